From an optimization exercise on the open Yosys and OpenROAD flow, aimed at small area and a short achievable clock period; shortcuts taken in it are not production practice. Where RTL was checked, it was by simulation tests only, not by an equivalence proof against the original. Runs are listed by start time; runs that overlapped did not see each other's results, and the first one shown may already differ from the original design. Some runs may be left out. An edit can pass the tests and still lose a function that they never use. Only the layout flow was run in runs 2 to 8 and 21; the RTL was not checked for function there. Power figures rest on the tool's default switching activity, not on a simulated workload.

==> design.v <==
`timescale 1ns / 1ps
module alu (
input [7:0] op_a,
input [7:0] op_b,
input [3:0] alu_op,
output reg [7:0] res,
output reg [7:0] ext_res,
output reg cb_out
);
parameter ALU_NOP = 4'b0000;
parameter ALU_ADD = 4'b0001;
parameter ALU_SUB = 4'b0010;
parameter ALU_MUL = 4'b0011;
parameter ALU_LSL = 4'b0100;
parameter ALU_LSR = 4'b0101;
parameter ALU_CIR = 4'b0110;
parameter ALU_CIL = 4'b0111;
parameter ALU_ASR = 4'b1000;
parameter ALU_AND = 4'b1001;
parameter ALU_XOR = 4'b1010;
parameter ALU_CMP = 4'b1011;
parameter ALU_INC = 4'b1100;
parameter ALU_DEC = 4'b1101;
parameter ALU_PASS_B = 4'b1110;
wire [8:0] add_tmp;
assign add_tmp = {1'b0, op_a} + {1'b0, op_b};
always @(*) begin
res = 8'b0;
ext_res = 8'b0;
cb_out = 1'b0;
case (alu_op)
ALU_ADD: begin
res = add_tmp[7:0];
cb_out = add_tmp[8];
end
ALU_SUB: begin
res = op_a - op_b;
cb_out = (op_b > op_a);
end
ALU_MUL: begin
{ext_res, res} = op_a * op_b;
end
ALU_LSL: begin
res = op_a << 1;
end
ALU_LSR: begin
  res = op_a >> 1;
end
ALU_CIR: begin
res = {op_a[0], op_a[7:1]};
end
ALU_CIL: begin
res = {op_a[6:0], op_a[7]};
end
ALU_ASR: begin
res = {op_a[7], op_a[7:1]};
end
ALU_AND: begin
res = op_a & op_b;
end
ALU_XOR: begin
res = op_a ^ op_b;
end
ALU_CMP: begin
res = op_a;
cb_out = (op_a < op_b);
end
ALU_INC: begin
res = op_a + 1;
cb_out = (op_a == 8'b11111111);
end
ALU_DEC: begin
res = op_a - 1;
cb_out = (op_a == 8'b00000000);
end
ALU_PASS_B: begin
res = op_b;
end
default: begin
res = op_a;
ext_res = 8'b0;
cb_out = 1'b0;
end
endcase
end
endmodule
`timescale 1ns / 1ps
module control_unit (
input clk,
input rst,
input [7:0] instr,
input cb_in,
output reg rf_we,
output reg [3:0] alu_op,
output reg pc_load,
output reg pc_inc,
output reg acc_we,
output reg ext_we,
output reg cb_we,
output reg halt
);
parameter OP_NOP = 8'b00000000;
parameter OP_LSL_ACC = 8'b00000001;
parameter OP_LSR_ACC = 8'b00000010;
parameter OP_CIR_ACC = 8'b00000011;
parameter OP_CIL_ACC = 8'b00000100;
parameter OP_ASR_ACC = 8'b00000101;
parameter OP_INC_ACC = 8'b00000110;
parameter OP_DEC_ACC = 8'b00000111;
parameter OP_HLT = 8'b11111111;
parameter OP4_ADD_RI = 4'b0001;
parameter OP4_SUB_RI = 4'b0010;
parameter OP4_MUL_RI = 4'b0011;
parameter OP4_AND_RI = 4'b0101;
parameter OP4_XRA_RI = 4'b0110;
parameter OP4_CMP_RI = 4'b0111;
parameter OP4_BR = 4'b1000;
parameter OP4_MOV_ACC_RI = 4'b1001;
parameter OP4_MOV_RI_ACC = 4'b1010;
parameter OP4_RET = 4'b1011;
parameter ALU_NOP = 4'b0000;
parameter ALU_ADD = 4'b0001;
parameter ALU_SUB = 4'b0010;
parameter ALU_MUL = 4'b0011;
parameter ALU_LSL = 4'b0100;
parameter ALU_LSR = 4'b0101;
parameter ALU_CIR = 4'b0110;
parameter ALU_CIL = 4'b0111;
parameter ALU_ASR = 4'b1000;
parameter ALU_AND = 4'b1001;
parameter ALU_XOR = 4'b1010;
parameter ALU_CMP = 4'b1011;
parameter ALU_INC = 4'b1100;
parameter ALU_DEC = 4'b1101;
parameter ALU_PASS_B = 4'b1110;
wire [3:0] op4 = instr[7:4];
always @(*) begin
rf_we = 1'b0;
alu_op = ALU_NOP;
pc_load = 1'b0;
pc_inc = 1'b0;
acc_we = 1'b0;
ext_we = 1'b0;
cb_we = 1'b0;
halt = 1'b0;
case (instr)
OP_NOP:
pc_inc = 1'b1;
OP_LSL_ACC: begin
alu_op = ALU_LSL;
acc_we = 1'b1;
pc_inc = 1'b1;
end
OP_LSR_ACC: begin
alu_op = ALU_LSR;
acc_we = 1'b1;
pc_inc = 1'b1;
end
OP_CIR_ACC: begin
alu_op = ALU_CIR;
acc_we = 1'b1;
pc_inc = 1'b1;
end
OP_CIL_ACC: begin
alu_op = ALU_CIL;
acc_we = 1'b1;
pc_inc = 1'b1;
end
OP_ASR_ACC: begin
alu_op = ALU_ASR;
acc_we = 1'b1;
pc_inc = 1'b1;
end
OP_INC_ACC: begin
alu_op = ALU_INC;
acc_we = 1'b1;
cb_we = 1'b1;
pc_inc = 1'b1;
end
OP_DEC_ACC: begin
alu_op = ALU_DEC;
acc_we = 1'b1;
cb_we = 1'b1;
pc_inc = 1'b1;
end
OP_HLT: begin
halt = 1'b1;
pc_inc = 1'b0;
end
default: begin
case (op4)
OP4_ADD_RI: begin
alu_op = ALU_ADD;
acc_we = 1'b1;
cb_we = 1'b1;
pc_inc = 1'b1;
end
OP4_SUB_RI: begin
alu_op = ALU_SUB;
acc_we = 1'b1;
cb_we = 1'b1;
pc_inc = 1'b1;
end
OP4_MUL_RI: begin
alu_op = ALU_MUL;
acc_we = 1'b1;
ext_we = 1'b1;
pc_inc = 1'b1;
end
OP4_AND_RI: begin
alu_op = ALU_AND;
acc_we = 1'b1;
  pc_inc = 1'b1;
end
OP4_XRA_RI: begin
alu_op = ALU_XOR;
acc_we = 1'b1;
pc_inc = 1'b1;
end
OP4_CMP_RI: begin
alu_op = ALU_CMP;
cb_we = 1'b1;
pc_inc = 1'b1;
end
OP4_BR: begin
if (cb_in == 1'b1) begin
pc_load = 1'b1;
pc_inc = 1'b0;
end else begin
pc_load = 1'b0;
pc_inc = 1'b1;
end
end
OP4_MOV_ACC_RI: begin
alu_op = ALU_PASS_B;
acc_we = 1'b1;
pc_inc = 1'b1;
end
OP4_MOV_RI_ACC: begin
rf_we = 1'b1;
pc_inc = 1'b1;
end
OP4_RET: begin
pc_load = 1'b1;
pc_inc = 1'b0;
end
default:
pc_inc = 1'b1;
endcase
end
endcase
if (halt)
pc_inc = 1'b0;
end
endmodule
`timescale 1ns / 1ps
module program_counter (
input clk,
input rst,
input load,
input inc,
input [4:0] adr_in,
output reg [4:0] pc
);
always @(posedge clk or posedge rst) begin
if (rst)
pc <= 5'b00000;
else begin
if (load)
pc <= adr_in;
else if (inc)
pc <= pc + 1;
end
end
endmodule
`timescale 1ns / 1ps
module register_file (
input clk,
input rst,
input [3:0] r_adr,
input [3:0] w_adr,
input [7:0] w_data,
input we,
output [7:0] r_data
);
reg [7:0] regs [0:15];
assign r_data = regs[r_adr];
integer i;
always @(posedge clk or posedge rst) begin
if (rst)
for (i = 0; i < 16; i = i + 1)
regs[i] <= i;
else if (we)
regs[w_adr] <= w_data;
end
endmodule
`timescale 1ns / 1ps
module processor_top (
input clk,
input rst,
input [7:0] instr_in,
output [4:0] pc_out,
output [7:0] acc_out,
output [7:0] ext_out,
output cb_out,
output halt_out
);
wire [4:0] pc_adr;
wire [7:0] instr;
wire [3:0] rf_adr;
wire [4:0] br_adr;
wire [7:0] rf_data;
wire [7:0] alu_res;
wire [7:0] alu_ext;
wire [3:0] alu_op_s;
wire alu_cb;
wire rf_we_s;
wire pc_load_s;
wire pc_inc_s;
wire acc_we_s;
wire ext_we_s;
wire cb_we_s;
wire halt_s;
reg [7:0] acc;
reg [7:0] ext;
reg cb;
program_counter pc0 (
.clk(clk),
.rst(rst),
.load(pc_load_s),
.inc(pc_inc_s),
.adr_in(br_adr),
.pc(pc_adr)
);
assign pc_out = pc_adr;
assign instr = instr_in;
assign rf_adr = instr[3:0];
register_file rf0 (
.clk(clk),
.rst(rst),
.r_adr(rf_adr),
.w_adr(rf_adr),
.w_data(acc),
.we(rf_we_s),
.r_data(rf_data)
);
alu alu0 (
.op_a(acc),
.op_b(rf_data),
.alu_op(alu_op_s),
.res(alu_res),
.ext_res(alu_ext),
.cb_out(alu_cb)
);
assign br_adr = instr[3:0];
control_unit cu0 (
.clk(clk),
.rst(rst),
.instr(instr),
.cb_in(cb),
.rf_we(rf_we_s),
.alu_op(alu_op_s),
.pc_load(pc_load_s),
.pc_inc(pc_inc_s),
.acc_we(acc_we_s),
.ext_we(ext_we_s),
.cb_we(cb_we_s),
.halt(halt_s)
);
always @(posedge clk or posedge rst) begin
if (rst) begin
acc <= 8'b0;
ext <= 8'b0;
cb <= 1'b0;
end else begin
if (acc_we_s)
acc <= alu_res;
if (ext_we_s)
ext <= alu_ext;
if (cb_we_s)
cb <= alu_cb;
end
end
assign halt_out = halt_s;
assign acc_out = acc;
assign ext_out = ext;
assign cb_out = cb;
endmodule
==> run.sh <==
#!/bin/bash
# synth_recipe.tcl (not shown) runs the flow's synth.tcl, then flattens the netlist and writes it again
# the make line also repeats each setting of config.mk as NAME=value (left out here)
make -C /OpenROAD-flow-scripts/flow DESIGN_CONFIG=/design/flow/config.mk WORK_HOME=/design/flow/orfs CLKGATE_MAP_FILE= SYNTH_SCRIPT=/design/flow/synth_recipe.tcl finish
==> config.mk <==
export PLATFORM = sky130hd
export DESIGN_NAME = processor_top
export DESIGN_NICKNAME = processor_top
export VERILOG_FILES = /design/flow/design.v
export SDC_FILE = /design/flow/constraint.sdc
export NUM_CORES = 4
export LEC_CHECK = 0
export CAP_MARGIN = 20
export CORE_MARGIN = 2
export CORE_UTILIZATION = 40
export SLEW_MARGIN = 20
==> constraint.sdc <==
create_clock -name core_clock -period 8.0 [get_ports {clk}]
set_input_delay 1.6000 -clock core_clock [delete_from_list [all_inputs] [get_ports {clk}]]
set_output_delay 1.6000 -clock core_clock [all_outputs]
set_load 0.01 [all_outputs]
==> results.sh, run 1 <==
export IMPL_outcome="finished clean"
export IMPL_initial_core_util_pct=40.3
export IMPL_dp_hpwl_um=22700
export IMPL_tns_ps=0
export IMPL_critPathKind="in2reg"
export IMPL_arrival_ps=7720
export IMPL_dpl_cell_area_um2=11200
export IMPL_powerDensity_nw_per_um2=285
export IMPL_nets=1290
export IMPL_tritoncts="yes"
export IMPL_clock_fmax_ghz=0.135
export IMPL_critPathCaptureType="flop"
export IMPL_routed_via_density=5.73
export IMPL_critical_path_max_fanout=42
export IMPL_leakagePower_nw=5.20
export IMPL_cellInternalPower_mw=1.96
export IMPL_syn_area_um2=10400
export IMPL_fin_crit_sh_pct=92.5
export IMPL_h_tree_depth=4
export IMPL_power_frac_clock_pct=24.2
export IMPL_coreArea_um2=25800
export IMPL_p_switching_mw=1.39
export IMPL_ant_nets=0
export IMPL_die_area_um2=27300
export IMPL_drv_slew=0
export IMPL_synth_nets=1278
export IMPL_layout_cells_non_filler=1528
export IMPL_cts_root_buf="clkbuf_16"
export IMPL_grt_pass1_wl_um=49900
export IMPL_grt_total_usage_pct=24.4
export IMPL_place_inst=1496
export IMPL_rsz0062_at_grt="no"
export IMPL_swShare_pct=41.4
export IMPL_fillCellCount=2546
export IMPL_drtPass1Iterations=5
export IMPL_numCtsBuffers=17
export IMPL_die_y_um=165
export IMPL_hold_path_class="reg2reg"
export IMPL_wl_per_cell_um=20.7
export IMPL_port_buffers=32
export IMPL_setup_slack_ps=597
export IMPL_period_needed_ps=7400
export IMPL_multi_input_area_um2=6000
export IMPL_synth_area_leader_cell="dfrtp_1"
export IMPL_fp_dieW_um=165
export IMPL_final_cell_mix="nand2_1 (171), o21ai_0 (136), dfrtp_1 (118)"
export IMPL_syn_to_final_growth_pct=12.8
export IMPL_place_congestion=0.966
export IMPL_syn_inst=1168
export IMPL_clk_path_buf_depth=2
export IMPL_drt_iter0_drc=817
export IMPL_cp_required_ps=8320
export IMPL_cap_violations=0
export IMPL_drt_wl_total_um=31700
export IMPL_clk_pin_slew_ps=70
export IMPL_post_cts_buffers=0
export IMPL_finalPower_mw=3.35
export IMPL_antenna_found_initial=0
export IMPL_seq_area_frac_synth_pct=36.4
export IMPL_synth_top_area_share_pct=28.4
export IMPL_seq_area_um2=3790
export IMPL_synth_area_top_cells="dfrtp_1 (28%), dfstp_2 (8.1%), fa_1 (7.5%)"
export IMPL_finalSetupViolCount=0
export IMPL_ir_drop_mv=0.250
export IMPL_p_seq_share_pct=31.3
export IMPL_drive_gt1_share_pct=12.6
export IMPL_cts_sinks=150
export IMPL_synth_ff_type="dfrtp_1"
export IMPL_final_common_cell="nand2_1"
export IMPL_finalHoldViolCount=0
export IMPL_grt_pass1_vias=8536
export IMPL_maxSlewHeadroom_pct=22.7
export IMPL_cts_resized=0
export IMPL_avgSynthCellArea_um2=8.92
export IMPL_remaining_drc_errors=0
export IMPL_async_reset_ff_share_pct=100
export IMPL_synth_edf_count=0
export IMPL_worst_pin_slew_ps=1150
export IMPL_fin_util_pct=45.5
export IMPL_boundaryPins=33
export IMPL_cts_hold_buf=0
export IMPL_pwr_share_comb_pct=44.4
export IMPL_ys_types=78
export IMPL_grt_overflow_total=0
export IMPL_whs_ps=479
export IMPL_num_rows=59
export IMPL_post_place_ws_ps=215
export IMPL_clk_latency_ps=440
export IMPL_grt_max_degree=90
export IMPL_startpoint_type="input port"
export IMPL_fin_skew_ps=13.4
export IMPL_antenna_cells=0
export IMPL_fin_area_um2=11700
export IMPL_yosys_warnings=6
export IMPL_vias=8759
export IMPL_ys_seq_elements=150
sequential cells by signal, indices dropped and copies added (netlist names):
signal,cells
ext,8
acc,8
pc0.pc,5
cb,1
rf0.regs,128
area by class of cell:
class | instances | area share (%)
inverters | 86 | 2.79
clock buffers | 19 | 3.86
repair buffers | 67 | 5.24
flip-flops and latches | 150 | 32.3
well taps | 335 | 3.57
multi-input cells | 858 | 51.1
clock inverters | 13 | 1.15
Yosys cell counts, types with 3 or more instances:
| master | instances |
|---|---|
| clkbuf_1 | 57 |
| dfstp_2 | 32 |
| o21ai_0 | 136 |
| o211ai_1 | 10 |
| or4_1 | 3 |
| or2_2 | 5 |
| a21o_1 | 5 |
| a31oi_1 | 9 |
| ha_1 | 61 |
| nand2_1 | 171 |
| nand4_1 | 5 |
| o21a_1 | 8 |
| o22ai_1 | 13 |
| a22oi_1 | 11 |
| nor3_1 | 21 |
| a22o_1 | 9 |
| mux2i_1 | 7 |
| nor4_1 | 5 |
| mux4_2 | 4 |
| inv_1 | 81 |
| a32oi_1 | 3 |
| o21bai_1 | 4 |
| and2_1 | 5 |
| nor2b_1 | 18 |
| o32ai_1 | 3 |
| xnor2_1 | 21 |
| a221oi_1 | 9 |
| buf_2 | 13 |
| a211oi_1 | 8 |
| nand3_1 | 11 |
| mux2_2 | 32 |
| a221o_1 | 3 |
| o41a_1 | 4 |
| and3_1 | 8 |
| nand2b_1 | 12 |
| a21oi_1 | 35 |
| xor2_1 | 7 |
| clkinv_1 | 5 |
| dfrtp_1 | 118 |
| a222oi_1 | 8 |
| nor2_1 | 98 |
| buf_1 | 3 |
| or3_1 | 6 |
| fa_1 | 39 |
worst paths after layout:
| path | start | end | slack [ps] | cells after the start |
|---|---|---|---|---|
| setup / recovery | instr_in[1] | acc[7]$_DFFE_PP0P_ | 600 | 21 |
| hold / removal | rf0.regs[1][0]$_DFFE_PP1P_ | rf0.regs[1][0]$_DFFE_PP1P_ | 480 | 2 |
| setup reg to reg | rf0.regs[15][7]$_DFFE_PP0P_ | acc[7]$_DFFE_PP0P_ | 2230 | 19 |
| hold reg to reg | rf0.regs[1][0]$_DFFE_PP1P_ | rf0.regs[1][0]$_DFFE_PP1P_ | 480 | 2 |
| max in group asynchronous | rst | rf0.regs[0][7]$_DFFE_PP0P_ | 4940 | 3 |
| min in group asynchronous | rst | rf0.regs[12][6]$_DFFE_PP0P_ | 1700 | 2 |
per-layer routing:
| metal | share of wire [%] | track usage (%) | wire length, um | vias up |
|---|---|---|---|---|
| li1 | - | - | - | 4086 |
| met1 | 46 | 34.3 | 14600 | 4296 |
| met2 | 45 | 37.3 | 14100 | 307 |
| met3 | 6.1 | 5.12 | 1930 | 70 |
| met4 | 3.1 | 8.78 | 982 | 0 |
| met5 | 0 | 0 | 0 | - |
power groups by stage:
stage                     Sequential (mW)  Combinational (mW)  Clock, mW
after floorplan                      1.00                1.03          0
after global placement               1.06                1.46          0
after detailed placement             1.06                1.48          0
after CTS                            1.05                1.49      0.821
after global routing                 1.06                1.68      0.860
final                                1.05                1.49      0.811
critical path: stages:
cell	delay, ps
clkdlybuf4s50_1	500
buf_12	220
nor2b_1	380
a22o_1	220
a22oi_1	70
a311oi_1	620
nand2_1	150
fa_1	500
fa_1	560
inv_1	60
fa_1	540
inv_1	60
fa_1	530
inv_1	40
ha_1	320
o21a_1	130
o31a_1	180
a21oi_1	100
a222oi_1	350
o211ai_1	130
o41a_1	420
kinds of logic after synthesis:
kind of cell | Yosys count | synth area share [%]
compound gates | 304 | 18.8
xor+xnor | 28 | 2.35
fa+ha+maj | 100 | 14.8
buf+inv | 160 | 5.96
flops | 150 | 36.4
mux | 44 | 5.11
simple gates | 382 | 16.6
==> run 2, diff against run 1 <==
==> design.v (replaced) <==
`timescale 1ns / 1ps
module alu (
input [7:0] a,
input [7:0] b,
input binv,
input bz,
input [9:0] sel,
output [7:0] res,
output [7:0] ext_res,
output cb
);
wire [7:0] bb = (b & {8{~bz}}) ^ {8{binv}};
wire [8:0] sum = {1'b0, a} + {1'b0, bb} + {8'd0, binv ^ bz};
wire [15:0] prod;
mul8 m0 (.a(a), .b(b), .p(prod));
assign cb = sum[8] ^ binv;
assign ext_res = prod[15:8];
assign res = ({8{sel[0]}} & {a[6:0], 1'b0})
           | ({8{sel[1]}} & {1'b0, a[7:1]})
           | ({8{sel[2]}} & {a[0], a[7:1]})
           | ({8{sel[3]}} & {a[6:0], a[7]})
           | ({8{sel[4]}} & {a[7], a[7:1]})
           | ({8{sel[5]}} & sum[7:0])
           | ({8{sel[6]}} & prod[7:0])
           | ({8{sel[7]}} & (a & b))
           | ({8{sel[8]}} & (a ^ b))
           | ({8{sel[9]}} & b);
endmodule
module mul8 (input [7:0] a, input [7:0] b, output [15:0] p);
wire [9:0] a1 = {2'b0, a};
wire [9:0] a2 = {1'b0, a, 1'b0};
wire [9:0] a3 = a1 + a2;
function [9:0] sel4(input [1:0] s, input [9:0] x1, input [9:0] x2, input [9:0] x3);
  case (s) 2'd0: sel4 = 10'd0; 2'd1: sel4 = x1; 2'd2: sel4 = x2; default: sel4 = x3; endcase
endfunction
wire [9:0] q0 = sel4(b[1:0], a1, a2, a3);
wire [9:0] q1 = sel4(b[3:2], a1, a2, a3);
wire [9:0] q2 = sel4(b[5:4], a1, a2, a3);
wire [9:0] q3 = sel4(b[7:6], a1, a2, a3);
assign p = {6'd0, q0} + {4'd0, q1, 2'd0} + {2'd0, q2, 4'd0} + {q3, 6'd0};
endmodule
`timescale 1ns / 1ps
module control_unit (
input [7:0] instr,
input cb_in,
output rf_we,
output pc_load,
output halt,
output acc_we,
output ext_we,
output cb_we,
output binv,
output bz,
output [9:0] sel
);
wire [3:0] h = instr[7:4];
wire [3:0] l = instr[3:0];
wire z = (h == 4'h0);
wire acc1 = z & ~l[3] & (l[2:0] != 3'd0);
wire is_inc = z & (l == 4'h6);
wire is_dec = z & (l == 4'h7);
wire is_add = (h == 4'h1);
wire is_sub = (h == 4'h2);
wire is_mul = (h == 4'h3);
wire is_and = (h == 4'h5);
wire is_xor = (h == 4'h6);
wire is_cmp = (h == 4'h7);
wire is_br  = (h == 4'h8);
wire is_mov = (h == 4'h9);
wire is_st  = (h == 4'hA);
wire is_ret = (h == 4'hB);
assign halt = (instr == 8'hFF);
assign rf_we = is_st;
assign pc_load = is_ret | (is_br & cb_in);
assign acc_we = acc1 | is_add | is_sub | is_mul | is_and | is_xor | is_mov;
assign ext_we = is_mul;
assign cb_we = is_inc | is_dec | is_add | is_sub | is_cmp;
assign binv = is_sub | is_cmp | is_dec;
assign bz = is_inc | is_dec;
assign sel[0] = z & (l == 4'h1);
assign sel[1] = z & (l == 4'h2);
assign sel[2] = z & (l == 4'h3);
assign sel[3] = z & (l == 4'h4);
assign sel[4] = z & (l == 4'h5);
assign sel[5] = is_inc | is_dec | is_add | is_sub;
assign sel[6] = is_mul;
assign sel[7] = is_and;
assign sel[8] = is_xor;
assign sel[9] = is_mov;
endmodule
`timescale 1ns / 1ps
module program_counter (
input clk,
input rst,
input load,
input hold,
input [3:0] adr_in,
output reg [4:0] pc
);
always @(posedge clk or posedge rst) begin
if (rst)
pc <= 5'b00000;
else if (load)
pc <= {1'b0, adr_in};
else if (!hold)
pc <= pc + 5'd1;
end
endmodule
`timescale 1ns / 1ps
module register_file (
input clk,
input rst,
input [3:0] adr,
input [7:0] w_data,
input we,
output [7:0] r_data
);
reg [7:0] regs [0:15];
assign r_data = regs[adr];
integer i;
always @(posedge clk or posedge rst) begin
if (rst)
for (i = 0; i < 16; i = i + 1)
regs[i] <= i;
else if (we)
regs[adr] <= w_data;
end
endmodule
`timescale 1ns / 1ps
module processor_top (
input clk,
input rst,
input [7:0] instr_in,
output [4:0] pc_out,
output [7:0] acc_out,
output [7:0] ext_out,
output cb_out,
output halt_out
);
wire [3:0] n = instr_in[3:0];
wire [7:0] rf_data;
wire [7:0] alu_res;
wire [7:0] alu_ext;
wire alu_cb;
wire rf_we, pc_load, halt, acc_we, ext_we, cb_we;
wire [9:0] sel;
wire binv, bz;
reg [7:0] acc;
reg [7:0] ext;
reg cb;
control_unit cu0 (
.instr(instr_in),
.cb_in(cb),
.rf_we(rf_we),
.pc_load(pc_load),
.halt(halt),
.acc_we(acc_we),
.ext_we(ext_we),
.cb_we(cb_we),
.binv(binv),
.bz(bz),
.sel(sel)
);
program_counter pc0 (
.clk(clk),
.rst(rst),
.load(pc_load),
.hold(halt),
.adr_in(n),
.pc(pc_out)
);
register_file rf0 (
.clk(clk),
.rst(rst),
.adr(n),
.w_data(acc),
.we(rf_we),
.r_data(rf_data)
);
alu alu0 (
.a(acc),
.b(rf_data),
.binv(binv),
.bz(bz),
.sel(sel),
.res(alu_res),
.ext_res(alu_ext),
.cb(alu_cb)
);
always @(posedge clk or posedge rst) begin
if (rst) begin
acc <= 8'b0;
ext <= 8'b0;
cb <= 1'b0;
end else begin
if (acc_we)
acc <= alu_res;
if (ext_we)
ext <= alu_ext;
if (cb_we)
cb <= alu_cb;
end
end
assign halt_out = halt;
assign acc_out = acc;
assign ext_out = ext;
assign cb_out = cb;
endmodule
==> run 2 against run 1 <==
- still clean
- worst setup slack improved by 400 ps
- sequential share of layout area rose by 2.0 points
- wire length fell by 9.0%
- die area fell by 5.4%
- fmax rose by 5.8%
- via count fell by 11%
- utilization rose by 0.21 points
- combinational power fell by 53%
- worst hold slack got worse by 0.51 ps
- synthesized cell count fell by 18%
- count of clock-buffer cells in the layout fell by 1
- power fell by 25%
==> results.sh, run 2 <==
export IMPL_startpoint_type="input port"
export IMPL_arrival_ps=7340
export IMPL_clk_pin_slew_ps=70
export IMPL_boundaryPins=33
export IMPL_synth_top_area_share_pct=30.0
export IMPL_outcome="finished clean"
export IMPL_critPathCaptureType="flop"
export IMPL_drtPass1Iterations=5
export IMPL_antenna_found_initial=0
export IMPL_async_reset_ff_share_pct=100
export IMPL_coreArea_um2=24200
export IMPL_largest_register="rf0.regs"
export IMPL_yosys_warnings=5
export IMPL_cts_hold_buf=0
export IMPL_final_cell_mix="dfrtp_1 (118), mux2_2 (109), nand2_1 (89)"
export IMPL_multi_input_area_um2=5590
export IMPL_drt_iter0_drc=575
export IMPL_wl_per_cell_um=22.0
export IMPL_crit_chain="buf_2 > buf_4 > nor2_2 > a22oi_1 > o221ai_1 > o32a_1 > buf_4 > and2_1 > nand2_1 > o21ai_0 > fa_1 > fa_1 > ha_1 > nor2b_1 > o21ai_0 > a21oi_1 > o21ai_0 > a21oi_1 > o211a_1 > o21a_1 > o31ai_1"
export IMPL_place_inst=1280
export IMPL_synth_nets=1036
export IMPL_clk_latency_ps=440
export IMPL_grt_total_usage_pct=22.8
export IMPL_initial_core_util_pct=40.6
export IMPL_yosys_top_cells_count="dfrtp_1 (118), mux2_2 (109), nand2_1 (89)"
export IMPL_ys_types=74
export IMPL_cts_resized=0
export IMPL_seq_area_frac_synth_pct=38.6
export IMPL_final_common_cell="dfrtp_1"
export IMPL_die_area_um2=25900
export IMPL_cts_root_buf="clkbuf_16"
export IMPL_fin_skew_ps=9.54
export IMPL_ir_drop_mv=0.128
export IMPL_rsz0062_at_grt="no"
export IMPL_post_cts_buffers=0
export IMPL_place_congestion=0.856
export IMPL_hold_path_class="reg2reg"
export IMPL_syn_inst=963
export IMPL_cp_top_family="compound AO/OA/AOI/OAI gates"
export IMPL_finalHoldViolCount=0
export IMPL_drive_gt1_share_pct=22.6
export IMPL_tritoncts="yes"
export IMPL_cp_required_ps=8340
export IMPL_drt_wl_total_um=28800
export IMPL_nets=1048
export IMPL_ant_nets=0
export IMPL_antenna_cells=0
export IMPL_tns_ps=0
export IMPL_cp_common_cell="o21ai_0"
export IMPL_synth_ff_type="dfrtp_1"
export IMPL_num_rows=57
export IMPL_clk_path_buf_depth=2
export IMPL_worst_pin_slew_ps=1100
export IMPL_dp_hpwl_um=19700
export IMPL_vias=7782
export IMPL_path_buf_inv=3
export IMPL_post_place_ws_ps=545
export IMPL_clock_fmax_ghz=0.143
export IMPL_synth_area_leader_cell="dfrtp_1"
export IMPL_slowest_stage="nor2_2"
export IMPL_ys_seq_elements=150
export IMPL_cts_sinks=150
export IMPL_reg_largest_list="rf0.regs: 128 flops, acc: 8 flops, ext: 8 flops"
export IMPL_die_y_um=161
export IMPL_finalSetupViolCount=0
export IMPL_numCtsBuffers=17
export IMPL_cap_violations=0
export IMPL_fillCellCount=2320
export IMPL_syn_area_um2=9840
export IMPL_period_needed_ps=7000
export IMPL_grt_overflow_total=0
export IMPL_h_tree_depth=4
export IMPL_cp_slowest_stage_delay_ps=590
export IMPL_setup_slack_ps=1000
export IMPL_leakagePower_nw=4.97
export IMPL_synth_edf_count=0
export IMPL_powerDensity_nw_per_um2=226
export IMPL_remaining_drc_errors=0
export IMPL_seq_area_um2=3790
export IMPL_routed_via_density=5.93
export IMPL_syn_to_final_growth_pct=12.6
export IMPL_grt_pass1_vias=7801
export IMPL_synth_area_top_cells="dfrtp_1 (30%), mux2_2 (12%), dfstp_2 (8.5%)"
export IMPL_critPathKind="in2reg"
export IMPL_fp_dieW_um=161
export IMPL_layout_cells_non_filler=1312
export IMPL_synth_most_common_cell="dfrtp_1"
export IMPL_critical_path_max_fanout=19
export IMPL_avgSynthCellArea_um2=10.2
export IMPL_drv_slew=0
export IMPL_maxSlewHeadroom_pct=25.6
export IMPL_largest_reg_flops=128
export IMPL_grt_max_degree=93
export IMPL_fin_crit_sh_pct=87.5
export IMPL_port_buffers=32
export IMPL_grt_pass1_wl_um=45400
-- run 2: path summary, 6_finish.rpt --
path	cells past startpoint	slack, ps	endpoint	startpoint
max in group asynchronous	3	5060	rf0.regs[3][3]$_DFFE_PP0P_	rst
hold / removal	2	480	ext[0]$_DFFE_PP0P_	ext[0]$_DFFE_PP0P_
min in group asynchronous	2	1680	rf0.regs[4][3]$_DFFE_PP0P_	rst
hold reg to reg	2	480	ext[0]$_DFFE_PP0P_	ext[0]$_DFFE_PP0P_
setup reg to reg	18	2280	ext[7]$_DFFE_PP0P_	acc[6]$_DFFE_PP0P_
setup / recovery	21	1000	ext[6]$_DFFE_PP0P_	instr_in[3]
-- run 2: tightest hold or removal path: cells and delay by family, from the launching register on --
kind / cells / cell delay (ps)
and+or+nand+nor: 1 / 50
AOI/OAI and AO/OA: 1 / 50
DFF: 1 / 340
-- run 2: metal layers --
metal  vias to the layer above  global-route usage (%)  routed length (um)
met2                       277                    36.4               13400
met1                      3918                    31.4               12900
li1                       3529                       -                   -
met5                         -                       0                   0
met4                         0                    8.73                 812
met3                        58                    3.46                1740
-- run 2: kinds of logic (layout without fill, tap and decap cells) --
| family | after synthesis | count (layout) | synth area share, % |
|---|---|---|---|
| AO/OA/AOI/OAI | 237 | 237 | 16.5 |
| XOR/XNOR | 23 | 23 | 2.05 |
| adder cells (fa/ha/maj) | 63 | 63 | 9.23 |
| buffers and inverters | 101 | 126 | 4.63 |
| flip-flops | 150 | 150 | 38.6 |
| multiplexers | 157 | 157 | 17.9 |
| AND/OR/NAND/NOR | 232 | 232 | 11.2 |
-- run 2: through the flow --
step / hold slack (ps) / power, mW / util (%) / cell area [um2]
finish: 479 / 2.50 / 45.7 / 11100
CTS: 481 / 2.51 / 45.7 / 11100
global placement: 459 / 1.64 / 43.1 / 10400
detailed placement: 466 / 1.64 / 43.1 / 10400
floorplan: 441 / 1.39 / - / 9840
global route: 504 / 2.63 / 45.7 / 11100
-- run 2: cell type report --
class | count | area share [%]
repair buffers | 57 | 4.61
well taps | 324 | 3.66
flip-flops and latches | 150 | 34.3
multi-input cells | 712 | 50.5
clock buffers | 18 | 3.97
inverters | 37 | 1.30
clock inverters | 14 | 1.69
-- run 2: power breakdown --
group / switching (mW) / internal [mW] / leakage (nW)
combinational: 0.418 / 0.289 / 2.74
clock: 0.358 / 0.509 / 0.310
sequential: 0.0758 / 0.854 / 1.93
==> run 3, diff against run 2 <==
--- a/design.v
+++ b/design.v
@@ -34,9 +34,13 @@
   case (s) 2'd0: sel4 = 10'd0; 2'd1: sel4 = x1; 2'd2: sel4 = x2; default: sel4 = x3; endcase
 endfunction
-wire [9:0] q0 = sel4(b[1:0], a1, a2, a3);
-wire [9:0] q1 = sel4(b[3:2], a1, a2, a3);
-wire [9:0] q2 = sel4(b[5:4], a1, a2, a3);
-wire [9:0] q3 = sel4(b[7:6], a1, a2, a3);
-assign p = {6'd0, q0} + {4'd0, q1, 2'd0} + {2'd0, q2, 4'd0} + {q3, 6'd0};
+wire [15:0] r0 = {6'd0, sel4(b[1:0], a1, a2, a3)};
+wire [15:0] r1 = {4'd0, sel4(b[3:2], a1, a2, a3), 2'd0};
+wire [15:0] r2 = {2'd0, sel4(b[5:4], a1, a2, a3), 4'd0};
+wire [15:0] r3 = {sel4(b[7:6], a1, a2, a3), 6'd0};
+wire [15:0] s1 = r0 ^ r1 ^ r2;
+wire [15:0] c1 = ((r0 & r1) | (r0 & r2) | (r1 & r2)) << 1;
+wire [15:0] s2 = s1 ^ c1 ^ r3;
+wire [15:0] c2 = ((s1 & c1) | (s1 & r3) | (c1 & r3)) << 1;
+assign p = s2 + c2;
 endmodule
 `timescale 1ns / 1ps
==> run 3 against run 2 <==
- highest routed layer unchanged
- largest power group unchanged
- largest cell class unchanged
- worst setup slack improved by 220 ps
- flip-flop and latch count did not move
- first-iteration DRC count rose by 8.2%
==> results.sh, run 3 <==
export IMPL_synthSimpleGateAreaFrac_pct=12.7
export IMPL_dp_hpwl_um=20800
export IMPL_nets=1078
export IMPL_initial_core_util_pct=40.9
export IMPL_fp_dieW_um=162
export IMPL_post_cts_buffers=0
export IMPL_pwr_share_comb_pct=33.5
export IMPL_synth_adder_area_share_pct=8.77
export IMPL_grt_max_degree=94
export IMPL_cellInternalPower_mw=1.69
export IMPL_synth_edf_count=0
export IMPL_synth_nets=1073
export IMPL_cts_root_buf="clkbuf_16"
export IMPL_ys_types=79
export IMPL_h_tree_depth=4
export IMPL_synth_area_top_cells="dfrtp_1 (29%), mux2_2 (10%), dfstp_2 (8.4%)"
export IMPL_wl_per_cell_um=22.3
export IMPL_cp_top_family="compound AO/OA/AOI/OAI gates"
export IMPL_fin_crit_sh_pct=84.7
export IMPL_clk_path_buf_depth=2
export IMPL_syn_inst=1003
export IMPL_die_y_um=162
export IMPL_swShare_pct=36.3
export IMPL_async_reset_ff_share_pct=100
export IMPL_seq_area_frac_synth_pct=37.9
export IMPL_cts_sinks=150
export IMPL_tns_ps=0
export IMPL_largest_reg_flops=128
export IMPL_critical_path_max_fanout=30
export IMPL_synth_ff_type="dfrtp_1"
export IMPL_port_buffers=32
export IMPL_fin_area_um2=11200
export IMPL_cp_required_ps=8280
export IMPL_place_congestion=0.919
export IMPL_rr_worst_depth=20
export IMPL_slowest_stage="mux4_2"
export IMPL_crit_end="ext[6]$_DFFE_PP0P_"
export IMPL_yosys_warnings=5
export IMPL_powerDensity_nw_per_um2=236
export IMPL_hp_start="rf0.regs[1][0]$_DFFE_PP1P_"
export IMPL_ys_seq_elements=150
export IMPL_tritoncts="yes"
export IMPL_finalHoldViolCount=0
export IMPL_vias=8081
export IMPL_drt_iter0_drc=622
export IMPL_fin_util_pct=45.9
export IMPL_routed_via_density=6.00
export IMPL_leakagePower_nw=4.97
export IMPL_coreArea_um2=24500
export IMPL_cp_slowest_stage_delay_ps=530
export IMPL_r2r_slack_ps=2490
export IMPL_synth_compound_area_share_pct=16.9
export IMPL_numCtsBuffers=17
export IMPL_startpoint_type="input port"
export IMPL_p_switching_uw=959
export IMPL_grt_pass1_wl_um=47300
export IMPL_r2r_end="ext[6]$_DFFE_PP0P_"
export IMPL_num_rows=57
export IMPL_worstSetupPathDepth=19
export IMPL_critPathCaptureType="flop"
export IMPL_hold_path_class="reg2reg"
export IMPL_p_seq_share_pct=35.5
export IMPL_synth_most_common_cell="dfrtp_1"
export IMPL_drtPass1Iterations=5
export IMPL_final_cell_mix="dfrtp_1 (118), nand2_1 (102), mux2_2 (93)"
export IMPL_path_buf_inv=4
export IMPL_yosys_mux_area_fraction_pct=17.2
export IMPL_synth_area_leader_cell="dfrtp_1"
export IMPL_cp_startpoint="instr_in[0]"
export IMPL_final_common_cell="dfrtp_1"
export IMPL_avgSynthCellArea_um2=9.98
export IMPL_grt_overflow_total=0
export IMPL_clk_latency_ps=430
export IMPL_cts_hold_buf=0
export IMPL_fin_skew_ps=10.4
export IMPL_drv_slew=0
export IMPL_synth_top_family_by_area="multiplexers"
export IMPL_finalSetupViolCount=0
export IMPL_drt_wl_total_um=30100
export IMPL_ir_drop_mv=0.141
export IMPL_crit_chain="buf_2 > buf_4 > mux4_2 > a221oi_1 > a31o_2 > inv_2 > nor3_2 > a22oi_1 > fa_1 > fa_1 > inv_1 > ha_1 > nor2b_1 > o21a_1 > o21ai_0 > a21oi_1 > a221oi_1 > xor2_1 > o21ai_0"
export IMPL_worst_pin_slew_ps=1080
export IMPL_syn_area_um2=10000
export IMPL_largest_register="rf0.regs"
export IMPL_die_area_um2=26300
export IMPL_cap_violations=0
export IMPL_ant_nets=0
export IMPL_cts_resized=0
export IMPL_finalPower_mw=2.65
export IMPL_yosys_top_cells_count="dfrtp_1 (118), nand2_1 (102), mux2_2 (93)"
export IMPL_syn_to_final_growth_pct=12.1
export IMPL_outcome="finished clean"
export IMPL_arrival_ps=7060
export IMPL_synth_top_area_share_pct=29.5
export IMPL_antenna_found_initial=1
export IMPL_dpl_cell_area_um2=10600
export IMPL_drive_gt1_share_pct=20.5
export IMPL_r2r_start="acc[0]$_DFFE_PP0P_"
export IMPL_critPathKind="in2reg"
export IMPL_boundaryPins=33
export IMPL_clock_fmax_ghz=0.148
export IMPL_grt_pass1_vias=8232
export IMPL_clk_pin_slew_ps=70
export IMPL_period_needed_ps=6780
export IMPL_maxSlewHeadroom_pct=27.3
export IMPL_remaining_drc_errors=0
export IMPL_grt_total_usage_pct=23.7
export IMPL_reg_largest_list="rf0.regs: 128 flops, acc: 8 flops, ext: 8 flops"
export IMPL_rsz0062_at_grt="no"
export IMPL_power_frac_clock_pct=31.0
export IMPL_synth_xor_area_share_pct=1.92
export IMPL_fillCellCount=2345
run 3: cells by family (layout without fill, tap and decap cells):
family,Yosys count,count (layout)
mux,153,153
xor+xnor,22,22
compound gates,251,251
simple gates,258,258
other cells,0,1
buf+inv,109,127
fa+ha+maj,60,60
flops,150,150
run 3: power groups by stage:
stage	sequential [mW]	combinational, mW	clock, mW
after CTS	0.939	0.883	0.838
after global routing	0.951	0.975	0.867
final	0.939	0.887	0.820
after global placement	0.950	0.869	0
after floorplan	0.956	0.551	0
after detailed placement	0.952	0.876	0
run 3: per-stage QoR:
step	hold WS, ps	cells	setup slack, ps
2_1_floorplan	443	1003	2020
3_3_place_gp	450	1313	896
3_5_place_dp	456	1313	821
4_1_cts	466	1345	1280
5_1_grt	500	1345	941
6_report	464	1346	1220
run 3: worst min-delay path by stage:
stage	slack, ps	endpoint	cells after the start
global route	500	rf0.regs[1][0]$_DFFE_PP1P_	2
CTS	470	rf0.regs[1][0]$_DFFE_PP1P_	2
floorplan	440	rf0.regs[1][0]$_DFFE_PP1P_	2
global placement	450	rf0.regs[1][0]$_DFFE_PP1P_	2
finish	460	rf0.regs[1][0]$_DFFE_PP1P_	2
detailed placement	460	rf0.regs[1][0]$_DFFE_PP1P_	2
run 3: layout make-up:
class                      count  area, um2  area share (%)
antenna                        1       2.50          0.0223
inverter                      35        136            1.22
clock inverter                14        169            1.51
sequential                   150       3790            33.8
multi-input combinational    744       5760            51.3
tap                          324        405            3.61
timing repair buffer          60        523            4.66
clock buffer                  18        429            3.83
run 3: layer usage:
metal	routed length, um	vias to the layer above	track usage (%)
li1	-	3647	-
met1	12600	4012	30.3
met2	14100	332	37.7
met3	2090	90	5.69
met4	1290	0	11.7
met5	0	-	0
run 3: tightest hold or removal path, cell delays in order (launching register included):
cell and delay, ps:
dfstp_2 370, nand2_1 40, o21ai_1 50
==> run 4, diff against run 3 <==
--- a/design.v
+++ b/design.v
@@ -34,13 +34,9 @@
   case (s) 2'd0: sel4 = 10'd0; 2'd1: sel4 = x1; 2'd2: sel4 = x2; default: sel4 = x3; endcase
 endfunction
-wire [15:0] r0 = {6'd0, sel4(b[1:0], a1, a2, a3)};
-wire [15:0] r1 = {4'd0, sel4(b[3:2], a1, a2, a3), 2'd0};
-wire [15:0] r2 = {2'd0, sel4(b[5:4], a1, a2, a3), 4'd0};
-wire [15:0] r3 = {sel4(b[7:6], a1, a2, a3), 6'd0};
-wire [15:0] s1 = r0 ^ r1 ^ r2;
-wire [15:0] c1 = ((r0 & r1) | (r0 & r2) | (r1 & r2)) << 1;
-wire [15:0] s2 = s1 ^ c1 ^ r3;
-wire [15:0] c2 = ((s1 & c1) | (s1 & r3) | (c1 & r3)) << 1;
-assign p = s2 + c2;
+wire [9:0] q0 = sel4(b[1:0], a1, a2, a3);
+wire [9:0] q1 = sel4(b[3:2], a1, a2, a3);
+wire [9:0] q2 = sel4(b[5:4], a1, a2, a3);
+wire [9:0] q3 = sel4(b[7:6], a1, a2, a3);
+assign p = {6'd0, q0} + {4'd0, q1, 2'd0} + {2'd0, q2, 4'd0} + {q3, 6'd0};
 endmodule
 `timescale 1ns / 1ps
--- a/config.mk
+++ b/config.mk
@@ -6,6 +6,8 @@
 export NUM_CORES = 4
 export LEC_CHECK = 0
+export ABC_AREA = 1
 export CAP_MARGIN = 20
 export CORE_MARGIN = 2
 export CORE_UTILIZATION = 40
+export SETUP_SLACK_MARGIN = 3
 export SLEW_MARGIN = 20
==> run 4 against run 3 <==
- still clean on timing, DRC and antenna
- wire length up 8.7%
- power is 9.8% higher
- cell count up 28%
- sequential power grew 4.8%
- flip-flop and latch count stayed put
- register-to-register slack improved by 640 ps
- critical path type unchanged
- highest routed layer unchanged
==> results.sh, run 4 <==
export IMPL_outcome="finished clean"
export IMPL_cts_root_buf="clkbuf_16"
export IMPL_seq_area_um2=3800
export IMPL_cp_common_cell="nand3_2"
export IMPL_die_y_um=159
export IMPL_startpoint_type="input port"
export IMPL_powerDensity_nw_per_um2=232
export IMPL_cp_top_family="adder cells"
export IMPL_place_inst=1605
export IMPL_syn_to_final_growth_pct=31.2
export IMPL_cp_required_ps=8350
export IMPL_clk_path_buf_depth=2
export IMPL_wl_per_cell_um=19.0
export IMPL_final_cell_mix="nand2_1 (386), o21ai_0 (157), dfrtp_1 (116)"
export IMPL_syn_inst=1286
export IMPL_final_common_cell="nand2_1"
export IMPL_antenna_found_initial=0
export IMPL_reg_largest_list="rf0.regs: 128 flops, acc: 8 flops, ext: 8 flops"
export IMPL_grt_total_usage_pct=26.7
export IMPL_avgSynthCellArea_um2=7.44
export IMPL_die_area_um2=25200
export IMPL_grt_max_degree=79
export IMPL_drtPass1Iterations=8
export IMPL_arrival_ps=5510
export IMPL_cp_slowest_stage_delay_ps=590
export IMPL_largest_reg_flops=128
export IMPL_synth_area_leader_cell="dfrtp_1"
export IMPL_initial_core_util_pct=40.8
export IMPL_coreArea_um2=23500
export IMPL_place_congestion=0.926
export IMPL_grt_pass1_vias=8986
export IMPL_seq_area_frac_synth_pct=39.7
export IMPL_largest_register="rf0.regs"
export IMPL_synth_most_common_cell="nand2_1"
export IMPL_fin_skew_ps=18.3
export IMPL_fin_crit_sh_pct=64.4
export IMPL_nets=1466
export IMPL_yosys_warnings=5
export IMPL_ys_seq_elements=150
export IMPL_clk_pin_slew_ps=70
export IMPL_routed_via_density=5.45
export IMPL_clk_latency_ps=440
export IMPL_synth_top_area_share_pct=30.9
export IMPL_critical_path_max_fanout=7
export IMPL_synth_edf_count=0
export IMPL_finalHoldViolCount=0
export IMPL_async_reset_ff_share_pct=100
export IMPL_port_buffers=32
export IMPL_dp_hpwl_um=21800
export IMPL_tritoncts="yes"
export IMPL_yosys_top_cells_count="nand2_1 (401), o21ai_0 (167), dfrtp_1 (118)"
export IMPL_synth_nets=1359
export IMPL_grt_overflow_total=0
export IMPL_boundaryPins=33
export IMPL_grt_pass1_wl_um=50600
export IMPL_remaining_drc_errors=0
export IMPL_critPathKind="in2reg"
export IMPL_drt_iter0_drc=970
export IMPL_maxSlewHeadroom_pct=33.2
export IMPL_multi_input_area_um2=6060
export IMPL_hold_path_class="reg2reg"
export IMPL_period_needed_ps=5160
export IMPL_synth_area_top_cells="dfrtp_1 (31%), nand2_1 (16%), dfstp_2 (8.8%)"
export IMPL_fp_dieW_um=159
export IMPL_h_tree_depth=4
export IMPL_numCtsBuffers=17
export IMPL_synth_ff_type="dfrtp_1"
export IMPL_worst_pin_slew_ps=1000
export IMPL_slowest_stage="fa_1"
export IMPL_cap_violations=0
export IMPL_fillCellCount=2199
export IMPL_drv_slew=0
export IMPL_num_rows=56
export IMPL_drt_wl_total_um=32700
export IMPL_ir_drop_mv=0.160
export IMPL_critPathCaptureType="flop"
export IMPL_clock_fmax_ghz=0.194
export IMPL_drive_gt1_share_pct=23.4
export IMPL_layout_cells_non_filler=1725
export IMPL_finalSetupViolCount=0
export IMPL_ys_types=42
export IMPL_cts_hold_buf=0
export IMPL_cts_sinks=150
export IMPL_ant_nets=0
export IMPL_rsz0062_at_grt="yes"
export IMPL_syn_area_um2=9570
export IMPL_leakagePower_nw=5.66
export IMPL_vias=9409
export IMPL_tns_ps=0
export IMPL_path_buf_inv=4
export IMPL_antenna_cells=0
## run 4: cell count changes in the layout (fill, tap and decap cells not counted), sizes merged, moves of 17 or more
cell and delta:
mux2i -35, mux2 -114, nand3 +56, nor2 +77, inv +77, o21ai +88
a22oi -26, buf +66, nand2 +307, nor2b -17
## run 4: kinds of logic after synthesis
family | after synthesis | synth area share, %
xor gates and xnor gates | 13 | 1.19
DFF | 150 | 39.7
and+or+nand+nor | 646 | 28.4
adders and majority gates | 63 | 9.50
AOI/OAI and AO/OA | 262 | 15.2
buffers and inverters | 152 | 6.08
## run 4: path summary, 6_finish.rpt
path	cells after the start	from	slack, ps	endpoint
max	25	instr_in[3]	2840	ext[5]$_DFFE_PP0P_
min	2	rf0.regs[11][2]$_DFFE_PP0P_	490	rf0.regs[11][2]$_DFFE_PP0P_
max reg2reg	23	acc[0]$_DFFE_PP0P_	3130	ext[4]$_DFFE_PP0P_
min reg2reg	2	rf0.regs[11][2]$_DFFE_PP0P_	490	rf0.regs[11][2]$_DFFE_PP0P_
max in group asynchronous	3	rst	5350	acc[1]$_DFFE_PP0P_
min in group asynchronous	2	rst	1520	rf0.regs[6][6]$_DFFE_PP0P_
## run 4: cell type report
cell class                      count  area share, %
Clock buffer                       18           3.42
Timing Repair Buffer              126           9.38
Clock inverter                     14           1.65
Multi-Input combinational cell    987           48.3
Sequential cell                   150           30.3
Tap cell                          319           3.18
Inverter                          111           3.83
## run 4: power breakdown
| group | internal (mW) | total [mW] | leakage [nW] | switching, mW |
|---|---|---|---|---|
| Clock | 0.509 | 0.891 | 0.312 | 0.382 |
| Sequential | 0.867 | 0.984 | 1.93 | 0.117 |
| Combinational | 0.372 | 1.03 | 3.42 | 0.659 |
## run 4: per-stage QoR
step	instance area, um2	util (%)	total power, mW	setup WS (ps)	hold WS (ps)
detailed placement	10500	44.6	1.85	1110	466
floorplan	9870	-	1.49	3000	445
global placement	10500	44.6	1.85	1020	461
CTS	11900	50.5	2.81	2890	487
finish	12500	53.5	2.91	2840	486
global route	12500	53.5	3.04	2740	508
## run 4: repair_timing
action | 4_1_cts | 5_1_grt
resized for setup | 107 | 88
pin swaps | 55 | 79
setup buffers | 51 | 33
setup endpoints to repair | 16 | 13
cloned | 3 | 0
## run 4: worst reg2reg max path: stages (launching register included)
cell and delay, ps:
dfrtp_2 530, ha_1 280, fa_1 400, a21oi_1 160
o21ai_0 170, a21oi_1 180, nor2_1 50, nor2_1 180
xor2_2 350, nand3_1 130, nand2_1 90, nor2_2 60
fa_1 510, inv_2 40, fa_1 520, inv_2 50
ha_4 240, a21oi_2 150, o21ai_2 80, a21oi_2 150
nor2_1 70, o21ai_1 160, nand3_1 110, a31oi_1 160
## run 4: per-layer routing
layer / vias to the layer above / global-route usage [%] / wire, um
li1: 4467 / - / -
met1: 4522 / 36.2 / 14300
met2: 344 / 43.4 / 15200
met3: 76 / 4.93 / 2250
met4: 0 / 8.24 / 951
met5: - / 0 / 0
==> run 5, diff against run 4 <==
==> flow/run.sh (new file) <==
#!/bin/bash
# Standard layout, but synthesis leaves full and half adders to ABC as plain
# gates instead of mapping them to the library's fa/ha cells.
set -euo pipefail
export ADDER_MAP_FILE=
bash standard.sh finish > flow.log 2>&1
==> standard.sh (new file) <==
#!/bin/bash
# synth_recipe.tcl (not shown) runs the flow's synth.tcl, then flattens the netlist and writes it again
# the make line also repeats each setting of config.mk as NAME=value (left out here)
make -C /OpenROAD-flow-scripts/flow DESIGN_CONFIG=/design/flow/config.mk WORK_HOME=/design/flow/orfs CLKGATE_MAP_FILE= SYNTH_SCRIPT=/design/flow/synth_recipe.tcl "${@:-finish}"
removed: run.sh
==> run 5 against run 4 <==
- clock skew rose by 1.9 ps
- first-iteration DRC count rose by 21%
- worst setup slack improved by 290 ps
- still clean on timing, DRC and antenna
- synthesized cell count rose by 27%
- via count rose by 17%
- sequential power fell by 2.9%
- combinational power fell by 13%
- clock power fell by 7.9%
==> results.sh, run 5 <==
export IMPL_outcome="finished clean"
export IMPL_critical_path_max_fanout=8
export IMPL_wl_per_cell_um=18.0
export IMPL_reg_largest_list="rf0.regs: 128 flops, acc: 8 flops, ext: 8 flops"
export IMPL_drive_gt1_share_pct=14.4
export IMPL_clk_latency_ps=440
export IMPL_port_buffers=32
export IMPL_tritoncts="yes"
export IMPL_worst_pin_slew_ps=1080
export IMPL_period_needed_ps=4870
export IMPL_antenna_found_initial=0
export IMPL_drt_iter0_drc=1170
export IMPL_yosys_warnings=5
export IMPL_swShare_pct=40.9
export IMPL_grt_overflow_total=0
export IMPL_cp_common_cell="buf_4"
export IMPL_cp_required_ps=6400
export IMPL_syn_to_final_growth_pct=19.6
export IMPL_post_place_ws_ps=1680
export IMPL_clk_path_buf_depth=2
export IMPL_coreArea_um2=25300
export IMPL_gr_usage_met2_pct=44.7
export IMPL_routed_via_density=5.45
export IMPL_cp_slowest_stage_delay_ps=540
export IMPL_fin_crit_sh_pct=60.8
export IMPL_cts_sinks=150
export IMPL_startpoint_type="input port"
export IMPL_num_rows=58
export IMPL_critPathCaptureType="output pin"
export IMPL_final_common_cell="nand2_1"
export IMPL_yosys_top_cells_count="nand2_1 (614), nand3_1 (187), nor2_1 (171)"
export IMPL_place_inst=1943
export IMPL_synth_ff_type="dfrtp_1"
export IMPL_p_switching_mw=1.09
export IMPL_boundaryPins=33
export IMPL_drt_wl_total_um=36500
export IMPL_seq_area_frac_synth_pct=36.7
export IMPL_nets=1695
export IMPL_final_cell_mix="nand2_1 (596), nand3_1 (182), o21ai_0 (155)"
export IMPL_die_y_um=165
export IMPL_tns_ps=0
export IMPL_setup_slack_ps=3130
export IMPL_arrival_ps=3270
export IMPL_ys_types=46
export IMPL_numCtsBuffers=17
export IMPL_syn_inst=1633
export IMPL_grt_pass1_vias=10143
export IMPL_synth_area_top_cells="dfrtp_1 (29%), nand2_1 (22%), nand3_1 (9.1%)"
export IMPL_cellInternalPower_mw=1.58
export IMPL_fp_dieW_um=165
export IMPL_seq_area_um2=3790
export IMPL_met1_usage_pct=36.0
export IMPL_clock_fmax_ghz=0.205
export IMPL_grt_pass1_wl_um=56100
export IMPL_synth_top_area_share_pct=28.6
export IMPL_crit_chain="clkbuf_4 > nand2_4 > nor2_4 > buf_4 > buf_4 > nand4_1 > inv_1 > clkdlybuf4s50_1"
export IMPL_powerDensity_nw_per_um2=217
export IMPL_pwr_share_comb_pct=33.7
export IMPL_cap_violations=0
export IMPL_drv_slew=0
export IMPL_place_congestion=0.958
export IMPL_drtPass1Iterations=6
export IMPL_grt_use_met3_pct=4.72
export IMPL_cp_top_family="buffers and inverters"
export IMPL_hold_path_class="reg2reg"
export IMPL_leakagePower_nw=6.14
export IMPL_die_area_um2=27100
export IMPL_grt_max_degree=71
export IMPL_maxSlewHeadroom_pct=27.9
export IMPL_whs_ps=483
export IMPL_rsz0062_at_grt="no"
export IMPL_antenna_cells=0
export IMPL_synth_edf_count=0
export IMPL_clk_pin_slew_ps=80
export IMPL_fillCellCount=2604
export IMPL_path_buf_inv=5
export IMPL_ir_drop_mv=0.151
export IMPL_vias=11053
export IMPL_synth_most_common_cell="nand2_1"
export IMPL_cts_root_buf="clkbuf_16"
export IMPL_power_frac_clock_pct=30.7
export IMPL_h_tree_depth=4
export IMPL_largest_reg_flops=128
export IMPL_dp_hpwl_um=25100
export IMPL_ys_seq_elements=150
export IMPL_synth_area_leader_cell="dfrtp_1"
export IMPL_finalSetupViolCount=0
export IMPL_synth_nets=1643
export IMPL_cts_hold_buf=0
export IMPL_syn_area_um2=10300
export IMPL_grt_total_usage_pct=27.1
export IMPL_largest_register="rf0.regs"
export IMPL_avgSynthCellArea_um2=6.32
export IMPL_async_reset_ff_share_pct=100
export IMPL_multi_input_area_um2=6140
export IMPL_slowest_stage="clkdlybuf4s50_1"
export IMPL_initial_core_util_pct=40.9
export IMPL_ant_nets=0
export IMPL_remaining_drc_errors=0
export IMPL_critPathKind="in2out"
export IMPL_fin_skew_ps=20.2
export IMPL_finalHoldViolCount=0
export IMPL_p_seq_share_pct=35.7
export IMPL_busiest_layer="met2"
export IMPL_layout_cells_non_filler=2028
-- run 5: changes by cell type after synthesis, moves of 5 or more --
cell / previous run / this run
buf_2: 6 / 14
buf_4: 1 / 6
fa_1: 16 / 0
nand2_1: 401 / 614
ha_1: 47 / 0
o211ai_1: 9 / 4
clkbuf_1: 34 / 43
nor2_1: 108 / 171
o21ai_0: 167 / 155
o21ai_1: 3 / 11
a211oi_1: 8 / 1
inv_1: 96 / 119
a21oi_1: 43 / 29
nand3_1: 70 / 187
-- run 5: path summary, 6_finish.rpt --
check	from	endpoint	slack (ps)	cells after the start
hold reg to reg	ext[2]$_DFFE_PP0P_	ext[2]$_DFFE_PP0P_	480	2
min in group asynchronous	rst	acc[5]$_DFFE_PP0P_	1650	2
setup reg to reg	acc[4]$_DFFE_PP0P_	ext[7]$_DFFE_PP0P_	3330	27
max in group asynchronous	rst	rf0.regs[7][4]$_DFFE_PP0P_	4970	3
setup / recovery	instr_in[1]	halt_out	3130	8
hold / removal	ext[2]$_DFFE_PP0P_	ext[2]$_DFFE_PP0P_	480	2
-- run 5: cells by family (layout without fill, tap and decap cells) --
group / Yosys count / count (layout) / share of synthesized area (%)
AND/OR/NAND/NOR: 1029 / 1030 / 41.4
buffers and inverters: 197 / 261 / 7.55
flip-flops: 150 / 150 / 36.7
AO/OA/AOI/OAI: 245 / 245 / 13.3
XOR/XNOR: 12 / 12 / 1.02
-- run 5: power groups by stage --
| stage | combinational (mW) | sequential (mW) | clock, mW |
|---|---|---|---|
| 3_3_place_gp | 0.813 | 0.962 | 0 |
| 4_1_cts | 0.847 | 0.950 | 0.831 |
| 2_1_floorplan | 0.548 | 0.944 | 0 |
| 5_1_grt | 0.995 | 0.967 | 0.863 |
| 3_5_place_dp | 0.819 | 0.963 | 0 |
| 6_report | 0.901 | 0.955 | 0.821 |
-- run 5: layer usage --
layer  wire length, um  vias up
li1                  -     5396
met2             16800      406
met4              1190        0
met1             16200     5167
met3              2380       84
met5                 0        -
-- run 5: what timing repair did --
item / CTS / global route
resized for setup: 48 / 78
endpoints found under the setup margin: 15 / 14
gates cloned: 0 / 3
buffers inserted: 25 / 25
pin swaps: 13 / 17
-- run 5: area by class of cell --
type	instances	area share, %
multi-input combinational	1287	49.7
clock inverter	15	1.43
tap	330	3.34
timing repair buffer	94	7.06
clock buffer	17	3.45
timing repair inverter	1	0.0405
inverter	134	4.21
sequential	150	30.7
-- run 5: stage by stage --
step	util [%]	total power [mW]	cell area, um2
finish	48.9	2.68	12300
global route	48.9	2.83	12300
CTS	47.1	2.63	11900
detailed placement	43.0	1.78	10900
global placement	43.0	1.77	10900
floorplan	-	1.49	10300
-- run 5: worst min-delay path, stage by stage (launching register included) --
cell,delay (ps)
dfrtp_1,350
nand2_1,50
nand2_1,50
==> run 6, diff against run 5 <==
==> design.v (replaced) <==
`timescale 1ns / 1ps
module alu (
input [7:0] a,
input [7:0] b,
input binv,
input bz,
input sh_l,
input sh_r,
input rot_l,
input rot_r,
input asr,
input s_add,
input s_mul,
input s_and,
input s_xor,
input s_mov,
output [7:0] res,
output [7:0] ext_res,
output cb
);
wire [7:0] bx = (b & {8{~bz}}) ^ {8{binv}};
wire [8:0] sum = {1'b0, a} + {1'b0, bx} + {8'd0, binv ^ bz};
wire [15:0] prod;
mul8 m0 (.a(a), .b(b), .p(prod));
assign cb = sum[8] ^ binv;
assign ext_res = prod[15:8];
wire [7:0] left = {a[6:0], rot_l & a[7]};
wire [7:0] right = {(rot_r & a[0]) | (asr & a[7]), a[7:1]};
assign res = ({8{sh_l}} & left)
           | ({8{sh_r}} & right)
           | ({8{s_add}} & sum[7:0])
           | ({8{s_mul}} & prod[7:0])
           | ({8{s_and}} & (a & b))
           | ({8{s_xor}} & (a ^ b))
           | ({8{s_mov}} & b);
endmodule
module mul8 (
input [7:0] a,
input [7:0] b,
output [15:0] p
);
wire [9:0] a1 = {2'b0, a};
wire [9:0] a2 = {1'b0, a, 1'b0};
wire [9:0] a3 = a1 + a2;
wire [39:0] r;
genvar k;
generate for (k = 0; k < 4; k = k + 1) begin : g_pp
wire s1 = ~b[2*k+1] & b[2*k];
wire s2 = b[2*k+1] & ~b[2*k];
wire s3 = b[2*k+1] & b[2*k];
assign r[10*k +: 10] = ({10{s1}} & a1) | ({10{s2}} & a2) | ({10{s3}} & a3);
end endgenerate
wire [15:0] r0 = {6'd0, r[9:0]};
wire [15:0] r1 = {4'd0, r[19:10], 2'd0};
wire [15:0] r2 = {2'd0, r[29:20], 4'd0};
wire [15:0] r3 = {r[39:30], 6'd0};
wire [15:0] s1 = r0 ^ r1 ^ r2;
wire [15:0] c1 = ((r0 & r1) | (r0 & r2) | (r1 & r2)) << 1;
wire [15:0] s2 = s1 ^ c1 ^ r3;
wire [15:0] c2 = ((s1 & c1) | (s1 & r3) | (c1 & r3)) << 1;
assign p = s2 + c2;
endmodule
`timescale 1ns / 1ps
module control_unit (
input [7:0] instr,
input cb_in,
output rf_we,
output pc_load,
output halt,
output acc_we,
output ext_we,
output cb_we,
output binv,
output bz,
output sh_l,
output sh_r,
output rot_l,
output rot_r,
output asr,
output s_add,
output s_mul,
output s_and,
output s_xor,
output s_mov
);
wire [3:0] h = instr[7:4];
wire [3:0] l = instr[3:0];
wire z = (h == 4'h0) & ~l[3];
wire is_inc = z & (l[2:0] == 3'd6);
wire is_dec = z & (l[2:0] == 3'd7);
wire is_add = (h == 4'h1);
wire is_sub = (h == 4'h2);
wire is_cmp = (h == 4'h7);
wire is_br  = (h == 4'h8);
wire is_ret = (h == 4'hB);
assign halt = (instr == 8'hFF);
assign rf_we = (h == 4'hA);
assign pc_load = is_ret | (is_br & cb_in);
assign sh_l = z & ((l[2:0] == 3'd1) | (l[2:0] == 3'd4));
assign sh_r = z & ((l[2:0] == 3'd2) | (l[2:0] == 3'd3) | (l[2:0] == 3'd5));
assign rot_l = (l[2:0] == 3'd4);
assign rot_r = (l[2:0] == 3'd3);
assign asr = (l[2:0] == 3'd5);
assign s_add = is_inc | is_dec | is_add | is_sub;
assign s_mul = (h == 4'h3);
assign s_and = (h == 4'h5);
assign s_xor = (h == 4'h6);
assign s_mov = (h == 4'h9);
assign acc_we = sh_l | sh_r | s_add | s_mul | s_and | s_xor | s_mov;
assign ext_we = s_mul;
assign cb_we = s_add | is_cmp;
assign binv = is_sub | is_cmp | is_dec;
assign bz = is_inc | is_dec;
endmodule
`timescale 1ns / 1ps
module program_counter (
input clk,
input rst,
input load,
input hold,
input [3:0] adr_in,
output reg [4:0] pc
);
always @(posedge clk or posedge rst) begin
if (rst)
pc <= 5'b00000;
else if (load)
pc <= {1'b0, adr_in};
else if (!hold)
pc <= pc + 5'd1;
end
endmodule
`timescale 1ns / 1ps
module register_file (
input clk,
input rst,
input [3:0] adr,
input [7:0] w_data,
input we,
output [7:0] r_data
);
reg [7:0] regs [0:15];
assign r_data = regs[adr];
integer i;
always @(posedge clk or posedge rst) begin
if (rst)
for (i = 0; i < 16; i = i + 1)
regs[i] <= i;
else if (we)
regs[adr] <= w_data;
end
endmodule
`timescale 1ns / 1ps
module processor_top (
input clk,
input rst,
input [7:0] instr_in,
output [4:0] pc_out,
output [7:0] acc_out,
output [7:0] ext_out,
output cb_out,
output halt_out
);
wire [3:0] n = instr_in[3:0];
wire [7:0] rf_data;
wire [7:0] alu_res;
wire [7:0] alu_ext;
wire alu_cb;
wire rf_we, pc_load, halt, acc_we, ext_we, cb_we;
wire binv, bz, sh_l, sh_r, rot_l, rot_r, asr;
wire s_add, s_mul, s_and, s_xor, s_mov;
reg [7:0] acc;
reg [7:0] ext;
reg cb;
control_unit cu0 (
.instr(instr_in),
.cb_in(cb),
.rf_we(rf_we),
.pc_load(pc_load),
.halt(halt),
.acc_we(acc_we),
.ext_we(ext_we),
.cb_we(cb_we),
.binv(binv),
.bz(bz),
.sh_l(sh_l),
.sh_r(sh_r),
.rot_l(rot_l),
.rot_r(rot_r),
.asr(asr),
.s_add(s_add),
.s_mul(s_mul),
.s_and(s_and),
.s_xor(s_xor),
.s_mov(s_mov)
);
program_counter pc0 (
.clk(clk),
.rst(rst),
.load(pc_load),
.hold(halt),
.adr_in(n),
.pc(pc_out)
);
register_file rf0 (
.clk(clk),
.rst(rst),
.adr(n),
.w_data(acc),
.we(rf_we),
.r_data(rf_data)
);
alu alu0 (
.a(acc),
.b(rf_data),
.binv(binv),
.bz(bz),
.sh_l(sh_l),
.sh_r(sh_r),
.rot_l(rot_l),
.rot_r(rot_r),
.asr(asr),
.s_add(s_add),
.s_mul(s_mul),
.s_and(s_and),
.s_xor(s_xor),
.s_mov(s_mov),
.res(alu_res),
.ext_res(alu_ext),
.cb(alu_cb)
);
always @(posedge clk or posedge rst) begin
if (rst) begin
acc <= 8'b0;
ext <= 8'b0;
cb <= 1'b0;
end else begin
if (acc_we)
acc <= alu_res;
if (ext_we)
ext <= alu_ext;
if (cb_we)
cb <= alu_cb;
end
end
assign halt_out = halt;
assign acc_out = acc;
assign ext_out = ext;
assign cb_out = cb;
endmodule
==> run 6 against run 5 <==
- still clean
- clock power grew 1%
- utilization fell by 1.7 points
- combinational power shrank 6.4%
- die area decreased by 1.3%
- flip-flop and latch count is the same
- non-clock buffer count down 19
- cell count is 2.8% lower
- synthesized cell count decreased by 2.4%
- worst hold slack better by 1.2 ps
==> results.sh, run 6 <==
export IMPL_outcome="finished clean"
export IMPL_swShare_pct=40.4
export IMPL_layout_cells_non_filler=1971
export IMPL_drive_gt1_share_pct=11.8
export IMPL_setup_slack_ps=3270
export IMPL_avgSynthCellArea_um2=6.40
export IMPL_port_buffers=32
export IMPL_rsz0062_at_grt="yes"
export IMPL_seq_area_frac_synth_pct=37.2
export IMPL_hold_path_class="reg2reg"
export IMPL_period_needed_ps=4730
export IMPL_fin_crit_sh_pct=59.1
export IMPL_synth_area_leader_cell="dfrtp_1"
export IMPL_dp_hpwl_um=23300
export IMPL_synth_nets=1603
export IMPL_grt_pass1_vias=9479
export IMPL_fp_dieW_um=164
export IMPL_yosys_mux_area_fraction_pct=0
export IMPL_critical_path_max_fanout=6
export IMPL_post_place_ws_ps=1890
export IMPL_cts_sinks=150
export IMPL_grt_total_usage_pct=25.8
export IMPL_synth_compound_area_share_pct=12.4
export IMPL_async_reset_ff_share_pct=100
export IMPL_grt_overflow_total=0
export IMPL_cp_required_ps=6400
export IMPL_final_common_cell="nand2_1"
export IMPL_clk_latency_ps=440
export IMPL_drtPass1Iterations=6
export IMPL_reg_largest_list="rf0.regs: 128 flops, acc: 8 flops, ext: 8 flops"
export IMPL_syn_area_um2=10200
export IMPL_arrival_ps=3130
export IMPL_die_y_um=164
export IMPL_cap_violations=0
export IMPL_critPathKind="in2out"
export IMPL_remaining_drc_errors=0
export IMPL_synth_top_area_share_pct=29.0
export IMPL_ir_drop_mv=0.118
export IMPL_power_frac_clock_pct=31.3
export IMPL_routed_via_density=5.38
export IMPL_startpoint_type="input port"
export IMPL_yosys_warnings=4
export IMPL_clk_path_buf_depth=2
export IMPL_drt_wl_total_um=34200
export IMPL_initial_core_util_pct=40.6
export IMPL_synth_top_family_by_area="simple AND/OR/NAND/NOR gates"
export IMPL_grt_pass1_wl_um=53400
export IMPL_final_cell_mix="nand2_1 (593), nand3_1 (178), o21ai_0 (166)"
export IMPL_grt_max_degree=151
export IMPL_largest_register="rf0.regs"
export IMPL_clock_fmax_ghz=0.212
export IMPL_p_seq_share_pct=37.0
export IMPL_cellInternalPower_mw=1.58
export IMPL_critPathCaptureType="output pin"
export IMPL_synth_edf_count=0
export IMPL_h_tree_depth=4
export IMPL_yosys_top_cells_count="nand2_1 (600), nand3_1 (178), nor2_1 (173)"
export IMPL_antenna_cells=0
export IMPL_largest_reg_flops=128
export IMPL_nets=1638
export IMPL_ant_nets=0
export IMPL_place_congestion=0.886
export IMPL_synth_xor_area_share_pct=1.19
export IMPL_antenna_found_initial=0
export IMPL_powerDensity_nw_per_um2=225
export IMPL_num_rows=58
export IMPL_synth_area_top_cells="dfrtp_1 (29%), nand2_1 (22%), nand3_1 (8.7%)"
export IMPL_maxSlewHeadroom_pct=26.4
export IMPL_die_area_um2=26800
export IMPL_syn_to_final_growth_pct=16.1
export IMPL_tns_ps=0
export IMPL_vias=10613
export IMPL_syn_inst=1593
export IMPL_clk_pin_slew_ps=80
export IMPL_boundaryPins=33
export IMPL_tritoncts="yes"
export IMPL_finalHoldViolCount=0
export IMPL_synth_adder_area_share_pct=0
export IMPL_finalSetupViolCount=0
export IMPL_leakagePower_nw=5.89
export IMPL_pwr_share_comb_pct=31.7
export IMPL_ys_seq_elements=150
export IMPL_cts_root_buf="clkbuf_16"
export IMPL_ys_types=46
export IMPL_place_inst=1899
export IMPL_coreArea_um2=25100
export IMPL_fin_skew_ps=23.6
export IMPL_numCtsBuffers=17
export IMPL_drv_slew=0
export IMPL_synth_most_common_cell="nand2_1"
export IMPL_wl_per_cell_um=17.3
export IMPL_worst_pin_slew_ps=1100
export IMPL_synthSimpleGateAreaFrac_pct=42.2
export IMPL_synth_ff_type="dfrtp_1"
export IMPL_p_switching_mw=1.08
export IMPL_drt_iter0_drc=1371
==> run 6: final timing paths <==
check                                        endpoint  slack (ps)               start  cells after the start
min reg2reg                        ext[7]$_DFFE_PP0P_         480  ext[7]$_DFFE_PP0P_                      2
min                                ext[7]$_DFFE_PP0P_         480  ext[7]$_DFFE_PP0P_                      2
max                                          halt_out        3270         instr_in[4]                      6
max reg2reg                        ext[5]$_DFFE_PP0P_        3770  acc[3]$_DFFE_PP0P_                     23
max in group asynchronous  rf0.regs[0][0]$_DFFE_PP0P_        5580                 rst                      3
min in group asynchronous       pc0.pc[0]$_DFFE_PP0P_        1730                 rst                      3
==> run 6: stage by stage <==
step	hold WS, ps	power (mW)	cell area, um2	util (%)
5_1_grt	504	2.81	11800	47.1
6_report	484	2.66	11800	47.1
2_1_floorplan	453	1.50	10200	-
4_1_cts	490	2.63	11500	45.9
3_3_place_gp	463	1.78	10700	42.6
3_5_place_dp	471	1.78	10700	42.6
==> run 6: layout make-up <==
class,count,area (um2)
flip-flops and latches,150,3790
clock inverters,14,155
clock buffers,18,429
fillers,2630,13300
repair buffers,75,726
repair inverters,1,7.51
multi-input cells,1265,5860
well taps,330,413
inverters,118,453
==> run 6: kinds of logic (layout without fill, tap and decap cells) <==
logic type / after synthesis / after routing
AO/OA/AOI/OAI: 227 / 227
XOR/XNOR: 13 / 13
buffers and inverters: 179 / 226
AND/OR/NAND/NOR: 1024 / 1025
flip-flops: 150 / 150
==> run 6: worst max-delay path, stage by stage <==
cell and delay [ps]:
clkdlybuf4s50_1 520, nand2_1 140, inv_1 80, nand4_1 120
inv_1 110, clkdlybuf4s50_1 560
==> run 6: per-layer routing <==
metal	track usage, %	vias up	routed length (um)
met5	0	-	0
met4	7.54	0	797
met3	4.27	50	2750
li1	-	5221	-
met2	38.4	432	14600
met1	38.3	4910	16000
==> run 6: power by group through the flow <==
| stage | Clock (mW) | Sequential, mW | Combinational, mW |
|---|---|---|---|
| after global routing | 0.875 | 0.995 | 0.941 |
| after detailed placement | 0 | 0.993 | 0.788 |
| after global placement | 0 | 0.991 | 0.787 |
| after floorplan | 0 | 0.947 | 0.549 |
| final | 0.833 | 0.984 | 0.843 |
| after CTS | 0.841 | 0.980 | 0.806 |
==> run 6: timing repair <==
item | 4_1_cts | 5_1_grt
hold buffers | 0 | 0
setup endpoints to repair | 15 | 14
pin swaps | 8 | 13
buffers inserted | 14 | 24
gates resized for setup | 26 | 38
cloned | 0 | 2
==> run 7, diff against run 6 <==
--- a/config.mk
+++ b/config.mk
@@ -10,4 +10,4 @@
 export CORE_MARGIN = 2
 export CORE_UTILIZATION = 40
-export SETUP_SLACK_MARGIN = 3
+export SETUP_SLACK_MARGIN = 3.6
 export SLEW_MARGIN = 20
==> run 7 against run 6 <==
- clock power is essentially flat
- power rose by 6.2%
- register-to-register slack improved by 60 ps
- sequential power is 0.4% higher
- still clean on timing, DRC and antenna
- final area up 12%
- synthesized area unchanged
- cell count is 2.5% higher
- largest power group is now combinational cells
- worst setup slack gained 360 ps
- wire length grew 6.4%
- die area did not move
- flip-flop and latch count stayed put
- highest routed layer unchanged
==> results.sh, run 7 <==
export IMPL_cts_root_buf="clkbuf_16"
export IMPL_critPathKind="in2reg"
export IMPL_avgSynthCellArea_um2=6.40
export IMPL_nets=1687
export IMPL_drtPass1Iterations=6
export IMPL_finalSetupViolCount=0
export IMPL_cp_common_cell="nand2_1"
export IMPL_place_congestion=0.886
export IMPL_h_tree_depth=4
export IMPL_worst_pin_slew_ps=1150
export IMPL_drt_iter0_drc=1328
export IMPL_maxSlewHeadroom_pct=23.3
export IMPL_arrival_ps=4690
export IMPL_synth_edf_count=0
export IMPL_leakagePower_nw=6.37
export IMPL_tns_ps=0
export IMPL_final_common_cell="nand2_1"
export IMPL_tritoncts="yes"
export IMPL_whs_ps=476
export IMPL_grt_pass1_wl_um=54700
export IMPL_drive_gt1_share_pct=26.9
export IMPL_clock_fmax_ghz=0.229
export IMPL_dp_hpwl_um=23300
export IMPL_grt_pass1_vias=9719
export IMPL_fp_dieW_um=164
export IMPL_boundaryPins=33
export IMPL_ys_seq_elements=150
export IMPL_syn_to_final_growth_pct=30.2
export IMPL_cts_hold_buf=0
export IMPL_cp_slowest_stage_delay_ps=190
export IMPL_grt_total_usage_pct=26.4
export IMPL_ant_nets=0
export IMPL_coreArea_um2=25100
export IMPL_cap_violations=0
export IMPL_slowest_stage="nor2_4"
export IMPL_syn_area_um2=10200
export IMPL_synth_ff_type="dfrtp_1"
export IMPL_grt_max_degree=151
export IMPL_seq_area_frac_synth_pct=37.2
export IMPL_synth_nets=1603
export IMPL_synth_top_area_share_pct=29.0
export IMPL_fin_crit_sh_pct=54.5
export IMPL_grt_overflow_total=0
export IMPL_drv_slew=0
export IMPL_yosys_warnings=4
export IMPL_syn_inst=1593
export IMPL_clk_pin_slew_ps=80
export IMPL_finalPower_mw=2.83
export IMPL_largest_reg_flops=128
export IMPL_num_rows=58
export IMPL_fin_skew_ps=19.7
export IMPL_critical_path_max_fanout=6
export IMPL_routed_via_density=5.52
export IMPL_wl_per_cell_um=18.0
export IMPL_reg_largest_list="rf0.regs: 128 flops, acc: 8 flops, ext: 8 flops"
export IMPL_synth_area_top_cells="dfrtp_1 (29%), nand2_1 (22%), nand3_1 (8.7%)"
export IMPL_antenna_found_initial=0
export IMPL_synth_area_leader_cell="dfrtp_1"
export IMPL_rsz0062_at_grt="yes"
export IMPL_yosys_top_cells_count="nand2_1 (600), nand3_1 (178), nor2_1 (173)"
export IMPL_critPathCaptureType="flop"
export IMPL_initial_core_util_pct=40.6
export IMPL_final_cell_mix="nand2_1 (491), o21ai_0 (164), nand3_1 (137)"
export IMPL_ys_types=46
export IMPL_clk_latency_ps=440
export IMPL_drt_wl_total_um=36300
export IMPL_startpoint_type="input port"
export IMPL_clk_path_buf_depth=2
export IMPL_vias=11156
export IMPL_hold_path_class="reg2reg"
export IMPL_synth_most_common_cell="nand2_1"
export IMPL_async_reset_ff_share_pct=100
export IMPL_numCtsBuffers=17
export IMPL_cts_sinks=150
export IMPL_outcome="finished clean"
export IMPL_period_needed_ps=4360
export IMPL_cp_required_ps=8330
export IMPL_die_area_um2=26800
export IMPL_ir_drop_mv=0.120
export IMPL_largest_register="rf0.regs"
export IMPL_antenna_cells=0
export IMPL_die_y_um=164
export IMPL_port_buffers=32
export IMPL_cp_top_family="simple AND/OR/NAND/NOR gates"
export IMPL_path_buf_inv=5
export IMPL_finalHoldViolCount=0
export IMPL_remaining_drc_errors=0
export IMPL_powerDensity_nw_per_um2=213
-- run 7: cell counts after synthesis --
Identical to the previous run, type by type.
-- run 7: final cells by class --
type                            instances  area (um2)
Inverter                              118         470
Tap cell                              330         413
Clock buffer                           18         429
Fill cell                            2489       11800
Sequential cell                       150        3790
Timing Repair Buffer                  124        1180
Multi-Input combinational cell       1265        6810
Clock inverter                         14         155
Timing Repair inverter                  1        7.51
-- run 7: worst reg2reg max path, cell delays in order, from the launching register on --
cell,delay (ps)
dfrtp_1,750
inv_1,650
nand2_1,210
o21ai_0,170
inv_1,140
nand4_1,150
a21oi_1,370
nand3_1,200
inv_1,80
nand2_1,90
nand2_2,80
nand2_1,60
nand2_2,110
nand2_1,60
nand2_1,90
nand2_1,70
nand2_2,110
nand2_2,70
inv_2,80
nand2_4,70
o21a_1,220
nand2_2,100
nand2_2,50
nand3_2,50
nand2_1,50
nand2_1,60
-- run 7: logic make-up after synthesis --
family	synth area share (%)
AND/OR/NAND/NOR	42.2
AO/OA/AOI/OAI	12.4
buffers and inverters	7.05
flip-flops	37.2
XOR/XNOR	1.19
-- run 7: worst paths after layout --
check                           depth (start not counted)  slack (ps)                           to               start
worst min register to register                          2         480           ext[7]$_DFFE_PP0P_  ext[7]$_DFFE_PP0P_
worst max register to register                         25        3830           ext[7]$_DFFE_PP0P_  acc[3]$_DFFE_PP0P_
min in group asynchronous                               3        1740        pc0.pc[0]$_DFFE_PP0P_                 rst
max in group asynchronous                               3        5600  rf0.regs[13][4]$_DFFE_PP0P_                 rst
worst max-delay path                                   31        3640           ext[4]$_DFFE_PP0P_         instr_in[3]
worst min-delay path                                    2         480           ext[7]$_DFFE_PP0P_  ext[7]$_DFFE_PP0P_
-- run 7: per-layer routing --
metal | part of all wire, % | GRT usage (%)
met4 | 2.8 | 7.93
met5 | 0 | 0
met3 | 8.7 | 4.65
met2 | 44 | 39.4
met1 | 45 | 38.8
-- run 7: report_power, final --
part	switching (mW)	internal (mW)
registers	0.119	0.868
logic	0.666	0.338
clock network	0.390	0.443
-- run 7: timing repair --
| item | 4_1_cts | 5_1_grt |
|---|---|---|
| gates cloned | 2 | 1 |
| setup buffers | 42 | 44 |
| hold endpoints to repair | 0 | 0 |
| gates resized for setup | 100 | 278 |
| endpoints found under the setup margin | 18 | 15 |
| pin swaps | 24 | 97 |
-- run 7: through the flow --
| step | instances | instance area (um2) | setup WS (ps) | util (%) |
|---|---|---|---|---|
| after floorplan | 1593 | 10200 | 3700 | - |
| after global placement | 1899 | 10700 | 1900 | 42.6 |
| after detailed placement | 1899 | 10700 | 1890 | 42.6 |
| after CTS | 1975 | 12000 | 3570 | 47.7 |
| after global routing | 2020 | 13300 | 3440 | 52.8 |
| final | 2020 | 13300 | 3640 | 52.8 |
==> run 8, diff against run 7 <==
==> flow/run.sh (replaced) <==
#!/bin/bash
# Standard layout (standard.sh) with two changes:
# - synthesis leaves full and half adders to ABC as plain gates instead of
#   mapping them to the library's slow fa/ha cells;
# - the port buffers that placement inserts are buf_2 cells.
set -euo pipefail
export ADDER_MAP_FILE=
export BUFFER_PORTS_ARGS="-buffer_cell sky130_fd_sc_hd__buf_2"
bash standard.sh finish > flow.log 2>&1
--- a/config.mk
+++ b/config.mk
@@ -10,4 +10,5 @@
 export CORE_MARGIN = 2
 export CORE_UTILIZATION = 40
-export SETUP_SLACK_MARGIN = 3.6
+export CTS_BUF_LIST = sky130_fd_sc_hd__clkbuf_8
+export SETUP_SLACK_MARGIN = 3
 export SLEW_MARGIN = 20
==> run 8 against run 7 <==
- register-to-register slack worse by 190 ps
- cell count decreased by 3.1%
- critical path type unchanged
- first-iteration DRC count rose by 14%
- fmax is 8.6% lower
- flip-flop and latch count unchanged
- largest power group is now sequential cells
- wire length shrank 2.8%
- worst setup slack worse by 410 ps
- via count down 2.8%
==> results.sh, run 8 <==
export IMPL_outcome="finished clean"
export IMPL_cp_slowest_stage_delay_ps=360
export IMPL_critPathCaptureType="flop"
export IMPL_clk_path_buf_depth=2
export IMPL_coreArea_um2=25100
export IMPL_critical_path_max_fanout=9
export IMPL_drv_slew=0
export IMPL_grt_total_usage_pct=26.2
export IMPL_hold_end="ext[4]$_DFFE_PP0P_"
export IMPL_worst_pin_slew_ps=1090
export IMPL_grt_overflow_total=0
export IMPL_largest_register="rf0.regs"
export IMPL_drive_gt1_share_pct=12.7
export IMPL_wl_per_cell_um=18.1
export IMPL_fin_crit_sh_pct=59.7
export IMPL_synth_ff_type="dfrtp_1"
export IMPL_finalHoldViolCount=0
export IMPL_path_buf_inv=3
export IMPL_cts_root_buf="clkbuf_8"
export IMPL_r2r_start="acc[3]$_DFFE_PP0P_"
export IMPL_h_tree_depth=4
export IMPL_avgSynthCellArea_um2=6.40
export IMPL_leakagePower_nw=5.75
export IMPL_r2r_slack_ps=3640
export IMPL_largest_reg_flops=128
export IMPL_clock_fmax_ghz=0.209
export IMPL_drtPass1Iterations=7
export IMPL_tns_ps=0
export IMPL_cp_required_ps=8370
export IMPL_final_common_cell="nand2_1"
export IMPL_num_rows=58
export IMPL_routed_top_layer="met4"
export IMPL_dp_hpwl_um=24200
export IMPL_ys_types=46
export IMPL_seq_area_frac_synth_pct=37.2
export IMPL_r2r_end="ext[5]$_DFFE_PP0P_"
export IMPL_antenna_found_initial=0
export IMPL_dpl_cell_area_um2=10600
export IMPL_maxSlewHeadroom_pct=27.1
export IMPL_syn_area_um2=10200
export IMPL_vias=10839
export IMPL_period_needed_ps=4770
export IMPL_syn_inst=1593
export IMPL_place_congestion=0.932
export IMPL_grt_max_degree=72
export IMPL_yosys_warnings=4
export IMPL_ir_drop_mv=0.108
export IMPL_initial_core_util_pct=40.6
export IMPL_cap_violations=0
export IMPL_wl_met1_um=16100
export IMPL_boundaryPins=33
export IMPL_drt_wl_total_um=35300
export IMPL_arrival_ps=5150
export IMPL_fin_area_um2=11400
export IMPL_cts_hold_buf=0
export IMPL_critPathKind="in2reg"
export IMPL_cts_sinks=150
export IMPL_fin_skew_ps=17.8
export IMPL_async_reset_ff_share_pct=100
export IMPL_clk_pin_slew_ps=110
export IMPL_ant_nets=0
export IMPL_synth_most_common_cell="nand2_1"
export IMPL_slowest_stage="nor2_1"
export IMPL_multi_input_area_um2=5870
export IMPL_yosys_top_cells_count="nand2_1 (600), nand3_1 (178), nor2_1 (173)"
export IMPL_tritoncts="yes"
export IMPL_syn_to_final_growth_pct=11.7
export IMPL_synth_top_area_share_pct=29.0
export IMPL_remaining_drc_errors=0
export IMPL_synth_edf_count=0
export IMPL_rsz0062_at_grt="yes"
export IMPL_grt_pass1_wl_um=54100
export IMPL_wl_met3_um=3120
export IMPL_fillCellCount=2643
export IMPL_hp_start="ext[4]$_DFFE_PP0P_"
export IMPL_cp_top_family="simple AND/OR/NAND/NOR gates"
export IMPL_synth_area_leader_cell="dfrtp_1"
export IMPL_startpoint_type="input port"
export IMPL_seq_area_um2=3790
export IMPL_fp_dieW_um=164
export IMPL_drt_iter0_drc=1516
export IMPL_grt_pass1_vias=9735
export IMPL_antenna_cells=0
export IMPL_hold_path_class="reg2reg"
export IMPL_die_area_um2=26800
export IMPL_die_y_um=164
export IMPL_port_buffers=32
export IMPL_powerDensity_nw_per_um2=214
export IMPL_clk_latency_ps=470
export IMPL_dr_wl_met2_um=15100
export IMPL_numCtsBuffers=17
export IMPL_synth_nets=1603
export IMPL_holdPathStages=2
export IMPL_reg_largest_list="rf0.regs: 128 flops, acc: 8 flops, ext: 8 flops"
export IMPL_ys_seq_elements=150
export IMPL_routed_via_density=5.54
export IMPL_cp_common_cell="nand2_1"
export IMPL_synth_area_top_cells="dfrtp_1 (29%), nand2_1 (22%), nand3_1 (8.7%)"
export IMPL_nets=1625
export IMPL_rr_worst_depth=23
export IMPL_final_cell_mix="nand2_1 (595), nand3_1 (178), o21ai_0 (166)"
export IMPL_finalSetupViolCount=0
-- run 8: cell count changes in the layout (fill, tap and decap cells not counted), sizes merged --
cell	change
buf	-35
clkbuf	-2
clkdlybuf4s50	-24
dlymetal6s2s	-3
nor2	+2
-- run 8: what timing repair did --
item                                    in CTS  in global routing
endpoints found under the setup margin       7                 11
pin swaps                                    0                 12
gates resized for setup                      4                 43
buffers inserted                             0                 20
gates cloned                                 0                  3
endpoints found under the hold margin        0                  0
-- run 8: power breakdown --
part,leakage [nW],switching [mW],internal [mW]
clock,0.199,0.376,0.265
sequential,1.92,0.110,0.868
combinational,3.63,0.587,0.234
total,5.75,1.07,1.37
-- run 8: per-stage QoR --
stage	setup slack (ps)	hold slack, ps	total power, mW	instances	util [%]
2_1_floorplan	3700	453	1.50	1593	-
3_3_place_gp	2310	458	1.75	1903	42.1
3_5_place_dp	2290	462	1.76	1903	42.1
4_1_cts	3020	490	2.40	1935	43.8
5_1_grt	2950	512	2.58	1958	45.3
6_report	3230	485	2.44	1958	45.3
-- run 8: kinds of logic after synthesis --
family / Yosys count / synth area share (%)
compound gates: 227 / 12.4
xor+xnor: 13 / 1.19
buf+inv: 179 / 7.05
flops: 150 / 37.2
simple gates: 1024 / 42.2
-- run 8: routing by layer --
| layer | track usage, % | vias up |
|---|---|---|
| met5 | 0 | - |
| met4 | 8.45 | 0 |
| met3 | 5.18 | 86 |
| met2 | 39.7 | 504 |
| met1 | 37.5 | 5033 |
| li1 | - | 5216 |
-- run 8: how the worst max path moves through the flow --
stage | slack (ps) | end | from | cells after the start
3_5_place_dp | 2290 | ext[6]$_DFFE_PP0P_ | instr_in[1] | 23
6_report | 3230 | ext[6]$_DFFE_PP0P_ | instr_in[0] | 25
2_1_floorplan | 3700 | ext[4]$_DFFE_PP0P_ | instr_in[2] | 26
3_3_place_gp | 2310 | ext[6]$_DFFE_PP0P_ | instr_in[1] | 23
5_1_grt | 2950 | ext[7]$_DFFE_PP0P_ | instr_in[0] | 29
4_1_cts | 3020 | ext[6]$_DFFE_PP0P_ | instr_in[2] | 22
-- run 8: area by class of cell --
cell class	count	share of cell area [%]
clock buffer	17	2.06
clock inverter	15	1.55
inverter	118	4.01
multi-input combinational	1267	51.6
sequential	150	33.3
tap	330	3.63
timing repair buffer	61	3.87
-- run 8: worst register-to-register path, delay by kind of cell (launching register included) --
kind / cells / cell delay [ps]
and+or+nand+nor: 17 / 2080
buffers and inverters: 4 / 880
DFF: 1 / 760
AOI/OAI and AO/OA: 2 / 530
==> run 9, diff against run 8 <==
--- a/design.v
+++ b/design.v
@@ -131,5 +131,4 @@
 end
 endmodule
-`timescale 1ns / 1ps
 module register_file (
 input clk,
@@ -141,6 +140,20 @@
 );
 reg [7:0] regs [0:15];
-assign r_data = regs[adr];
 integer i;
+wire [3:0] lo = 4'd1 << adr[1:0];
+wire [3:0] hi = 4'd1 << adr[3:2];
+reg [7:0] g [0:3];
+reg [7:0] rd;
+integer k, m;
+always @(*) begin
+  rd = 8'd0;
+  for (k = 0; k < 4; k = k + 1) begin
+    g[k] = 8'd0;
+    for (m = 0; m < 4; m = m + 1)
+      g[k] = g[k] | ({8{lo[m]}} & regs[4*k+m]);
+    rd = rd | ({8{hi[k]}} & g[k]);
+  end
+end
+assign r_data = rd;
 always @(posedge clk or posedge rst) begin
 if (rst)
==> run 9 against run 8 <==
- critical path depth rose by 2
- sequential power fell by 2%
- synthesized area rose by 3.3%
- clock power fell by 14%
==> results.sh, run 9 <==
export IMPL_cp_required_ps=8380
export IMPL_fin_skew_ps=25.7
export IMPL_port_buffers=32
export IMPL_drive_gt1_share_pct=12.8
export IMPL_die_y_um=166
export IMPL_syn_area_um2=10500
export IMPL_nets=1606
export IMPL_synth_top_area_share_pct=28.0
export IMPL_synth_nets=1611
export IMPL_synth_edf_count=0
export IMPL_coreArea_um2=26000
export IMPL_seq_area_frac_synth_pct=36.0
export IMPL_worst_pin_slew_ps=1090
export IMPL_grt_pass1_wl_um=52400
export IMPL_critPathKind="in2reg"
export IMPL_clk_path_buf_depth=2
export IMPL_yosys_top_cells_count="nand2_1 (566), nand3_1 (210), o21ai_0 (170)"
export IMPL_boundaryPins=33
export IMPL_h_tree_depth=4
export IMPL_cap_violations=0
export IMPL_synth_area_leader_cell="dfrtp_1"
export IMPL_async_reset_ff_share_pct=100
export IMPL_dp_hpwl_um=22400
export IMPL_final_common_cell="nand2_1"
export IMPL_die_area_um2=27600
export IMPL_place_congestion=0.902
export IMPL_ys_seq_elements=150
export IMPL_antenna_found_initial=1
export IMPL_setup_slack_ps=3290
export IMPL_grt_overflow_total=0
export IMPL_largest_register="rf0.regs"
export IMPL_remaining_drc_errors=0
export IMPL_numCtsBuffers=17
export IMPL_syn_inst=1601
export IMPL_num_rows=59
export IMPL_whs_ps=487
export IMPL_clk_pin_slew_ps=110
export IMPL_post_place_ws_ps=2500
export IMPL_fin_crit_sh_pct=58.8
export IMPL_syn_to_final_growth_pct=6.83
export IMPL_tritoncts="yes"
export IMPL_cts_hold_buf=0
export IMPL_fillCellCount=2741
export IMPL_clock_fmax_ghz=0.212
export IMPL_cts_sinks=150
export IMPL_ys_types=47
export IMPL_critical_path_max_fanout=37
export IMPL_clk_latency_ps=480
export IMPL_critPathCaptureType="flop"
export IMPL_hold_path_class="reg2reg"
export IMPL_initial_core_util_pct=40.5
export IMPL_drt_wl_total_um=32600
export IMPL_yosys_warnings=5
export IMPL_fp_dieW_um=166
export IMPL_largest_reg_flops=128
export IMPL_period_needed_ps=4710
export IMPL_leakagePower_nw=5.64
export IMPL_drtPass1Iterations=6
export IMPL_synth_most_common_cell="nand2_1"
export IMPL_grt_total_usage_pct=23.7
export IMPL_finalSetupViolCount=0
export IMPL_wl_per_cell_um=16.7
export IMPL_cts_root_buf="clkbuf_8"
export IMPL_rsz0062_at_grt="no"
export IMPL_avgSynthCellArea_um2=6.58
export IMPL_final_cell_mix="nand2_1 (565), nand3_1 (210), o21ai_0 (169)"
export IMPL_tns_ps=0
export IMPL_grt_max_degree=151
export IMPL_powerDensity_nw_per_um2=203
export IMPL_finalHoldViolCount=0
export IMPL_drt_iter0_drc=1100
export IMPL_grt_pass1_vias=9667
export IMPL_drv_slew=0
export IMPL_ir_drop_mv=0.125
export IMPL_routed_via_density=5.38
export IMPL_ant_nets=0
export IMPL_startpoint_type="input port"
export IMPL_vias=10461
export IMPL_reg_largest_list="rf0.regs: 128 flops, acc: 8 flops, ext: 8 flops"
export IMPL_arrival_ps=5090
export IMPL_synth_ff_type="dfrtp_1"
export IMPL_outcome="finished clean"
export IMPL_synth_area_top_cells="dfrtp_1 (28%), nand2_1 (20%), nand3_1 (10%)"
export IMPL_maxSlewHeadroom_pct=27.0
## run 9: cell types whose count changed after synthesis, sizes merged, moves of 4 or more
cell    before  now
a21oi       19   23
buf         20   36
inv        116  123
nand2      607  591
nand3      181  212
nand4       15   21
nor2       193  127
nor4         1    5
o211ai       1    7
o21ai      169  206
o21bai       7    1
xnor2        6    2
## run 9: what timing repair did
| action | 4_1_cts | 5_1_grt |
|---|---|---|
| buffers inserted | 0 | 7 |
| setup endpoints to repair | 0 | 16 |
| resized for setup | 0 | 17 |
## run 9: kinds of logic after synthesis
logic type	after synthesis	synth area share, %
and+or+nand+nor	977	40.9
AOI/OAI and AO/OA	262	13.6
buffers and inverters	202	8.61
DFF	150	36.0
xor gates and xnor gates	10	0.832
## run 9: final cells by class
| class | instances | area, um2 | share of cell area (%) |
|---|---|---|---|
| multi-input combinational | 1249 | 5840 | 52.0 |
| sequential | 150 | 3790 | 33.7 |
| inverter | 125 | 480 | 4.27 |
| tap | 335 | 419 | 3.73 |
| timing repair buffer | 53 | 360 | 3.20 |
| clock buffer | 18 | 248 | 2.20 |
| clock inverter | 14 | 101 | 0.901 |
| antenna | 1 | 2.50 | 0.0222 |
## run 9: stage by stage
stage          cell area [um2]  util (%)  total power, mW  std cells
6_report                 11200      43.3             2.29       1945
3_3_place_gp             10800      41.5             1.72       1904
3_5_place_dp             10800      41.5             1.73       1905
5_1_grt                  11200      43.3             2.43       1944
4_1_cts                  11100      42.9             2.28       1937
2_1_floorplan            10500         -             1.48       1601
## run 9: final timing paths
check | startpoint | to | slack [ps] | cells past startpoint
max | instr_in[0] | ext[4]$_DFFE_PP0P_ | 3290 | 27
min | ext[3]$_DFFE_PP0P_ | ext[3]$_DFFE_PP0P_ | 490 | 2
max reg2reg | acc[4]$_DFFE_PP0P_ | ext[4]$_DFFE_PP0P_ | 4000 | 26
min reg2reg | ext[3]$_DFFE_PP0P_ | ext[3]$_DFFE_PP0P_ | 490 | 2
max in group asynchronous | rst | rf0.regs[4][1]$_DFFE_PP0P_ | 5980 | 3
min in group asynchronous | rst | pc0.pc[4]$_DFFE_PP0P_ | 1320 | 3
## run 9: critical path, cell delays in order
cell and delay, ps:
clkbuf_4 290, buf_8 310, nand2_2 130, inv_4 200, nand2_1 90, nand2_1 100
o21ai_0 90, nand2_1 230, inv_1 70, nand2_1 280, nand2_1 110, xor2_1 210
inv_1 60, nand2_1 100, nand2_1 60, nand2_1 90, nand2_1 70, nand2_2 100
nand2_2 90, nor2_1 210, nand2_1 100, nand2_2 110, nand3_1 100, nand2_1 70
nand2_1 50, nand3_1 80, nand2_1 50
## run 9: power by group
group	internal (mW)	total [mW]	switching [mW]
clock	0.225	0.553	0.328
sequential	0.858	0.960	0.102
combinational	0.217	0.773	0.557
total	1.30	2.29	0.987
## run 9: routing by layer
layer / global-route usage, % / share of wire, %
met1: 32.9 / 46
met2: 38.1 / 46
met3: 4.41 / 6.6
met4: 6.07 / 1.6
met5: 0 / 0.037
==> run 10, diff against run 9 <==
==> flow/run.sh (replaced) <==
#!/bin/bash
# The standard layout (standard.sh) with three changes:
# - synthesis leaves full and half adders to ABC as plain gates instead of
#   mapping them to the library's fa/ha cells (ADDER_MAP_FILE empty);
# - ABC maps the logic with flow/abc.script (a delay target with area
#   recovery) instead of ORFS's abc_area.script; everything else in the
#   synthesis (synth_recipe.tcl) is unchanged, so the registers are the same;
# - the port buffers that placement inserts are buf_2 cells.
set -euo pipefail
W=$PWD
export ADDER_MAP_FILE=
export BUFFER_PORTS_ARGS="-buffer_cell sky130_fd_sc_hd__buf_2"
export MY_ABC_SCRIPT=$W/flow/abc.script
cat > $W/my_synth.tcl <<EOF
proc abc {args} {
  set i [lsearch \$args -script]
  if { \$i >= 0 } { lset args [expr {\$i + 1}] \$::env(MY_ABC_SCRIPT) }
  yosys abc {*}\$args
}
source $W/synth_recipe.tcl
EOF
sed "s#SYNTH_SCRIPT=[^ ]*#SYNTH_SCRIPT=$W/my_synth.tcl#" standard.sh > $W/my_standard.sh
grep -q "SYNTH_SCRIPT=$W/my_synth.tcl" $W/my_standard.sh
bash $W/my_standard.sh finish > $W/flow.log 2>&1
==> flow/abc.script (new file) <==
strash
dch
map -D 2200
strash
dch
map -D 2200
topo
stime -c
buffer -c
upsize -c
dnsize -c
--- a/config.mk
+++ b/config.mk
@@ -11,4 +11,4 @@
 export CORE_UTILIZATION = 40
 export CTS_BUF_LIST = sky130_fd_sc_hd__clkbuf_8
-export SETUP_SLACK_MARGIN = 3
+export SETUP_SLACK_MARGIN = 3.3
 export SLEW_MARGIN = 20
==> run 10 against run 9 <==
- critical path depth is 3 lower
- still clean on timing, DRC and antenna
- sequential share of layout area is 0.29 points higher
- synthesized cell count is 18% lower
- highest routed layer is now met4
- register-to-register slack worse by 240 ps
- worst hold slack worse by 6.1 ps
==> results.sh, run 10 <==
export IMPL_tns_ps=0
export IMPL_arrival_ps=4990
export IMPL_synth_ff_type="dfrtp_1"
export IMPL_port_buffers=32
export IMPL_vias=9615
export IMPL_numCtsBuffers=17
export IMPL_boundaryPins=33
export IMPL_holdPathStages=1
export IMPL_period_needed_ps=4580
export IMPL_synth_most_common_cell="nand2_1"
export IMPL_finalPower_mw=2.32
export IMPL_critPathKind="in2reg"
export IMPL_critical_path_max_fanout=5
export IMPL_wl_per_cell_um=19.4
export IMPL_rsz0062_at_grt="yes"
export IMPL_routed_via_density=5.74
export IMPL_synth_area_top_cells="dfrtp_1 (31%), nand2_1 (16%), dfstp_2 (8.9%)"
export IMPL_fin_skew_ps=20.4
export IMPL_nets=1353
export IMPL_synth_nets=1319
export IMPL_seq_area_um2=3790
export IMPL_remaining_drc_errors=0
export IMPL_outcome="finished clean"
export IMPL_grt_total_usage_pct=25.2
export IMPL_h_tree_depth=4
export IMPL_ys_types=63
export IMPL_num_rows=56
export IMPL_clk_path_buf_depth=2
export IMPL_grt_pass1_vias=8918
export IMPL_cp_required_ps=8400
export IMPL_ant_nets=0
export IMPL_drive_gt1_share_pct=20.3
export IMPL_cts_sinks=150
export IMPL_dp_hpwl_um=20400
export IMPL_synth_xor_area_share_pct=1.57
export IMPL_largest_register="rf0.regs"
export IMPL_async_reset_ff_share_pct=100
export IMPL_synthSimpleGateAreaFrac_pct=28.2
export IMPL_coreArea_um2=23300
export IMPL_drtPass1Iterations=7
export IMPL_ys_seq_elements=150
export IMPL_reg_largest_list="rf0.regs: 128 flops, acc: 8 flops, ext: 8 flops"
export IMPL_ir_drop_mv=0.102
export IMPL_fin_crit_sh_pct=57.3
export IMPL_tritoncts="yes"
export IMPL_initial_core_util_pct=40.6
export IMPL_worst_pin_slew_ps=1020
export IMPL_fillCellCount=2344
export IMPL_synth_adder_area_share_pct=0
export IMPL_startpoint_type="input port"
export IMPL_antenna_cells=0
export IMPL_final_common_cell="nand2_1"
export IMPL_drt_iter0_drc=1109
export IMPL_fp_dieW_um=158
export IMPL_drv_slew=0
export IMPL_seq_area_frac_synth_pct=40.1
export IMPL_final_cell_mix="nand2_1 (400), o21ai_0 (158), dfrtp_1 (117)"
export IMPL_clk_latency_ps=460
export IMPL_cp_slowest_stage_delay_ps=330
export IMPL_syn_area_um2=9460
export IMPL_cts_root_buf="clkbuf_8"
export IMPL_drt_wl_total_um=32400
export IMPL_antenna_found_initial=0
export IMPL_synth_compound_area_share_pct=23.7
export IMPL_yosys_mux_area_fraction_pct=0
export IMPL_cp_common_cell="nand3_1"
export IMPL_synth_area_leader_cell="dfrtp_1"
export IMPL_avgSynthCellArea_um2=7.23
export IMPL_rr_worst_depth=22
export IMPL_multi_input_area_um2=5550
export IMPL_place_congestion=0.909
export IMPL_cap_violations=0
export IMPL_powerDensity_nw_per_um2=208
export IMPL_synth_top_area_share_pct=31.2
export IMPL_yosys_warnings=5
export IMPL_slowest_stage="a22oi_2"
export IMPL_grt_pass1_wl_um=48900
export IMPL_crit_chain="buf_12 > clkinv_8 > nor2_4 > clkbuf_16 > buf_12 > a22oi_2 > nand3_2 > a22oi_2 > nand2_4 > a21oi_4 > inv_4 > o211ai_4 > nor2_4 > inv_2 > nor2_2 > o22ai_2 > nand3_1 > nand4_1 > nand4_1 > nor3_2 > nand3_1 > nand3_2 > nand3_1 > a21oi_2"
export IMPL_die_area_um2=24900
export IMPL_critPathCaptureType="flop"
export IMPL_clk_pin_slew_ps=110
export IMPL_leakagePower_nw=4.69
export IMPL_syn_inst=1309
export IMPL_largest_reg_flops=128
export IMPL_hold_path_class="reg2reg"
export IMPL_grt_max_degree=66
export IMPL_synth_edf_count=0
export IMPL_clock_fmax_ghz=0.218
export IMPL_syn_to_final_growth_pct=17.9
export IMPL_synth_top_family_by_area="simple AND/OR/NAND/NOR gates"
export IMPL_die_y_um=158
export IMPL_finalSetupViolCount=0
export IMPL_yosys_top_cells_count="nand2_1 (410), o21ai_0 (164), dfrtp_1 (118)"
export IMPL_grt_overflow_total=0
export IMPL_maxSlewHeadroom_pct=32.0
export IMPL_finalHoldViolCount=0
-- run 10: cell types whose count changed in the layout (fill, tap and decap cells not counted), moves of 26 or more --
cell     previous run  this run
a22oi_1             2        41
nand3_1           210        59
nand2_1           565       400
inv_1             106        66
a21oi_1            20        46
o21ai_1            36         8
nor2_1             97        66
-- run 10: cell type report --
| cell class | instances | area share, % |
|---|---|---|
| Multi-Input combinational cell | 1016 | 49.8 |
| Timing Repair inverter | 3 | 0.168 |
| Inverter | 83 | 3.38 |
| Sequential cell | 150 | 34.0 |
| Clock buffer | 17 | 2.10 |
| Clock inverter | 15 | 1.72 |
| Tap cell | 319 | 3.58 |
| Timing Repair Buffer | 72 | 5.28 |
-- run 10: what timing repair did --
item / 4_1_cts / 5_1_grt
setup endpoints to repair: 13 / 12
buffers inserted: 0 / 28
hold buffers: 0 / 0
gates resized for setup: 26 / 135
pin swaps: 1 / 39
cloned: 0 / 5
-- run 10: worst paths after layout --
check | start | endpoint | slack [ps]
max reg2reg | acc[4]$_DFFE_PP0P_ | ext[4]$_DFFE_PP0P_ | 3760
min | pc0.pc[4]$_DFFE_PP0P_ | pc0.pc[4]$_DFFE_PP0P_ | 480
max | instr_in[0] | ext[7]$_DFFE_PP0P_ | 3420
min reg2reg | pc0.pc[4]$_DFFE_PP0P_ | pc0.pc[4]$_DFFE_PP0P_ | 480
min in group asynchronous | rst | pc0.pc[4]$_DFFE_PP0P_ | 1190
max in group asynchronous | rst | rf0.regs[4][1]$_DFFE_PP0P_ | 5570
-- run 10: cells by family (layout without fill, tap and decap cells) --
| family | Yosys count | in the layout |
|---|---|---|
| XOR/XNOR | 17 | 17 |
| AND/OR/NAND/NOR | 631 | 631 |
| AO/OA/AOI/OAI | 368 | 368 |
| flip-flops | 150 | 150 |
| buffers and inverters | 143 | 190 |
-- run 10: power by group --
part           total, mW  switching [mW]  internal (mW)  leakage (nW)
clock network      0.624           0.377          0.247         0.213
registers          0.952          0.0980          0.854          1.92
logic              0.744           0.518          0.226          2.57
-- run 10: metrics by stage --
stage	instances	util (%)	hold WS, ps	cell area, um2	worst slack [ps]
finish	1675	47.8	481	11200	3420
global route	1675	47.8	515	11200	3230
CTS	1642	44.3	479	10300	3290
detailed placement	1610	42.0	455	9810	2430
global placement	1610	42.0	447	9810	2420
floorplan	1309	-	453	9470	3610
-- run 10: layer usage --
layer	up-vias	share of wire, %	GRT usage (%)
li1	4557	-	-
met1	4597	45	35.1
met2	400	45	39.2
met3	61	7.6	4.85
met4	0	2.4	8.44
met5	-	0	0
-- run 10: critical path: cells and delay by family --
kind | cells | cell delay [ps]
simple gates | 12 | 1480
buf+inv | 6 | 640
compound gates | 6 | 1240
==> run 11, diff against run 10 <==
==> flow/run.sh (replaced) <==
#!/bin/bash
# Standard layout (standard.sh) with two changes:
# - synthesis leaves full and half adders to ABC as plain gates instead of
#   mapping them to the library's slow fa/ha cells;
# - the port buffers that placement inserts are buf_2 cells.
set -euo pipefail
export ADDER_MAP_FILE=
export BUFFER_PORTS_ARGS="-buffer_cell sky130_fd_sc_hd__buf_2"
bash standard.sh finish > flow.log 2>&1
removed: flow/abc.script
==> run 11 against run 10 <==
- highest routed layer is now met5
- die area rose by 11%
- worst setup slack improved by 160 ps
- via count rose by 10%
- cell count rose by 17%
- largest cell class unchanged
==> results.sh, run 11 <==
export IMPL_outcome="finished clean"
export IMPL_fin_crit_sh_pct=55.3
export IMPL_critPathKind="in2reg"
export IMPL_critPathCaptureType="flop"
export IMPL_ys_types=47
export IMPL_startpoint_type="input port"
export IMPL_syn_area_um2=10500
export IMPL_period_needed_ps=4430
export IMPL_cp_slowest_stage_delay_ps=230
export IMPL_async_reset_ff_share_pct=100
export IMPL_fin_skew_ps=29.5
export IMPL_coreArea_um2=26000
export IMPL_seq_area_frac_synth_pct=36.0
export IMPL_cp_required_ps=8390
export IMPL_arrival_ps=4820
export IMPL_r2r_slack_ps=3930
export IMPL_maxSlewHeadroom_pct=28.5
export IMPL_tritoncts="yes"
export IMPL_synth_area_leader_cell="dfrtp_1"
export IMPL_avgSynthCellArea_um2=6.58
export IMPL_cts_root_buf="clkbuf_8"
export IMPL_rsz0062_at_grt="no"
export IMPL_finalSetupViolCount=0
export IMPL_remaining_drc_errors=0
export IMPL_nets=1615
export IMPL_drv_slew=0
export IMPL_drt_wl_total_um=33200
export IMPL_synth_area_top_cells="dfrtp_1 (28%), nand2_1 (20%), nand3_1 (10%)"
export IMPL_yosys_top_cells_count="nand2_1 (566), nand3_1 (210), o21ai_0 (170)"
export IMPL_yosys_warnings=5
export IMPL_rr_worst_depth=26
export IMPL_final_common_cell="nand2_1"
export IMPL_synth_ff_type="dfrtp_1"
export IMPL_cts_sinks=150
export IMPL_critical_path_max_fanout=19
export IMPL_boundaryPins=33
export IMPL_grt_overflow_total=0
export IMPL_tns_ps=0
export IMPL_die_y_um=166
export IMPL_routed_via_density=5.43
export IMPL_holdPathStages=2
export IMPL_clk_path_buf_depth=2
export IMPL_grt_max_degree=151
export IMPL_clk_latency_ps=490
export IMPL_final_cell_mix="nand2_1 (563), nand3_1 (210), o21ai_0 (169)"
export IMPL_clock_fmax_ghz=0.226
export IMPL_place_congestion=0.902
export IMPL_hold_path_class="reg2reg"
export IMPL_syn_to_final_growth_pct=8.31
export IMPL_antenna_cells=0
export IMPL_worst_pin_slew_ps=1070
export IMPL_leakagePower_nw=5.71
export IMPL_port_buffers=32
export IMPL_fp_dieW_um=166
export IMPL_cp_common_cell="nand2_1"
export IMPL_numCtsBuffers=17
export IMPL_wl_per_cell_um=17.0
export IMPL_synth_nets=1611
export IMPL_dp_hpwl_um=22400
export IMPL_ys_seq_elements=150
export IMPL_synth_most_common_cell="nand2_1"
export IMPL_drt_iter0_drc=1023
export IMPL_setup_slack_ps=3570
export IMPL_antenna_found_initial=1
export IMPL_slowest_stage="nor2_1"
export IMPL_clk_pin_slew_ps=110
export IMPL_cap_violations=0
export IMPL_cts_hold_buf=0
export IMPL_largest_reg_flops=128
export IMPL_h_tree_depth=4
export IMPL_drive_gt1_share_pct=13.7
export IMPL_post_place_ws_ps=2500
export IMPL_ant_nets=0
export IMPL_synth_edf_count=0
export IMPL_die_area_um2=27600
export IMPL_synth_top_area_share_pct=28.0
export IMPL_reg_largest_list="rf0.regs: 128 flops, acc: 8 flops, ext: 8 flops"
export IMPL_largest_register="rf0.regs"
export IMPL_initial_core_util_pct=40.5
export IMPL_powerDensity_nw_per_um2=202
export IMPL_finalHoldViolCount=0
export IMPL_syn_inst=1601
export IMPL_grt_pass1_wl_um=52700
export IMPL_vias=10602
export IMPL_drtPass1Iterations=7
export IMPL_ir_drop_mv=0.132
export IMPL_grt_total_usage_pct=23.8
export IMPL_grt_pass1_vias=9739
export IMPL_num_rows=59
[run 11: cell types whose count changed in the layout (fill, tap and decap cells not counted), sizes merged, moves of 6 or more]
cell | previous run | this run
and2 | 6 | 0
inv | 86 | 130
a31oi | 25 | 2
o21ai | 174 | 206
nand3 | 67 | 212
o22ai | 11 | 5
nor2 | 87 | 127
a21boi | 8 | 0
buf | 69 | 60
a21oi | 59 | 23
a22oi | 54 | 2
nand2 | 419 | 591
clkinv | 9 | 3
[run 11: kinds of logic (layout without fill, tap and decap cells)]
| logic type | count (synthesis) | after routing | synth area share [%] |
|---|---|---|---|
| compound gates | 262 | 262 | 13.6 |
| simple gates | 977 | 977 | 40.9 |
| flops | 150 | 150 | 36.0 |
| buf+inv | 202 | 219 | 8.61 |
| xor+xnor | 10 | 10 | 0.832 |
[run 11: critical path: cells and delay by family]
kind / cells / cell delay, ps
and+or+nand+nor: 22 / 2420
AOI/OAI and AO/OA: 1 / 220
buffers and inverters: 4 / 540
[run 11: where the power goes]
group | leakage, nW | internal [mW] | total [mW] | switching (mW)
clock network | 0.178 | 0.225 | 0.554 | 0.329
registers | 1.93 | 0.858 | 0.961 | 0.103
logic | 3.60 | 0.226 | 0.788 | 0.562
total | 5.71 | 1.31 | 2.30 | 0.994
[run 11: worst paths after layout]
kind	startpoint	end
max in group asynchronous	rst	rf0.regs[4][1]$_DFFE_PP0P_
worst min-delay path	ext[3]$_DFFE_PP0P_	ext[3]$_DFFE_PP0P_
worst min register to register	ext[3]$_DFFE_PP0P_	ext[3]$_DFFE_PP0P_
worst max register to register	acc[4]$_DFFE_PP0P_	ext[4]$_DFFE_PP0P_
worst max-delay path	instr_in[0]	ext[4]$_DFFE_PP0P_
min in group asynchronous	rst	pc0.pc[4]$_DFFE_PP0P_
[run 11: layout make-up]
type / count / area, um2
clock buffer: 18 / 248
clock inverter: 14 / 101
multi-input combinational: 1249 / 5870
timing repair buffer: 62 / 480
tap: 335 / 419
sequential: 150 / 3790
inverter: 125 / 489
fill: 2735 / 14600
[run 11: timing repair]
item                                    CTS  global route
cloned                                    0             2
gates resized for setup                  12            18
pin swaps                                 2             3
setup buffers                             8             6
endpoints found under the setup margin   12            17
hold endpoints to repair                  0             0
[run 11: per-stage QoR]
stage | cells | power [mW] | instance area (um2) | hold WS (ps) | utilization [%]
2_1_floorplan | 1601 | 1.48 | 10500 | 453 | -
3_3_place_gp | 1904 | 1.72 | 10800 | 460 | 41.5
3_5_place_dp | 1905 | 1.73 | 10800 | 466 | 41.5
4_1_cts | 1945 | 2.29 | 11200 | 492 | 43.2
5_1_grt | 1953 | 2.45 | 11400 | 512 | 43.9
6_report | 1953 | 2.30 | 11400 | 488 | 43.9
[run 11: per-layer routing]
metal	track usage, %	routed length, um
met2	38.4	15100
met1	33.0	15300
met3	4.55	2290
met5	0	12
met4	6.00	557
==> run 12, diff against run 11 <==
--- a/config.mk
+++ b/config.mk
@@ -11,4 +11,5 @@
 export CORE_UTILIZATION = 40
 export CTS_BUF_LIST = sky130_fd_sc_hd__clkbuf_8
+export PLACE_DENSITY = 0.8
 export SETUP_SLACK_MARGIN = 3.3
 export SLEW_MARGIN = 20
==> run 12 against run 11 <==
- final area decreased by 0.59%
- flip-flop and latch count stayed put
- still clean
- worst hold slack worse by 2.9 ps
- largest cell class unchanged
- synthesized cell count stayed put
==> results.sh, run 12 <==
export IMPL_cp_common_cell="nand2_1"
export IMPL_grt_total_usage_pct=22.6
export IMPL_num_rows=59
export IMPL_critPathCaptureType="flop"
export IMPL_remaining_drc_errors=0
export IMPL_wl_per_cell_um=16.2
export IMPL_tns_ps=0
export IMPL_fin_crit_sh_pct=56.4
export IMPL_ant_nets=0
export IMPL_grt_max_degree=151
export IMPL_grt_pass1_wl_um=51200
export IMPL_hold_path_class="reg2reg"
export IMPL_cellInternalPower_mw=1.32
export IMPL_fp_dieW_um=166
export IMPL_synth_nets=1611
export IMPL_clk_path_buf_depth=2
export IMPL_synth_ff_type="dfrtp_1"
export IMPL_pwr_share_comb_pct=33.1
export IMPL_largest_reg_flops=128
export IMPL_fin_util_pct=43.6
export IMPL_routed_via_density=5.60
export IMPL_die_area_um2=27600
export IMPL_async_reset_ff_share_pct=100
export IMPL_yosys_warnings=5
export IMPL_cts_hold_buf=0
export IMPL_cp_slowest_stage_delay_ps=300
export IMPL_drtPass1Iterations=9
export IMPL_grt_overflow_total=0
export IMPL_p_switching_uw=989
export IMPL_critPathKind="in2reg"
export IMPL_reg_largest_list="rf0.regs: 128 flops, acc: 8 flops, ext: 8 flops"
export IMPL_nets=1601
export IMPL_layout_cells_non_filler=1939
export IMPL_clk_latency_ps=470
export IMPL_whs_ps=485
export IMPL_gr_usage_met2_pct=36.1
export IMPL_largest_register="rf0.regs"
export IMPL_powerDensity_nw_per_um2=203
export IMPL_synth_area_top_cells="dfrtp_1 (28%), nand2_1 (20%), nand3_1 (10%)"
export IMPL_power_frac_clock_pct=24.6
export IMPL_post_place_ws_ps=2350
export IMPL_boundaryPins=33
export IMPL_cap_violations=0
export IMPL_startpoint_type="input port"
export IMPL_cp_top_family="simple AND/OR/NAND/NOR gates"
export IMPL_die_y_um=166
export IMPL_hp_start="ext[3]$_DFFE_PP0P_"
export IMPL_port_buffers=32
export IMPL_syn_area_um2=10500
export IMPL_place_congestion=0.937
export IMPL_fin_skew_ps=27.5
export IMPL_syn_inst=1601
export IMPL_r2r_start="acc[6]$_DFFE_PP0P_"
export IMPL_final_cell_mix="nand2_1 (564), nand3_1 (210), o21ai_0 (169)"
export IMPL_met1_usage_pct=29.5
export IMPL_maxSlewHeadroom_pct=27.6
export IMPL_drive_gt1_share_pct=13.2
export IMPL_outcome="finished clean"
export IMPL_drv_slew=0
export IMPL_vias=10852
export IMPL_cp_required_ps=8360
export IMPL_seq_area_frac_synth_pct=36.0
export IMPL_syn_to_final_growth_pct=7.66
export IMPL_synth_top_area_share_pct=28.0
export IMPL_place_inst=1897
export IMPL_synth_edf_count=0
export IMPL_ys_seq_elements=150
export IMPL_antenna_cells=0
export IMPL_critical_path_max_fanout=16
export IMPL_path_buf_inv=5
export IMPL_numCtsBuffers=17
export IMPL_cp_startpoint="instr_in[3]"
export IMPL_fin_area_um2=11300
export IMPL_yosys_top_cells_count="nand2_1 (566), nand3_1 (210), o21ai_0 (170)"
export IMPL_grt_pass1_vias=10143
export IMPL_dp_hpwl_um=21100
export IMPL_h_tree_depth=4
export IMPL_rsz0062_at_grt="yes"
export IMPL_avgSynthCellArea_um2=6.58
export IMPL_ys_types=47
export IMPL_cts_sinks=150
export IMPL_finalPower_mw=2.30
export IMPL_period_needed_ps=4510
export IMPL_leakagePower_nw=5.62
export IMPL_coreArea_um2=26000
export IMPL_setup_slack_ps=3490
export IMPL_p_seq_share_pct=42.3
export IMPL_fillCellCount=2644
export IMPL_antenna_found_initial=1
export IMPL_slowest_stage="nand2_1"
export IMPL_busiest_layer="met2"
export IMPL_tritoncts="yes"
export IMPL_finalHoldViolCount=0
export IMPL_final_common_cell="nand2_1"
export IMPL_synth_area_leader_cell="dfrtp_1"
export IMPL_dpl_cell_area_um2=10700
export IMPL_synth_most_common_cell="nand2_1"
export IMPL_ir_drop_mv=0.159
export IMPL_grt_use_met3_pct=4.36
export IMPL_drt_wl_total_um=31300
export IMPL_cts_root_buf="clkbuf_8"
export IMPL_arrival_ps=4870
export IMPL_initial_core_util_pct=40.5
export IMPL_swShare_pct=42.9
export IMPL_clk_pin_slew_ps=110
export IMPL_worst_pin_slew_ps=1080
export IMPL_drt_iter0_drc=1235
export IMPL_finalSetupViolCount=0
export IMPL_clock_fmax_ghz=0.222
## run 12: cell counts after synthesis
Identical to the previous run, type by type.
## run 12: cells by family after synthesis
group / after synthesis / share of synthesized area [%]
AO/OA/AOI/OAI: 262 / 13.6
flip-flops: 150 / 36.0
XOR/XNOR: 10 / 0.832
buffers and inverters: 202 / 8.61
AND/OR/NAND/NOR: 977 / 40.9
## run 12: power by group through the flow
stage | Combinational [mW] | Clock [mW] | Sequential, mW
floorplan | 0.548 | 0 | 0.935
global placement | 0.709 | 0 | 0.976
detailed placement | 0.724 | 0 | 0.977
CTS | 0.728 | 0.572 | 0.964
global route | 0.846 | 0.608 | 0.984
finish | 0.763 | 0.568 | 0.974
## run 12: layer usage
layer	vias to the layer above	share of wire (%)
met5	-	0.042
met4	2	4.3
met3	119	9.3
met2	568	45
met1	4939	41
li1	5224	-
## run 12: worst paths after layout
check	endpoint	slack, ps	depth (start not counted)
hold reg to reg	ext[3]$_DFFE_PP0P_	480	2
min in group asynchronous	ext[1]$_DFFE_PP0P_	1340	3
setup / recovery	acc[7]$_DFFE_PP0P_	3490	25
hold / removal	ext[3]$_DFFE_PP0P_	480	2
setup reg to reg	ext[5]$_DFFE_PP0P_	3770	25
max in group asynchronous	rf0.regs[4][3]$_DFFE_PP0P_	6030	3
## run 12: what timing repair did
action | CTS | global route
cloned | 1 | 2
resized for setup | 7 | 24
setup buffers | 0 | 7
pin swaps | 1 | 5
setup endpoints to repair | 17 | 17
## run 12: worst register-to-register path, delay by kind of cell, from the launching register on
kind	cells	cell delay (ps)
DFF	1	800
buffers and inverters	3	810
and+or+nand+nor	22	2540
## run 12: area by class of cell
class | count | area (um2) | share of cell area [%]
multi-input combinational | 1250 | 5890 | 52.0
timing repair buffer | 45 | 357 | 3.15
timing repair inverter | 2 | 10.0 | 0.0883
inverter | 125 | 488 | 4.30
tap | 335 | 419 | 3.70
clock inverter | 13 | 115 | 1.02
sequential | 150 | 3790 | 33.5
clock buffer | 19 | 262 | 2.31
==> run 13, diff against run 12 <==
--- a/config.mk
+++ b/config.mk
@@ -11,5 +11,4 @@
 export CORE_UTILIZATION = 40
 export CTS_BUF_LIST = sky130_fd_sc_hd__clkbuf_8
-export PLACE_DENSITY = 0.8
-export SETUP_SLACK_MARGIN = 3.3
+export SETUP_SLACK_MARGIN = 3.9
 export SLEW_MARGIN = 20
==> run 13 against run 12 <==
- worst hold slack improved by 3.9 ps
- largest power group unchanged
- still clean
- combinational power grew 22%
- largest cell class unchanged
- worst setup slack better by 390 ps
- non-clock buffer count is 66 higher
- count of clock-buffer cells in the layout fell by 1
- final area increased by 13%
- die area did not move
==> results.sh, run 13 <==
export IMPL_drive_gt1_share_pct=25.6
export IMPL_dr_wl_met2_um=16500
export IMPL_tns_ps=0
export IMPL_whs_ps=489
export IMPL_routed_top_layer="met5"
export IMPL_fin_crit_sh_pct=51.5
export IMPL_leakagePower_nw=6.22
export IMPL_seq_area_um2=3790
export IMPL_cts_hold_buf=0
export IMPL_ir_drop_mv=0.133
export IMPL_dp_hpwl_um=22400
export IMPL_grt_pass1_wl_um=54200
export IMPL_period_needed_ps=4120
export IMPL_clock_fmax_ghz=0.243
export IMPL_clk_latency_ps=490
export IMPL_place_congestion=0.902
export IMPL_drtPass1Iterations=5
export IMPL_wl_per_cell_um=17.7
export IMPL_synth_top_area_share_pct=28.0
export IMPL_largest_register="rf0.regs"
export IMPL_arrival_ps=2520
export IMPL_antenna_found_initial=1
export IMPL_routed_via_density=5.51
export IMPL_ant_nets=0
export IMPL_worst_pin_slew_ps=1090
export IMPL_nets=1667
export IMPL_async_reset_ff_share_pct=100
export IMPL_yosys_warnings=5
export IMPL_startpoint_type="input port"
export IMPL_largest_reg_flops=128
export IMPL_vias=11057
export IMPL_syn_inst=1601
export IMPL_critPathCaptureType="output pin"
export IMPL_finalSetupViolCount=0
export IMPL_critPathKind="in2out"
export IMPL_clk_path_buf_depth=2
export IMPL_fp_dieW_um=166
export IMPL_synth_area_leader_cell="dfrtp_1"
export IMPL_rsz0062_at_grt="yes"
export IMPL_wl_met1_um=15900
export IMPL_maxSlewHeadroom_pct=26.8
export IMPL_cts_sinks=150
export IMPL_synth_ff_type="dfrtp_1"
export IMPL_ys_seq_elements=150
export IMPL_wl_met3_um=2390
export IMPL_synth_nets=1611
export IMPL_powerDensity_nw_per_um2=191
export IMPL_grt_overflow_total=0
export IMPL_tritoncts="yes"
export IMPL_initial_core_util_pct=40.5
export IMPL_synth_area_top_cells="dfrtp_1 (28%), nand2_1 (20%), nand3_1 (10%)"
export IMPL_antenna_cells=0
export IMPL_grt_max_degree=151
export IMPL_coreArea_um2=26000
export IMPL_remaining_drc_errors=0
export IMPL_synth_edf_count=0
export IMPL_r2r_slack_ps=4060
export IMPL_final_common_cell="nand2_1"
export IMPL_yosys_top_cells_count="nand2_1 (566), nand3_1 (210), o21ai_0 (170)"
export IMPL_synth_most_common_cell="nand2_1"
export IMPL_die_area_um2=27600
export IMPL_critical_path_max_fanout=6
export IMPL_hold_path_class="reg2reg"
export IMPL_seq_area_frac_synth_pct=36.0
export IMPL_port_buffers=32
export IMPL_cp_required_ps=6400
export IMPL_cap_violations=0
export IMPL_syn_to_final_growth_pct=21.7
export IMPL_drt_iter0_drc=1071
export IMPL_ys_types=47
export IMPL_multi_input_area_um2=6680
export IMPL_drv_slew=0
export IMPL_boundaryPins=33
export IMPL_clk_pin_slew_ps=100
export IMPL_grt_total_usage_pct=24.5
export IMPL_h_tree_depth=4
export IMPL_die_y_um=166
export IMPL_syn_area_um2=10500
export IMPL_reg_largest_list="rf0.regs: 128 flops, acc: 8 flops, ext: 8 flops"
export IMPL_finalHoldViolCount=0
export IMPL_fillCellCount=2599
export IMPL_outcome="finished clean"
export IMPL_num_rows=59
export IMPL_fin_skew_ps=29.3
export IMPL_grt_pass1_vias=9981
export IMPL_avgSynthCellArea_um2=6.58
export IMPL_final_cell_mix="nand2_1 (496), nand3_1 (178), o21ai_0 (160)"
export IMPL_drt_wl_total_um=35600
export IMPL_numCtsBuffers=17
export IMPL_cts_root_buf="clkbuf_8"
[run 13: final cells by class]
cell class,count,area share (%)
clock buffers,18,1.93
clock inverters,14,0.791
inverters,125,4.03
multi-input cells,1252,52.1
flip-flops and latches,150,29.6
well taps,335,3.27
repair buffers,111,8.27
[run 13: logic make-up after synthesis]
family | Yosys count | share of synthesized area, %
AND/OR/NAND/NOR | 977 | 40.9
AO/OA/AOI/OAI | 262 | 13.6
flip-flops | 150 | 36.0
XOR/XNOR | 10 | 0.832
buffers and inverters | 202 | 8.61
[run 13: critical path: stages]
cell	delay, ps
buf_2	210
nand2_2	210
nor4_4	320
buf_2	180
[run 13: layer usage]
metal,track usage [%],up-vias
li1,-,5362
met1,33.7,5222
met2,39.5,402
met3,4.96,69
met4,6.82,2
met5,0,-
[run 13: power by group]
| part | internal (mW) | total (mW) | leakage [nW] | switching (mW) |
|---|---|---|---|---|
| Sequential | 0.858 | 0.965 | 1.93 | 0.107 |
| Combinational | 0.296 | 0.934 | 4.11 | 0.638 |
| Clock | 0.225 | 0.554 | 0.178 | 0.329 |
| Total | 1.38 | 2.45 | 6.22 | 1.07 |
[run 13: final timing paths]
check | start | to | cells after the start
setup / recovery | instr_in[3] | halt_out | 4
max in group asynchronous | rst | acc[3]$_DFFE_PP0P_ | 3
min in group asynchronous | rst | pc0.pc[4]$_DFFE_PP0P_ | 3
hold reg to reg | ext[3]$_DFFE_PP0P_ | ext[3]$_DFFE_PP0P_ | 2
setup reg to reg | acc[4]$_DFFE_PP0P_ | acc[7]$_DFFE_PP0P_ | 24
hold / removal | ext[3]$_DFFE_PP0P_ | ext[3]$_DFFE_PP0P_ | 2
[run 13: through the flow]
step                setup slack, ps  power (mW)  instances  utilization (%)  instance area, um2
floorplan                      3940        1.48       1601                -               10500
global placement               2270        1.72       1904             41.5               10800
detailed placement             2500        1.73       1905             41.5               10800
CTS                            3900        2.33       1964             45.1               11700
global route                   3690        2.59       2005             49.3               12800
finish                         3880        2.45       2005             49.3               12800
[run 13: timing repair]
action | 4_1_cts | 5_1_grt
pin swaps | 17 | 75
gates resized for setup | 71 | 199
setup buffers | 23 | 36
setup endpoints to repair | 18 | 16
cloned | 4 | 5
==> run 14, diff against run 13 <==
--- a/config.mk
+++ b/config.mk
@@ -11,4 +11,4 @@
 export CORE_UTILIZATION = 40
 export CTS_BUF_LIST = sky130_fd_sc_hd__clkbuf_8
-export SETUP_SLACK_MARGIN = 3.9
+export SETUP_SLACK_MARGIN = 3.6
 export SLEW_MARGIN = 20
==> run 14 against run 13 <==
- still clean on timing, DRC and antenna
- largest cell class unchanged
- critical path depth increased by 1
- first-iteration DRC count increased by 13%
- flip-flop and latch count unchanged
- register-to-register slack improved by 50 ps
- non-clock buffer count decreased by 42
- global-route usage decreased by 0.69 points
- combinational power decreased by 13%
- sequential share of layout area increased by 2.9 points
- fmax decreased by 2.6%
- via count decreased by 3.3%
- power decreased by 4.9%
- count of clock-buffer cells in the layout unchanged
==> results.sh, run 14 <==
export IMPL_grt_pass1_vias=9741
export IMPL_rsz0062_at_grt="yes"
export IMPL_antenna_found_initial=1
export IMPL_hold_path_class="reg2reg"
export IMPL_critical_path_max_fanout=19
export IMPL_place_congestion=0.902
export IMPL_period_needed_ps=4230
export IMPL_place_inst=1905
export IMPL_leakagePower_nw=5.79
export IMPL_synth_edf_count=0
export IMPL_seq_area_frac_synth_pct=36.0
export IMPL_slowest_stage="nor4_2"
export IMPL_cp_slowest_stage_delay_ps=350
export IMPL_ir_drop_mv=0.134
export IMPL_drtPass1Iterations=6
export IMPL_fin_crit_sh_pct=52.9
export IMPL_critPathCaptureType="output pin"
export IMPL_vias=10694
export IMPL_cts_root_buf="clkbuf_8"
export IMPL_startpoint_type="input port"
export IMPL_cp_common_cell="buf_12"
export IMPL_clk_pin_slew_ps=100
export IMPL_async_reset_ff_share_pct=100
export IMPL_path_buf_inv=3
export IMPL_syn_area_um2=10500
export IMPL_dpl_cell_area_um2=10800
export IMPL_tritoncts="yes"
export IMPL_maxSlewHeadroom_pct=27.8
export IMPL_numCtsBuffers=17
export IMPL_die_y_um=166
export IMPL_largest_register="rf0.regs"
export IMPL_wl_met1_um=15400
export IMPL_final_cell_mix="nand2_1 (551), nand3_1 (208), o21ai_0 (165)"
export IMPL_wl_met3_um=2310
export IMPL_routed_via_density=5.44
export IMPL_fin_area_um2=11700
export IMPL_grt_max_degree=151
export IMPL_boundaryPins=33
export IMPL_drive_gt1_share_pct=15.8
export IMPL_ant_nets=0
export IMPL_wl_per_cell_um=17.2
export IMPL_cap_violations=0
export IMPL_outcome="finished clean"
export IMPL_largest_reg_flops=128
export IMPL_syn_inst=1601
export IMPL_ys_types=47
export IMPL_drt_wl_total_um=33900
export IMPL_crit_chain="buf_12 > buf_12 > nand2_2 > nor4_2 > buf_2"
export IMPL_clk_latency_ps=490
export IMPL_finalHoldViolCount=0
export IMPL_routed_top_layer="met4"
export IMPL_fin_skew_ps=26.6
export IMPL_synth_area_top_cells="dfrtp_1 (28%), nand2_1 (20%), nand3_1 (10%)"
export IMPL_synth_nets=1611
export IMPL_drv_slew=0
export IMPL_final_common_cell="nand2_1"
export IMPL_synth_most_common_cell="nand2_1"
export IMPL_synth_area_leader_cell="dfrtp_1"
export IMPL_arrival_ps=2630
export IMPL_post_place_ws_ps=2500
export IMPL_ys_seq_elements=150
export IMPL_cts_sinks=150
export IMPL_reg_largest_list="rf0.regs: 128 flops, acc: 8 flops, ext: 8 flops"
export IMPL_whs_ps=488
export IMPL_port_buffers=32
export IMPL_clk_path_buf_depth=2
export IMPL_dp_hpwl_um=22400
export IMPL_syn_to_final_growth_pct=10.8
export IMPL_synth_top_area_share_pct=28.0
export IMPL_initial_core_util_pct=40.5
export IMPL_finalSetupViolCount=0
export IMPL_fin_util_pct=44.9
export IMPL_h_tree_depth=4
export IMPL_dr_wl_met2_um=15600
export IMPL_nets=1626
export IMPL_coreArea_um2=26000
export IMPL_drt_iter0_drc=1214
export IMPL_grt_total_usage_pct=23.8
export IMPL_cp_top_family="buffers and inverters"
export IMPL_num_rows=59
export IMPL_grt_overflow_total=0
export IMPL_fp_dieW_um=166
export IMPL_yosys_top_cells_count="nand2_1 (566), nand3_1 (210), o21ai_0 (170)"
export IMPL_tns_ps=0
export IMPL_worst_pin_slew_ps=1070
export IMPL_die_area_um2=27600
export IMPL_cp_required_ps=6400
export IMPL_finalPower_mw=2.33
export IMPL_setup_slack_ps=3770
export IMPL_yosys_warnings=5
export IMPL_grt_pass1_wl_um=52800
export IMPL_avgSynthCellArea_um2=6.58
export IMPL_remaining_drc_errors=0
export IMPL_synth_ff_type="dfrtp_1"
export IMPL_critPathKind="in2out"
export IMPL_layout_cells_non_filler=1965
export IMPL_powerDensity_nw_per_um2=200
export IMPL_clock_fmax_ghz=0.236
[run 14: cell counts after synthesis]
No cell type changed its count.
[run 14: area by class of cell]
cell class              instances  area [um2]
repair buffers                 69         583
diodes                          1        2.50
inverters                     125         495
clock inverters                14         101
fillers                      2714       14300
flip-flops and latches        150        3790
clock buffers                  18         248
multi-input cells            1253        6030
well taps                     335         419
[run 14: timing repair]
item	CTS	global route
resized for setup	23	55
setup endpoints to repair	17	17
hold buffers	0	0
cloned	0	6
buffers inserted	8	13
pin swaps	2	12
[run 14: metal layers]
| layer | up-vias | track usage (%) |
|---|---|---|
| met5 | - | 0 |
| met4 | 0 | 6.03 |
| met3 | 51 | 4.60 |
| met2 | 404 | 38.4 |
| met1 | 4955 | 33.0 |
| li1 | 5284 | - |
[run 14: worst register-to-register path: cells and delay by family, from the launching register on]
family	cells	cell delay (ps)
XOR/XNOR	1	330
buffers and inverters	3	600
flip-flops	1	820
AND/OR/NAND/NOR	22	2060
[run 14: power breakdown]
part	total, mW	internal [mW]	switching (mW)
Sequential	0.961	0.858	0.103
Clock	0.557	0.225	0.332
Combinational	0.814	0.238	0.576
Total	2.33	1.32	1.01
[run 14: cell families (layout without fill, tap and decap cells)]
group / Yosys count / count (layout) / synth area share, %
buf+inv: 202 / 226 / 8.61
other cells: 0 / 1 / 0
simple gates: 977 / 981 / 40.9
flops: 150 / 150 / 36.0
compound gates: 262 / 262 / 13.6
xor+xnor: 10 / 10 / 0.832
[run 14: path summary, 6_finish.rpt]
path | slack [ps] | end | depth (start not counted) | start
setup / recovery | 3770 | halt_out | 5 | instr_in[0]
hold / removal | 490 | ext[3]$_DFFE_PP0P_ | 2 | ext[3]$_DFFE_PP0P_
setup reg to reg | 4110 | ext[4]$_DFFE_PP0P_ | 26 | acc[4]$_DFFE_PP0P_
hold reg to reg | 490 | ext[3]$_DFFE_PP0P_ | 2 | ext[3]$_DFFE_PP0P_
max in group asynchronous | 6010 | rf0.regs[4][1]$_DFFE_PP0P_ | 3 | rst
min in group asynchronous | 1320 | pc0.pc[4]$_DFFE_PP0P_ | 3 | rst
==> run 15, diff against run 14 <==
==> flow/run.sh (replaced) <==
#!/bin/bash
# The standard layout (standard.sh) with three changes:
# - synthesis leaves full and half adders to ABC as plain gates instead of
#   mapping them to the library's fa/ha cells (ADDER_MAP_FILE empty);
# - ABC maps the logic with flow/abc.script (a delay target with area
#   recovery) instead of ORFS's abc_area.script; everything else in the
#   synthesis (synth_recipe.tcl) is unchanged, so the registers are the same;
# - the port buffers that placement inserts are buf_2 cells.
set -euo pipefail
W=$PWD
export ADDER_MAP_FILE=
export BUFFER_PORTS_ARGS="-buffer_cell sky130_fd_sc_hd__buf_2"
export MY_ABC_SCRIPT=$W/flow/abc.script
cat > $W/my_synth.tcl <<EOF
proc abc {args} {
  set i [lsearch \$args -script]
  if { \$i >= 0 } { lset args [expr {\$i + 1}] \$::env(MY_ABC_SCRIPT) }
  yosys abc {*}\$args
}
source $W/synth_recipe.tcl
EOF
sed "s#SYNTH_SCRIPT=[^ ]*#SYNTH_SCRIPT=$W/my_synth.tcl#" standard.sh > $W/my_standard.sh
grep -q "SYNTH_SCRIPT=$W/my_synth.tcl" $W/my_standard.sh
bash $W/my_standard.sh finish > $W/flow.log 2>&1
==> flow/abc.script (new file) <==
strash
dch
map -B 0.9
strash
dch
map -B 0.9
topo
stime -c
buffer -c
upsize -c
dnsize -c
==> run 15 against run 14 <==
- via count grew 0.78%
- count of clock-buffer cells in the layout shrank 1
- clock power grew 11%
- still clean
- global-route usage grew 0.46 points
- clock skew shrank 8.4 ps
- largest cell class unchanged
- critical endpoint unchanged
- sequential power is essentially flat
- critical path depth is the same
- worst hold slack lost 6.6 ps
- die area shrank 0.41%
- power shrank 1.4%
- wire length grew 1.7%
- critical path type unchanged
==> results.sh, run 15 <==
export IMPL_outcome="finished clean"
export IMPL_final_common_cell="nand2_1"
export IMPL_ant_nets=0
export IMPL_die_area_um2=27500
export IMPL_cts_hold_buf=0
export IMPL_rsz0062_at_grt="yes"
export IMPL_drtPass1Iterations=7
export IMPL_r2r_end="ext[6]$_DFFE_PP0P_"
export IMPL_post_place_ws_ps=2480
export IMPL_cts_root_buf="clkbuf_8"
export IMPL_largest_register="rf0.regs"
export IMPL_drt_wl_total_um=34400
export IMPL_seq_area_frac_synth_pct=36.2
export IMPL_syn_to_final_growth_pct=10.7
export IMPL_coreArea_um2=25900
export IMPL_fin_skew_ps=18.2
export IMPL_synth_edf_count=0
export IMPL_clk_path_buf_depth=2
export IMPL_yosys_top_cells_count="nand2_1 (595), nand3_1 (202), o21ai_0 (173)"
export IMPL_hp_start="ext[5]$_DFFE_PP0P_"
export IMPL_fp_dieW_um=166
export IMPL_ys_seq_elements=150
export IMPL_period_needed_ps=4280
export IMPL_yosys_warnings=5
export IMPL_drv_slew=0
export IMPL_finalHoldViolCount=0
export IMPL_finalSetupViolCount=0
export IMPL_powerDensity_nw_per_um2=198
export IMPL_arrival_ps=2680
export IMPL_r2r_slack_ps=4000
export IMPL_antenna_cells=0
export IMPL_tritoncts="yes"
export IMPL_clock_fmax_ghz=0.234
export IMPL_startpoint_type="input port"
export IMPL_crit_chain="buf_12 > buf_12 > nand2_4 > nor4_4 > buf_2"
export IMPL_antenna_found_initial=0
export IMPL_largest_reg_flops=128
export IMPL_clk_latency_ps=470
export IMPL_synth_nets=1622
export IMPL_crit_end="halt_out"
export IMPL_num_rows=59
export IMPL_die_y_um=166
export IMPL_syn_inst=1612
export IMPL_syn_area_um2=10500
export IMPL_r2r_start="acc[3]$_DFFE_PP0P_"
export IMPL_routed_via_density=5.48
export IMPL_path_buf_inv=3
export IMPL_worst_pin_slew_ps=1110
export IMPL_grt_total_usage_pct=24.3
export IMPL_reg_largest_list="rf0.regs: 128 flops, acc: 8 flops, ext: 8 flops"
export IMPL_cp_top_family="buffers and inverters"
export IMPL_grt_pass1_vias=9615
export IMPL_grt_overflow_total=0
export IMPL_ys_types=47
export IMPL_fin_crit_sh_pct=53.5
export IMPL_critPathKind="in2out"
export IMPL_slowest_stage="nor4_4"
export IMPL_maxSlewHeadroom_pct=25.8
export IMPL_async_reset_ff_share_pct=100
export IMPL_rr_worst_depth=28
export IMPL_cellInternalPower_mw=1.33
export IMPL_tns_ps=0
export IMPL_synth_most_common_cell="nand2_1"
export IMPL_dp_hpwl_um=24000
export IMPL_drt_iter0_drc=980
export IMPL_synth_area_leader_cell="dfrtp_1"
export IMPL_avgSynthCellArea_um2=6.50
export IMPL_wl_per_cell_um=17.5
export IMPL_vias=10777
export IMPL_setup_slack_ps=3720
export IMPL_remaining_drc_errors=0
export IMPL_clk_pin_slew_ps=100
export IMPL_power_frac_clock_pct=26.8
export IMPL_cts_sinks=150
export IMPL_cp_slowest_stage_delay_ps=360
export IMPL_leakagePower_nw=5.82
export IMPL_port_buffers=32
export IMPL_boundaryPins=33
export IMPL_swShare_pct=42.4
export IMPL_initial_core_util_pct=40.5
export IMPL_grt_max_degree=83
export IMPL_whs_ps=482
export IMPL_pwr_share_comb_pct=31.5
export IMPL_drive_gt1_share_pct=15.6
export IMPL_nets=1630
export IMPL_h_tree_depth=4
export IMPL_ir_drop_mv=0.138
export IMPL_hold_path_class="reg2reg"
export IMPL_grt_pass1_wl_um=53500
export IMPL_critPathCaptureType="output pin"
export IMPL_p_switching_uw=975
export IMPL_synth_ff_type="dfrtp_1"
export IMPL_cp_common_cell="buf_12"
export IMPL_place_congestion=0.972
export IMPL_numCtsBuffers=17
export IMPL_cap_violations=0
export IMPL_final_cell_mix="nand2_1 (588), nand3_1 (194), o21ai_0 (168)"
export IMPL_cp_required_ps=6400
export IMPL_critical_path_max_fanout=30
export IMPL_p_seq_share_pct=41.7
export IMPL_cp_startpoint="instr_in[0]"
export IMPL_worstSetupPathDepth=5
export IMPL_synth_top_area_share_pct=28.2
export IMPL_synth_area_top_cells="dfrtp_1 (28%), nand2_1 (21%), nand3_1 (9.6%)"
-- run 15: repair_timing --
item / 4_1_cts / 5_1_grt
pin swaps: 1 / 13
endpoints found under the setup margin: 14 / 14
setup buffers: 1 / 18
resized for setup: 16 / 62
gates cloned: 0 / 4
-- run 15: logic make-up (layout without fill, tap and decap cells) --
logic type | Yosys count | count (layout) | share of synthesized area, %
DFF | 150 | 150 | 36.2
AOI/OAI and AO/OA | 255 | 255 | 13.2
and+or+nand+nor | 1013 | 1014 | 42.0
xor gates and xnor gates | 9 | 9 | 0.823
buffers and inverters | 185 | 205 | 7.86
-- run 15: power by group through the flow --
stage	registers, mW	logic, mW	clock network [mW]
after floorplan	0.923	0.495	0
after global placement	0.966	0.669	0
after detailed placement	0.963	0.677	0
after CTS	0.950	0.682	0.630
after global routing	0.971	0.801	0.663
final	0.959	0.724	0.617
-- run 15: through the flow --
step / total power, mW / cells / util, % / area, um2
6_report: 2.30 / 1968 / 44.8 / 11600
5_1_grt: 2.44 / 1968 / 44.8 / 11600
4_1_cts: 2.26 / 1946 / 43.2 / 11200
3_5_place_dp: 1.64 / 1913 / 41.4 / 10700
3_3_place_gp: 1.64 / 1913 / 41.4 / 10700
2_1_floorplan: 1.42 / 1612 / - / 10500
-- run 15: how the worst min path moves through the flow --
stage	to	slack [ps]	cells after the start
after CTS	pc0.pc[4]$_DFFE_PP0P_	480	1
after global placement	pc0.pc[4]$_DFFE_PP0P_	450	1
after floorplan	rf0.regs[15][4]$_DFFE_PP0P_	450	2
after global routing	rf0.regs[14][1]$_DFFE_PP1P_	510	2
after detailed placement	ext[5]$_DFFE_PP0P_	460	2
final	ext[5]$_DFFE_PP0P_	480	2
-- run 15: layout make-up --
type,count,area (um2)
clock inverters,15,181
flip-flops and latches,150,3800
repair inverters,3,17.5
inverters,112,463
multi-input cells,1278,6060
repair buffers,58,442
fillers,2693,14300
clock buffers,17,234
well taps,335,419
-- run 15: per-layer routing --
metal	track usage (%)	wire length (um)	part of all wire, %
met5	0	0	0
met4	7.26	851	2.5
met3	3.79	2420	7.0
met2	36.6	14800	43
met1	36.0	16400	47
-- run 15: worst reg2reg max path: cells and delay by family, from the launching register on --
family                 cells  cell delay (ps)
DFF                        1              650
and+or+nand+nor           26             2670
buffers and inverters      2              600
==> run 16, diff against run 15 <==
==> flow/run.sh (replaced) <==
#!/bin/bash
# Standard layout (standard.sh) with two changes:
# - synthesis leaves full and half adders to ABC as plain gates instead of
#   mapping them to the library's slow fa/ha cells;
# - the port buffers that placement inserts are buf_2 cells.
set -euo pipefail
export ADDER_MAP_FILE=
export BUFFER_PORTS_ARGS="-buffer_cell sky130_fd_sc_hd__buf_2"
bash standard.sh finish > flow.log 2>&1
--- a/config.mk
+++ b/config.mk
@@ -7,8 +7,8 @@
 export LEC_CHECK = 0
 export ABC_AREA = 1
-export CAP_MARGIN = 20
+export CAP_MARGIN = 5
 export CORE_MARGIN = 2
 export CORE_UTILIZATION = 40
 export CTS_BUF_LIST = sky130_fd_sc_hd__clkbuf_8
 export SETUP_SLACK_MARGIN = 3.6
-export SLEW_MARGIN = 20
+export SLEW_MARGIN = 5
removed: flow/abc.script
==> run 16 against run 15 <==
- flip-flop and latch count unchanged
- still clean on timing, DRC and antenna
- sequential power hardly changed
- synthesized cell count shrank 0.68%
==> results.sh, run 16 <==
export IMPL_syn_to_final_growth_pct=11.6
export IMPL_num_rows=59
export IMPL_grt_overflow_total=0
export IMPL_place_inst=1904
export IMPL_tritoncts="yes"
export IMPL_hold_path_class="reg2reg"
export IMPL_critPathCaptureType="output pin"
export IMPL_drive_gt1_share_pct=16.4
export IMPL_arrival_ps=2630
export IMPL_slowest_stage="nor4_2"
export IMPL_drt_wl_total_um=33700
export IMPL_ys_seq_elements=150
export IMPL_grt_pass1_wl_um=53000
export IMPL_yosys_top_cells_count="nand2_1 (566), nand3_1 (210), o21ai_0 (170)"
export IMPL_clock_fmax_ghz=0.236
export IMPL_fin_skew_ps=30.3
export IMPL_h_tree_depth=4
export IMPL_async_reset_ff_share_pct=100
export IMPL_yosys_warnings=5
export IMPL_cp_common_cell="buf_12"
export IMPL_worst_pin_slew_ps=1150
export IMPL_rr_worst_depth=26
export IMPL_grt_pass1_vias=9703
export IMPL_cts_hold_buf=0
export IMPL_boundaryPins=33
export IMPL_finalHoldViolCount=0
export IMPL_synth_area_top_cells="dfrtp_1 (28%), nand2_1 (20%), nand3_1 (10%)"
export IMPL_syn_inst=1601
export IMPL_startpoint_type="input port"
export IMPL_synth_edf_count=0
export IMPL_routed_via_density=5.46
export IMPL_coreArea_um2=26000
export IMPL_leakagePower_nw=5.84
export IMPL_tns_ps=0
export IMPL_place_congestion=0.902
export IMPL_synth_area_leader_cell="dfrtp_1"
export IMPL_avgSynthCellArea_um2=6.58
export IMPL_critPathKind="in2out"
export IMPL_period_needed_ps=4230
export IMPL_final_common_cell="nand2_1"
export IMPL_finalPower_mw=2.39
export IMPL_synth_most_common_cell="nand2_1"
export IMPL_die_y_um=166
export IMPL_layout_cells_non_filler=1964
export IMPL_fillCellCount=2689
export IMPL_antenna_found_initial=1
export IMPL_remaining_drc_errors=0
export IMPL_initial_core_util_pct=40.5
export IMPL_cts_root_buf="clkbuf_8"
export IMPL_ir_drop_mv=0.118
export IMPL_drtPass1Iterations=7
export IMPL_rsz0062_at_grt="yes"
export IMPL_holdPathStages=2
export IMPL_largest_reg_flops=128
export IMPL_clk_pin_slew_ps=110
export IMPL_die_area_um2=27600
export IMPL_fin_util_pct=45.2
export IMPL_cts_sinks=150
export IMPL_clk_latency_ps=490
export IMPL_maxSlewHeadroom_pct=22.5
export IMPL_drv_slew=0
export IMPL_synth_ff_type="dfrtp_1"
export IMPL_nets=1626
export IMPL_antenna_cells=0
export IMPL_fp_dieW_um=166
export IMPL_grt_total_usage_pct=23.9
export IMPL_reg_largest_list="rf0.regs: 128 flops, acc: 8 flops, ext: 8 flops"
export IMPL_vias=10725
export IMPL_seq_area_frac_synth_pct=36.0
export IMPL_port_buffers=32
export IMPL_ys_types=47
export IMPL_powerDensity_nw_per_um2=203
export IMPL_clk_path_buf_depth=2
export IMPL_critical_path_max_fanout=19
export IMPL_drt_iter0_drc=1117
export IMPL_largest_register="rf0.regs"
export IMPL_crit_chain="buf_12 > buf_12 > nand2_2 > nor4_2 > buf_2"
export IMPL_synth_nets=1611
export IMPL_final_cell_mix="nand2_1 (549), nand3_1 (208), o21ai_0 (164)"
export IMPL_wl_per_cell_um=17.2
export IMPL_cap_violations=0
export IMPL_fin_area_um2=11800
export IMPL_numCtsBuffers=17
export IMPL_grt_max_degree=151
export IMPL_cp_slowest_stage_delay_ps=350
export IMPL_dpl_cell_area_um2=10800
export IMPL_outcome="finished clean"
export IMPL_cp_required_ps=6400
export IMPL_finalSetupViolCount=0
export IMPL_syn_area_um2=10500
export IMPL_ant_nets=0
export IMPL_fin_crit_sh_pct=52.9
export IMPL_synth_top_area_share_pct=28.0
export IMPL_dp_hpwl_um=22300
## run 16: stage by stage
stage / setup WS, ps / hold slack, ps
final: 3770 / 491
after global routing: 3510 / 506
after CTS: 3610 / 492
after detailed placement: 2250 / 465
after global placement: 2270 / 460
after floorplan: 3940 / 453
## run 16: routing by layer
layer / vias up / part of all wire (%) / global-route usage, %
li1: 5277 / - / -
met1: 4992 / 46 / 33.2
met2: 386 / 46 / 38.1
met3: 68 / 6.0 / 3.81
met4: 2 / 2.7 / 7.98
met5: - / 0.039 / 0
## run 16: timing repair
| action | CTS | global route |
|---|---|---|
| pin swaps | 3 | 16 |
| gates resized for setup | 25 | 58 |
| cloned | 1 | 3 |
| buffers inserted | 10 | 14 |
| endpoints found under the setup margin | 18 | 17 |
## run 16: cell type report
class,count,area (um2),area share (%)
repair buffers,71,617,5.25
multi-input cells,1251,6050,51.4
clock buffers,18,248,2.11
flip-flops and latches,150,3790,32.3
clock inverters,14,139,1.18
inverters,125,492,4.18
well taps,335,419,3.57
## run 16: final timing paths
| path | endpoint | start | slack [ps] |
|---|---|---|---|
| min reg2reg | ext[4]$_DFFE_PP0P_ | ext[4]$_DFFE_PP0P_ | 490 |
| min in group asynchronous | rf0.regs[12][6]$_DFFE_PP0P_ | rst | 1310 |
| max in group asynchronous | rf0.regs[4][1]$_DFFE_PP0P_ | rst | 6000 |
| min | ext[4]$_DFFE_PP0P_ | ext[4]$_DFFE_PP0P_ | 490 |
| max reg2reg | ext[4]$_DFFE_PP0P_ | acc[4]$_DFFE_PP0P_ | 4080 |
| max | halt_out | instr_in[0] | 3770 |
## run 16: logic make-up (layout without fill, tap and decap cells)
| group | Yosys count | in the layout | share of synthesized area (%) |
|---|---|---|---|
| buffers and inverters | 202 | 228 | 8.61 |
| flip-flops | 150 | 150 | 36.0 |
| AO/OA/AOI/OAI | 262 | 262 | 13.6 |
| XOR/XNOR | 10 | 10 | 0.832 |
| AND/OR/NAND/NOR | 977 | 979 | 40.9 |
## run 16: power by group
part / total (mW) / internal, mW / switching [mW]
Clock: 0.607 / 0.264 / 0.343
Sequential: 0.962 / 0.858 / 0.103
Combinational: 0.818 / 0.240 / 0.577
## run 16: worst max-delay path: cells and delay by family
family / cells / cell delay, ps
and+or+nand+nor: 2 / 480
buffers and inverters: 3 / 530
==> run 17, diff against run 16 <==
==> flow/run.sh (replaced) <==
#!/bin/bash
# The standard layout (standard.sh) with three changes:
# - synthesis leaves full and half adders to ABC as plain gates instead of
#   mapping them to the library's fa/ha cells (ADDER_MAP_FILE empty);
# - ABC maps the logic with flow/abc.script (a delay target with area
#   recovery) instead of ORFS's abc_area.script; everything else in the
#   synthesis (synth_recipe.tcl) is unchanged, so the registers are the same;
# - the port buffers that placement inserts are buf_2 cells.
set -euo pipefail
W=$PWD
export ADDER_MAP_FILE=
export BUFFER_PORTS_ARGS="-buffer_cell sky130_fd_sc_hd__buf_2"
export MY_ABC_SCRIPT=$W/flow/abc.script
cat > $W/my_synth.tcl <<EOF
proc abc {args} {
  set i [lsearch \$args -script]
  if { \$i >= 0 } { lset args [expr {\$i + 1}] \$::env(MY_ABC_SCRIPT) }
  yosys abc {*}\$args
}
source $W/synth_recipe.tcl
EOF
sed "s#SYNTH_SCRIPT=[^ ]*#SYNTH_SCRIPT=$W/my_synth.tcl#" standard.sh > $W/my_standard.sh
grep -q "SYNTH_SCRIPT=$W/my_synth.tcl" $W/my_standard.sh
bash $W/my_standard.sh finish > $W/flow.log 2>&1
==> flow/abc.script (new file) <==
strash
dch
map -B 0.9
strash
dch
map -B 0.9
topo
stime -c
buffer -c
upsize -c
dnsize -c
--- a/config.mk
+++ b/config.mk
@@ -7,8 +7,8 @@
 export LEC_CHECK = 0
 export ABC_AREA = 1
-export CAP_MARGIN = 5
+export CAP_MARGIN = 20
 export CORE_MARGIN = 2
-export CORE_UTILIZATION = 40
+export CORE_UTILIZATION = 48
 export CTS_BUF_LIST = sky130_fd_sc_hd__clkbuf_8
 export SETUP_SLACK_MARGIN = 3.6
-export SLEW_MARGIN = 5
+export SLEW_MARGIN = 20
==> run 17 against run 16 <==
- critical path depth is 21 higher
- critical endpoint is now ext[6]$_DFFE_PP0P_
- register-to-register slack lost 100 ps
- clock power is 7.2% higher
- largest power group unchanged
- first-iteration DRC count increased by 3.9%
- worst setup slack got worse by 33 ps
- largest cell class unchanged
- non-clock buffer count rose by 9
- utilization increased by 10 points
- still clean on timing, DRC and antenna
- synthesized cell count grew 0.69%
==> results.sh, run 17 <==
export IMPL_boundaryPins=33
export IMPL_synth_most_common_cell="nand2_1"
export IMPL_coreArea_um2=21600
export IMPL_seq_area_frac_synth_pct=36.2
export IMPL_hold_path_class="reg2reg"
export IMPL_fp_dieW_um=152
export IMPL_ys_seq_elements=150
export IMPL_cap_violations=0
export IMPL_layout_cells_non_filler=1940
export IMPL_clock_fmax_ghz=0.234
export IMPL_clk_latency_ps=470
export IMPL_antenna_found_initial=0
export IMPL_clk_path_buf_depth=2
export IMPL_grt_max_degree=77
export IMPL_powerDensity_nw_per_um2=198
export IMPL_synth_area_top_cells="dfrtp_1 (28%), nand2_1 (21%), nand3_1 (9.6%)"
export IMPL_critPathCaptureType="flop"
export IMPL_dp_hpwl_um=24100
export IMPL_syn_to_final_growth_pct=14.0
export IMPL_grt_overflow_total=0
export IMPL_leakagePower_nw=6.05
export IMPL_ir_drop_mv=0.0936
export IMPL_arrival_ps=4620
export IMPL_maxSlewHeadroom_pct=33.1
export IMPL_syn_inst=1612
export IMPL_drv_slew=0
export IMPL_die_area_um2=23000
export IMPL_finalHoldViolCount=0
export IMPL_yosys_warnings=5
export IMPL_avgSynthCellArea_um2=6.50
export IMPL_final_common_cell="nand2_1"
export IMPL_initial_core_util_pct=48.5
export IMPL_grt_total_usage_pct=31.1
export IMPL_clk_pin_slew_ps=80
export IMPL_largest_reg_flops=128
export IMPL_period_needed_ps=4270
export IMPL_ys_types=47
export IMPL_fin_crit_sh_pct=53.3
export IMPL_antenna_cells=0
export IMPL_synth_nets=1622
export IMPL_remaining_drc_errors=0
export IMPL_wl_per_cell_um=18.8
export IMPL_h_tree_depth=4
export IMPL_drtPass1Iterations=7
export IMPL_async_reset_ff_share_pct=100
export IMPL_startpoint_type="input port"
export IMPL_port_buffers=32
export IMPL_drt_iter0_drc=1161
export IMPL_synth_edf_count=0
export IMPL_ant_nets=0
export IMPL_place_congestion=0.984
export IMPL_num_rows=54
export IMPL_synth_area_leader_cell="dfrtp_1"
export IMPL_routed_via_density=5.65
export IMPL_numCtsBuffers=17
export IMPL_finalSetupViolCount=0
export IMPL_yosys_top_cells_count="nand2_1 (595), nand3_1 (202), o21ai_0 (173)"
export IMPL_cp_required_ps=8350
export IMPL_drt_wl_total_um=36500
export IMPL_nets=1657
export IMPL_critical_path_max_fanout=12
export IMPL_worst_pin_slew_ps=1000
export IMPL_rsz0062_at_grt="yes"
export IMPL_outcome="finished clean"
export IMPL_final_cell_mix="nand2_1 (582), nand3_1 (191), o21ai_0 (167)"
export IMPL_reg_largest_list="rf0.regs: 128 flops, acc: 8 flops, ext: 8 flops"
export IMPL_place_inst=1861
export IMPL_synth_ff_type="dfrtp_1"
export IMPL_fin_skew_ps=18.0
export IMPL_cts_root_buf="clkbuf_8"
export IMPL_cts_sinks=150
export IMPL_largest_register="rf0.regs"
export IMPL_drive_gt1_share_pct=17.9
export IMPL_cts_hold_buf=0
export IMPL_tritoncts="yes"
export IMPL_vias=10966
export IMPL_grt_pass1_vias=9645
export IMPL_tns_ps=0
export IMPL_critPathKind="in2reg"
export IMPL_synth_top_area_share_pct=28.2
export IMPL_die_y_um=152
export IMPL_syn_area_um2=10500
export IMPL_grt_pass1_wl_um=54500
-- run 17: cell types whose count changed after synthesis, sizes merged, moves of 11 or more --
cell,before,now
inv,123,110
o21ai,206,195
nand2,591,619
nor2,127,151
-- run 17: cell families (layout without fill, tap and decap cells) --
kind of cell           count (synthesis)  in the layout  synth area share, %
flip-flops                           150            150                 36.2
AND/OR/NAND/NOR                     1013           1020                 42.0
AO/OA/AOI/OAI                        255            255                 13.2
XOR/XNOR                               9              9                0.823
buffers and inverters                185            226                 7.86
-- run 17: through the flow --
stage                     worst slack [ps]  instance area (um2)  utilization [%]  total power, mW  hold WS (ps)
after CTS                             3610                11300             52.1             2.31           478
after global placement                2560                10700             49.4             1.64           455
after floorplan                       3990                10500                -             1.42           453
after detailed placement              2540                10700             49.4             1.64           461
final                                 3730                12000             55.3             2.37           476
after global routing                  3560                12000             55.3             2.50           500
-- run 17: final cells by class --
class | instances | area [um2]
clock buffers | 17 | 234
clock inverters | 15 | 188
fillers | 2180 | 9670
inverters | 112 | 459
multi-input cells | 1284 | 6180
flip-flops and latches | 150 | 3800
well taps | 280 | 350
repair buffers | 80 | 737
repair inverters | 2 | 12.5
-- run 17: worst paths after layout --
path / startpoint / endpoint / slack, ps / cells past startpoint
min in group asynchronous: rst / rf0.regs[10][5]$_DFFE_PP0P_ / 1340 / 3
min reg2reg: ext[3]$_DFFE_PP0P_ / ext[3]$_DFFE_PP0P_ / 480 / 2
max: instr_in[1] / ext[6]$_DFFE_PP0P_ / 3730 / 26
min: ext[3]$_DFFE_PP0P_ / ext[3]$_DFFE_PP0P_ / 480 / 2
max reg2reg: acc[3]$_DFFE_PP0P_ / ext[6]$_DFFE_PP0P_ / 3980 / 28
max in group asynchronous: rst / acc[4]$_DFFE_PP0P_ / 5120 / 4
-- run 17: timing repair --
action	CTS	global route
resized for setup	20	83
endpoints found under the setup margin	16	13
buffers inserted	6	25
pin swaps	3	28
cloned	3	13
-- run 17: routing by layer --
metal	up-vias	share of wire (%)	global-route usage [%]
met5	-	0	0
met4	0	2.9	10.1
met3	90	10	6.56
met2	515	42	44.9
met1	5020	45	46.3
li1	5341	-	-
-- run 17: where the power goes --
| group | internal, mW | total (mW) | switching [mW] |
|---|---|---|---|
| sequential | 0.852 | 0.959 | 0.107 |
| combinational | 0.226 | 0.761 | 0.535 |
| clock | 0.317 | 0.651 | 0.335 |
-- run 17: critical path, stage by stage --
cell	delay (ps)
buf_8	140
clkbuf_16	170
nor2_4	230
buf_4	170
nand2_1	50
nand2_1	110
o21ai_1	80
nand2_1	140
nor2_4	80
buf_4	160
nor2_2	180
nand2_1	80
nand3_1	150
nand3_1	170
nand2_1	100
nand2_1	70
nand3_1	110
nand2_2	110
nor2_1	140
nand2_1	90
nor2_2	100
nand4_1	110
nand3_1	100
nand2_1	50
nand3_1	70
nand2_1	50
==> run 18, diff against run 17 <==
--- a/flow/run.sh
+++ b/flow/run.sh
@@ -1,4 +1,4 @@
 #!/bin/bash
-# The standard layout (standard.sh) with three changes:
+# The standard layout (standard.sh) with four changes:
 # - synthesis leaves full and half adders to ABC as plain gates instead of
 #   mapping them to the library's fa/ha cells (ADDER_MAP_FILE empty);
@@ -6,5 +6,6 @@
 #   recovery) instead of ORFS's abc_area.script; everything else in the
 #   synthesis (synth_recipe.tcl) is unchanged, so the registers are the same;
-# - the port buffers that placement inserts are buf_2 cells.
+# - the port buffers that placement inserts are buf_2 cells;
+# - all ports are placed on the right edge of the die (flow/io.tcl).
 set -euo pipefail
 W=$PWD
@@ -12,4 +13,5 @@
 export BUFFER_PORTS_ARGS="-buffer_cell sky130_fd_sc_hd__buf_2"
 export MY_ABC_SCRIPT=$W/flow/abc.script
+export IO_CONSTRAINTS=$W/flow/io.tcl
 cat > $W/my_synth.tcl <<EOF
 proc abc {args} {
==> flow/io.tcl (new file) <==
# Keep every port on the right edge of the die, close to each other.
set_io_pin_constraint -region right:* -pin_names {clk rst instr_in[0] instr_in[1] instr_in[2] instr_in[3] instr_in[4] instr_in[5] instr_in[6] instr_in[7] pc_out[0] pc_out[1] pc_out[2] pc_out[3] pc_out[4] acc_out[0] acc_out[1] acc_out[2] acc_out[3] acc_out[4] acc_out[5] acc_out[6] acc_out[7] ext_out[0] ext_out[1] ext_out[2] ext_out[3] ext_out[4] ext_out[5] ext_out[6] ext_out[7] cb_out halt_out}
--- a/config.mk
+++ b/config.mk
@@ -9,5 +9,5 @@
 export CAP_MARGIN = 20
 export CORE_MARGIN = 2
-export CORE_UTILIZATION = 48
+export CORE_UTILIZATION = 40
 export CTS_BUF_LIST = sky130_fd_sc_hd__clkbuf_8
 export SETUP_SLACK_MARGIN = 3.6
==> run 18 against run 17 <==
- clock power decreased by 3%
- final area grew 0.54%
- die area grew 19%
- flip-flop and latch count is the same
- critical path depth is 3 higher
- still clean on timing, DRC and antenna
- non-clock buffer count grew 12
- global-route usage decreased by 6.6 points
- largest power group unchanged
==> results.sh, run 18 <==
export IMPL_ir_drop_mv=0.129
export IMPL_h_tree_depth=4
export IMPL_cellInternalPower_mw=1.36
export IMPL_synth_ff_type="dfrtp_1"
export IMPL_routed_via_density=5.46
export IMPL_cp_required_ps=8370
export IMPL_clk_latency_ps=470
export IMPL_final_cell_mix="nand2_1 (578), nand3_1 (193), o21ai_0 (169)"
export IMPL_ys_types=47
export IMPL_tns_ps=0
export IMPL_grt_pass1_wl_um=54200
export IMPL_drtPass1Iterations=5
export IMPL_clk_pin_slew_ps=100
export IMPL_p_switching_uw=984
export IMPL_drv_slew=0
export IMPL_vias=10931
export IMPL_wl_per_cell_um=17.5
export IMPL_grt_max_degree=78
export IMPL_p_seq_share_pct=39.5
export IMPL_grt_overflow_total=0
export IMPL_antenna_found_initial=0
export IMPL_worst_pin_slew_ps=991
export IMPL_drt_wl_total_um=35000
export IMPL_tritoncts="yes"
export IMPL_power_frac_clock_pct=26.9
export IMPL_maxSlewHeadroom_pct=33.9
export IMPL_dp_hpwl_um=23400
export IMPL_drt_iter0_drc=997
export IMPL_critical_path_max_fanout=16
export IMPL_die_y_um=166
export IMPL_place_congestion=0.904
export IMPL_port_buffers=32
export IMPL_cts_root_buf="clkbuf_8"
export IMPL_cap_violations=0
export IMPL_grt_pass1_vias=9881
export IMPL_reg_largest_list="rf0.regs: 128 flops, acc: 8 flops, ext: 8 flops"
export IMPL_fin_skew_ps=19.6
export IMPL_swShare_pct=41.9
export IMPL_yosys_warnings=5
export IMPL_gr_usage_met2_pct=38.3
export IMPL_final_common_cell="nand2_1"
export IMPL_outcome="finished clean"
export IMPL_drive_gt1_share_pct=18.6
export IMPL_ant_nets=0
export IMPL_synth_edf_count=0
export IMPL_initial_core_util_pct=40.5
export IMPL_avgSynthCellArea_um2=6.50
export IMPL_met1_usage_pct=34.6
export IMPL_startpoint_type="input port"
export IMPL_layout_cells_non_filler=2003
export IMPL_cts_sinks=150
export IMPL_synth_area_top_cells="dfrtp_1 (28%), nand2_1 (21%), nand3_1 (9.6%)"
export IMPL_async_reset_ff_share_pct=100
export IMPL_antenna_cells=0
export IMPL_clk_path_buf_depth=2
export IMPL_finalHoldViolCount=0
export IMPL_powerDensity_nw_per_um2=195
export IMPL_largest_register="rf0.regs"
export IMPL_yosys_top_cells_count="nand2_1 (595), nand3_1 (202), o21ai_0 (173)"
export IMPL_hold_path_class="reg2reg"
export IMPL_leakagePower_nw=6.03
export IMPL_numCtsBuffers=17
export IMPL_slowest_stage="buf_16"
export IMPL_cp_top_family="simple AND/OR/NAND/NOR gates"
export IMPL_fin_crit_sh_pct=52.2
export IMPL_largest_reg_flops=128
export IMPL_synth_top_area_share_pct=28.2
export IMPL_seq_area_frac_synth_pct=36.2
export IMPL_cp_common_cell="nand2_1"
export IMPL_grt_total_usage_pct=24.5
export IMPL_boundaryPins=33
export IMPL_ys_seq_elements=150
export IMPL_cp_slowest_stage_delay_ps=170
export IMPL_critPathCaptureType="flop"
export IMPL_critPathKind="in2reg"
export IMPL_pwr_share_comb_pct=33.6
export IMPL_remaining_drc_errors=0
export IMPL_finalSetupViolCount=0
export IMPL_clock_fmax_ghz=0.239
export IMPL_nets=1665
export IMPL_syn_area_um2=10500
export IMPL_rsz0062_at_grt="yes"
export IMPL_synth_area_leader_cell="dfrtp_1"
export IMPL_arrival_ps=4540
export IMPL_fp_dieW_um=166
export IMPL_place_inst=1921
export IMPL_period_needed_ps=4180
export IMPL_busiest_layer="met2"
export IMPL_synth_most_common_cell="nand2_1"
export IMPL_die_area_um2=27500
export IMPL_grt_use_met3_pct=5.22
export IMPL_num_rows=59
export IMPL_synth_nets=1622
export IMPL_syn_to_final_growth_pct=14.6
export IMPL_path_buf_inv=5
export IMPL_coreArea_um2=25900
export IMPL_syn_inst=1612
==> run 18: layout make-up <==
class / count / area [um2]
Sequential cell: 150 / 3790
Clock buffer: 19 / 262
Fill cell: 2672 / 13900
Timing Repair Buffer: 92 / 782
Clock inverter: 13 / 153
Timing Repair inverter: 1 / 5.00
Tap cell: 335 / 419
Multi-Input combinational cell: 1281 / 6130
Inverter: 112 / 473
==> run 18: logic make-up (layout without fill, tap and decap cells) <==
| family | count (synthesis) | in the layout | share of synthesized area (%) |
|---|---|---|---|
| buf+inv | 185 | 237 | 7.86 |
| xor+xnor | 9 | 9 | 0.823 |
| simple gates | 1013 | 1017 | 42.0 |
| flops | 150 | 150 | 36.2 |
| compound gates | 255 | 255 | 13.2 |
==> run 18: per-stage QoR <==
step,hold slack (ps),utilization (%),area [um2],total power [mW],setup WS (ps)
floorplan,453,-,10500,1.42,3990
global placement,448,41.6,10800,1.64,2530
detailed placement,449,41.6,10800,1.65,2510
CTS,466,43.5,11300,2.29,3470
global route,475,46.4,12000,2.49,3550
finish,461,46.4,12000,2.35,3820
==> run 18: timing repair <==
item / in CTS / in global routing
setup endpoints to repair: 14 / 14
resized for setup: 9 / 91
pin swaps: 3 / 31
hold buffers: 0 / 0
cloned: 1 / 8
buffers inserted: 3 / 38
==> run 18: power groups by stage <==
stage	logic (mW)	registers, mW	clock network [mW]
2_1_floorplan	0.495	0.923	0
3_3_place_gp	0.704	0.938	0
3_5_place_dp	0.712	0.938	0
4_1_cts	0.719	0.924	0.645
5_1_grt	0.874	0.939	0.679
6_report	0.788	0.928	0.632
==> run 18: routing by layer <==
metal	routed length, um	up-vias
met5	0	-
met4	806	0
met3	2880	65
met2	15500	418
met1	15800	5095
li1	-	5353
==> run 18: final timing paths <==
path	start	endpoint	slack (ps)	cells past startpoint
max	instr_in[0]	ext[6]$_DFFE_PP0P_	3820	29
min	pc0.pc[4]$_DFFE_PP0P_	pc0.pc[4]$_DFFE_PP0P_	460	1
max reg2reg	acc[4]$_DFFE_PP0P_	ext[5]$_DFFE_PP0P_	4070	24
min reg2reg	pc0.pc[4]$_DFFE_PP0P_	pc0.pc[4]$_DFFE_PP0P_	460	1
max in group asynchronous	rst	rf0.regs[9][4]$_DFFE_PP0P_	5840	3
min in group asynchronous	rst	rf0.regs[12][4]$_DFFE_PP0P_	1030	2
==> run 19, diff against run 18 <==
--- a/flow/run.sh
+++ b/flow/run.sh
@@ -1,4 +1,4 @@
 #!/bin/bash
-# The standard layout (standard.sh) with four changes:
+# The standard layout (standard.sh) with three changes:
 # - synthesis leaves full and half adders to ABC as plain gates instead of
 #   mapping them to the library's fa/ha cells (ADDER_MAP_FILE empty);
@@ -6,6 +6,5 @@
 #   recovery) instead of ORFS's abc_area.script; everything else in the
 #   synthesis (synth_recipe.tcl) is unchanged, so the registers are the same;
-# - the port buffers that placement inserts are buf_2 cells;
-# - all ports are placed on the right edge of the die (flow/io.tcl).
+# - the port buffers that placement inserts are buf_2 cells.
 set -euo pipefail
 W=$PWD
@@ -13,5 +12,4 @@
 export BUFFER_PORTS_ARGS="-buffer_cell sky130_fd_sc_hd__buf_2"
 export MY_ABC_SCRIPT=$W/flow/abc.script
-export IO_CONSTRAINTS=$W/flow/io.tcl
 cat > $W/my_synth.tcl <<EOF
 proc abc {args} {
--- a/config.mk
+++ b/config.mk
@@ -11,4 +11,4 @@
 export CORE_UTILIZATION = 40
 export CTS_BUF_LIST = sky130_fd_sc_hd__clkbuf_8
-export SETUP_SLACK_MARGIN = 3.6
+export SETUP_SLACK_MARGIN = 3.75
 export SLEW_MARGIN = 20
removed: flow/io.tcl
==> run 19 against run 18 <==
- worst hold slack better by 19 ps
- non-clock buffer count down 14
- still clean on timing, DRC and antenna
- fmax up 1.2%
- cell count down 0.75%
- power up 0.21%
- synthesized cell count unchanged
- critical endpoint is now halt_out
==> results.sh, run 19 <==
export IMPL_cap_violations=0
export IMPL_slowest_stage="nor4_4"
export IMPL_seq_area_frac_synth_pct=36.2
export IMPL_cp_slowest_stage_delay_ps=350
export IMPL_arrival_ps=2530
export IMPL_grt_overflow_total=0
export IMPL_antenna_cells=0
export IMPL_place_congestion=0.972
export IMPL_synth_top_area_share_pct=28.2
export IMPL_coreArea_um2=25900
export IMPL_boundaryPins=33
export IMPL_cp_required_ps=6400
export IMPL_synth_most_common_cell="nand2_1"
export IMPL_drv_slew=0
export IMPL_critical_path_max_fanout=7
export IMPL_vias=10963
export IMPL_numCtsBuffers=17
export IMPL_grt_max_degree=83
export IMPL_cellInternalPower_mw=1.35
export IMPL_ir_drop_mv=0.119
export IMPL_finalSetupViolCount=0
export IMPL_drive_gt1_share_pct=19.7
export IMPL_largest_register="rf0.regs"
export IMPL_finalHoldViolCount=0
export IMPL_fin_crit_sh_pct=51.6
export IMPL_grt_total_usage_pct=24.7
export IMPL_synth_adder_area_share_pct=0
export IMPL_antenna_found_initial=0
export IMPL_die_y_um=166
export IMPL_p_seq_share_pct=40.9
export IMPL_tritoncts="yes"
export IMPL_die_area_um2=27500
export IMPL_synth_area_top_cells="dfrtp_1 (28%), nand2_1 (21%), nand3_1 (9.6%)"
export IMPL_remaining_drc_errors=0
export IMPL_syn_to_final_growth_pct=15.8
export IMPL_syn_area_um2=10500
export IMPL_swShare_pct=42.6
export IMPL_grt_pass1_wl_um=54200
export IMPL_maxSlewHeadroom_pct=29.5
export IMPL_yosys_mux_area_fraction_pct=0
export IMPL_h_tree_depth=4
export IMPL_critPathCaptureType="output pin"
export IMPL_dp_hpwl_um=24000
export IMPL_clk_path_buf_depth=2
export IMPL_period_needed_ps=4130
export IMPL_p_switching_mw=1.00
export IMPL_worst_pin_slew_ps=1060
export IMPL_ys_seq_elements=150
export IMPL_synthSimpleGateAreaFrac_pct=42.0
export IMPL_yosys_warnings=5
export IMPL_final_common_cell="nand2_1"
export IMPL_clk_latency_ps=480
export IMPL_routed_via_density=5.51
export IMPL_outcome="finished clean"
export IMPL_pwr_share_comb_pct=32.8
export IMPL_ant_nets=0
export IMPL_leakagePower_nw=6.04
export IMPL_fin_skew_ps=18.8
export IMPL_startpoint_type="input port"
export IMPL_fillCellCount=2642
export IMPL_critPathKind="in2out"
export IMPL_crit_chain="buf_16 > buf_16 > nand2_8 > nor4_4 > buf_2"
export IMPL_synth_edf_count=0
export IMPL_grt_pass1_vias=9656
export IMPL_rsz0062_at_grt="no"
export IMPL_yosys_top_cells_count="nand2_1 (595), nand3_1 (202), o21ai_0 (173)"
export IMPL_drt_wl_total_um=35900
export IMPL_synth_top_family_by_area="simple AND/OR/NAND/NOR gates"
export IMPL_synth_compound_area_share_pct=13.2
export IMPL_synth_area_leader_cell="dfrtp_1"
export IMPL_largest_reg_flops=128
export IMPL_fp_dieW_um=166
export IMPL_synth_ff_type="dfrtp_1"
export IMPL_final_cell_mix="nand2_1 (559), nand3_1 (186), o21ai_0 (167)"
export IMPL_powerDensity_nw_per_um2=194
export IMPL_nets=1650
export IMPL_async_reset_ff_share_pct=100
export IMPL_cts_sinks=150
export IMPL_clock_fmax_ghz=0.242
export IMPL_synth_nets=1622
export IMPL_synth_xor_area_share_pct=0.823
export IMPL_cts_hold_buf=0
export IMPL_avgSynthCellArea_um2=6.50
export IMPL_cts_root_buf="clkbuf_8"
export IMPL_clk_pin_slew_ps=90
export IMPL_tns_ps=0
export IMPL_num_rows=59
export IMPL_drtPass1Iterations=8
export IMPL_reg_largest_list="rf0.regs: 128 flops, acc: 8 flops, ext: 8 flops"
export IMPL_cp_common_cell="buf_16"
export IMPL_ys_types=47
export IMPL_drt_iter0_drc=1044
export IMPL_power_frac_clock_pct=26.4
export IMPL_hold_path_class="reg2reg"
export IMPL_initial_core_util_pct=40.5
export IMPL_whs_ps=481
export IMPL_port_buffers=32
export IMPL_wl_per_cell_um=18.1
export IMPL_syn_inst=1612
## run 19: cell counts after synthesis
No cell type changed its count.
## run 19: worst max-delay path, delay by kind of cell
family	cells	cell delay (ps)
AND/OR/NAND/NOR	2	420
buffers and inverters	3	490
## run 19: layer usage
layer | routed length (um) | share of wire, % | vias to the layer above | global-route usage, %
li1 | - | - | 5335 | -
met1 | 16500 | 46 | 5088 | 36.5
met2 | 15400 | 43 | 468 | 37.1
met3 | 2960 | 8.2 | 72 | 4.03
met4 | 985 | 2.7 | 0 | 7.41
met5 | 0 | 0 | - | 0
## run 19: kinds of logic (layout without fill, tap and decap cells)
family | Yosys count | in the layout
buffers and inverters | 185 | 225
XOR/XNOR | 9 | 9
AND/OR/NAND/NOR | 1013 | 1014
AO/OA/AOI/OAI | 255 | 255
flip-flops | 150 | 150
## run 19: through the flow
step	cells	worst slack (ps)	util [%]	cell area (um2)	power [mW]
2_1_floorplan	1612	3990	-	10500	1.42
3_3_place_gp	1913	2550	41.4	10700	1.64
3_5_place_dp	1913	2480	41.4	10700	1.64
4_1_cts	1949	3720	43.6	11300	2.28
5_1_grt	1988	3640	46.9	12100	2.48
6_report	1988	3870	46.9	12100	2.35
## run 19: cell type report
| cell class | count | area [um2] | share of cell area [%] |
|---|---|---|---|
| well taps | 335 | 419 | 3.45 |
| clock inverters | 15 | 181 | 1.49 |
| repair buffers | 78 | 721 | 5.94 |
| multi-input cells | 1278 | 6290 | 51.8 |
| repair inverters | 3 | 17.5 | 0.144 |
| inverters | 112 | 477 | 3.93 |
| flip-flops and latches | 150 | 3800 | 31.3 |
| clock buffers | 17 | 234 | 1.93 |
## run 19: final timing paths
kind	startpoint	endpoint	slack [ps]	depth (start not counted)
max	instr_in[0]	halt_out	3870	5
min	pc0.pc[4]$_DFFE_PP0P_	pc0.pc[4]$_DFFE_PP0P_	480	1
max reg2reg	acc[2]$_DFFE_PP0P_	ext[5]$_DFFE_PP0P_	4140	25
min reg2reg	pc0.pc[4]$_DFFE_PP0P_	pc0.pc[4]$_DFFE_PP0P_	480	1
max in group asynchronous	rst	acc[4]$_DFFE_PP0P_	5130	4
min in group asynchronous	rst	rf0.regs[11][5]$_DFFE_PP0P_	1350	3
## run 19: timing repair
action	CTS	global route
setup endpoints to repair	16	14
hold endpoints to repair	0	0
cloned	2	7
resized for setup	32	125
buffers inserted	2	32
pin swaps	4	39
## run 19: power by group through the flow
stage          combinational, mW  sequential (mW)  clock (mW)
2_1_floorplan              0.495            0.923           0
3_3_place_gp               0.669            0.966           0
3_5_place_dp               0.677            0.963           0
4_1_cts                    0.692            0.953       0.630
5_1_grt                    0.847            0.973       0.663
6_report                   0.771            0.962       0.620
==> run 20, diff against run 19 <==
--- a/design.v
+++ b/design.v
@@ -131,4 +131,5 @@
 end
 endmodule
+`timescale 1ns / 1ps
 module register_file (
 input clk,
--- a/flow/run.sh
+++ b/flow/run.sh
@@ -2,9 +2,11 @@
 # The standard layout (standard.sh) with three changes:
 # - synthesis leaves full and half adders to ABC as plain gates instead of
-#   mapping them to the library's fa/ha cells (ADDER_MAP_FILE empty);
-# - ABC maps the logic with flow/abc.script (a delay target with area
-#   recovery) instead of ORFS's abc_area.script; everything else in the
-#   synthesis (synth_recipe.tcl) is unchanged, so the registers are the same;
+#   mapping them to the library's slow fa/ha cells (ADDER_MAP_FILE empty);
+# - ABC maps the logic with flow/abc.script (ORFS's abc_area.script with the
+#   strash/dch/map steps run twice) in place of abc_area.script; everything
+#   else in the synthesis (synth_recipe.tcl) is unchanged, so the registers
+#   are the same;
 # - the port buffers that placement inserts are buf_2 cells.
+# The make output goes to flow.log; ORFS keeps each tool's log in orfs/logs.
 set -euo pipefail
 W=$PWD
--- a/config.mk
+++ b/config.mk
@@ -11,4 +11,4 @@
 export CORE_UTILIZATION = 40
 export CTS_BUF_LIST = sky130_fd_sc_hd__clkbuf_8
-export SETUP_SLACK_MARGIN = 3.75
+export SETUP_SLACK_MARGIN = 3.6
 export SLEW_MARGIN = 20
==> run 20 against run 19 <==
- still clean on timing, DRC and antenna
- cell count decreased by 1.0%
- utilization shrank 2.0 points
- combinational power is 6.1% lower
- die area stayed put
- first-iteration DRC count is 6.1% lower
- register-to-register slack got worse by 140 ps
- count of clock-buffer cells in the layout unchanged
- sequential share of layout area is 1.4 points higher
- final area down 4.4%
- flip-flop and latch count stayed put
- worst setup slack got worse by 150 ps
==> results.sh, run 20 <==
export IMPL_drt_wl_total_um=34400
export IMPL_grt_pass1_vias=9615
export IMPL_ys_seq_elements=150
export IMPL_synth_ff_type="dfrtp_1"
export IMPL_ant_nets=0
export IMPL_clk_path_buf_depth=2
export IMPL_rsz0062_at_grt="yes"
export IMPL_fp_dieW_um=166
export IMPL_fin_util_pct=44.8
export IMPL_initial_core_util_pct=40.5
export IMPL_wl_per_cell_um=17.5
export IMPL_finalPower_mw=2.30
export IMPL_antenna_cells=0
export IMPL_fin_skew_ps=18.2
export IMPL_grt_pass1_wl_um=53500
export IMPL_numCtsBuffers=17
export IMPL_antenna_found_initial=0
export IMPL_async_reset_ff_share_pct=100
export IMPL_place_congestion=0.972
export IMPL_powerDensity_nw_per_um2=198
export IMPL_layout_cells_non_filler=1968
export IMPL_tritoncts="yes"
export IMPL_whs_ps=482
export IMPL_place_inst=1913
export IMPL_die_area_um2=27500
export IMPL_cp_required_ps=6400
export IMPL_final_cell_mix="nand2_1 (588), nand3_1 (194), o21ai_0 (168)"
export IMPL_boundaryPins=33
export IMPL_cap_violations=0
export IMPL_yosys_warnings=5
export IMPL_ys_types=47
export IMPL_remaining_drc_errors=0
export IMPL_syn_inst=1612
export IMPL_rr_worst_depth=28
export IMPL_cts_hold_buf=0
export IMPL_grt_overflow_total=0
export IMPL_fillCellCount=2693
export IMPL_fin_area_um2=11600
export IMPL_die_y_um=166
export IMPL_finalSetupViolCount=0
export IMPL_num_rows=59
export IMPL_reg_largest_list="rf0.regs: 128 flops, acc: 8 flops, ext: 8 flops"
export IMPL_grt_total_usage_pct=24.3
export IMPL_critical_path_max_fanout=30
export IMPL_critPathKind="in2out"
export IMPL_clk_latency_ps=470
export IMPL_seq_area_frac_synth_pct=36.2
export IMPL_drive_gt1_share_pct=15.6
export IMPL_clock_fmax_ghz=0.234
export IMPL_vias=10777
export IMPL_dp_hpwl_um=24000
export IMPL_largest_reg_flops=128
export IMPL_holdPathStages=2
export IMPL_startpoint_type="input port"
export IMPL_port_buffers=32
export IMPL_multi_input_area_um2=6060
export IMPL_final_common_cell="nand2_1"
export IMPL_maxSlewHeadroom_pct=25.8
export IMPL_cts_root_buf="clkbuf_8"
export IMPL_post_place_ws_ps=2480
export IMPL_synth_edf_count=0
export IMPL_synth_nets=1622
export IMPL_synth_area_top_cells="dfrtp_1 (28%), nand2_1 (21%), nand3_1 (9.6%)"
export IMPL_worst_pin_slew_ps=1110
export IMPL_dpl_cell_area_um2=10700
export IMPL_ir_drop_mv=0.138
export IMPL_synth_area_leader_cell="dfrtp_1"
export IMPL_nets=1630
export IMPL_drt_iter0_drc=980
export IMPL_coreArea_um2=25900
export IMPL_synth_top_area_share_pct=28.2
export IMPL_tns_ps=0
export IMPL_synth_most_common_cell="nand2_1"
export IMPL_critPathCaptureType="output pin"
export IMPL_drv_slew=0
export IMPL_arrival_ps=2680
export IMPL_finalHoldViolCount=0
export IMPL_outcome="finished clean"
export IMPL_hold_path_class="reg2reg"
export IMPL_fin_crit_sh_pct=53.5
export IMPL_syn_area_um2=10500
export IMPL_period_needed_ps=4280
export IMPL_largest_register="rf0.regs"
export IMPL_seq_area_um2=3800
export IMPL_leakagePower_nw=5.82
export IMPL_h_tree_depth=4
export IMPL_syn_to_final_growth_pct=10.7
export IMPL_clk_pin_slew_ps=100
export IMPL_grt_max_degree=83
export IMPL_routed_via_density=5.48
export IMPL_setup_slack_ps=3720
export IMPL_avgSynthCellArea_um2=6.50
export IMPL_yosys_top_cells_count="nand2_1 (595), nand3_1 (202), o21ai_0 (173)"
export IMPL_cts_sinks=150
export IMPL_drtPass1Iterations=7
==> run 20: cell counts after synthesis <==
Identical to the previous run, type by type.
==> run 20: power by group <==
| part | internal (mW) | switching (mW) | leakage [nW] |
|---|---|---|---|
| clock | 0.267 | 0.351 | 0.208 |
| sequential | 0.852 | 0.107 | 1.93 |
| combinational | 0.207 | 0.517 | 3.69 |
| total | 1.33 | 0.975 | 5.82 |
==> run 20: cell families (layout without fill, tap and decap cells) <==
logic type	count (synthesis)	after routing	share of synthesized area, %
xor+xnor	9	9	0.823
compound gates	255	255	13.2
flops	150	150	36.2
buf+inv	185	205	7.86
simple gates	1013	1014	42.0
==> run 20: final timing paths <==
check / startpoint / to / slack (ps)
worst max-delay path: instr_in[0] / halt_out / 3720
worst min-delay path: ext[5]$_DFFE_PP0P_ / ext[5]$_DFFE_PP0P_ / 480
worst max register to register: acc[3]$_DFFE_PP0P_ / ext[6]$_DFFE_PP0P_ / 4000
worst min register to register: ext[5]$_DFFE_PP0P_ / ext[5]$_DFFE_PP0P_ / 480
max in group asynchronous: rst / acc[5]$_DFFE_PP0P_ / 5130
min in group asynchronous: rst / rf0.regs[9][2]$_DFFE_PP0P_ / 1360
==> run 20: worst max-delay path: stages <==
cell and delay [ps]:
buf_12 190, buf_12 230, nand2_4 90, nor4_4 360
buf_2 190
==> run 20: layout make-up <==
cell class / instances / share of cell area, %
multi-input combinational: 1278 / 52.2
timing repair buffer: 58 / 3.80
clock inverter: 15 / 1.56
clock buffer: 17 / 2.02
tap: 335 / 3.61
inverter: 112 / 3.99
sequential: 150 / 32.7
timing repair inverter: 3 / 0.151
==> run 20: routing by layer <==
layer  part of all wire [%]  up-vias  global-route usage (%)
li1                       -     5285                       -
met1                     47     5047                    36.0
met2                     43      394                    36.6
met3                    7.0       51                    3.79
met4                    2.5        0                    7.26
met5                      0        -                       0
==> run 20: what timing repair did <==
| item | in CTS | in global routing |
|---|---|---|
| gates resized for setup | 16 | 62 |
| setup endpoints to repair | 14 | 14 |
| cloned | 0 | 4 |
| setup buffers | 1 | 18 |
| pin swaps | 1 | 13 |
==> run 21, diff against run 20 <==
==> design.v: back to that of run 3 <==
==> run 21 against run 20 <==
- still clean on timing, DRC and antenna
- clock power decreased by 3%
- utilization increased by 6.2 points
- global-route usage increased by 2.0 points
- largest cell class unchanged
==> results.sh, run 21 <==
export IMPL_wl_per_cell_um=17.7
export IMPL_yosys_top_cells_count="nand2_1 (602), o21ai_0 (171), nand3_1 (152)"
export IMPL_grt_pass1_wl_um=53800
export IMPL_synthSimpleGateAreaFrac_pct=40.6
export IMPL_slowest_stage="nor2_4"
export IMPL_num_rows=57
export IMPL_clk_pin_slew_ps=100
export IMPL_boundaryPins=33
export IMPL_period_needed_ps=4210
export IMPL_place_congestion=0.937
export IMPL_arrival_ps=4570
export IMPL_syn_inst=1558
export IMPL_powerDensity_nw_per_um2=194
export IMPL_power_frac_clock_pct=24.9
export IMPL_cp_required_ps=8360
export IMPL_synth_area_leader_cell="dfrtp_1"
export IMPL_syn_to_final_growth_pct=24.6
export IMPL_synth_compound_area_share_pct=13.5
export IMPL_dp_hpwl_um=23300
export IMPL_rsz0062_at_grt="yes"
export IMPL_grt_max_degree=64
export IMPL_reg_largest_list="rf0.regs: 128 flops, acc: 8 flops, ext: 8 flops"
export IMPL_finalHoldViolCount=0
export IMPL_clock_fmax_ghz=0.237
export IMPL_grt_overflow_total=0
export IMPL_cts_hold_buf=0
export IMPL_worst_pin_slew_ps=1140
export IMPL_drv_slew=0
export IMPL_synth_top_family_by_area="simple AND/OR/NAND/NOR gates"
export IMPL_yosys_mux_area_fraction_pct=0
export IMPL_synth_area_top_cells="dfrtp_1 (30%), nand2_1 (23%), o21ai_0 (8.6%)"
export IMPL_synth_xor_area_share_pct=0.963
export IMPL_p_switching_mw=1.02
export IMPL_drt_iter0_drc=1084
export IMPL_ys_types=42
export IMPL_startpoint_type="input port"
export IMPL_clk_path_buf_depth=2
export IMPL_synth_most_common_cell="nand2_1"
export IMPL_ys_seq_elements=150
export IMPL_synth_ff_type="dfrtp_1"
export IMPL_final_common_cell="nand2_1"
export IMPL_tritoncts="yes"
export IMPL_layout_cells_non_filler=1980
export IMPL_numCtsBuffers=17
export IMPL_cts_sinks=150
export IMPL_pwr_share_comb_pct=35.4
export IMPL_cellInternalPower_mw=1.40
export IMPL_initial_core_util_pct=40.9
export IMPL_critical_path_max_fanout=6
export IMPL_synth_edf_count=0
export IMPL_async_reset_ff_share_pct=100
export IMPL_die_y_um=162
export IMPL_whs_ps=484
export IMPL_remaining_drc_errors=0
export IMPL_swShare_pct=42.1
export IMPL_post_place_ws_ps=2610
export IMPL_drive_gt1_share_pct=24.6
export IMPL_avgSynthCellArea_um2=6.42
export IMPL_cts_root_buf="clkbuf_8"
export IMPL_largest_reg_flops=128
export IMPL_final_cell_mix="nand2_1 (532), o21ai_0 (159), nand3_1 (121)"
export IMPL_grt_total_usage_pct=26.3
export IMPL_finalSetupViolCount=0
export IMPL_fin_crit_sh_pct=52.6
export IMPL_cp_slowest_stage_delay_ps=270
export IMPL_critPathCaptureType="flop"
export IMPL_fin_skew_ps=14.7
export IMPL_place_inst=1869
export IMPL_tns_ps=0
export IMPL_maxSlewHeadroom_pct=24.2
export IMPL_h_tree_depth=4
export IMPL_yosys_warnings=5
export IMPL_cap_violations=0
export IMPL_syn_area_um2=10000
export IMPL_grt_pass1_vias=9867
export IMPL_synth_nets=1568
export IMPL_p_seq_share_pct=39.7
export IMPL_antenna_found_initial=0
export IMPL_nets=1653
export IMPL_leakagePower_nw=6.03
export IMPL_cp_common_cell="nand2_2"
export IMPL_vias=10768
export IMPL_cp_top_family="simple AND/OR/NAND/NOR gates"
export IMPL_routed_via_density=5.44
export IMPL_die_area_um2=26300
export IMPL_outcome="finished clean"
export IMPL_critPathKind="in2reg"
export IMPL_ant_nets=0
export IMPL_path_buf_inv=5
export IMPL_ir_drop_mv=0.105
export IMPL_antenna_cells=0
export IMPL_seq_area_frac_synth_pct=37.9
export IMPL_port_buffers=32
export IMPL_coreArea_um2=24500
export IMPL_synth_top_area_share_pct=29.5
export IMPL_synth_adder_area_share_pct=0
export IMPL_hold_path_class="reg2reg"
export IMPL_setup_slack_ps=3790
export IMPL_clk_latency_ps=470
export IMPL_largest_register="rf0.regs"
export IMPL_drtPass1Iterations=5
export IMPL_fp_dieW_um=162
export IMPL_drt_wl_total_um=35000
-- run 21: cell families (layout without fill, tap and decap cells) --
kind of cell / Yosys count / in the layout
and+or+nand+nor: 972 / 975
buffers and inverters: 178 / 273
DFF: 150 / 150
AOI/OAI and AO/OA: 247 / 247
xor gates and xnor gates: 11 / 11
-- run 21: power groups by stage --
stage               clock (mW)  sequential (mW)  combinational, mW
floorplan                    0            0.940              0.492
global placement             0            0.964              0.690
detailed placement           0            0.966              0.700
CTS                      0.606            0.953              0.735
global route             0.638            0.969              0.939
finish                   0.601            0.958              0.856
-- run 21: timing repair --
item / in CTS / in global routing
pin swaps: 17 / 60
resized for setup: 61 / 226
cloned: 0 / 3
setup buffers: 38 / 37
endpoints found under the hold margin: 0 / 0
endpoints found under the setup margin: 15 / 14
-- run 21: cell type report --
cell class              instances  area [um2]
fillers                      2419       12000
multi-input cells            1233        6410
flip-flops and latches        150        3790
repair buffers                116         960
inverters                     125         520
well taps                     324         405
clock buffers                  18         248
clock inverters                14         139
-- run 21: per-layer routing --
layer	track usage, %	vias to the layer above	routed length, um	share of wire, %
li1	-	5225	-	-
met1	34.7	4965	14800	42
met2	43.2	467	15900	46
met4	11.5	0	1550	4.4
met5	0	-	0	0
met3	3.60	111	2690	7.7
-- run 21: tightest hold or removal path, cell delays in order (launching register included) --
cell     delay (ps)
dfrtp_1         350
nand2_1          50
nand2_1          50
-- run 21: metrics by stage --
stage / power (mW) / utilization, % / cell area (um2)
5_1_grt: 2.55 / 51.0 / 12500
4_1_cts: 2.29 / 46.5 / 11400
2_1_floorplan: 1.43 / - / 10000
6_report: 2.42 / 51.0 / 12500
3_3_place_gp: 1.65 / 42.5 / 10400
3_5_place_dp: 1.67 / 42.5 / 10400
-- run 21: path summary, 6_finish.rpt --
check                                   start                     endpoint  slack, ps  cells past startpoint
max                               instr_in[1]           ext[5]$_DFFE_PP0P_       3790                     31
max reg2reg                acc[2]$_DFFE_PP0P_           ext[5]$_DFFE_PP0P_       3950                     27
max in group asynchronous                 rst  rf0.regs[14][0]$_DFFE_PP0P_       5540                      4
min                        ext[6]$_DFFE_PP0P_           ext[6]$_DFFE_PP0P_        480                      2
min reg2reg                ext[6]$_DFFE_PP0P_           ext[6]$_DFFE_PP0P_        480                      2
min in group asynchronous                 rst           ext[0]$_DFFE_PP0P_       1100                      2
==> run 22, diff against run 21 <==
==> design.v: back to that of run 20 <==
--- a/config.mk
+++ b/config.mk
@@ -11,4 +11,5 @@
 export CORE_UTILIZATION = 40
 export CTS_BUF_LIST = sky130_fd_sc_hd__clkbuf_8
+export GPL_ROUTABILITY_DRIVEN = 0
 export SETUP_SLACK_MARGIN = 3.6
 export SLEW_MARGIN = 20
==> run 22 against run 21 <==
- via count increased by 0.21%
- non-clock buffer count decreased by 52
- critical path depth decreased by 26
- cell count decreased by 0.30%
- first-iteration DRC count increased by 13%
- register-to-register slack improved by 70 ps
- worst setup slack got worse by 29 ps
- highest routed layer unchanged
==> results.sh, run 22 <==
export IMPL_leakagePower_nw=5.88
export IMPL_grt_pass1_vias=9609
export IMPL_boundaryPins=33
export IMPL_synth_edf_count=0
export IMPL_clk_latency_ps=470
export IMPL_yosys_warnings=5
export IMPL_remaining_drc_errors=0
export IMPL_rsz0062_at_grt="yes"
export IMPL_cp_required_ps=6400
export IMPL_die_y_um=166
export IMPL_cp_slowest_stage_delay_ps=360
export IMPL_tritoncts="yes"
export IMPL_wl_per_cell_um=17.6
export IMPL_seq_area_frac_synth_pct=36.2
export IMPL_clk_path_buf_depth=2
export IMPL_fillCellCount=2675
export IMPL_ir_drop_mv=0.100
export IMPL_fp_dieW_um=166
export IMPL_die_area_um2=27500
export IMPL_port_buffers=32
export IMPL_synth_area_leader_cell="dfrtp_1"
export IMPL_h_tree_depth=4
export IMPL_clock_fmax_ghz=0.236
export IMPL_avgSynthCellArea_um2=6.50
export IMPL_drtPass1Iterations=5
export IMPL_routed_via_density=5.47
export IMPL_critPathKind="in2out"
export IMPL_worst_pin_slew_ps=1030
export IMPL_cp_top_family="buffers and inverters"
export IMPL_fin_crit_sh_pct=53.0
export IMPL_path_buf_inv=3
export IMPL_grt_max_degree=151
export IMPL_drv_slew=0
export IMPL_ant_nets=0
export IMPL_place_inst=1912
export IMPL_syn_area_um2=10500
export IMPL_synth_ff_type="dfrtp_1"
export IMPL_final_common_cell="nand2_1"
export IMPL_async_reset_ff_share_pct=100
export IMPL_slowest_stage="nor4_4"
export IMPL_numCtsBuffers=17
export IMPL_synth_nets=1622
export IMPL_reg_largest_list="rf0.regs: 128 flops, acc: 8 flops, ext: 8 flops"
export IMPL_grt_pass1_wl_um=53500
export IMPL_synth_top_area_share_pct=28.2
export IMPL_drt_wl_total_um=34800
export IMPL_syn_to_final_growth_pct=11.6
export IMPL_finalHoldViolCount=0
export IMPL_drive_gt1_share_pct=15.9
export IMPL_antenna_found_initial=0
export IMPL_fin_skew_ps=16.6
export IMPL_antenna_cells=0
export IMPL_initial_core_util_pct=40.5
export IMPL_tns_ps=0
export IMPL_synth_most_common_cell="nand2_1"
export IMPL_clk_pin_slew_ps=80
export IMPL_synth_area_top_cells="dfrtp_1 (28%), nand2_1 (21%), nand3_1 (9.6%)"
export IMPL_syn_inst=1612
export IMPL_powerDensity_nw_per_um2=193
export IMPL_arrival_ps=2640
export IMPL_crit_chain="buf_16 > buf_12 > nand2_4 > nor4_4 > buf_2"
export IMPL_period_needed_ps=4240
export IMPL_dp_hpwl_um=23300
export IMPL_ys_types=47
export IMPL_drt_iter0_drc=1230
export IMPL_final_cell_mix="nand2_1 (588), nand3_1 (195), o21ai_0 (168)"
export IMPL_yosys_top_cells_count="nand2_1 (595), nand3_1 (202), o21ai_0 (173)"
export IMPL_startpoint_type="input port"
export IMPL_hold_path_class="reg2reg"
export IMPL_maxSlewHeadroom_pct=31.3
export IMPL_coreArea_um2=25900
export IMPL_nets=1636
export IMPL_cts_root_buf="clkbuf_8"
export IMPL_finalSetupViolCount=0
export IMPL_ys_seq_elements=150
export IMPL_critical_path_max_fanout=24
export IMPL_outcome="finished clean"
export IMPL_grt_total_usage_pct=24.2
export IMPL_largest_reg_flops=128
export IMPL_largest_register="rf0.regs"
export IMPL_num_rows=59
export IMPL_layout_cells_non_filler=1974
export IMPL_cap_violations=0
export IMPL_cts_sinks=150
export IMPL_vias=10791
export IMPL_grt_overflow_total=0
export IMPL_critPathCaptureType="output pin"
[run 22: cell count changes after synthesis, moves of 5 or more]
cell and change:
nand3_1 +50, xnor2_1 -7, o21ai_1 +11, inv_2 +12, nand4_1 +8, o211ai_1 +5, buf_6 +10, inv_1 -27
buf_2 +10, nand2_1 -7, nor2_4 +6, nor2_1 -21, nand2_2 +7
[run 22: cells by family (layout without fill, tap and decap cells)]
| family | Yosys count | count (layout) | share of synthesized area (%) |
|---|---|---|---|
| AO/OA/AOI/OAI | 255 | 255 | 13.2 |
| XOR/XNOR | 9 | 9 | 0.823 |
| buffers and inverters | 185 | 211 | 7.86 |
| flip-flops | 150 | 150 | 36.2 |
| AND/OR/NAND/NOR | 1013 | 1014 | 42.0 |
[run 22: final timing paths]
| check | slack (ps) | cells after the start | endpoint | from |
|---|---|---|---|---|
| max in group asynchronous | 5970 | 3 | acc[4]$_DFFE_PP0P_ | rst |
| worst min-delay path | 470 | 1 | pc0.pc[4]$_DFFE_PP0P_ | pc0.pc[4]$_DFFE_PP0P_ |
| worst min register to register | 470 | 1 | pc0.pc[4]$_DFFE_PP0P_ | pc0.pc[4]$_DFFE_PP0P_ |
| min in group asynchronous | 1360 | 3 | rf0.regs[13][4]$_DFFE_PP0P_ | rst |
| worst max-delay path | 3760 | 5 | halt_out | instr_in[0] |
| worst max register to register | 4020 | 28 | ext[6]$_DFFE_PP0P_ | acc[3]$_DFFE_PP0P_ |
[run 22: per-layer routing]
| layer | wire length, um | track usage (%) | part of all wire (%) | vias to the layer above |
|---|---|---|---|---|
| li1 | - | - | - | 5303 |
| met1 | 15800 | 35.1 | 45 | 4969 |
| met2 | 15300 | 36.4 | 44 | 435 |
| met3 | 2750 | 4.55 | 7.9 | 84 |
| met4 | 1020 | 8.05 | 2.9 | 0 |
| met5 | 0 | 0 | 0 | - |
[run 22: final cells by class]
cell class	count	area [um2]	area share (%)
well taps	335	419	3.58
clock inverters	13	113	0.962
clock buffers	19	262	2.23
repair inverters	3	17.5	0.150
multi-input cells	1278	6060	51.8
inverters	112	462	3.95
repair buffers	64	571	4.88
flip-flops and latches	150	3800	32.4
[run 22: power breakdown]
group / switching (mW) / leakage [nW] / total, mW / internal (mW)
clock network: 0.327 / 0.194 / 0.568 / 0.241
registers: 0.106 / 1.93 / 0.958 / 0.852
logic: 0.521 / 3.76 / 0.734 / 0.214
total: 0.953 / 5.88 / 2.26 / 1.31
[run 22: worst register-to-register path: cells and delay by family, from the launching register on]
family                 cells  cell delay, ps
flip-flops                 1             630
AND/OR/NAND/NOR           26            2640
buffers and inverters      2             600
[run 22: metrics by stage]
stage                     power (mW)  util, %  instance area [um2]  setup WS (ps)  hold WS [ps]
after global placement          1.63     41.4                10700           2470           452
after detailed placement        1.64     41.4                10700           2470           455
after global routing            2.39     45.2                11700           3550           482
after floorplan                 1.42        -                10500           3990           453
final                           2.26     45.2                11700           3760           474
after CTS                       2.21     43.1                11200           3590           469
[run 22: timing repair]
| item | 4_1_cts | 5_1_grt |
|---|---|---|
| buffers inserted | 2 | 22 |
| endpoints found under the setup margin | 14 | 16 |
| hold buffers | 0 | 0 |
| pin swaps | 2 | 17 |
| resized for setup | 15 | 68 |
| cloned | 0 | 6 |
==> run 23, diff against run 22 <==
--- a/config.mk
+++ b/config.mk
@@ -11,5 +11,5 @@
 export CORE_UTILIZATION = 40
 export CTS_BUF_LIST = sky130_fd_sc_hd__clkbuf_8
-export GPL_ROUTABILITY_DRIVEN = 0
 export SETUP_SLACK_MARGIN = 3.6
 export SLEW_MARGIN = 20
+export TNS_END_PERCENT = 0
==> run 23 against run 22 <==
- clock power is 8.6% higher
- global-route usage increased by 0.083 points
- combinational power is 0.7% lower
- first-iteration DRC count fell by 9.3%
- worst setup slack improved by 6.8 ps
- sequential share of layout area is 0.056 points higher
- fmax is 0.16% higher
==> results.sh, run 23 <==
export IMPL_outcome="finished clean"
export IMPL_fp_dieW_um=166
export IMPL_cap_violations=0
export IMPL_critPathCaptureType="output pin"
export IMPL_clk_path_buf_depth=2
export IMPL_synth_area_top_cells="dfrtp_1 (28%), nand2_1 (21%), nand3_1 (9.6%)"
export IMPL_grt_pass1_wl_um=53500
export IMPL_finalHoldViolCount=0
export IMPL_hold_path_class="reg2reg"
export IMPL_wl_per_cell_um=17.7
export IMPL_hp_start="pc0.pc[4]$_DFFE_PP0P_"
export IMPL_whs_ps=479
export IMPL_port_buffers=32
export IMPL_seq_area_um2=3800
export IMPL_powerDensity_nw_per_um2=197
export IMPL_cts_sinks=150
export IMPL_h_tree_depth=4
export IMPL_vias=10814
export IMPL_post_place_ws_ps=2480
export IMPL_grt_total_usage_pct=24.3
export IMPL_yosys_warnings=5
export IMPL_cts_root_buf="clkbuf_8"
export IMPL_die_y_um=166
export IMPL_fin_skew_ps=17.4
export IMPL_final_cell_mix="nand2_1 (590), nand3_1 (194), o21ai_0 (169)"
export IMPL_ant_nets=0
export IMPL_arrival_ps=2630
export IMPL_multi_input_area_um2=6060
export IMPL_cp_slowest_stage_delay_ps=350
export IMPL_fillCellCount=2692
export IMPL_numCtsBuffers=17
export IMPL_startpoint_type="input port"
export IMPL_largest_reg_flops=128
export IMPL_yosys_top_cells_count="nand2_1 (595), nand3_1 (202), o21ai_0 (173)"
export IMPL_routed_top_layer="met4"
export IMPL_tritoncts="yes"
export IMPL_dp_hpwl_um=24000
export IMPL_synth_ff_type="dfrtp_1"
export IMPL_synth_edf_count=0
export IMPL_worst_pin_slew_ps=1110
export IMPL_cts_hold_buf=0
export IMPL_rr_worst_depth=28
export IMPL_dr_wl_met2_um=15000
export IMPL_leakagePower_nw=5.87
export IMPL_crit_chain="buf_12 > buf_16 > nand2_4 > nor4_4 > buf_2"
export IMPL_fin_crit_sh_pct=52.9
export IMPL_syn_inst=1612
export IMPL_drt_iter0_drc=1115
export IMPL_clk_pin_slew_ps=90
export IMPL_grt_max_degree=83
export IMPL_r2r_slack_ps=4000
export IMPL_place_inst=1913
export IMPL_routed_via_density=5.48
export IMPL_reg_largest_list="rf0.regs: 128 flops, acc: 8 flops, ext: 8 flops"
export IMPL_drv_slew=0
export IMPL_holdPathStages=1
export IMPL_clock_fmax_ghz=0.236
export IMPL_drive_gt1_share_pct=15.8
export IMPL_synth_top_area_share_pct=28.2
export IMPL_boundaryPins=33
export IMPL_ys_seq_elements=150
export IMPL_initial_core_util_pct=40.5
export IMPL_syn_area_um2=10500
export IMPL_clk_latency_ps=470
export IMPL_wl_met1_um=16400
export IMPL_nets=1636
export IMPL_wl_met3_um=2520
export IMPL_synth_most_common_cell="nand2_1"
export IMPL_setup_slack_ps=3770
export IMPL_slowest_stage="nor4_4"
export IMPL_finalSetupViolCount=0
export IMPL_syn_to_final_growth_pct=11.4
export IMPL_seq_area_frac_synth_pct=36.2
export IMPL_num_rows=59
export IMPL_tns_ps=0
export IMPL_synth_nets=1622
export IMPL_drtPass1Iterations=5
export IMPL_rsz0062_at_grt="yes"
export IMPL_cp_required_ps=6400
export IMPL_layout_cells_non_filler=1975
export IMPL_r2r_end="ext[6]$_DFFE_PP0P_"
export IMPL_grt_pass1_vias=9603
export IMPL_drt_wl_total_um=34900
export IMPL_maxSlewHeadroom_pct=26.1
export IMPL_fin_util_pct=45.1
export IMPL_critical_path_max_fanout=31
export IMPL_async_reset_ff_share_pct=100
export IMPL_r2r_start="acc[3]$_DFFE_PP0P_"
export IMPL_synth_area_leader_cell="dfrtp_1"
export IMPL_place_congestion=0.972
export IMPL_hold_end="pc0.pc[4]$_DFFE_PP0P_"
export IMPL_coreArea_um2=25900
export IMPL_period_needed_ps=4230
export IMPL_die_area_um2=27500
export IMPL_ys_types=47
export IMPL_largest_register="rf0.regs"
export IMPL_final_common_cell="nand2_1"
export IMPL_ir_drop_mv=0.139
export IMPL_grt_overflow_total=0
export IMPL_avgSynthCellArea_um2=6.50
export IMPL_remaining_drc_errors=0
export IMPL_critPathKind="in2out"
export IMPL_antenna_found_initial=0
-- run 23: power breakdown --
part / total [mW] / switching, mW / internal, mW / leakage [nW]
Clock: 0.617 / 0.350 / 0.267 / 0.208
Sequential: 0.960 / 0.108 / 0.852 / 1.93
Combinational: 0.729 / 0.519 / 0.210 / 3.73
-- run 23: repair_timing --
action / in CTS / in global routing
setup endpoints to repair: 14 / 14
setup buffers: 0 / 23
pin swaps: 1 / 11
cloned: 0 / 6
resized for setup: 15 / 63
-- run 23: cell families after synthesis --
family | share of synthesized area (%)
AND/OR/NAND/NOR | 42.0
AO/OA/AOI/OAI | 13.2
buffers and inverters | 7.86
flip-flops | 36.2
XOR/XNOR | 0.823
-- run 23: stage by stage --
step	total power, mW	instance area, um2
6_report	2.31	11700
5_1_grt	2.44	11700
4_1_cts	2.26	11200
2_1_floorplan	1.42	10500
3_5_place_dp	1.64	10700
3_3_place_gp	1.64	10700
-- run 23: layout make-up --
cell class | instances | area share, %
Tap cell | 335 | 3.59
Sequential cell | 150 | 32.5
Antenna cell | 1 | 0.0214
Timing Repair Buffer | 63 | 4.29
Clock buffer | 17 | 2.00
Inverter | 112 | 4.01
Timing Repair inverter | 3 | 0.129
Multi-Input combinational cell | 1279 | 51.9
Clock inverter | 15 | 1.55
-- run 23: how the worst max path moves through the flow --
stage                            from            endpoint  slack [ps]
after CTS                 instr_in[1]  ext[5]$_DFFE_PP0P_        3600
final                     instr_in[0]            halt_out        3770
after global routing      instr_in[0]  ext[6]$_DFFE_PP0P_        3550
after global placement    instr_in[1]  ext[6]$_DFFE_PP0P_        2550
after floorplan           instr_in[0]  ext[6]$_DFFE_PP0P_        3990
after detailed placement  instr_in[0]  ext[5]$_DFFE_PP0P_        2480
-- run 23: critical path: cells and delay by family --
family,cells,cell delay [ps]
buffers and inverters,3,580
AND/OR/NAND/NOR,2,430
-- run 23: per-layer routing --
metal  up-vias  GRT usage, %
li1       5305             -
met1      5022          36.2
met2       419          36.6
met3        68          3.72
met4         0          6.92
met5         -             0

## port drivers added, routing unchanged
The results above use ideal ports. As a check the final layouts listed here were re-extracted and re-timed, cells and wires unchanged. Step 1 sets driving cells, clkbuf_16 on the clock port and buf_2 on the other inputs (assumed; they add their load-dependent delay and slew). Step 2 times the ports against the registers' clock, not the clock port: input delays grow and output delays shrink by t, the midpoint of the rising clock arrivals with the driver on. Slacks: ideal ports / drivers / drivers and shift; pairs: ideal ports / drivers.
| run | shift t [ns] | slack for setup (ns) | worst setup path after step 2 | slew at the worst register clock pin (ns) |
|---|---|---|---|---|
| run 1 | 0.475 | 0.597 / 0.620 / 0.145 | input to register | 0.07 / 0.07 |
| run 2 | 0.480 | 1.000 / 1.015 / 0.535 | input to register | 0.07 / 0.07 |
| run 3 | 0.471 | 1.225 / 1.240 / 0.769 | input to register | 0.07 / 0.07 |
| run 4 | 0.479 | 2.844 / 2.824 / 2.344 | input to register | 0.08 / 0.08 |
| run 5 | 0.470 | 3.134 / 3.094 / 2.879 | input to register | 0.08 / 0.08 |
| run 6 | 0.480 | 3.274 / 3.249 / 2.844 | input to register | 0.09 / 0.09 |
| run 7 | 0.478 | 3.637 / 3.634 / 3.155 | input to register | 0.08 / 0.08 |
| run 8 | 0.502 | 3.226 / 3.229 / 2.738 | input to register | 0.12 / 0.12 |
| run 9 | 0.508 | 3.294 / 3.304 / 2.796 | input to register | 0.11 / 0.11 |
| run 10 | 0.490 | 3.416 / 3.408 / 2.918 | input to register | 0.11 / 0.11 |
| run 11 | 0.516 | 3.574 / 3.553 / 3.057 | input to register | 0.11 / 0.11 |
| run 12 | 0.501 | 3.490 / 3.474 / 2.973 | input to register | 0.11 / 0.11 |
| run 13 | 0.520 | 3.878 / 3.749 / 3.229 | input to register | 0.11 / 0.11 |
| run 14 | 0.518 | 3.768 / 3.698 / 3.289 | input to register | 0.11 / 0.11 |
| run 15 | 0.504 | 3.719 / 3.652 / 3.301 | input to register | 0.10 / 0.10 |
| run 16 | 0.514 | 3.765 / 3.696 / 3.270 | input to register | 0.11 / 0.11 |
| run 17 | 0.505 | 3.732 / 3.627 / 3.122 | input to register | 0.10 / 0.10 |
| run 18 | 0.504 | 3.821 / 3.588 / 3.166 | input to register | 0.11 / 0.11 |
| run 19 | 0.512 | 3.870 / 3.624 / 3.224 | input to register | 0.10 / 0.10 |
| run 20 | 0.504 | 3.719 / 3.652 / 3.301 | input to register | 0.10 / 0.10 |
| run 21 | 0.506 | 3.789 / 3.770 / 3.284 | input to register | 0.10 / 0.10 |
| run 22 | 0.510 | 3.760 / 3.562 / 3.180 | input to register | 0.10 / 0.10 |
| run 23 | 0.508 | 3.767 / 3.700 / 3.303 | input to register | 0.10 / 0.10 |
After both steps every run listed still meets setup and hold. The setup slack of run 18, which loses most, moves by -0.233 ns with the drivers and by -0.655 ns with both steps.
